Background: an optimization exercise with open tools, aiming at small area. Do not read the settings as production practice. Where RTL was checked, it was by simulation tests only, not by an equivalence proof against the original. Order is by start time. A run may have started before the one above it ended, and the first run may already hold edits. The series may have gaps, and a smaller design here may also do less where the tests do not look. The RTL of runs 6 and 7 was laid out without a check of its function. Power and IR drop assume default switching activity.

`flow/design.v`:
```
module clock_generator(
    input logic clk,
    input logic rst,
    output logic low_clk,
    output logic tick
);
logic [10:0] ct;
assign tick = (ct == 11'd399);
always_ff @ (posedge clk) begin
    if (rst) begin
        ct <= 11'd0;
        low_clk <= 1'b0;
    end else begin
        if (ct == 11'd200) low_clk <= 1'b0;
        if (ct == 11'd399) begin
            low_clk <= 1'b1;
            ct <= 11'd0;
        end else ct <= ct + 11'd1;
    end
end
endmodule
module processor(
    input logic rst,
    input logic clk,
    input logic tick,
    input logic [167:0] msg,
    output logic signal,
    output logic [31:0] balance,
    output logic msg_enable,
    output logic msg_type
);
logic [31:0] bestBid;
logic [31:0] myBid;
logic [31:0] bestAsk;
logic [31:0] myAsk;
logic [31:0] seq;
logic [1:0] state;
logic [31:0] stock;
logic [31:0] prev_ct;
logic [31:0] cur_ct;
always_ff @ (posedge clk) begin
    if (rst) begin
        msg_enable <= 1'b0;
        prev_ct <= 32'd0;
    end else if (tick) begin
        if (cur_ct != prev_ct) begin
            prev_ct <= cur_ct;
            msg_enable <= 1'b1;
        end else begin
            msg_enable <= 1'b0;
        end
    end
end
always_ff @ (posedge clk) begin
    if (rst) begin
        balance <= 32'd100000;
        cur_ct <= 32'd0;
        bestBid <= 32'd0;
        myBid <= 32'd1;
        bestAsk <= 32'hFFFFFFFF;
        myAsk <= 32'hFFFFFFFE;
        seq <= 32'd0;
        state <= 2'd0;
        stock <= 32'd0;
        signal <= 1'b0;
        msg_type <= 1'b0;
    end else if (state == 2'd0) begin
        signal <= 1'b0;
        if (seq == msg[39:8]) begin
            if (msg[7:0] == 8'd0) begin
                if (msg[47:40] == 8'd0) begin
                    if (msg[111:80] >= myAsk) begin
                        state <= 2'd1;
                        stock <= stock - msg[143:112];
                        balance <= balance + msg[111:80] * msg[143:112];
                        cur_ct <= cur_ct + 32'd1;
                        msg_type <= 1'b1;
                    end
                    else begin
                        if (msg[111:80] > bestBid) begin
                            bestBid <= msg[111:80];
                            myBid <= msg[111:80] + 32'd1;
                        end
                    end
                end else begin
                    if (msg[111:80] <= myBid) begin
                        state <= 2'd1;
                        stock <= stock + msg[143:112];
                        balance <= balance - msg[111:80] * msg[143:112];
                        cur_ct <= cur_ct + 32'd1;
                        msg_type <= 1'b0;
                    end
                    else begin
                        if (msg[111:80] < bestAsk) begin
                            bestAsk <= msg[111:80];
                            myAsk <= msg[111:80] - 32'd1;
                        end
                    end
                end
            seq <= seq + 32'd1;
            end
        end
    end else if (state == 2'd1) begin
        state <= 2'd0;
        signal <= 1'b1;
    end
end
endmodule
module led_driver(
    input logic rst,
    input logic clk,
    input logic [31:0] balance,
    output logic cclr_neg,
    output logic[3:0] num,
    output logic clk_out,
    output logic tick
);
logic [3:0] buffer[0:7];
logic [3:0] ct;
logic [2:0] state_1;
clock_generator gen(.clk(clk), .rst(rst), .low_clk(clk_out), .tick(tick));
always_ff @ (posedge clk) begin
    if (rst) begin
        state_1 <= 3'd0;
        ct <= 4'd0;
        cclr_neg <= 1'b0;
        num <= 4'd0;
    end else if (tick) begin
        if (state_1 == 3'd0) begin
            cclr_neg <= 1'b0;
            state_1 <= 3'd1;
            ct <= 4'd0;
        end else if (state_1 == 3'd1) begin
            state_1 <= 3'd2;
            cclr_neg <= 1'b1;
        end else begin
            cclr_neg <= 1'b1;
            num <= buffer[ct[2:0]];
            if (ct == 4'd7) ct <= 4'd0;
            else ct <= ct + 4'd1;
        end
    end
end
logic [3:0] calculation[0:7];
logic [3:0] ct_cal;
logic [3:0] state;
logic [31:0] balance_buf;
logic [31:0] place;
always_comb begin
    case (state)
        4'd1: place = 32'd10000000;
        4'd2: place = 32'd1000000;
        4'd3: place = 32'd100000;
        4'd4: place = 32'd10000;
        4'd5: place = 32'd1000;
        4'd6: place = 32'd100;
        4'd7: place = 32'd10;
        4'd8: place = 32'd1;
        default: place = 32'd0;
    endcase
end
always_ff @ (posedge clk) begin
    if (rst) begin
        state <= 4'd0;
        ct_cal <= 4'd0;
    end else if (state == 4'd0) begin
        balance_buf <= balance;
        ct_cal <= 4'd0;
        state <= 4'd1;
    end else if (state == 4'd9) begin
        buffer[ct_cal[2:0]] <= calculation[ct_cal[2:0]];
        if (ct_cal == 4'd7) begin
            ct_cal <= 4'd0;
            state <= 4'd0;
        end else ct_cal <= ct_cal + 4'd1;
    end else begin
        if (({28'd0, ct_cal} + 32'd1) * place > balance_buf) begin
            calculation[state[2:0] - 3'd1] <= ct_cal;
            balance_buf <= balance_buf - {28'd0, ct_cal} * place;
            ct_cal <= 4'd0;
            state <= state + 4'd1;
        end else ct_cal <= ct_cal + 4'd1;
    end
end
endmodule
module trader_core(
    input logic rst,
    input logic clk,
    input logic [167:0] msg,
    output logic signal,
    output logic [31:0] balance,
    output logic cclr_neg,
    output logic clk_out,
    output logic [3:0] num,
    output logic msg_enable,
    output logic msg_type
);
logic tick;
led_driver driver(.rst(rst), .clk(clk), .balance(balance), .cclr_neg(cclr_neg),
                  .num(num), .clk_out(clk_out), .tick(tick));
processor process(.rst(rst), .clk(clk), .tick(tick), .msg(msg), .signal(signal),
                  .balance(balance), .msg_enable(msg_enable), .msg_type(msg_type));
endmodule
```
`flow/run.sh`:
```
#!/bin/bash
# synth_recipe.tcl (not shown) runs the flow's synth.tcl, then flattens the netlist and writes it again
# the make line also repeats each setting of config.mk as NAME=value (left out here)
make -C /OpenROAD-flow-scripts/flow DESIGN_CONFIG=/design/flow/config.mk WORK_HOME=/design/flow/orfs CLKGATE_MAP_FILE= SYNTH_SCRIPT=/design/flow/synth_recipe.tcl finish
```
`flow/config.mk`:
```
export PLATFORM = sky130hd
export DESIGN_NAME = trader_core
export DESIGN_NICKNAME = trader_core
export VERILOG_FILES = /design/flow/design.v
export SDC_FILE = /design/flow/constraint.sdc
export NUM_CORES = 4
export LEC_CHECK = 0
export CAP_MARGIN = 20
export CORE_MARGIN = 2
export CORE_UTILIZATION = 40
export SLEW_MARGIN = 20
```
`flow/constraint.sdc`:
```
create_clock -name core_clock -period 12.0 [get_ports {clk}]
set_input_delay 2.4000 -clock core_clock [delete_from_list [all_inputs] [get_ports {clk}]]
set_output_delay 2.4000 -clock core_clock [all_outputs]
set_load 0.01 [all_outputs]
```
==> summary.md, run 1 <==
| Metric | Value |
|---|---|
| Outcome | timing/DRC/antenna clean |
| Synthesis Warnings | 3 |
| Reg-to-reg startpoint | driver.state[0] |
| 1st-iter DRT viols | between 1,500 and 2,000 |
| Sequential fraction of the synthesis area | a little under a fifth |
| Min-delay src | driver.gen.ct[0] |
| Pin count of the biggest net entering global routing | 95 |
| Post-Synth XOR/XNOR Area | roughly 7.2% |
| Clock tree root buffer cell | clkbuf_16 |
| CTS sink count | approximately 390 |
| FF+latch area | 8710 um^2 |
| Fin nets | about 6,400 |
| H-tree levels | 2 |
| Global-route wire length before repair | 189,000 um |
| Min Tclk post-route | between 10 and 15 ns |
| # fillers | approximately 11,000 |
| Clk buf depth | 3 |
| Top_reg_cell synth | dfxtp_1 |
| Drt first pass iters | 6 |
| Hold Crit Class | flop to flop |
| Routed Antenna Nets | 0 |
| Setup CP Type | input port to flop |
| Clock Pin Slew Worst Setup and Hold Paths | 0.06 ns |
| CP top delay family | adder cells |
| MaxCap Viol Count | 0 |
| Syn_nets | 6,289 |
| Area Growth Syn to Fin | 12.0% |
| Die ar. | roughly 120,000 um^2 |
| Die Ht | 341 um |
| Worst Path Max Fanout | 13 |
| Main combinational cell family by area after synthesis | adder cells |
| Final slew viol count | 0 |
| Crit path from | msg[92] |
| Starting Density | around two fifths |
| Most frequent cells in the layout | inv_1 (730), fa_1 (520), nand2_1 (513) |
| Fmax | roughly 87 MHz |
| Port Buffers | approximately 150 |
| Placeable Area | about 110,000 um^2 |
| Yosys cell types | 77 |
| Post-Synth Simple-Gate Area | between 10% and 20% |
| Compound-Gate Fraction of Synth Area | between 8 and 9% |
| Worst relative slew slack | a little under a third |
| Number of synthesized flops with an enable pin | 96 |
| Worst-Margin Slew | 1.03 ns |
| Fin. Hold Viols | 0 |
| Critical Path Max Stage Delay | just over 0.7 ns |
| Area of the multi-input gates | roughly 33,000 um^2 |
| CP max-delay cell | clkdlybuf4s50_1 |
| Vias/cell | roughly 5.1 |
| Setup bufs post-CTS | 0 |
| CP bufs+invs | 5 |
| Final period utilization | 95.6% |
| # hold bufs at CTS | 0 |
| Antenna cell count | 0 |
| DRC viols | 0 |
| WL/cell | 17.0 um |
| Final setup viols | 0 |
| I/O Pins | 211 |
| Total grt overflow | 0 |
| Die width | 341 um |
| CP Capture Type | flop |
| Placer Congestion | roughly 0.9 |
| Post-synthesis adder-cell area fraction | roughly a third |
| Ys async rst share | 0% |
| Initial antenna violation count | 8 |
| Total CTS buffers | 44 |
| Clock skew | 0.0379 ns |
| HPWL after detailed placement | a little over 90,000 um |
| Vias | between 30,000 and 40,000 |
| Setup crit start kind | input port |
| RSZ-0062 raised after global routing | false |
| Critical Path Most Common Cell | fa_1 |
| Avg Inst Size Synth | 8.75 um^2 |
| FP Rows | roughly 120 |
| Mux share of post-synthesis cell area | 4.03% |
| Setup TNS | 0 ns |
| Arr. time, crit path | roughly 12 ns |
| Worst skew pair latency | 0.62 ns |
| PostCTS Resize Cnt | 0 |
| Yosys reg bits | ~390 |
| Layout cells sized above 1 | between 5 and 6% |
| Tot GR Track Use | 20.2% |
| CP required | between 10 and 15 ns |
| Mapped Area | roughly 45,000 um^2 |
| Commonest non-fill, non-tap cell in the layout | inv_1 |
| Vias in the first global route | around 35,000 |
| CTS tree | done |
| Syn Inst Count | between 5,000 and 6,000 |
| Routed WL | around 120,000 um |
==> synth_stat cells (50+ instances only) <==
cell      number  area share [%]
a21oi_1      165             1.8
and2_1       290             4.0
nor2_1       476             3.9
edfxtp_1      96             6.4
mux2i_1      157             3.5
and3_1        60            0.83
dfxtp_1      291              13
ha_1         413              11
nand4_1       61            0.84
fa_1         520              23
o21ai_0       98             1.1
xor2_1       163             3.1
nor3_1        51            0.56
clkbuf_1     220             1.8
xnor2_1      212             4.1
nand3_1       81            0.89
a21o_1       100             1.7
nand2_1      514             4.3
a211oi_1      50            0.83
inv_1        730             6.0
==> sequential cells by signal (all words and copies together) (netlist names), 11 cells and up <==
signal / flops
driver.balance_buf: 32
driver.buffer: 32
driver.calculation: 32
driver.gen.ct: 11
process.balance: 32
process.bestAsk: 32
process.bestBid: 32
process.cur_ct: 32
process.myAsk: 32
process.myBid: 32
process.prev_ct: 32
process.seq: 32
==> metal layers <==
| layer | routed length [um] | part of all wire [%] | vias to the layer above | global-route usage (%) |
|---|---|---|---|---|
| li1 | - | - | 17000 | - |
| met1 | 52600 | 45 | 17000 | 27.1 |
| met2 | 55500 | 48 | 674 | 34.2 |
| met3 | 4400 | 3.8 | 173 | 2.04 |
| met4 | 3490 | 3.0 | 6 | 6.18 |
| met5 | 34 | 0.029 | - | 0 |
==> through the flow <==
stage	instances	setup WS [ns]	util, %	hold slack [ns]	area (um^2)
floorplan	5186	0.603	-	0.426	45400
global placement	6738	-0.0961	43.6	0.442	49100
detailed placement	6738	-0.0844	43.6	0.457	49100
CTS	6820	0.540	45.2	0.471	50800
global route	6821	0.0132	45.2	0.489	50800
finish	6821	0.530	45.2	0.466	50800
==> area by class of cell <==
cell class	count	area share [%]
Clock buffer	50	2.29
Clock inverter	32	1.13
Inverter	732	5.41
Multi-Input combinational cell	3817	65.0
Sequential cell	387	17.1
Tap cell	1500	3.69
Timing Repair Buffer	303	5.36
==> worst paths after layout <==
path,slack [ns],cells past startpoint,end
hold / removal,0.47,1,driver.gen.ct[0]
setup reg to reg,1.62,30,driver.calculation[7][2]
setup / recovery,0.53,30,process.balance[31]
hold reg to reg,0.47,1,driver.gen.ct[0]
==> worst register-to-register path, delay by kind of cell, from the launching register on <==
kind	cells	cell delay, ns
adders and majority gates	6	2.95
and+or+nand+nor	10	3.05
AOI/OAI and AO/OA	12	3.07
DFF	1	0.59
buffers and inverters	2	0.34
==> kinds of logic (layout without fill, tap and decap cells) <==
logic type / after synthesis / count (layout)
AO/OA/AOI/OAI: 592 / 592
adder cells (fa/ha/maj): 933 / 933
multiplexers: 170 / 170
AND/OR/NAND/NOR: 1747 / 1747
XOR/XNOR: 375 / 375
flip-flops: 387 / 387
buffers and inverters: 982 / 1117
Power of run 1 is not shown: default switching activity piles up to over one toggle a cycle in this logic, so the estimate is an artifact.
==> run 2, diff against run 1 <==
==> flow/design.v (replaced) <==
module clock_generator(
    input logic clk,
    input logic rst,
    output logic [8:0] phase,
    output logic tick
);
assign tick = (phase == 9'd198);
always_ff @ (posedge clk) begin
    if (rst | tick) phase <= 9'd311;
    else phase <= phase + 9'd1;
end
endmodule
module processor(
    input logic rst,
    input logic clk,
    input logic tick,
    input logic [167:0] msg,
    output logic signal,
    output logic [31:0] balance,
    output logic msg_enable,
    output logic msg_type
);
logic [31:0] bestBid;
logic [31:0] myAsk;
logic [31:0] seq;
logic post;       
logic traded;     
wire [31:0] price = msg[111:80];
wire [31:0] qty = msg[143:112];
wire is_ask = |msg[47:40];
wire accept = ~post & (msg[7:0] == 8'd0) & (msg[39:8] == seq);
wire cmp_ask = is_ask ? (price > myAsk) : (price >= myAsk);
wire [31:0] pm1 = price - 32'd1;
wire pz = (price == 32'd0);
wire cmp_bid = ~pz & (is_ask ? (pm1 > bestBid) : (pm1 >= bestBid));
wire trade = accept & (is_ask ? ~cmp_bid : cmp_ask);
wire [31:0] new_balance;
mac m(.a(price), .b(qty), .acc(balance), .sub(is_ask), .y(new_balance));
always_ff @ (posedge clk) begin
    if (rst) begin
        balance <= 32'd100000;
        bestBid <= 32'd0;
        myAsk <= 32'hFFFFFFFE;
        seq <= 32'd0;
        post <= 1'b0;
        signal <= 1'b0;
        msg_type <= 1'b0;
        traded <= 1'b0;
        msg_enable <= 1'b0;
    end else begin
        post <= trade;
        signal <= post;
        if (accept) seq <= seq + 32'd1;
        if (trade) begin
            balance <= new_balance;
            msg_type <= ~is_ask;
        end
        if (accept & ~is_ask & ~cmp_ask & cmp_bid) bestBid <= price;
        if (accept & is_ask & cmp_bid & ~cmp_ask) myAsk <= pm1;
        if (tick) begin
            msg_enable <= traded | post;
            traded <= 1'b0;
        end else begin
            traded <= traded | post;
        end
    end
end
endmodule
module mac(
    input  logic [31:0] a,
    input  logic [31:0] b,
    input  logic [31:0] acc,
    input  logic        sub,
    output logic [31:0] y
);
    wire one0 = b[0] ^ 1'b0;
    wire two0 = (b[1] & ~b[0] & ~1'b0) | (~b[1] & b[0] & 1'b0);
    wire neg0 = b[1] ^ sub;
    wire one1 = b[2] ^ b[1];
    wire two1 = (b[3] & ~b[2] & ~b[1]) | (~b[3] & b[2] & b[1]);
    wire neg1 = b[3] ^ sub;
    wire one2 = b[4] ^ b[3];
    wire two2 = (b[5] & ~b[4] & ~b[3]) | (~b[5] & b[4] & b[3]);
    wire neg2 = b[5] ^ sub;
    wire one3 = b[6] ^ b[5];
    wire two3 = (b[7] & ~b[6] & ~b[5]) | (~b[7] & b[6] & b[5]);
    wire neg3 = b[7] ^ sub;
    wire one4 = b[8] ^ b[7];
    wire two4 = (b[9] & ~b[8] & ~b[7]) | (~b[9] & b[8] & b[7]);
    wire neg4 = b[9] ^ sub;
    wire one5 = b[10] ^ b[9];
    wire two5 = (b[11] & ~b[10] & ~b[9]) | (~b[11] & b[10] & b[9]);
    wire neg5 = b[11] ^ sub;
    wire one6 = b[12] ^ b[11];
    wire two6 = (b[13] & ~b[12] & ~b[11]) | (~b[13] & b[12] & b[11]);
    wire neg6 = b[13] ^ sub;
    wire one7 = b[14] ^ b[13];
    wire two7 = (b[15] & ~b[14] & ~b[13]) | (~b[15] & b[14] & b[13]);
    wire neg7 = b[15] ^ sub;
    wire one8 = b[16] ^ b[15];
    wire two8 = (b[17] & ~b[16] & ~b[15]) | (~b[17] & b[16] & b[15]);
    wire neg8 = b[17] ^ sub;
    wire one9 = b[18] ^ b[17];
    wire two9 = (b[19] & ~b[18] & ~b[17]) | (~b[19] & b[18] & b[17]);
    wire neg9 = b[19] ^ sub;
    wire one10 = b[20] ^ b[19];
    wire two10 = (b[21] & ~b[20] & ~b[19]) | (~b[21] & b[20] & b[19]);
    wire neg10 = b[21] ^ sub;
    wire one11 = b[22] ^ b[21];
    wire two11 = (b[23] & ~b[22] & ~b[21]) | (~b[23] & b[22] & b[21]);
    wire neg11 = b[23] ^ sub;
    wire one12 = b[24] ^ b[23];
    wire two12 = (b[25] & ~b[24] & ~b[23]) | (~b[25] & b[24] & b[23]);
    wire neg12 = b[25] ^ sub;
    wire one13 = b[26] ^ b[25];
    wire two13 = (b[27] & ~b[26] & ~b[25]) | (~b[27] & b[26] & b[25]);
    wire neg13 = b[27] ^ sub;
    wire one14 = b[28] ^ b[27];
    wire two14 = (b[29] & ~b[28] & ~b[27]) | (~b[29] & b[28] & b[27]);
    wire neg14 = b[29] ^ sub;
    wire one15 = b[30] ^ b[29];
    wire two15 = (b[31] & ~b[30] & ~b[29]) | (~b[31] & b[30] & b[29]);
    wire neg15 = b[31] ^ sub;
    wire pp0_0 = (a[0] & one0) ^ neg0;
    wire pp0_1 = ((a[1] & one0) | (a[0] & two0)) ^ neg0;
    wire pp0_2 = ((a[2] & one0) | (a[1] & two0)) ^ neg0;
    wire pp0_3 = ((a[3] & one0) | (a[2] & two0)) ^ neg0;
    wire pp0_4 = ((a[4] & one0) | (a[3] & two0)) ^ neg0;
    wire pp0_5 = ((a[5] & one0) | (a[4] & two0)) ^ neg0;
    wire pp0_6 = ((a[6] & one0) | (a[5] & two0)) ^ neg0;
    wire pp0_7 = ((a[7] & one0) | (a[6] & two0)) ^ neg0;
    wire pp0_8 = ((a[8] & one0) | (a[7] & two0)) ^ neg0;
    wire pp0_9 = ((a[9] & one0) | (a[8] & two0)) ^ neg0;
    wire pp0_10 = ((a[10] & one0) | (a[9] & two0)) ^ neg0;
    wire pp0_11 = ((a[11] & one0) | (a[10] & two0)) ^ neg0;
    wire pp0_12 = ((a[12] & one0) | (a[11] & two0)) ^ neg0;
    wire pp0_13 = ((a[13] & one0) | (a[12] & two0)) ^ neg0;
    wire pp0_14 = ((a[14] & one0) | (a[13] & two0)) ^ neg0;
    wire pp0_15 = ((a[15] & one0) | (a[14] & two0)) ^ neg0;
    wire pp0_16 = ((a[16] & one0) | (a[15] & two0)) ^ neg0;
    wire pp0_17 = ((a[17] & one0) | (a[16] & two0)) ^ neg0;
    wire pp0_18 = ((a[18] & one0) | (a[17] & two0)) ^ neg0;
    wire pp0_19 = ((a[19] & one0) | (a[18] & two0)) ^ neg0;
    wire pp0_20 = ((a[20] & one0) | (a[19] & two0)) ^ neg0;
    wire pp0_21 = ((a[21] & one0) | (a[20] & two0)) ^ neg0;
    wire pp0_22 = ((a[22] & one0) | (a[21] & two0)) ^ neg0;
    wire pp0_23 = ((a[23] & one0) | (a[22] & two0)) ^ neg0;
    wire pp0_24 = ((a[24] & one0) | (a[23] & two0)) ^ neg0;
    wire pp0_25 = ((a[25] & one0) | (a[24] & two0)) ^ neg0;
    wire pp0_26 = ((a[26] & one0) | (a[25] & two0)) ^ neg0;
    wire pp0_27 = ((a[27] & one0) | (a[26] & two0)) ^ neg0;
    wire pp0_28 = ((a[28] & one0) | (a[27] & two0)) ^ neg0;
    wire pp0_29 = ((a[29] & one0) | (a[28] & two0)) ^ neg0;
    wire pp0_30 = ((a[30] & one0) | (a[29] & two0)) ^ neg0;
    wire pp0_31 = ((a[31] & one0) | (a[30] & two0)) ^ neg0;
    wire pp1_0 = (a[0] & one1) ^ neg1;
    wire pp1_1 = ((a[1] & one1) | (a[0] & two1)) ^ neg1;
    wire pp1_2 = ((a[2] & one1) | (a[1] & two1)) ^ neg1;
    wire pp1_3 = ((a[3] & one1) | (a[2] & two1)) ^ neg1;
    wire pp1_4 = ((a[4] & one1) | (a[3] & two1)) ^ neg1;
    wire pp1_5 = ((a[5] & one1) | (a[4] & two1)) ^ neg1;
    wire pp1_6 = ((a[6] & one1) | (a[5] & two1)) ^ neg1;
    wire pp1_7 = ((a[7] & one1) | (a[6] & two1)) ^ neg1;
    wire pp1_8 = ((a[8] & one1) | (a[7] & two1)) ^ neg1;
    wire pp1_9 = ((a[9] & one1) | (a[8] & two1)) ^ neg1;
    wire pp1_10 = ((a[10] & one1) | (a[9] & two1)) ^ neg1;
    wire pp1_11 = ((a[11] & one1) | (a[10] & two1)) ^ neg1;
    wire pp1_12 = ((a[12] & one1) | (a[11] & two1)) ^ neg1;
    wire pp1_13 = ((a[13] & one1) | (a[12] & two1)) ^ neg1;
    wire pp1_14 = ((a[14] & one1) | (a[13] & two1)) ^ neg1;
    wire pp1_15 = ((a[15] & one1) | (a[14] & two1)) ^ neg1;
    wire pp1_16 = ((a[16] & one1) | (a[15] & two1)) ^ neg1;
    wire pp1_17 = ((a[17] & one1) | (a[16] & two1)) ^ neg1;
    wire pp1_18 = ((a[18] & one1) | (a[17] & two1)) ^ neg1;
    wire pp1_19 = ((a[19] & one1) | (a[18] & two1)) ^ neg1;
    wire pp1_20 = ((a[20] & one1) | (a[19] & two1)) ^ neg1;
    wire pp1_21 = ((a[21] & one1) | (a[20] & two1)) ^ neg1;
    wire pp1_22 = ((a[22] & one1) | (a[21] & two1)) ^ neg1;
    wire pp1_23 = ((a[23] & one1) | (a[22] & two1)) ^ neg1;
    wire pp1_24 = ((a[24] & one1) | (a[23] & two1)) ^ neg1;
    wire pp1_25 = ((a[25] & one1) | (a[24] & two1)) ^ neg1;
    wire pp1_26 = ((a[26] & one1) | (a[25] & two1)) ^ neg1;
    wire pp1_27 = ((a[27] & one1) | (a[26] & two1)) ^ neg1;
    wire pp1_28 = ((a[28] & one1) | (a[27] & two1)) ^ neg1;
    wire pp1_29 = ((a[29] & one1) | (a[28] & two1)) ^ neg1;
    wire pp2_0 = (a[0] & one2) ^ neg2;
    wire pp2_1 = ((a[1] & one2) | (a[0] & two2)) ^ neg2;
    wire pp2_2 = ((a[2] & one2) | (a[1] & two2)) ^ neg2;
    wire pp2_3 = ((a[3] & one2) | (a[2] & two2)) ^ neg2;
    wire pp2_4 = ((a[4] & one2) | (a[3] & two2)) ^ neg2;
    wire pp2_5 = ((a[5] & one2) | (a[4] & two2)) ^ neg2;
    wire pp2_6 = ((a[6] & one2) | (a[5] & two2)) ^ neg2;
    wire pp2_7 = ((a[7] & one2) | (a[6] & two2)) ^ neg2;
    wire pp2_8 = ((a[8] & one2) | (a[7] & two2)) ^ neg2;
    wire pp2_9 = ((a[9] & one2) | (a[8] & two2)) ^ neg2;
    wire pp2_10 = ((a[10] & one2) | (a[9] & two2)) ^ neg2;
    wire pp2_11 = ((a[11] & one2) | (a[10] & two2)) ^ neg2;
    wire pp2_12 = ((a[12] & one2) | (a[11] & two2)) ^ neg2;
    wire pp2_13 = ((a[13] & one2) | (a[12] & two2)) ^ neg2;
    wire pp2_14 = ((a[14] & one2) | (a[13] & two2)) ^ neg2;
    wire pp2_15 = ((a[15] & one2) | (a[14] & two2)) ^ neg2;
    wire pp2_16 = ((a[16] & one2) | (a[15] & two2)) ^ neg2;
    wire pp2_17 = ((a[17] & one2) | (a[16] & two2)) ^ neg2;
    wire pp2_18 = ((a[18] & one2) | (a[17] & two2)) ^ neg2;
    wire pp2_19 = ((a[19] & one2) | (a[18] & two2)) ^ neg2;
    wire pp2_20 = ((a[20] & one2) | (a[19] & two2)) ^ neg2;
    wire pp2_21 = ((a[21] & one2) | (a[20] & two2)) ^ neg2;
    wire pp2_22 = ((a[22] & one2) | (a[21] & two2)) ^ neg2;
    wire pp2_23 = ((a[23] & one2) | (a[22] & two2)) ^ neg2;
    wire pp2_24 = ((a[24] & one2) | (a[23] & two2)) ^ neg2;
    wire pp2_25 = ((a[25] & one2) | (a[24] & two2)) ^ neg2;
    wire pp2_26 = ((a[26] & one2) | (a[25] & two2)) ^ neg2;
    wire pp2_27 = ((a[27] & one2) | (a[26] & two2)) ^ neg2;
    wire pp3_0 = (a[0] & one3) ^ neg3;
    wire pp3_1 = ((a[1] & one3) | (a[0] & two3)) ^ neg3;
    wire pp3_2 = ((a[2] & one3) | (a[1] & two3)) ^ neg3;
    wire pp3_3 = ((a[3] & one3) | (a[2] & two3)) ^ neg3;
    wire pp3_4 = ((a[4] & one3) | (a[3] & two3)) ^ neg3;
    wire pp3_5 = ((a[5] & one3) | (a[4] & two3)) ^ neg3;
    wire pp3_6 = ((a[6] & one3) | (a[5] & two3)) ^ neg3;
    wire pp3_7 = ((a[7] & one3) | (a[6] & two3)) ^ neg3;
    wire pp3_8 = ((a[8] & one3) | (a[7] & two3)) ^ neg3;
    wire pp3_9 = ((a[9] & one3) | (a[8] & two3)) ^ neg3;
    wire pp3_10 = ((a[10] & one3) | (a[9] & two3)) ^ neg3;
    wire pp3_11 = ((a[11] & one3) | (a[10] & two3)) ^ neg3;
    wire pp3_12 = ((a[12] & one3) | (a[11] & two3)) ^ neg3;
    wire pp3_13 = ((a[13] & one3) | (a[12] & two3)) ^ neg3;
    wire pp3_14 = ((a[14] & one3) | (a[13] & two3)) ^ neg3;
    wire pp3_15 = ((a[15] & one3) | (a[14] & two3)) ^ neg3;
    wire pp3_16 = ((a[16] & one3) | (a[15] & two3)) ^ neg3;
    wire pp3_17 = ((a[17] & one3) | (a[16] & two3)) ^ neg3;
    wire pp3_18 = ((a[18] & one3) | (a[17] & two3)) ^ neg3;
    wire pp3_19 = ((a[19] & one3) | (a[18] & two3)) ^ neg3;
    wire pp3_20 = ((a[20] & one3) | (a[19] & two3)) ^ neg3;
    wire pp3_21 = ((a[21] & one3) | (a[20] & two3)) ^ neg3;
    wire pp3_22 = ((a[22] & one3) | (a[21] & two3)) ^ neg3;
    wire pp3_23 = ((a[23] & one3) | (a[22] & two3)) ^ neg3;
    wire pp3_24 = ((a[24] & one3) | (a[23] & two3)) ^ neg3;
    wire pp3_25 = ((a[25] & one3) | (a[24] & two3)) ^ neg3;
    wire pp4_0 = (a[0] & one4) ^ neg4;
    wire pp4_1 = ((a[1] & one4) | (a[0] & two4)) ^ neg4;
    wire pp4_2 = ((a[2] & one4) | (a[1] & two4)) ^ neg4;
    wire pp4_3 = ((a[3] & one4) | (a[2] & two4)) ^ neg4;
    wire pp4_4 = ((a[4] & one4) | (a[3] & two4)) ^ neg4;
    wire pp4_5 = ((a[5] & one4) | (a[4] & two4)) ^ neg4;
    wire pp4_6 = ((a[6] & one4) | (a[5] & two4)) ^ neg4;
    wire pp4_7 = ((a[7] & one4) | (a[6] & two4)) ^ neg4;
    wire pp4_8 = ((a[8] & one4) | (a[7] & two4)) ^ neg4;
    wire pp4_9 = ((a[9] & one4) | (a[8] & two4)) ^ neg4;
    wire pp4_10 = ((a[10] & one4) | (a[9] & two4)) ^ neg4;
    wire pp4_11 = ((a[11] & one4) | (a[10] & two4)) ^ neg4;
    wire pp4_12 = ((a[12] & one4) | (a[11] & two4)) ^ neg4;
    wire pp4_13 = ((a[13] & one4) | (a[12] & two4)) ^ neg4;
    wire pp4_14 = ((a[14] & one4) | (a[13] & two4)) ^ neg4;
    wire pp4_15 = ((a[15] & one4) | (a[14] & two4)) ^ neg4;
    wire pp4_16 = ((a[16] & one4) | (a[15] & two4)) ^ neg4;
    wire pp4_17 = ((a[17] & one4) | (a[16] & two4)) ^ neg4;
    wire pp4_18 = ((a[18] & one4) | (a[17] & two4)) ^ neg4;
    wire pp4_19 = ((a[19] & one4) | (a[18] & two4)) ^ neg4;
    wire pp4_20 = ((a[20] & one4) | (a[19] & two4)) ^ neg4;
    wire pp4_21 = ((a[21] & one4) | (a[20] & two4)) ^ neg4;
    wire pp4_22 = ((a[22] & one4) | (a[21] & two4)) ^ neg4;
    wire pp4_23 = ((a[23] & one4) | (a[22] & two4)) ^ neg4;
    wire pp5_0 = (a[0] & one5) ^ neg5;
    wire pp5_1 = ((a[1] & one5) | (a[0] & two5)) ^ neg5;
    wire pp5_2 = ((a[2] & one5) | (a[1] & two5)) ^ neg5;
    wire pp5_3 = ((a[3] & one5) | (a[2] & two5)) ^ neg5;
    wire pp5_4 = ((a[4] & one5) | (a[3] & two5)) ^ neg5;
    wire pp5_5 = ((a[5] & one5) | (a[4] & two5)) ^ neg5;
    wire pp5_6 = ((a[6] & one5) | (a[5] & two5)) ^ neg5;
    wire pp5_7 = ((a[7] & one5) | (a[6] & two5)) ^ neg5;
    wire pp5_8 = ((a[8] & one5) | (a[7] & two5)) ^ neg5;
    wire pp5_9 = ((a[9] & one5) | (a[8] & two5)) ^ neg5;
    wire pp5_10 = ((a[10] & one5) | (a[9] & two5)) ^ neg5;
    wire pp5_11 = ((a[11] & one5) | (a[10] & two5)) ^ neg5;
    wire pp5_12 = ((a[12] & one5) | (a[11] & two5)) ^ neg5;
    wire pp5_13 = ((a[13] & one5) | (a[12] & two5)) ^ neg5;
    wire pp5_14 = ((a[14] & one5) | (a[13] & two5)) ^ neg5;
    wire pp5_15 = ((a[15] & one5) | (a[14] & two5)) ^ neg5;
    wire pp5_16 = ((a[16] & one5) | (a[15] & two5)) ^ neg5;
    wire pp5_17 = ((a[17] & one5) | (a[16] & two5)) ^ neg5;
    wire pp5_18 = ((a[18] & one5) | (a[17] & two5)) ^ neg5;
    wire pp5_19 = ((a[19] & one5) | (a[18] & two5)) ^ neg5;
    wire pp5_20 = ((a[20] & one5) | (a[19] & two5)) ^ neg5;
    wire pp5_21 = ((a[21] & one5) | (a[20] & two5)) ^ neg5;
    wire pp6_0 = (a[0] & one6) ^ neg6;
    wire pp6_1 = ((a[1] & one6) | (a[0] & two6)) ^ neg6;
    wire pp6_2 = ((a[2] & one6) | (a[1] & two6)) ^ neg6;
    wire pp6_3 = ((a[3] & one6) | (a[2] & two6)) ^ neg6;
    wire pp6_4 = ((a[4] & one6) | (a[3] & two6)) ^ neg6;
    wire pp6_5 = ((a[5] & one6) | (a[4] & two6)) ^ neg6;
    wire pp6_6 = ((a[6] & one6) | (a[5] & two6)) ^ neg6;
    wire pp6_7 = ((a[7] & one6) | (a[6] & two6)) ^ neg6;
    wire pp6_8 = ((a[8] & one6) | (a[7] & two6)) ^ neg6;
    wire pp6_9 = ((a[9] & one6) | (a[8] & two6)) ^ neg6;
    wire pp6_10 = ((a[10] & one6) | (a[9] & two6)) ^ neg6;
    wire pp6_11 = ((a[11] & one6) | (a[10] & two6)) ^ neg6;
    wire pp6_12 = ((a[12] & one6) | (a[11] & two6)) ^ neg6;
    wire pp6_13 = ((a[13] & one6) | (a[12] & two6)) ^ neg6;
    wire pp6_14 = ((a[14] & one6) | (a[13] & two6)) ^ neg6;
    wire pp6_15 = ((a[15] & one6) | (a[14] & two6)) ^ neg6;
    wire pp6_16 = ((a[16] & one6) | (a[15] & two6)) ^ neg6;
    wire pp6_17 = ((a[17] & one6) | (a[16] & two6)) ^ neg6;
    wire pp6_18 = ((a[18] & one6) | (a[17] & two6)) ^ neg6;
    wire pp6_19 = ((a[19] & one6) | (a[18] & two6)) ^ neg6;
    wire pp7_0 = (a[0] & one7) ^ neg7;
    wire pp7_1 = ((a[1] & one7) | (a[0] & two7)) ^ neg7;
    wire pp7_2 = ((a[2] & one7) | (a[1] & two7)) ^ neg7;
    wire pp7_3 = ((a[3] & one7) | (a[2] & two7)) ^ neg7;
    wire pp7_4 = ((a[4] & one7) | (a[3] & two7)) ^ neg7;
    wire pp7_5 = ((a[5] & one7) | (a[4] & two7)) ^ neg7;
    wire pp7_6 = ((a[6] & one7) | (a[5] & two7)) ^ neg7;
    wire pp7_7 = ((a[7] & one7) | (a[6] & two7)) ^ neg7;
    wire pp7_8 = ((a[8] & one7) | (a[7] & two7)) ^ neg7;
    wire pp7_9 = ((a[9] & one7) | (a[8] & two7)) ^ neg7;
    wire pp7_10 = ((a[10] & one7) | (a[9] & two7)) ^ neg7;
    wire pp7_11 = ((a[11] & one7) | (a[10] & two7)) ^ neg7;
    wire pp7_12 = ((a[12] & one7) | (a[11] & two7)) ^ neg7;
    wire pp7_13 = ((a[13] & one7) | (a[12] & two7)) ^ neg7;
    wire pp7_14 = ((a[14] & one7) | (a[13] & two7)) ^ neg7;
    wire pp7_15 = ((a[15] & one7) | (a[14] & two7)) ^ neg7;
    wire pp7_16 = ((a[16] & one7) | (a[15] & two7)) ^ neg7;
    wire pp7_17 = ((a[17] & one7) | (a[16] & two7)) ^ neg7;
    wire pp8_0 = (a[0] & one8) ^ neg8;
    wire pp8_1 = ((a[1] & one8) | (a[0] & two8)) ^ neg8;
    wire pp8_2 = ((a[2] & one8) | (a[1] & two8)) ^ neg8;
    wire pp8_3 = ((a[3] & one8) | (a[2] & two8)) ^ neg8;
    wire pp8_4 = ((a[4] & one8) | (a[3] & two8)) ^ neg8;
    wire pp8_5 = ((a[5] & one8) | (a[4] & two8)) ^ neg8;
    wire pp8_6 = ((a[6] & one8) | (a[5] & two8)) ^ neg8;
    wire pp8_7 = ((a[7] & one8) | (a[6] & two8)) ^ neg8;
    wire pp8_8 = ((a[8] & one8) | (a[7] & two8)) ^ neg8;
    wire pp8_9 = ((a[9] & one8) | (a[8] & two8)) ^ neg8;
    wire pp8_10 = ((a[10] & one8) | (a[9] & two8)) ^ neg8;
    wire pp8_11 = ((a[11] & one8) | (a[10] & two8)) ^ neg8;
    wire pp8_12 = ((a[12] & one8) | (a[11] & two8)) ^ neg8;
    wire pp8_13 = ((a[13] & one8) | (a[12] & two8)) ^ neg8;
    wire pp8_14 = ((a[14] & one8) | (a[13] & two8)) ^ neg8;
    wire pp8_15 = ((a[15] & one8) | (a[14] & two8)) ^ neg8;
    wire pp9_0 = (a[0] & one9) ^ neg9;
    wire pp9_1 = ((a[1] & one9) | (a[0] & two9)) ^ neg9;
    wire pp9_2 = ((a[2] & one9) | (a[1] & two9)) ^ neg9;
    wire pp9_3 = ((a[3] & one9) | (a[2] & two9)) ^ neg9;
    wire pp9_4 = ((a[4] & one9) | (a[3] & two9)) ^ neg9;
    wire pp9_5 = ((a[5] & one9) | (a[4] & two9)) ^ neg9;
    wire pp9_6 = ((a[6] & one9) | (a[5] & two9)) ^ neg9;
    wire pp9_7 = ((a[7] & one9) | (a[6] & two9)) ^ neg9;
    wire pp9_8 = ((a[8] & one9) | (a[7] & two9)) ^ neg9;
    wire pp9_9 = ((a[9] & one9) | (a[8] & two9)) ^ neg9;
    wire pp9_10 = ((a[10] & one9) | (a[9] & two9)) ^ neg9;
    wire pp9_11 = ((a[11] & one9) | (a[10] & two9)) ^ neg9;
    wire pp9_12 = ((a[12] & one9) | (a[11] & two9)) ^ neg9;
    wire pp9_13 = ((a[13] & one9) | (a[12] & two9)) ^ neg9;
    wire pp10_0 = (a[0] & one10) ^ neg10;
    wire pp10_1 = ((a[1] & one10) | (a[0] & two10)) ^ neg10;
    wire pp10_2 = ((a[2] & one10) | (a[1] & two10)) ^ neg10;
    wire pp10_3 = ((a[3] & one10) | (a[2] & two10)) ^ neg10;
    wire pp10_4 = ((a[4] & one10) | (a[3] & two10)) ^ neg10;
    wire pp10_5 = ((a[5] & one10) | (a[4] & two10)) ^ neg10;
    wire pp10_6 = ((a[6] & one10) | (a[5] & two10)) ^ neg10;
    wire pp10_7 = ((a[7] & one10) | (a[6] & two10)) ^ neg10;
    wire pp10_8 = ((a[8] & one10) | (a[7] & two10)) ^ neg10;
    wire pp10_9 = ((a[9] & one10) | (a[8] & two10)) ^ neg10;
    wire pp10_10 = ((a[10] & one10) | (a[9] & two10)) ^ neg10;
    wire pp10_11 = ((a[11] & one10) | (a[10] & two10)) ^ neg10;
    wire pp11_0 = (a[0] & one11) ^ neg11;
    wire pp11_1 = ((a[1] & one11) | (a[0] & two11)) ^ neg11;
    wire pp11_2 = ((a[2] & one11) | (a[1] & two11)) ^ neg11;
    wire pp11_3 = ((a[3] & one11) | (a[2] & two11)) ^ neg11;
    wire pp11_4 = ((a[4] & one11) | (a[3] & two11)) ^ neg11;
    wire pp11_5 = ((a[5] & one11) | (a[4] & two11)) ^ neg11;
    wire pp11_6 = ((a[6] & one11) | (a[5] & two11)) ^ neg11;
    wire pp11_7 = ((a[7] & one11) | (a[6] & two11)) ^ neg11;
    wire pp11_8 = ((a[8] & one11) | (a[7] & two11)) ^ neg11;
    wire pp11_9 = ((a[9] & one11) | (a[8] & two11)) ^ neg11;
    wire pp12_0 = (a[0] & one12) ^ neg12;
    wire pp12_1 = ((a[1] & one12) | (a[0] & two12)) ^ neg12;
    wire pp12_2 = ((a[2] & one12) | (a[1] & two12)) ^ neg12;
    wire pp12_3 = ((a[3] & one12) | (a[2] & two12)) ^ neg12;
    wire pp12_4 = ((a[4] & one12) | (a[3] & two12)) ^ neg12;
    wire pp12_5 = ((a[5] & one12) | (a[4] & two12)) ^ neg12;
    wire pp12_6 = ((a[6] & one12) | (a[5] & two12)) ^ neg12;
    wire pp12_7 = ((a[7] & one12) | (a[6] & two12)) ^ neg12;
    wire pp13_0 = (a[0] & one13) ^ neg13;
    wire pp13_1 = ((a[1] & one13) | (a[0] & two13)) ^ neg13;
    wire pp13_2 = ((a[2] & one13) | (a[1] & two13)) ^ neg13;
    wire pp13_3 = ((a[3] & one13) | (a[2] & two13)) ^ neg13;
    wire pp13_4 = ((a[4] & one13) | (a[3] & two13)) ^ neg13;
    wire pp13_5 = ((a[5] & one13) | (a[4] & two13)) ^ neg13;
    wire pp14_0 = (a[0] & one14) ^ neg14;
    wire pp14_1 = ((a[1] & one14) | (a[0] & two14)) ^ neg14;
    wire pp14_2 = ((a[2] & one14) | (a[1] & two14)) ^ neg14;
    wire pp14_3 = ((a[3] & one14) | (a[2] & two14)) ^ neg14;
    wire pp15_0 = (a[0] & one15) ^ neg15;
    wire pp15_1 = ((a[1] & one15) | (a[0] & two15)) ^ neg15;
    wire s1 = acc[0] ^ neg0;
    wire c2 = acc[0] & neg0;
    wire s3 = acc[1] ^ c2;
    wire c4 = acc[1] & c2;
    wire s5 = acc[2] ^ neg1 ^ c4;
    wire c6 = (acc[2] & neg1) | (c4 & (acc[2] ^ neg1));
    wire s7 = pp0_2 ^ pp1_0;
    wire c8 = pp0_2 & pp1_0;
    wire s9 = acc[3] ^ pp0_3 ^ pp1_1;
    wire c10 = (acc[3] & pp0_3) | (pp1_1 & (acc[3] ^ pp0_3));
    wire s11 = c8 ^ c6 ^ s9;
    wire c12 = (c8 & c6) | (s9 & (c8 ^ c6));
    wire s13 = acc[4] ^ neg2 ^ pp0_4;
    wire c14 = (acc[4] & neg2) | (pp0_4 & (acc[4] ^ neg2));
    wire s15 = pp1_2 ^ pp2_0 ^ c10;
    wire c16 = (pp1_2 & pp2_0) | (c10 & (pp1_2 ^ pp2_0));
    wire s17 = s13 ^ s15 ^ c12;
    wire c18 = (s13 & s15) | (c12 & (s13 ^ s15));
    wire s19 = acc[5] ^ pp0_5 ^ pp1_3;
    wire c20 = (acc[5] & pp0_5) | (pp1_3 & (acc[5] ^ pp0_5));
    wire s21 = pp2_1 ^ c14 ^ s19;
    wire c22 = (pp2_1 & c14) | (s19 & (pp2_1 ^ c14));
    wire s23 = c16 ^ s21 ^ c18;
    wire c24 = (c16 & s21) | (c18 & (c16 ^ s21));
    wire s25 = acc[6] ^ neg3 ^ pp0_6;
    wire c26 = (acc[6] & neg3) | (pp0_6 & (acc[6] ^ neg3));
    wire s27 = pp1_4 ^ pp2_2 ^ pp3_0;
    wire c28 = (pp1_4 & pp2_2) | (pp3_0 & (pp1_4 ^ pp2_2));
    wire s29 = c20 ^ s25 ^ s27;
    wire c30 = (c20 & s25) | (s27 & (c20 ^ s25));
    wire s31 = c22 ^ s29;
    wire c32 = c22 & s29;
    wire s33 = acc[7] ^ pp0_7 ^ pp1_5;
    wire c34 = (acc[7] & pp0_7) | (pp1_5 & (acc[7] ^ pp0_7));
    wire s35 = pp2_3 ^ pp3_1 ^ c26;
    wire c36 = (pp2_3 & pp3_1) | (c26 & (pp2_3 ^ pp3_1));
    wire s37 = c28 ^ s33 ^ s35;
    wire c38 = (c28 & s33) | (s35 & (c28 ^ s33));
    wire s39 = c30 ^ c32 ^ s37;
    wire c40 = (c30 & c32) | (s37 & (c30 ^ c32));
    wire s41 = acc[8] ^ neg4 ^ pp0_8;
    wire c42 = (acc[8] & neg4) | (pp0_8 & (acc[8] ^ neg4));
    wire s43 = pp1_6 ^ pp2_4 ^ pp3_2;
    wire c44 = (pp1_6 & pp2_4) | (pp3_2 & (pp1_6 ^ pp2_4));
    wire s45 = pp4_0 ^ c34 ^ s41;
    wire c46 = (pp4_0 & c34) | (s41 & (pp4_0 ^ c34));
    wire s47 = s43 ^ c36 ^ s45;
    wire c48 = (s43 & c36) | (s45 & (s43 ^ c36));
    wire s49 = c38 ^ s47 ^ c40;
    wire c50 = (c38 & s47) | (c40 & (c38 ^ s47));
    wire s51 = acc[9] ^ pp0_9 ^ pp1_7;
    wire c52 = (acc[9] & pp0_9) | (pp1_7 & (acc[9] ^ pp0_9));
    wire s53 = pp2_5 ^ pp3_3 ^ pp4_1;
    wire c54 = (pp2_5 & pp3_3) | (pp4_1 & (pp2_5 ^ pp3_3));
    wire s55 = c42 ^ c44 ^ s51;
    wire c56 = (c42 & c44) | (s51 & (c42 ^ c44));
    wire s57 = s53 ^ c46 ^ s55;
    wire c58 = (s53 & c46) | (s55 & (s53 ^ c46));
    wire s59 = c48 ^ s57;
    wire c60 = c48 & s57;
    wire s61 = acc[10] ^ neg5 ^ pp0_10;
    wire c62 = (acc[10] & neg5) | (pp0_10 & (acc[10] ^ neg5));
    wire s63 = pp1_8 ^ pp2_6 ^ pp3_4;
    wire c64 = (pp1_8 & pp2_6) | (pp3_4 & (pp1_8 ^ pp2_6));
    wire s65 = pp4_2 ^ pp5_0 ^ c52;
    wire c66 = (pp4_2 & pp5_0) | (c52 & (pp4_2 ^ pp5_0));
    wire s67 = c54 ^ s61 ^ s63;
    wire c68 = (c54 & s61) | (s63 & (c54 ^ s61));
    wire s69 = s65 ^ c56 ^ s67;
    wire c70 = (s65 & c56) | (s67 & (s65 ^ c56));
    wire s71 = c58 ^ s69 ^ c60;
    wire c72 = (c58 & s69) | (c60 & (c58 ^ s69));
    wire s73 = acc[11] ^ pp0_11 ^ pp1_9;
    wire c74 = (acc[11] & pp0_11) | (pp1_9 & (acc[11] ^ pp0_11));
    wire s75 = pp2_7 ^ pp3_5 ^ pp4_3;
    wire c76 = (pp2_7 & pp3_5) | (pp4_3 & (pp2_7 ^ pp3_5));
    wire s77 = pp5_1 ^ c62 ^ c64;
    wire c78 = (pp5_1 & c62) | (c64 & (pp5_1 ^ c62));
    wire s79 = s73 ^ s75 ^ c66;
    wire c80 = (s73 & s75) | (c66 & (s73 ^ s75));
    wire s81 = s77 ^ c68 ^ s79;
    wire c82 = (s77 & c68) | (s79 & (s77 ^ c68));
    wire s83 = c70 ^ s81;
    wire c84 = c70 & s81;
    wire s85 = acc[12] ^ neg6 ^ pp0_12;
    wire c86 = (acc[12] & neg6) | (pp0_12 & (acc[12] ^ neg6));
    wire s87 = pp1_10 ^ pp2_8 ^ pp3_6;
    wire c88 = (pp1_10 & pp2_8) | (pp3_6 & (pp1_10 ^ pp2_8));
    wire s89 = pp4_4 ^ pp5_2 ^ pp6_0;
    wire c90 = (pp4_4 & pp5_2) | (pp6_0 & (pp4_4 ^ pp5_2));
    wire s91 = c74 ^ c76 ^ s85;
    wire c92 = (c74 & c76) | (s85 & (c74 ^ c76));
    wire s93 = s87 ^ s89 ^ c78;
    wire c94 = (s87 & s89) | (c78 & (s87 ^ s89));
    wire s95 = s91 ^ c80 ^ s93;
    wire c96 = (s91 & c80) | (s93 & (s91 ^ c80));
    wire s97 = c82 ^ s95 ^ c84;
    wire c98 = (c82 & s95) | (c84 & (c82 ^ s95));
    wire s99 = acc[13] ^ pp0_13 ^ pp1_11;
    wire c100 = (acc[13] & pp0_13) | (pp1_11 & (acc[13] ^ pp0_13));
    wire s101 = pp2_9 ^ pp3_7 ^ pp4_5;
    wire c102 = (pp2_9 & pp3_7) | (pp4_5 & (pp2_9 ^ pp3_7));
    wire s103 = pp5_3 ^ pp6_1 ^ c86;
    wire c104 = (pp5_3 & pp6_1) | (c86 & (pp5_3 ^ pp6_1));
    wire s105 = c88 ^ c90 ^ s99;
    wire c106 = (c88 & c90) | (s99 & (c88 ^ c90));
    wire s107 = s101 ^ s103 ^ c92;
    wire c108 = (s101 & s103) | (c92 & (s101 ^ s103));
    wire s109 = s105 ^ c94 ^ s107;
    wire c110 = (s105 & c94) | (s107 & (s105 ^ c94));
    wire s111 = c96 ^ s109;
    wire c112 = c96 & s109;
    wire s113 = acc[14] ^ neg7 ^ pp0_14;
    wire c114 = (acc[14] & neg7) | (pp0_14 & (acc[14] ^ neg7));
    wire s115 = pp1_12 ^ pp2_10 ^ pp3_8;
    wire c116 = (pp1_12 & pp2_10) | (pp3_8 & (pp1_12 ^ pp2_10));
    wire s117 = pp4_6 ^ pp5_4 ^ pp6_2;
    wire c118 = (pp4_6 & pp5_4) | (pp6_2 & (pp4_6 ^ pp5_4));
    wire s119 = pp7_0 ^ c100 ^ c102;
    wire c120 = (pp7_0 & c100) | (c102 & (pp7_0 ^ c100));
    wire s121 = s113 ^ s115 ^ s117;
    wire c122 = (s113 & s115) | (s117 & (s113 ^ s115));
    wire s123 = c104 ^ s119 ^ c106;
    wire c124 = (c104 & s119) | (c106 & (c104 ^ s119));
    wire s125 = s121 ^ c108 ^ s123;
    wire c126 = (s121 & c108) | (s123 & (s121 ^ c108));
    wire s127 = c110 ^ s125 ^ c112;
    wire c128 = (c110 & s125) | (c112 & (c110 ^ s125));
    wire s129 = acc[15] ^ pp0_15 ^ pp1_13;
    wire c130 = (acc[15] & pp0_15) | (pp1_13 & (acc[15] ^ pp0_15));
    wire s131 = pp2_11 ^ pp3_9 ^ pp4_7;
    wire c132 = (pp2_11 & pp3_9) | (pp4_7 & (pp2_11 ^ pp3_9));
    wire s133 = pp5_5 ^ pp6_3 ^ pp7_1;
    wire c134 = (pp5_5 & pp6_3) | (pp7_1 & (pp5_5 ^ pp6_3));
    wire s135 = c114 ^ c116 ^ c118;
    wire c136 = (c114 & c116) | (c118 & (c114 ^ c116));
    wire s137 = s129 ^ s131 ^ s133;
    wire c138 = (s129 & s131) | (s133 & (s129 ^ s131));
    wire s139 = c120 ^ s135 ^ c122;
    wire c140 = (c120 & s135) | (c122 & (c120 ^ s135));
    wire s141 = s137 ^ c124 ^ s139;
    wire c142 = (s137 & c124) | (s139 & (s137 ^ c124));
    wire s143 = c126 ^ s141;
    wire c144 = c126 & s141;
    wire s145 = acc[16] ^ neg8 ^ pp0_16;
    wire c146 = (acc[16] & neg8) | (pp0_16 & (acc[16] ^ neg8));
    wire s147 = pp1_14 ^ pp2_12 ^ pp3_10;
    wire c148 = (pp1_14 & pp2_12) | (pp3_10 & (pp1_14 ^ pp2_12));
    wire s149 = pp4_8 ^ pp5_6 ^ pp6_4;
    wire c150 = (pp4_8 & pp5_6) | (pp6_4 & (pp4_8 ^ pp5_6));
    wire s151 = pp7_2 ^ pp8_0 ^ c130;
    wire c152 = (pp7_2 & pp8_0) | (c130 & (pp7_2 ^ pp8_0));
    wire s153 = c132 ^ c134 ^ s145;
    wire c154 = (c132 & c134) | (s145 & (c132 ^ c134));
    wire s155 = s147 ^ s149 ^ c136;
    wire c156 = (s147 & s149) | (c136 & (s147 ^ s149));
    wire s157 = s151 ^ c138 ^ s153;
    wire c158 = (s151 & c138) | (s153 & (s151 ^ c138));
    wire s159 = s155 ^ c140 ^ s157;
    wire c160 = (s155 & c140) | (s157 & (s155 ^ c140));
    wire s161 = c142 ^ s159 ^ c144;
    wire c162 = (c142 & s159) | (c144 & (c142 ^ s159));
    wire s163 = acc[17] ^ pp0_17 ^ pp1_15;
    wire c164 = (acc[17] & pp0_17) | (pp1_15 & (acc[17] ^ pp0_17));
    wire s165 = pp2_13 ^ pp3_11 ^ pp4_9;
    wire c166 = (pp2_13 & pp3_11) | (pp4_9 & (pp2_13 ^ pp3_11));
    wire s167 = pp5_7 ^ pp6_5 ^ pp7_3;
    wire c168 = (pp5_7 & pp6_5) | (pp7_3 & (pp5_7 ^ pp6_5));
    wire s169 = pp8_1 ^ c146 ^ c148;
    wire c170 = (pp8_1 & c146) | (c148 & (pp8_1 ^ c146));
    wire s171 = c150 ^ s163 ^ s165;
    wire c172 = (c150 & s163) | (s165 & (c150 ^ s163));
    wire s173 = s167 ^ c152 ^ s169;
    wire c174 = (s167 & c152) | (s169 & (s167 ^ c152));
    wire s175 = c154 ^ s171 ^ c156;
    wire c176 = (c154 & s171) | (c156 & (c154 ^ s171));
    wire s177 = c158 ^ s173 ^ s175;
    wire c178 = (c158 & s173) | (s175 & (c158 ^ s173));
    wire s179 = c160 ^ s177;
    wire c180 = c160 & s177;
    wire s181 = acc[18] ^ neg9 ^ pp0_18;
    wire c182 = (acc[18] & neg9) | (pp0_18 & (acc[18] ^ neg9));
    wire s183 = pp1_16 ^ pp2_14 ^ pp3_12;
    wire c184 = (pp1_16 & pp2_14) | (pp3_12 & (pp1_16 ^ pp2_14));
    wire s185 = pp4_10 ^ pp5_8 ^ pp6_6;
    wire c186 = (pp4_10 & pp5_8) | (pp6_6 & (pp4_10 ^ pp5_8));
    wire s187 = pp7_4 ^ pp8_2 ^ pp9_0;
    wire c188 = (pp7_4 & pp8_2) | (pp9_0 & (pp7_4 ^ pp8_2));
    wire s189 = c164 ^ c166 ^ c168;
    wire c190 = (c164 & c166) | (c168 & (c164 ^ c166));
    wire s191 = s181 ^ s183 ^ s185;
    wire c192 = (s181 & s183) | (s185 & (s181 ^ s183));
    wire s193 = s187 ^ c170 ^ s189;
    wire c194 = (s187 & c170) | (s189 & (s187 ^ c170));
    wire s195 = c172 ^ s191 ^ c174;
    wire c196 = (c172 & s191) | (c174 & (c172 ^ s191));
    wire s197 = s193 ^ c176 ^ s195;
    wire c198 = (s193 & c176) | (s195 & (s193 ^ c176));
    wire s199 = c178 ^ s197 ^ c180;
    wire c200 = (c178 & s197) | (c180 & (c178 ^ s197));
    wire s201 = acc[19] ^ pp0_19 ^ pp1_17;
    wire c202 = (acc[19] & pp0_19) | (pp1_17 & (acc[19] ^ pp0_19));
    wire s203 = pp2_15 ^ pp3_13 ^ pp4_11;
    wire c204 = (pp2_15 & pp3_13) | (pp4_11 & (pp2_15 ^ pp3_13));
    wire s205 = pp5_9 ^ pp6_7 ^ pp7_5;
    wire c206 = (pp5_9 & pp6_7) | (pp7_5 & (pp5_9 ^ pp6_7));
    wire s207 = pp8_3 ^ pp9_1 ^ c182;
    wire c208 = (pp8_3 & pp9_1) | (c182 & (pp8_3 ^ pp9_1));
    wire s209 = c184 ^ c186 ^ c188;
    wire c210 = (c184 & c186) | (c188 & (c184 ^ c186));
    wire s211 = s201 ^ s203 ^ s205;
    wire c212 = (s201 & s203) | (s205 & (s201 ^ s203));
    wire s213 = c190 ^ s207 ^ s209;
    wire c214 = (c190 & s207) | (s209 & (c190 ^ s207));
    wire s215 = c192 ^ s211 ^ c194;
    wire c216 = (c192 & s211) | (c194 & (c192 ^ s211));
    wire s217 = s213 ^ c196 ^ s215;
    wire c218 = (s213 & c196) | (s215 & (s213 ^ c196));
    wire s219 = c198 ^ s217;
    wire c220 = c198 & s217;
    wire s221 = acc[20] ^ neg10 ^ pp0_20;
    wire c222 = (acc[20] & neg10) | (pp0_20 & (acc[20] ^ neg10));
    wire s223 = pp1_18 ^ pp2_16 ^ pp3_14;
    wire c224 = (pp1_18 & pp2_16) | (pp3_14 & (pp1_18 ^ pp2_16));
    wire s225 = pp4_12 ^ pp5_10 ^ pp6_8;
    wire c226 = (pp4_12 & pp5_10) | (pp6_8 & (pp4_12 ^ pp5_10));
    wire s227 = pp7_6 ^ pp8_4 ^ pp9_2;
    wire c228 = (pp7_6 & pp8_4) | (pp9_2 & (pp7_6 ^ pp8_4));
    wire s229 = pp10_0 ^ c202 ^ c204;
    wire c230 = (pp10_0 & c202) | (c204 & (pp10_0 ^ c202));
    wire s231 = c206 ^ s221 ^ s223;
    wire c232 = (c206 & s221) | (s223 & (c206 ^ s221));
    wire s233 = s225 ^ s227 ^ c208;
    wire c234 = (s225 & s227) | (c208 & (s225 ^ s227));
    wire s235 = c210 ^ s229 ^ c212;
    wire c236 = (c210 & s229) | (c212 & (c210 ^ s229));
    wire s237 = s231 ^ c214 ^ s233;
    wire c238 = (s231 & c214) | (s233 & (s231 ^ c214));
    wire s239 = s235 ^ c216 ^ s237;
    wire c240 = (s235 & c216) | (s237 & (s235 ^ c216));
    wire s241 = c218 ^ s239 ^ c220;
    wire c242 = (c218 & s239) | (c220 & (c218 ^ s239));
    wire s243 = acc[21] ^ pp0_21 ^ pp1_19;
    wire c244 = (acc[21] & pp0_21) | (pp1_19 & (acc[21] ^ pp0_21));
    wire s245 = pp2_17 ^ pp3_15 ^ pp4_13;
    wire c246 = (pp2_17 & pp3_15) | (pp4_13 & (pp2_17 ^ pp3_15));
    wire s247 = pp5_11 ^ pp6_9 ^ pp7_7;
    wire c248 = (pp5_11 & pp6_9) | (pp7_7 & (pp5_11 ^ pp6_9));
    wire s249 = pp8_5 ^ pp9_3 ^ pp10_1;
    wire c250 = (pp8_5 & pp9_3) | (pp10_1 & (pp8_5 ^ pp9_3));
    wire s251 = c222 ^ c224 ^ c226;
    wire c252 = (c222 & c224) | (c226 & (c222 ^ c224));
    wire s253 = c228 ^ s243 ^ s245;
    wire c254 = (c228 & s243) | (s245 & (c228 ^ s243));
    wire s255 = s247 ^ s249 ^ c230;
    wire c256 = (s247 & s249) | (c230 & (s247 ^ s249));
    wire s257 = s251 ^ c232 ^ s253;
    wire c258 = (s251 & c232) | (s253 & (s251 ^ c232));
    wire s259 = c234 ^ s255 ^ c236;
    wire c260 = (c234 & s255) | (c236 & (c234 ^ s255));
    wire s261 = s257 ^ c238 ^ s259;
    wire c262 = (s257 & c238) | (s259 & (s257 ^ c238));
    wire s263 = c240 ^ s261;
    wire c264 = c240 & s261;
    wire s265 = acc[22] ^ neg11 ^ pp0_22;
    wire c266 = (acc[22] & neg11) | (pp0_22 & (acc[22] ^ neg11));
    wire s267 = pp1_20 ^ pp2_18 ^ pp3_16;
    wire c268 = (pp1_20 & pp2_18) | (pp3_16 & (pp1_20 ^ pp2_18));
    wire s269 = pp4_14 ^ pp5_12 ^ pp6_10;
    wire c270 = (pp4_14 & pp5_12) | (pp6_10 & (pp4_14 ^ pp5_12));
    wire s271 = pp7_8 ^ pp8_6 ^ pp9_4;
    wire c272 = (pp7_8 & pp8_6) | (pp9_4 & (pp7_8 ^ pp8_6));
    wire s273 = pp10_2 ^ pp11_0 ^ c244;
    wire c274 = (pp10_2 & pp11_0) | (c244 & (pp10_2 ^ pp11_0));
    wire s275 = c246 ^ c248 ^ c250;
    wire c276 = (c246 & c248) | (c250 & (c246 ^ c248));
    wire s277 = s265 ^ s267 ^ s269;
    wire c278 = (s265 & s267) | (s269 & (s265 ^ s267));
    wire s279 = s271 ^ c252 ^ s273;
    wire c280 = (s271 & c252) | (s273 & (s271 ^ c252));
    wire s281 = s275 ^ c254 ^ s277;
    wire c282 = (s275 & c254) | (s277 & (s275 ^ c254));
    wire s283 = c256 ^ c258 ^ s279;
    wire c284 = (c256 & c258) | (s279 & (c256 ^ c258));
    wire s285 = s281 ^ c260 ^ s283;
    wire c286 = (s281 & c260) | (s283 & (s281 ^ c260));
    wire s287 = c262 ^ s285 ^ c264;
    wire c288 = (c262 & s285) | (c264 & (c262 ^ s285));
    wire s289 = acc[23] ^ pp0_23 ^ pp1_21;
    wire c290 = (acc[23] & pp0_23) | (pp1_21 & (acc[23] ^ pp0_23));
    wire s291 = pp2_19 ^ pp3_17 ^ pp4_15;
    wire c292 = (pp2_19 & pp3_17) | (pp4_15 & (pp2_19 ^ pp3_17));
    wire s293 = pp5_13 ^ pp6_11 ^ pp7_9;
    wire c294 = (pp5_13 & pp6_11) | (pp7_9 & (pp5_13 ^ pp6_11));
    wire s295 = pp8_7 ^ pp9_5 ^ pp10_3;
    wire c296 = (pp8_7 & pp9_5) | (pp10_3 & (pp8_7 ^ pp9_5));
    wire s297 = pp11_1 ^ c266 ^ c268;
    wire c298 = (pp11_1 & c266) | (c268 & (pp11_1 ^ c266));
    wire s299 = c270 ^ c272 ^ s289;
    wire c300 = (c270 & c272) | (s289 & (c270 ^ c272));
    wire s301 = s291 ^ s293 ^ s295;
    wire c302 = (s291 & s293) | (s295 & (s291 ^ s293));
    wire s303 = c274 ^ c276 ^ s297;
    wire c304 = (c274 & c276) | (s297 & (c274 ^ c276));
    wire s305 = c278 ^ s299 ^ s301;
    wire c306 = (c278 & s299) | (s301 & (c278 ^ s299));
    wire s307 = c280 ^ c282 ^ s303;
    wire c308 = (c280 & c282) | (s303 & (c280 ^ c282));
    wire s309 = s305 ^ c284 ^ s307;
    wire c310 = (s305 & c284) | (s307 & (s305 ^ c284));
    wire s311 = c286 ^ s309;
    wire c312 = c286 & s309;
    wire s313 = acc[24] ^ neg12 ^ pp0_24;
    wire c314 = (acc[24] & neg12) | (pp0_24 & (acc[24] ^ neg12));
    wire s315 = pp1_22 ^ pp2_20 ^ pp3_18;
    wire c316 = (pp1_22 & pp2_20) | (pp3_18 & (pp1_22 ^ pp2_20));
    wire s317 = pp4_16 ^ pp5_14 ^ pp6_12;
    wire c318 = (pp4_16 & pp5_14) | (pp6_12 & (pp4_16 ^ pp5_14));
    wire s319 = pp7_10 ^ pp8_8 ^ pp9_6;
    wire c320 = (pp7_10 & pp8_8) | (pp9_6 & (pp7_10 ^ pp8_8));
    wire s321 = pp10_4 ^ pp11_2 ^ pp12_0;
    wire c322 = (pp10_4 & pp11_2) | (pp12_0 & (pp10_4 ^ pp11_2));
    wire s323 = c290 ^ c292 ^ c294;
    wire c324 = (c290 & c292) | (c294 & (c290 ^ c292));
    wire s325 = c296 ^ s313 ^ s315;
    wire c326 = (c296 & s313) | (s315 & (c296 ^ s313));
    wire s327 = s317 ^ s319 ^ s321;
    wire c328 = (s317 & s319) | (s321 & (s317 ^ s319));
    wire s329 = c298 ^ s323 ^ c300;
    wire c330 = (c298 & s323) | (c300 & (c298 ^ s323));
    wire s331 = c302 ^ s325 ^ s327;
    wire c332 = (c302 & s325) | (s327 & (c302 ^ s325));
    wire s333 = c304 ^ c306 ^ s329;
    wire c334 = (c304 & c306) | (s329 & (c304 ^ c306));
    wire s335 = s331 ^ c308 ^ s333;
    wire c336 = (s331 & c308) | (s333 & (s331 ^ c308));
    wire s337 = c310 ^ s335 ^ c312;
    wire c338 = (c310 & s335) | (c312 & (c310 ^ s335));
    wire s339 = acc[25] ^ pp0_25 ^ pp1_23;
    wire c340 = (acc[25] & pp0_25) | (pp1_23 & (acc[25] ^ pp0_25));
    wire s341 = pp2_21 ^ pp3_19 ^ pp4_17;
    wire c342 = (pp2_21 & pp3_19) | (pp4_17 & (pp2_21 ^ pp3_19));
    wire s343 = pp5_15 ^ pp6_13 ^ pp7_11;
    wire c344 = (pp5_15 & pp6_13) | (pp7_11 & (pp5_15 ^ pp6_13));
    wire s345 = pp8_9 ^ pp9_7 ^ pp10_5;
    wire c346 = (pp8_9 & pp9_7) | (pp10_5 & (pp8_9 ^ pp9_7));
    wire s347 = pp11_3 ^ pp12_1 ^ c314;
    wire c348 = (pp11_3 & pp12_1) | (c314 & (pp11_3 ^ pp12_1));
    wire s349 = c316 ^ c318 ^ c320;
    wire c350 = (c316 & c318) | (c320 & (c316 ^ c318));
    wire s351 = c322 ^ s339 ^ s341;
    wire c352 = (c322 & s339) | (s341 & (c322 ^ s339));
    wire s353 = s343 ^ s345 ^ c324;
    wire c354 = (s343 & s345) | (c324 & (s343 ^ s345));
    wire s355 = s347 ^ s349 ^ c326;
    wire c356 = (s347 & s349) | (c326 & (s347 ^ s349));
    wire s357 = c328 ^ s351 ^ s353;
    wire c358 = (c328 & s351) | (s353 & (c328 ^ s351));
    wire s359 = c330 ^ c332 ^ s355;
    wire c360 = (c330 & c332) | (s355 & (c330 ^ c332));
    wire s361 = c334 ^ s357 ^ s359;
    wire c362 = (c334 & s357) | (s359 & (c334 ^ s357));
    wire s363 = c336 ^ s361;
    wire c364 = c336 & s361;
    wire s365 = acc[26] ^ neg13 ^ pp0_26;
    wire c366 = (acc[26] & neg13) | (pp0_26 & (acc[26] ^ neg13));
    wire s367 = pp1_24 ^ pp2_22 ^ pp3_20;
    wire c368 = (pp1_24 & pp2_22) | (pp3_20 & (pp1_24 ^ pp2_22));
    wire s369 = pp4_18 ^ pp5_16 ^ pp6_14;
    wire c370 = (pp4_18 & pp5_16) | (pp6_14 & (pp4_18 ^ pp5_16));
    wire s371 = pp7_12 ^ pp8_10 ^ pp9_8;
    wire c372 = (pp7_12 & pp8_10) | (pp9_8 & (pp7_12 ^ pp8_10));
    wire s373 = pp10_6 ^ pp11_4 ^ pp12_2;
    wire c374 = (pp10_6 & pp11_4) | (pp12_2 & (pp10_6 ^ pp11_4));
    wire s375 = pp13_0 ^ c340 ^ c342;
    wire c376 = (pp13_0 & c340) | (c342 & (pp13_0 ^ c340));
    wire s377 = c344 ^ c346 ^ s365;
    wire c378 = (c344 & c346) | (s365 & (c344 ^ c346));
    wire s379 = s367 ^ s369 ^ s371;
    wire c380 = (s367 & s369) | (s371 & (s367 ^ s369));
    wire s381 = s373 ^ c348 ^ c350;
    wire c382 = (s373 & c348) | (c350 & (s373 ^ c348));
    wire s383 = s375 ^ c352 ^ s377;
    wire c384 = (s375 & c352) | (s377 & (s375 ^ c352));
    wire s385 = s379 ^ c354 ^ s381;
    wire c386 = (s379 & c354) | (s381 & (s379 ^ c354));
    wire s387 = c356 ^ s383 ^ c358;
    wire c388 = (c356 & s383) | (c358 & (c356 ^ s383));
    wire s389 = c360 ^ s385 ^ s387;
    wire c390 = (c360 & s385) | (s387 & (c360 ^ s385));
    wire s391 = c362 ^ c364 ^ s389;
    wire c392 = (c362 & c364) | (s389 & (c362 ^ c364));
    wire s393 = acc[27] ^ pp0_27 ^ pp1_25;
    wire c394 = (acc[27] & pp0_27) | (pp1_25 & (acc[27] ^ pp0_27));
    wire s395 = pp2_23 ^ pp3_21 ^ pp4_19;
    wire c396 = (pp2_23 & pp3_21) | (pp4_19 & (pp2_23 ^ pp3_21));
    wire s397 = pp5_17 ^ pp6_15 ^ pp7_13;
    wire c398 = (pp5_17 & pp6_15) | (pp7_13 & (pp5_17 ^ pp6_15));
    wire s399 = pp8_11 ^ pp9_9 ^ pp10_7;
    wire c400 = (pp8_11 & pp9_9) | (pp10_7 & (pp8_11 ^ pp9_9));
    wire s401 = pp11_5 ^ pp12_3 ^ pp13_1;
    wire c402 = (pp11_5 & pp12_3) | (pp13_1 & (pp11_5 ^ pp12_3));
    wire s403 = c366 ^ c368 ^ c370;
    wire c404 = (c366 & c368) | (c370 & (c366 ^ c368));
    wire s405 = c372 ^ c374 ^ s393;
    wire c406 = (c372 & c374) | (s393 & (c372 ^ c374));
    wire s407 = s395 ^ s397 ^ s399;
    wire c408 = (s395 & s397) | (s399 & (s395 ^ s397));
    wire s409 = s401 ^ c376 ^ s403;
    wire c410 = (s401 & c376) | (s403 & (s401 ^ c376));
    wire s411 = c378 ^ c380 ^ s405;
    wire c412 = (c378 & c380) | (s405 & (c378 ^ c380));
    wire s413 = s407 ^ c382 ^ c384;
    wire c414 = (s407 & c382) | (c384 & (s407 ^ c382));
    wire s415 = s409 ^ s411 ^ c386;
    wire c416 = (s409 & s411) | (c386 & (s409 ^ s411));
    wire s417 = s413 ^ c388 ^ s415;
    wire c418 = (s413 & c388) | (s415 & (s413 ^ c388));
    wire s419 = c390 ^ s417;
    wire c420 = c390 & s417;
    wire s421 = acc[28] ^ neg14 ^ pp0_28;
    wire c422 = (acc[28] & neg14) | (pp0_28 & (acc[28] ^ neg14));
    wire s423 = pp1_26 ^ pp2_24 ^ pp3_22;
    wire c424 = (pp1_26 & pp2_24) | (pp3_22 & (pp1_26 ^ pp2_24));
    wire s425 = pp4_20 ^ pp5_18 ^ pp6_16;
    wire c426 = (pp4_20 & pp5_18) | (pp6_16 & (pp4_20 ^ pp5_18));
    wire s427 = pp7_14 ^ pp8_12 ^ pp9_10;
    wire c428 = (pp7_14 & pp8_12) | (pp9_10 & (pp7_14 ^ pp8_12));
    wire s429 = pp10_8 ^ pp11_6 ^ pp12_4;
    wire c430 = (pp10_8 & pp11_6) | (pp12_4 & (pp10_8 ^ pp11_6));
    wire s431 = pp13_2 ^ pp14_0 ^ c394;
    wire c432 = (pp13_2 & pp14_0) | (c394 & (pp13_2 ^ pp14_0));
    wire s433 = c396 ^ c398 ^ c400;
    wire c434 = (c396 & c398) | (c400 & (c396 ^ c398));
    wire s435 = c402 ^ s421 ^ s423;
    wire c436 = (c402 & s421) | (s423 & (c402 ^ s421));
    wire s437 = s425 ^ s427 ^ s429;
    wire c438 = (s425 & s427) | (s429 & (s425 ^ s427));
    wire s439 = c404 ^ s431 ^ s433;
    wire c440 = (c404 & s431) | (s433 & (c404 ^ s431));
    wire s441 = c406 ^ c408 ^ s435;
    wire c442 = (c406 & c408) | (s435 & (c406 ^ c408));
    wire s443 = s437 ^ c410 ^ c412;
    wire c444 = (s437 & c410) | (c412 & (s437 ^ c410));
    wire s445 = s439 ^ s441 ^ c414;
    wire c446 = (s439 & s441) | (c414 & (s439 ^ s441));
    wire s447 = s443 ^ c416 ^ s445;
    wire c448 = (s443 & c416) | (s445 & (s443 ^ c416));
    wire s449 = c418 ^ s447 ^ c420;
    wire c450 = (c418 & s447) | (c420 & (c418 ^ s447));
    wire s451 = acc[29] ^ pp0_29 ^ pp1_27;
    wire c452 = (acc[29] & pp0_29) | (pp1_27 & (acc[29] ^ pp0_29));
    wire s453 = pp2_25 ^ pp3_23 ^ pp4_21;
    wire c454 = (pp2_25 & pp3_23) | (pp4_21 & (pp2_25 ^ pp3_23));
    wire s455 = pp5_19 ^ pp6_17 ^ pp7_15;
    wire c456 = (pp5_19 & pp6_17) | (pp7_15 & (pp5_19 ^ pp6_17));
    wire s457 = pp8_13 ^ pp9_11 ^ pp10_9;
    wire c458 = (pp8_13 & pp9_11) | (pp10_9 & (pp8_13 ^ pp9_11));
    wire s459 = pp11_7 ^ pp12_5 ^ pp13_3;
    wire c460 = (pp11_7 & pp12_5) | (pp13_3 & (pp11_7 ^ pp12_5));
    wire s461 = pp14_1 ^ c422 ^ c424;
    wire c462 = (pp14_1 & c422) | (c424 & (pp14_1 ^ c422));
    wire s463 = c426 ^ c428 ^ c430;
    wire c464 = (c426 & c428) | (c430 & (c426 ^ c428));
    wire s465 = s451 ^ s453 ^ s455;
    wire c466 = (s451 & s453) | (s455 & (s451 ^ s453));
    wire s467 = s457 ^ s459 ^ c432;
    wire c468 = (s457 & s459) | (c432 & (s457 ^ s459));
    wire s469 = c434 ^ s461 ^ s463;
    wire c470 = (c434 & s461) | (s463 & (c434 ^ s461));
    wire s471 = c436 ^ c438 ^ s465;
    wire c472 = (c436 & c438) | (s465 & (c436 ^ c438));
    wire s473 = c440 ^ s467 ^ c442;
    wire c474 = (c440 & s467) | (c442 & (c440 ^ s467));
    wire s475 = s469 ^ s471 ^ c444;
    wire c476 = (s469 & s471) | (c444 & (s469 ^ s471));
    wire s477 = s473 ^ c446 ^ s475;
    wire c478 = (s473 & c446) | (s475 & (s473 ^ c446));
    wire s479 = c448 ^ s477;
    wire c480 = c448 & s477;
    wire s481 = acc[30] ^ neg15 ^ pp0_30;
    wire c482 = (acc[30] & neg15) | (pp0_30 & (acc[30] ^ neg15));
    wire s483 = pp1_28 ^ pp2_26 ^ pp3_24;
    wire c484 = (pp1_28 & pp2_26) | (pp3_24 & (pp1_28 ^ pp2_26));
    wire s485 = pp4_22 ^ pp5_20 ^ pp6_18;
    wire c486 = (pp4_22 & pp5_20) | (pp6_18 & (pp4_22 ^ pp5_20));
    wire s487 = pp7_16 ^ pp8_14 ^ pp9_12;
    wire c488 = (pp7_16 & pp8_14) | (pp9_12 & (pp7_16 ^ pp8_14));
    wire s489 = pp10_10 ^ pp11_8 ^ pp12_6;
    wire c490 = (pp10_10 & pp11_8) | (pp12_6 & (pp10_10 ^ pp11_8));
    wire s491 = pp13_4 ^ pp14_2 ^ pp15_0;
    wire c492 = (pp13_4 & pp14_2) | (pp15_0 & (pp13_4 ^ pp14_2));
    wire s493 = c452 ^ c454 ^ c456;
    wire c494 = (c452 & c454) | (c456 & (c452 ^ c454));
    wire s495 = c458 ^ c460 ^ s481;
    wire c496 = (c458 & c460) | (s481 & (c458 ^ c460));
    wire s497 = s483 ^ s485 ^ s487;
    wire c498 = (s483 & s485) | (s487 & (s483 ^ s485));
    wire s499 = s489 ^ s491 ^ c462;
    wire c500 = (s489 & s491) | (c462 & (s489 ^ s491));
    wire s501 = c464 ^ s493 ^ c466;
    wire c502 = (c464 & s493) | (c466 & (c464 ^ s493));
    wire s503 = s495 ^ s497 ^ c468;
    wire c504 = (s495 & s497) | (c468 & (s495 ^ s497));
    wire s505 = c470 ^ s499 ^ c472;
    wire c506 = (c470 & s499) | (c472 & (c470 ^ s499));
    wire s507 = s501 ^ s503 ^ c474;
    wire c508 = (s501 & s503) | (c474 & (s501 ^ s503));
    wire s509 = s505 ^ c476 ^ s507;
    wire c510 = (s505 & c476) | (s507 & (s505 ^ c476));
    wire s511 = c478 ^ s509 ^ c480;
    wire c512 = (c478 & s509) | (c480 & (c478 ^ s509));
    wire s513 = acc[31] ^ pp0_31;
    wire s514 = pp1_29 ^ pp2_27;
    wire s515 = pp3_25 ^ pp4_23;
    wire s516 = pp5_21 ^ pp6_19;
    wire s517 = pp7_17 ^ pp8_15;
    wire s518 = pp9_13 ^ pp10_11;
    wire s519 = pp11_9 ^ pp12_7;
    wire s520 = pp13_5 ^ pp14_3;
    wire s521 = pp15_1 ^ s513;
    wire s522 = s514 ^ s515;
    wire s523 = s516 ^ s517;
    wire s524 = s518 ^ s519;
    wire s525 = s520 ^ c482;
    wire s526 = c484 ^ c486;
    wire s527 = c488 ^ c490;
    wire s528 = c492 ^ s521;
    wire s529 = s522 ^ s523;
    wire s530 = s524 ^ s525;
    wire s531 = s526 ^ s527;
    wire s532 = c494 ^ s528;
    wire s533 = s529 ^ c496;
    wire s534 = c498 ^ s530;
    wire s535 = s531 ^ s532;
    wire s536 = c500 ^ s533;
    wire s537 = s534 ^ c502;
    wire s538 = s535 ^ s536;
    wire s539 = c504 ^ s537;
    wire s540 = s538 ^ c506;
    wire s541 = s539 ^ s540;
    wire s542 = c508 ^ s541;
    wire s543 = s542 ^ c510;
    wire r544 = s1 ^ pp0_0;
    wire g545 = s1 & pp0_0;
    wire r546 = pp0_1 ^ s3 ^ g545;
    wire g547 = (pp0_1 & s3) | (g545 & (pp0_1 ^ s3));
    wire r548 = s7 ^ s5 ^ g547;
    wire g549 = (s7 & s5) | (g547 & (s7 ^ s5));
    wire r550 = 1'b0 ^ s11 ^ g549;
    wire g551 = (1'b0 & s11) | (g549 & (1'b0 ^ s11));
    wire r552 = 1'b0 ^ s17 ^ g551;
    wire g553 = (1'b0 & s17) | (g551 & (1'b0 ^ s17));
    wire r554 = 1'b0 ^ s23 ^ g553;
    wire g555 = (1'b0 & s23) | (g553 & (1'b0 ^ s23));
    wire r556 = s31 ^ c24 ^ g555;
    wire g557 = (s31 & c24) | (g555 & (s31 ^ c24));
    wire r558 = 1'b0 ^ s39 ^ g557;
    wire g559 = (1'b0 & s39) | (g557 & (1'b0 ^ s39));
    wire r560 = 1'b0 ^ s49 ^ g559;
    wire g561 = (1'b0 & s49) | (g559 & (1'b0 ^ s49));
    wire r562 = s59 ^ c50 ^ g561;
    wire g563 = (s59 & c50) | (g561 & (s59 ^ c50));
    wire r564 = 1'b0 ^ s71 ^ g563;
    wire g565 = (1'b0 & s71) | (g563 & (1'b0 ^ s71));
    wire r566 = c72 ^ s83 ^ g565;
    wire g567 = (c72 & s83) | (g565 & (c72 ^ s83));
    wire r568 = 1'b0 ^ s97 ^ g567;
    wire g569 = (1'b0 & s97) | (g567 & (1'b0 ^ s97));
    wire r570 = s111 ^ c98 ^ g569;
    wire g571 = (s111 & c98) | (g569 & (s111 ^ c98));
    wire r572 = 1'b0 ^ s127;
    wire g573 = 1'b0 & s127;
    wire r574 = s143 ^ c128 ^ g573;
    wire g575 = (s143 & c128) | (g573 & (s143 ^ c128));
    wire r576 = 1'b0 ^ s161 ^ g575;
    wire g577 = (1'b0 & s161) | (g575 & (1'b0 ^ s161));
    wire r578 = c162 ^ s179 ^ g577;
    wire g579 = (c162 & s179) | (g577 & (c162 ^ s179));
    wire r580 = 1'b0 ^ s199 ^ g579;
    wire g581 = (1'b0 & s199) | (g579 & (1'b0 ^ s199));
    wire r582 = s219 ^ c200 ^ g581;
    wire g583 = (s219 & c200) | (g581 & (s219 ^ c200));
    wire r584 = 1'b0 ^ s241 ^ g583;
    wire g585 = (1'b0 & s241) | (g583 & (1'b0 ^ s241));
    wire r586 = s263 ^ c242 ^ g585;
    wire g587 = (s263 & c242) | (g585 & (s263 ^ c242));
    wire r588 = 1'b0 ^ s287 ^ g587;
    wire g589 = (1'b0 & s287) | (g587 & (1'b0 ^ s287));
    wire r590 = s311 ^ c288 ^ g589;
    wire g591 = (s311 & c288) | (g589 & (s311 ^ c288));
    wire y592 = r572 ^ g571;
    wire y593 = r574 ^ (g571 & r572);
    wire t594 = r572 & r574;
    wire y595 = r576 ^ (g571 & t594);
    wire t596 = t594 & r576;
    wire y597 = r578 ^ (g571 & t596);
    wire t598 = t596 & r578;
    wire y599 = r580 ^ (g571 & t598);
    wire t600 = t598 & r580;
    wire y601 = r582 ^ (g571 & t600);
    wire t602 = t600 & r582;
    wire y603 = r584 ^ (g571 & t602);
    wire t604 = t602 & r584;
    wire y605 = r586 ^ (g571 & t604);
    wire t606 = t604 & r586;
    wire y607 = r588 ^ (g571 & t606);
    wire t608 = t606 & r588;
    wire y609 = r590 ^ (g571 & t608);
    wire t610 = t608 & r590;
    wire q611 = g591 | (g571 & t610);
    wire r612 = 1'b0 ^ s337;
    wire g613 = 1'b0 & s337;
    wire r614 = s363 ^ c338 ^ g613;
    wire g615 = (s363 & c338) | (g613 & (s363 ^ c338));
    wire r616 = 1'b0 ^ s391 ^ g615;
    wire g617 = (1'b0 & s391) | (g615 & (1'b0 ^ s391));
    wire r618 = s419 ^ c392 ^ g617;
    wire g619 = (s419 & c392) | (g617 & (s419 ^ c392));
    wire r620 = 1'b0 ^ s449 ^ g619;
    wire g621 = (1'b0 & s449) | (g619 & (1'b0 ^ s449));
    wire r622 = s479 ^ c450 ^ g621;
    wire g623 = (s479 & c450) | (g621 & (s479 ^ c450));
    wire r624 = 1'b0 ^ s511 ^ g623;
    wire g625 = (1'b0 & s511) | (g623 & (1'b0 ^ s511));
    wire r626 = s543 ^ c512 ^ g625;
    wire y627 = r612 ^ q611;
    wire y628 = r614 ^ (q611 & r612);
    wire t629 = r612 & r614;
    wire y630 = r616 ^ (q611 & t629);
    wire t631 = t629 & r616;
    wire y632 = r618 ^ (q611 & t631);
    wire t633 = t631 & r618;
    wire y634 = r620 ^ (q611 & t633);
    wire t635 = t633 & r620;
    wire y636 = r622 ^ (q611 & t635);
    wire t637 = t635 & r622;
    wire y638 = r624 ^ (q611 & t637);
    wire t639 = t637 & r624;
    wire y640 = r626 ^ (q611 & t639);
    wire t641 = t639 & r626;
    assign y = {y640, y638, y636, y634, y632, y630, y628, y627, y609, y607, y605, y603, y601, y599, y597, y595, y593, y592, r570, r568, r566, r564, r562, r560, r558, r556, r554, r552, r550, r548, r546, r544};
endmodule
module led_driver(
    input logic rst,
    input logic clk,
    input logic [31:0] balance,
    output logic cclr_neg,
    output logic[3:0] num,
    output logic clk_out,
    output logic tick
);
logic [8:0] phase;
logic ticked;           
logic [2:0] digit;      
logic [3:0] bcd[0:7];   
clock_generator gen(.clk(clk), .rst(rst), .phase(phase), .tick(tick));
assign clk_out = ticked & phase[8];
wire start = (phase == 9'd171);
logic bin;
always_comb begin
    case (phase[4:0])
        5'd11: bin = balance[26];
        5'd12: bin = balance[25];
        5'd13: bin = balance[24];
        5'd14: bin = balance[23];
        5'd15: bin = balance[22];
        5'd16: bin = balance[21];
        5'd17: bin = balance[20];
        5'd18: bin = balance[19];
        5'd19: bin = balance[18];
        5'd20: bin = balance[17];
        5'd21: bin = balance[16];
        5'd22: bin = balance[15];
        5'd23: bin = balance[14];
        5'd24: bin = balance[13];
        5'd25: bin = balance[12];
        5'd26: bin = balance[11];
        5'd27: bin = balance[10];
        5'd28: bin = balance[9];
        5'd29: bin = balance[8];
        5'd30: bin = balance[7];
        5'd31: bin = balance[6];
        5'd0:  bin = balance[5];
        5'd1:  bin = balance[4];
        5'd2:  bin = balance[3];
        5'd3:  bin = balance[2];
        5'd4:  bin = balance[1];
        5'd5:  bin = balance[0];
        default: bin = 1'b0;
    endcase
end
logic [3:0] adj[1:7];
always_comb begin
    for (int i = 1; i < 8; i++)
        adj[i] = (bcd[i] >= 4'd5) ? bcd[i] + 4'd3 : bcd[i];
end
always_ff @ (posedge clk) begin
    if (start) begin
        for (int i = 0; i < 7; i++) bcd[i] <= 4'd0;
        bcd[7] <= {3'd0, bin};
    end else begin
        bcd[0] <= {bcd[0][2:0], adj[1][3]};
        for (int i = 1; i < 7; i++) bcd[i] <= {adj[i][2:0], adj[i+1][3]};
        bcd[7] <= {adj[7][2:0], bin};
    end
end
always_ff @ (posedge clk) begin
    if (rst) begin
        ticked <= 1'b0;
        cclr_neg <= 1'b0;
        digit <= 3'd0;
        num <= 4'd0;
    end else if (tick) begin
        ticked <= 1'b1;
        cclr_neg <= ticked;
        if (cclr_neg) begin
            num <= bcd[digit];
            digit <= digit + 3'd1;
        end
    end
end
endmodule
module trader_core(
    input logic rst,
    input logic clk,
    input logic [167:0] msg,
    output logic signal,
    output logic [31:0] balance,
    output logic cclr_neg,
    output logic clk_out,
    output logic [3:0] num,
    output logic msg_enable,
    output logic msg_type
);
logic tick;
led_driver driver(.rst(rst), .clk(clk), .balance(balance), .cclr_neg(cclr_neg),
                  .num(num), .clk_out(clk_out), .tick(tick));
processor process(.rst(rst), .clk(clk), .tick(tick), .msg(msg), .signal(signal),
                  .balance(balance), .msg_enable(msg_enable), .msg_type(msg_type));
endmodule
==> summary.md, run 2 <==
| Metric | Value |
|---|---|
| Outcome | timing/DRC/antenna clean |
| Syn_nets | 3,684 (-41%) |
| DRC viols | 0 (unchanged) |
| RSZ-0062 raised after global routing | false |
| MaxCap Viol Count | 0 (unchanged) |
| Vias in the first global route | 22,200 (-37%) |
| Sequential fraction of the synthesis area | 13.6% (-5.6 points) |
| Count leader, synth | xnor2_1 |
| Synthesis Warnings | 5 (+2) |
| Yosys top cell by area | fa_1 |
| CP bufs+invs | 7 (+2) |
| Starting Density | 40.2% (-0.12 points) |
| Placeable Area | 66,800 um^2 (-41%) |
| Area contributors post-synth | fa_1 (19%), dfxtp_1 (14%), xnor2_1 (10%) |
| Clock tree root buffer cell | clkbuf_16 |
| Worst skew pair latency | 0.51 ns (-0.11 ns) |
| Final setup viols | 0 (unchanged) |
| Mux share of post-synthesis cell area | 10.6% (+6.5 points) |
| Worst Path Max Fanout | 14 (+1) |
| Post-synthesis adder-cell area fraction | 24.7% (-9.7 points) |
| Die Ht | 263 um (-23%) |
| Yosys cell types | 71 (-7.8%) |
| HPWL after detailed placement | 66,200 um (-28%) |
| CP Capture Type | flop |
| Setup bufs post-CTS | 0 (unchanged) |
| Clock Pin Slew Worst Setup and Hold Paths | 0.08 ns (+0.02 ns) |
| Commonest non-fill, non-tap cell in the layout | xnor2_1 |
| Setup WS post-layout | 0.940 ns (+0.410 ns) |
| Pwr dens | 293 nW/um^2 |
| # hold bufs at CTS | 0 (unchanged) |
| Setup CP Type | input port to flop |
| Post-synth top cells | xnor2_1 (313), a21oi_1 (266), inv_1 (255), fa_1 (253), clkbuf_1 (216) |
| Port Buffers | 154 (unchanged) |
| Place WS | 0.487 ns (+0.571 ns) |
| Layout cells sized above 1 | 11.5% (+6.2 points) |
| Post-Synth Simple-Gate Area | 10.4% (-8.0 points) |
| Vias/cell | 5.72 (+12%) |
| Routed WL | 87,400 um (-25%) |
| H-tree levels | 4 (+2) |
| CP max-delay cell | clkdlybuf4s50_1 |
| Total grt overflow | 0 (unchanged) |
| I/O Pins | 211 (unchanged) |
| Number of synthesized flops with an enable pin | 0 (-100%) |
| Fmax | 90.4 MHz (+3.7%) |
| Mapped Area | 26,900 um^2 (-41%) |
| Tot GR Track Use | 25.4% (+5.3 points) |
| Fin. Hold Viols | 0 (unchanged) |
| Placer Congestion | 0.886 (-1.4%) |
| Worst relative slew slack | 32.1% (+0.95 points) |
| CTS sink count | 183 (-53%) |
| Setup crit start kind | input port |
| Power Total | 8.67 mW |
| Share of the synthesized area in the top cell type | 18.9% (-4.1 points) |
| WL/cell | 21.9 um (+29%) |
| Core Util, Final | 44.3% (-0.89 points) |
| Pin count of the biggest net entering global routing | 78 (-18%) |
| Ys async rst share | 0% (unchanged) |
| Setup TNS | 0 ns (unchanged) |
| CP top delay family | adder cells |
| Post-Synth XOR/XNOR Area | 14.9% (+7.7 points) |
| Die width | 263 um (-23%) |
| WHS | 0.460 ns (-0.00562 ns) |
| Worst reg2reg setup slack | 4.42 ns (+2.80 ns) |
| Die ar. | 69,300 um^2 (-40%) |
| Clk buf depth | 2 (-1) |
| Compound-Gate Fraction of Synth Area | 17.6% (+9.0 points) |
| 1st-iter DRT viols | 2,057 (+9.1%) |
| Cells after DPL | 3,958 (-41%) |
| CTS tree | done |
| Most frequent cells in the layout | xnor2_1 (313), a21oi_1 (266), inv_1 (255) |
| Yosys reg bits | 183 (-53%) |
| Arr. time, crit path | 11.42 ns (-0.53 ns) |
| Initial antenna violation count | 5 (-3) |
| Final cell count without fillers | 3,992 (-41%) |
| Final slew viol count | 0 (unchanged) |
| Leakage | around 12 nW |
| PostCTS Resize Cnt | 0 (unchanged) |
| Global-route wire length before repair | 137,000 um (-28%) |
| Min Tclk post-route | 11.06 ns (-0.410 ns) |
| Main combinational cell family by area after synthesis | adder cells |
| Max IR drop VDD | 1.16 mV |
| Syn Inst Count | 3,136 (-40%) |
| Routed Antenna Nets | 0 (unchanged) |
| Critical Path Most Common Cell | fa_1 |
| Area Growth Syn to Fin | 10.1% |
| FP Rows | 95 (-23%) |
| Fin nets | 3,652 (-43%) |
| Avg Inst Size Synth | 8.57 um^2 (-2.1%) |
| Total CTS buffers | 17 (-61%) |
| Worst-Margin Slew | 1.02 ns (-0.0165 ns) |
| Vias | 22,800 (-34%) |
| Placed Instance Area | 29,000 um^2 (-41%) |
| Top_reg_cell synth | dfxtp_1 |
| Clock skew | 0.0316 ns (-0.00627 ns) |
| Final Instance Area | 29,600 um^2 (-42%) |
| Hold Crit Class | flop to flop |
| Critical Path Max Stage Delay | 0.92 ns (+0.21 ns) |
| CP required | 12.36 ns (-0.12 ns) |
| Drt first pass iters | 7 (+1) |
| Final period utilization | 92.2% (-3.4 points) |
-- run 2: changes by cell type in the layout (fill, tap and decap cells not counted), moves of 102 or more --
cell	change
a21oi_1	+102
a221oi_1	+211
and2_1	-274
dfxtp_1	-107
fa_1	-267
ha_1	-288
inv_1	-475
mux2_2	+172
nand2_1	-331
nor2_1	-294
-- run 2: path summary, 6_finish.rpt --
path                  startpoint             endpoint  cells past startpoint
max                     msg[121]  process.balance[31]                     34
min reg2reg       process.traded       process.traded                      2
min               process.traded       process.traded                      2
max reg2reg  process.balance[24]  process.balance[31]                     28
-- run 2: layout make-up --
type,count,area [um^2]
tap,873,1090
timing repair buffer,256,2270
clock inverter,14,128
antenna,2,5.00
fill,6653,37200
sequential,183,3660
clock buffer,18,439
inverter,256,962
multi-input combinational,2390,21000
-- run 2: worst min-delay path, stage by stage (launching register included) --
cell	delay [ns]
dfxtp_1	0.31
nor2_1	0.05
nor2_1	0.07
-- run 2: power breakdown --
| group | internal (mW) | total [mW] | switching, mW |
|---|---|---|---|
| Combinational | 3.44 | 7.34 | 3.90 |
| Sequential | 0.662 | 0.720 | 0.0586 |
| Clock | 0.280 | 0.602 | 0.322 |
| Total | 4.39 | 8.67 | 4.28 |
-- run 2: routing by layer --
layer / vias up / GRT usage (%) / share of wire, %
met5: - / 0 / 0.015
met4: 2 / 8.79 / 3.1
met3: 139 / 4.17 / 7.3
met2: 928 / 40.6 / 46
met1: 11100 / 34.8 / 44
li1: 10700 / - / -
-- run 2: kinds of logic (layout without fill, tap and decap cells) --
kind of cell,count (synthesis),after routing
buffers and inverters,563,544
DFF,183,183
xor gates and xnor gates,450,450
AOI/OAI and AO/OA,708,708
and+or+nand+nor,594,594
adders and majority gates,378,378
muxes,260,260
other,0,2
==> run 3, diff against run 2 <==
--- a/flow/design.v
+++ b/flow/design.v
@@ -30,8 +30,10 @@
 wire is_ask = |msg[47:40];
 wire accept = ~post & (msg[7:0] == 8'd0) & (msg[39:8] == seq);
-wire cmp_ask = is_ask ? (price > myAsk) : (price >= myAsk);
+wire [32:0] sum_ask = {1'b0, price} + {1'b0, ~myAsk} + {32'd0, ~is_ask};
+wire cmp_ask = sum_ask[32];
 wire [31:0] pm1 = price - 32'd1;
 wire pz = (price == 32'd0);
-wire cmp_bid = ~pz & (is_ask ? (pm1 > bestBid) : (pm1 >= bestBid));
+wire [32:0] sum_bid = {1'b0, pm1} + {1'b0, ~bestBid} + {32'd0, ~is_ask};
+wire cmp_bid = ~pz & sum_bid[32];
 wire trade = accept & (is_ask ? ~cmp_bid : cmp_ask);
 wire [31:0] new_balance;
@@ -51,5 +53,5 @@
         post <= trade;
         signal <= post;
-        if (accept) seq <= seq + 32'd1;
+        seq <= seq + {31'd0, accept};
         if (trade) begin
             balance <= new_balance;
--- a/flow/config.mk
+++ b/flow/config.mk
@@ -6,4 +6,6 @@
 export NUM_CORES = 4
 export LEC_CHECK = 0
+export ABC_AREA = 1
+export ABC_CLOCK_PERIOD_IN_PS = 100000
 export CAP_MARGIN = 20
 export CORE_MARGIN = 2
==> summary.md, run 3 <==
| Metric | Value |
|---|---|
| Hold EP | driver.gen.phase[0] |
| MaxCap Viol Count | 0 (unchanged) |
| Total CTS buffers | 17 (unchanged) |
| Sequential fraction of the synthesis area | 15.9% (+2.3 points) |
| Starting Density | 40.6% (+0.40 points) |
| Area contributors post-synth | fa_1 (22%), dfxtp_1 (16%), xor2_1 (9.1%) |
| CP Capture Type | flop |
| Area of the multi-input gates | 16,900 um^2 (-20%) |
| Clk buf depth | 2 (unchanged) |
| Count leader, synth | inv_1 |
| Arr. time, crit path | 10.50 ns (-0.92 ns) |
| Critical Path Most Common Cell | fa_1 |
| Number of synthesized flops with an enable pin | 0 (unchanged) |
| 1st-iter DRT viols | 1,923 (-6.5%) |
| Initial antenna violation count | 1 (-4) |
| Yosys top cell by area | fa_1 |
| Post-synth top cells | inv_1 (448), nand2_1 (431), fa_1 (253), o22ai_1 (249), xor2_1 (238) |
| Top_reg_cell synth | dfxtp_1 |
| Final period utilization | 84.6% (-7.5 points) |
| Worst-Margin Slew | 1.08 ns (+0.0642 ns) |
| # hold bufs at CTS | 0 (unchanged) |
| Drt first pass iters | 5 (-2) |
| RR Endpoint | process.balance[31] |
| Worst Path Max Fanout | 16 (+2) |
| Area Growth Syn to Fin | 12.2% |
| Hold path depth | 1 (-1) |
| Avg Inst Size Synth | 7.80 um^2 (-8.9%) |
| Hold Crit Class | flop to flop |
| Placeable Area | 56,600 um^2 (-15%) |
| Placer Congestion | 0.957 (+8.0%) |
| Die width | 244 um (-7.4%) |
| Outcome | timing/DRC/antenna clean |
| Syn_nets | 3,496 (-5.1%) |
| Pin count of the biggest net entering global routing | 75 (-3.8%) |
| Fin. Hold Viols | 0 (unchanged) |
| Setup CP Type | input port to flop |
| Vias | 21,000 (-8.0%) |
| Final cell count without fillers | 3,797 (-4.9%) |
| Global-route wire length before repair | 118,000 um (-13%) |
| Synthesis Warnings | 5 (unchanged) |
| Routed Antenna Nets | 0 (unchanged) |
| Routed WL | 75,600 um (-13%) |
| CTS tree | done |
| Setup bufs post-CTS | 0 (unchanged) |
| Fin nets | 3,579 (-2.0%) |
| Worst relative slew slack | 28.0% (-4.0 points) |
| Min Tclk post-route | 10.16 ns (-0.902 ns) |
| Total grt overflow | 0 (unchanged) |
| Fmax | 98.4 MHz (+8.9%) |
| Final slew viol count | 0 (unchanged) |
| Final Instance Area | 25,800 um^2 (-13%) |
| Final setup viols | 0 (unchanged) |
| Share of the synthesized area in the top cell type | 22.0% (+3.2 points) |
| Min-delay src | driver.gen.phase[0] |
| PostCTS Resize Cnt | 0 (unchanged) |
| Critical Path Max Stage Delay | 0.62 ns (-0.30 ns) |
| Clock Pin Slew Worst Setup and Hold Paths | 0.09 ns (about the same) |
| CTS sink count | 183 (unchanged) |
| Most frequent cells in the layout | inv_1 (447), nand2_1 (430), fa_1 (253) |
| Clock tree root buffer cell | clkbuf_16 |
| Tot GR Track Use | 25.6% (+0.19 points) |
| Layout cells sized above 1 | 5.39% (-6.1 points) |
| Die ar. | 59,400 um^2 (-14%) |
| FF+latch area | 3660 um^2 (unchanged) |
| Worst reg2reg setup slack | 5.40 ns (+0.98 ns) |
| Ys async rst share | 0% (unchanged) |
| Antenna cell count | 0 (-2) |
| WL/cell | 19.9 um (-9.0%) |
| CP max-delay cell | xor2_4 |
| Cells after DPL | 3,767 (-4.8%) |
| Mapped Area | 23,000 um^2 (-14%) |
| CP required | 12.35 ns (about the same) |
| Commonest non-fill, non-tap cell in the layout | inv_1 |
| Syn Inst Count | 2,947 (-6.0%) |
| Vias/cell | 5.53 (-3.3%) |
| R2R depth | 33 (+18%) |
| FP Rows | 87 (-8.4%) |
| Setup crit start kind | input port |
| I/O Pins | 211 (unchanged) |
| # fillers | 5,639 (-15%) |
| HPWL after detailed placement | 58,700 um (-11%) |
| Vias in the first global route | 21,200 (-4.6%) |
| Worst skew pair latency | 0.50 ns (about the same) |
| DRC viols | 0 (unchanged) |
| Yosys cell types | 58 (-18%) |
| H-tree levels | 4 (unchanged) |
| Die Ht | 244 um (-7.4%) |
| RSZ-0062 raised after global routing | false |
| Port Buffers | 154 (unchanged) |
| Clock skew | 0.0248 ns (-0.00684 ns) |
| Placed Instance Area | 25,200 um^2 (-13%) |
| Setup TNS | 0 ns (unchanged) |
| Yosys reg bits | 183 (unchanged) |
| Reg-to-reg startpoint | process.balance[0] |
## run 3: cell count changes after synthesis, moves of 83 or more
cell	delta
a21oi_1	-95
a221oi_1	-210
nand2_1	+248
xor2_1	+106
clkbuf_1	-131
mux2_2	-175
inv_1	+193
mux2i_1	-83
xnor2_1	-219
o22ai_1	+248
## run 3: how the worst max path moves through the flow
| stage | start | endpoint | slack [ns] | cells after the start |
|---|---|---|---|---|
| after floorplan | msg[41] | process.balance[31] | 2.79 | 36 |
| after global placement | msg[44] | process.balance[31] | 1.41 | 33 |
| after detailed placement | msg[41] | process.balance[31] | 1.33 | 33 |
| after CTS | msg[41] | process.balance[31] | 1.85 | 33 |
| after global routing | msg[41] | process.balance[31] | 1.48 | 34 |
| final | msg[41] | process.balance[31] | 1.84 | 33 |
## run 3: logic make-up (layout without fill, tap and decap cells)
family	after synthesis	count (layout)	share of synthesized area, %
and+or+nand+nor	823	823	16.2
buffers and inverters	616	710	10.7
AOI/OAI and AO/OA	611	611	15.3
xor gates and xnor gates	335	335	13.0
DFF	183	183	15.9
adders and majority gates	379	379	28.9
## run 3: layout make-up
type                       instances  area share (%)
clock buffer                      20            1.81
clock inverter                    10           0.437
inverter                         480            6.98
multi-input combinational       2148            65.6
sequential                       183            14.2
tap                              756            3.67
timing repair buffer             200            7.31
## run 3: per-layer routing
metal | track usage (%) | vias up | routed length [um]
li1 | - | 9777 | -
met1 | 33.9 | 10200 | 32500
met2 | 41.1 | 859 | 34500
met3 | 5.16 | 157 | 5910
met4 | 10.0 | 2 | 2650
met5 | 0 | - | 16
## run 3: worst max-delay path, delay by kind of cell
| kind | cells | cell delay [ns] |
|---|---|---|
| buffers and inverters | 8 | 1.21 |
| adders and majority gates | 13 | 4.37 |
| AOI/OAI and AO/OA | 2 | 0.35 |
| xor gates and xnor gates | 2 | 0.84 |
| and+or+nand+nor | 8 | 1.28 |
## run 3: per-stage QoR
| stage | setup slack, ns | utilization (%) | hold slack [ns] |
|---|---|---|---|
| floorplan | 2.79 | - | 0.400 |
| detailed placement | 1.33 | 44.5 | 0.424 |
| global route | 1.48 | 45.6 | 0.462 |
| CTS | 1.85 | 45.6 | 0.437 |
| finish | 1.84 | 45.6 | 0.436 |
| global placement | 1.41 | 44.5 | 0.416 |
Power of run 3 is not shown: the default activity estimate is doubtful for this run.
==> run 4, diff against run 3 <==
--- a/flow/config.mk
+++ b/flow/config.mk
@@ -10,4 +10,4 @@
 export CAP_MARGIN = 20
 export CORE_MARGIN = 2
-export CORE_UTILIZATION = 40
+export CORE_UTILIZATION = 70
 export SLEW_MARGIN = 20
==> summary.md, run 4 <==
| Metric | Value |
|---|---|
| Synthesis Warnings | 5 (unchanged) |
| Critical Path Max Stage Delay | 0.76 ns (+0.14 ns) |
| Fin. Hold Viols | 0 (unchanged) |
| I/O Pins | 211 (unchanged) |
| Initial antenna violation count | 0 (-1) |
| CTS sink count | 183 (unchanged) |
| Number of synthesized flops with an enable pin | 0 (unchanged) |
| Area contributors post-synth | fa_1 (22%), dfxtp_1 (16%), xor2_1 (9.1%) |
| Antenna cell count | 0 (unchanged) |
| Hold EP | driver.bcd[0][2] |
| Worst skew pair latency | 0.49 ns (about the same) |
| Syn Inst Count | 2,947 (unchanged) |
| Post-synthesis adder-cell area fraction | 28.9% (unchanged) |
| Clock skew | 0.0236 ns (-0.00112 ns) |
| Setup CP Type | input port to flop |
| RSZ-0062 raised after global routing | false |
| Yosys top cell by area | fa_1 |
| Arr. time, crit path | 10.74 ns (+0.24 ns) |
| Pin count of the biggest net entering global routing | 65 (-13%) |
| Ys async rst share | 0% (unchanged) |
| Yosys reg bits | 183 (unchanged) |
| Clk buf depth | 2 (unchanged) |
| Hold Crit Class | flop to flop |
| H-tree levels | 4 (unchanged) |
| Top_reg_cell synth | dfxtp_1 |
| Share of the synthesized area in the top cell type | 22.0% (unchanged) |
| Clock tree root buffer cell | clkbuf_16 |
| PostCTS Resize Cnt | 0 (unchanged) |
| Tot GR Track Use | 42.4% (+17 points) |
| Vias/cell | 6.31 (+14%) |
| Setup crit start kind | input port |
| Starting Density | 70.8% (+30 points) |
| FP Rows | 66 (-24%) |
| Total grt overflow | 0 (unchanged) |
| Sequential fraction of the synthesis area | 15.9% (unchanged) |
| Worst reg2reg setup slack | 5.44 ns (+0.04 ns) |
| Post-Synth Simple-Gate Area | 16.2% (unchanged) |
| CP required | 12.33 ns (-0.02 ns) |
| MaxCap Viol Count | 0 (unchanged) |
| Placer Congestion | 0.967 (+1.1%) |
| Vias in the first global route | 21,800 (+3.1%) |
| Clock Pin Slew Worst Setup and Hold Paths | 0.08 ns (about the same) |
| Routed WL | 71,400 um (-5.6%) |
| Post-Synth XOR/XNOR Area | 13.0% (unchanged) |
| Port Buffers | 154 (unchanged) |
| Outcome | timing/DRC/antenna clean |
| Yosys cell types | 58 (unchanged) |
| Fin nets | 3,565 (-0.39%) |
| Die Ht | 185 um (-24%) |
| Min-delay src | driver.bcd[0][1] |
| CP max-delay cell | xor2_2 |
| R2R depth | 33 (unchanged) |
| DRC viols | 0 (unchanged) |
| Fmax | 96.0 MHz (-2.5%) |
| Final slew viol count | 0 (unchanged) |
| Min Tclk post-route | 10.41 ns (+0.256 ns) |
| Commonest non-fill, non-tap cell in the layout | inv_1 |
| Total CTS buffers | 17 (unchanged) |
| CTS tree | done |
| Setup bufs post-CTS | 0 (unchanged) |
| Vias | 21,900 (+4.1%) |
| Hold path depth | 2 (+1) |
| Placeable Area | 32,500 um^2 (-43%) |
| RR Endpoint | process.balance[31] |
| Compound-Gate Fraction of Synth Area | 15.3% (unchanged) |
| HPWL after detailed placement | 54,000 um (-8.0%) |
| Mapped Area | 23,000 um^2 (unchanged) |
| CP Capture Type | flop |
| Routed Antenna Nets | 0 (unchanged) |
| Die width | 185 um (-24%) |
| Die ar. | 34,300 um^2 (-42%) |
| Main combinational cell family by area after synthesis | adder cells |
| Avg Inst Size Synth | 7.80 um^2 (unchanged) |
| Final period utilization | 86.8% (+2.1 points) |
| Mux share of post-synthesis cell area | 0% (unchanged) |
| Area Growth Syn to Fin | 10.2% |
| Syn_nets | 3,496 (unchanged) |
| Count leader, synth | inv_1 |
| Post-synth top cells | inv_1 (448), nand2_1 (431), fa_1 (253), o22ai_1 (249), xor2_1 (238) |
| Setup TNS | 0 ns (unchanged) |
| # hold bufs at CTS | 0 (unchanged) |
| Reg-to-reg startpoint | process.balance[0] |
| # fillers | 2,379 (-58%) |
| Final setup viols | 0 (unchanged) |
| WL/cell | 20.6 um (+3.2%) |
| Drt first pass iters | 6 (+1) |
| Most frequent cells in the layout | inv_1 (447), nand2_1 (430), fa_1 (253) |
| Core Util, Final | 78.1% (+32 points) |
| Layout cells sized above 1 | 5.02% (-0.37 points) |
| Worst Path Max Fanout | 18 (+2) |
| 1st-iter DRT viols | 2,535 (+32%) |
| Global-route wire length before repair | 112,000 um (-4.9%) |
| Worst-Margin Slew | 1.08 ns (+0.00516 ns) |
| Worst relative slew slack | 27.5% (-0.52 points) |
| Critical Path Most Common Cell | fa_1 |
run 4: layout make-up:
| class | instances | area [um^2] | share of cell area (%) |
|---|---|---|---|
| Timing Repair Buffer | 186 | 1780 | 7.01 |
| Inverter | 480 | 1800 | 7.11 |
| Clock buffer | 17 | 425 | 1.68 |
| Multi-Input combinational cell | 2148 | 16900 | 66.8 |
| Tap cell | 442 | 553 | 2.18 |
| Clock inverter | 15 | 193 | 0.761 |
| Sequential cell | 183 | 3660 | 14.5 |
run 4: how the worst max path moves through the flow:
| stage | startpoint | end | cells after the start |
|---|---|---|---|
| after floorplan | msg[41] | process.balance[31] | 36 |
| after detailed placement | msg[40] | process.balance[31] | 33 |
| final | msg[40] | process.balance[31] | 33 |
| after global placement | msg[44] | process.balance[31] | 33 |
| after global routing | msg[44] | process.balance[31] | 33 |
| after CTS | msg[40] | process.balance[31] | 33 |
run 4: cell families (layout without fill, tap and decap cells):
logic type / count (synthesis) / count (layout)
compound gates: 611 / 611
xor+xnor: 335 / 335
flops: 183 / 183
buf+inv: 616 / 698
fa+ha+maj: 379 / 379
simple gates: 823 / 823
run 4: worst max-delay path: cells and delay by family:
kind	cells	cell delay, ns
AOI/OAI and AO/OA	1	0.07
xor gates and xnor gates	2	0.99
adders and majority gates	11	4.03
buffers and inverters	10	1.60
and+or+nand+nor	9	1.62
run 4: per-stage QoR:
step | worst slack, ns | area (um^2) | instances | hold WS [ns]
CTS | 1.76 | 25300 | 3471 | 0.429
detailed placement | 1.28 | 24700 | 3439 | 0.421
floorplan | 2.79 | 23000 | 2947 | 0.400
finish | 1.59 | 25300 | 3471 | 0.427
global route | 1.19 | 25300 | 3471 | 0.459
global placement | 1.44 | 24700 | 3439 | 0.415
run 4: per-layer routing:
layer / global-route usage, % / vias up / wire, um
met3: 11.9 / 362 / 8600
li1: - / 9736 / -
met4: 26.3 / 0 / 5020
met1: 52.7 / 10300 / 26300
met5: 0 / - / 0
met2: 65.5 / 1471 / 31400
Power of run 4 is not shown: the default activity estimate is doubtful for this run.
==> run 5, diff against run 4 <==
--- a/flow/design.v
+++ b/flow/design.v
@@ -30,10 +30,19 @@
 wire is_ask = |msg[47:40];
 wire accept = ~post & (msg[7:0] == 8'd0) & (msg[39:8] == seq);
-wire [32:0] sum_ask = {1'b0, price} + {1'b0, ~myAsk} + {32'd0, ~is_ask};
-wire cmp_ask = sum_ask[32];
-wire [31:0] pm1 = price - 32'd1;
-wire pz = (price == 32'd0);
-wire [32:0] sum_bid = {1'b0, pm1} + {1'b0, ~bestBid} + {32'd0, ~is_ask};
-wire cmp_bid = ~pz & sum_bid[32];
+logic [32:0] ca, cb, z;
+logic [31:0] pm1;
+assign ca[0] = ~is_ask;
+assign cb[0] = ~is_ask;
+assign z[0] = 1'b1;
+genvar i;
+for (i = 0; i < 32; i++) begin : chain
+    assign pm1[i] = price[i] ^ z[i];
+    assign z[i+1] = z[i] & ~price[i];
+    assign ca[i+1] = (price[i] & ~myAsk[i]) | (ca[i] & (price[i] | ~myAsk[i]));
+    assign cb[i+1] = (pm1[i] & ~bestBid[i]) | (cb[i] & (pm1[i] | ~bestBid[i]));
+end
+wire pz = z[32];
+wire cmp_ask = ca[32];
+wire cmp_bid = ~pz & cb[32];
 wire trade = accept & (is_ask ? ~cmp_bid : cmp_ask);
 wire [31:0] new_balance;
@@ -1051,5 +1060,5 @@
 logic ticked;           
 logic [2:0] digit;      
-logic [3:0] bcd[0:7];   
+logic [3:0] bcd[0:7];
 clock_generator gen(.clk(clk), .rst(rst), .phase(phase), .tick(tick));
 assign clk_out = ticked & phase[8];
@@ -1088,18 +1097,22 @@
     endcase
 end
-logic [3:0] adj[1:7];
+logic [3:0] adj[0:7];
+logic [7:0] cin;
+logic [7:0] inj;    
 always_comb begin
-    for (int i = 1; i < 8; i++)
-        adj[i] = (bcd[i] >= 4'd5) ? bcd[i] + 4'd3 : bcd[i];
+    for (int i = 0; i < 8; i++) begin
+        adj[i][3] = bcd[i][3] | (bcd[i][2] & (bcd[i][1] | bcd[i][0]));
+        adj[i][2] = (bcd[i][2] & ~bcd[i][1] & ~bcd[i][0]) | (bcd[i][3] & bcd[i][0]);
+        adj[i][1] = (bcd[i][1] & ~bcd[i][2]) | (bcd[i][1] & bcd[i][0]) | (bcd[i][3] & ~bcd[i][0]);
+        adj[i][0] = (~bcd[i][3] & ~bcd[i][2] & bcd[i][0]) | (bcd[i][2] & bcd[i][1] & ~bcd[i][0])
+                  | (bcd[i][3] & ~bcd[i][0]);
+    end
+    for (int i = 0; i < 8; i++) inj[i] = (digit == 3'(7 - i));
+    for (int i = 0; i < 7; i++) cin[i] = inj[i] ? bin : adj[i + 1][3];
+    cin[7] = bin;
 end
 always_ff @ (posedge clk) begin
-    if (start) begin
-        for (int i = 0; i < 7; i++) bcd[i] <= 4'd0;
-        bcd[7] <= {3'd0, bin};
-    end else begin
-        bcd[0] <= {bcd[0][2:0], adj[1][3]};
-        for (int i = 1; i < 7; i++) bcd[i] <= {adj[i][2:0], adj[i+1][3]};
-        bcd[7] <= {adj[7][2:0], bin};
-    end
+    for (int i = 0; i < 8; i++)
+        bcd[i] <= start ? {3'd0, inj[i] & bin} : {adj[i][2:0], cin[i]};
 end
 always_ff @ (posedge clk) begin
@@ -1113,5 +1126,5 @@
         cclr_neg <= ticked;
         if (cclr_neg) begin
-            num <= bcd[digit];
+            num <= bcd[0];
             digit <= digit + 3'd1;
         end
==> flow/flow/run.sh (new file) <==
#!/bin/bash
# Own flow: the standard synthesis, then an area re-mapping of its logic
# (full-adder polarity clean-up, then ABC with an area script), then the standard flow's
# standard layout from that netlist. Each tool writes its own log here.
set -euo pipefail
W=$(pwd)
R=$W/orfs/results/$FLOW_PLATFORM/trader_core/base
YOSYS=$FLOW_HOME/../tools/install/yosys/bin/yosys
[[ -x $YOSYS ]] || YOSYS=$(command -v yosys)
LIB=$FLOW_HOME/platforms/sky130hd/lib/sky130_fd_sc_hd__tt_025C_1v80.lib
DONTUSE=$(grep -o 'sky130_fd_sc_hd__[a-z0-9_]*' flow/dont_use.txt | sed 's/^/-dont_use /' | tr '\n' ' ')

bash standard.sh synth > synth_standard.log 2>&1
cp "$R/1_2_yosys.v" standard.v
python3 flow/fapol.py standard.v fapol.v > fapol.log 2>&1
sed -e "s|@LIB@|$LIB|g" -e "s|@DONTUSE@|$DONTUSE|g" flow/remap.ys > remap_run.ys
"$YOSYS" -l remap.log -q -s remap_run.ys > /dev/null 2>&1
cp remap.v "$R/1_2_yosys.v"
rm -f "$R/1_synth.odb" "$R/1_synth.sdc"
bash standard.sh finish > layout.log 2>&1
==> flow/flow/area.abc (new file) <==
strash
dc2
dch -f
amap
topo
==> flow/flow/dont_use.txt (new file) <==
sky130_fd_sc_hd__probe_p_8
sky130_fd_sc_hd__probec_p_8
sky130_fd_sc_hd__lpflow_bleeder_1
sky130_fd_sc_hd__lpflow_clkbufkapwr_1
sky130_fd_sc_hd__lpflow_clkbufkapwr_16
sky130_fd_sc_hd__lpflow_clkbufkapwr_2
sky130_fd_sc_hd__lpflow_clkbufkapwr_4
sky130_fd_sc_hd__lpflow_clkbufkapwr_8
sky130_fd_sc_hd__lpflow_clkinvkapwr_1
sky130_fd_sc_hd__lpflow_clkinvkapwr_16
sky130_fd_sc_hd__lpflow_clkinvkapwr_2
sky130_fd_sc_hd__lpflow_clkinvkapwr_4
sky130_fd_sc_hd__lpflow_clkinvkapwr_8
sky130_fd_sc_hd__lpflow_decapkapwr_12
sky130_fd_sc_hd__lpflow_decapkapwr_3
sky130_fd_sc_hd__lpflow_decapkapwr_4
sky130_fd_sc_hd__lpflow_decapkapwr_6
sky130_fd_sc_hd__lpflow_decapkapwr_8
sky130_fd_sc_hd__lpflow_inputiso0n_1
sky130_fd_sc_hd__lpflow_inputiso0p_1
sky130_fd_sc_hd__lpflow_inputiso1n_1
sky130_fd_sc_hd__lpflow_inputiso1p_1
sky130_fd_sc_hd__lpflow_inputisolatch_1
sky130_fd_sc_hd__lpflow_isobufsrc_1
sky130_fd_sc_hd__lpflow_isobufsrc_16
sky130_fd_sc_hd__lpflow_isobufsrc_2
sky130_fd_sc_hd__lpflow_isobufsrc_4
sky130_fd_sc_hd__lpflow_isobufsrc_8
sky130_fd_sc_hd__lpflow_isobufsrckapwr_16
sky130_fd_sc_hd__lpflow_lsbuf_lh_hl_isowell_tap_1
sky130_fd_sc_hd__lpflow_lsbuf_lh_hl_isowell_tap_2
sky130_fd_sc_hd__lpflow_lsbuf_lh_hl_isowell_tap_4
sky130_fd_sc_hd__lpflow_lsbuf_lh_isowell_4
sky130_fd_sc_hd__lpflow_lsbuf_lh_isowell_tap_1
sky130_fd_sc_hd__lpflow_lsbuf_lh_isowell_tap_2
sky130_fd_sc_hd__lpflow_lsbuf_lh_isowell_tap_4
==> flow/flow/fapol.py (new file) <==
#!/usr/bin/env python3
"""Flip full adders (FA(~a,~b,~c) = ~FA(a,b,c)) to cut inverters between adder cells.
usage: fapol.py in.v out.v   (flat mapped netlist, one module)"""
import re, sys, random
src = open(sys.argv[1]).read()
cell_re = re.compile(r'^(\s*)(sky130_fd_sc_hd__\w+)\s+(\S+)\s*\((.*?)\);', re.S | re.M)
pin_re = re.compile(r'\.(\w+)\(\s*(\\\S+ |[^()\s]+)\s*\)')
cells = []
for m in cell_re.finditer(src):
    pins = {p: v.strip() for p, v in pin_re.findall(m.group(4))}
    cells.append(dict(type=m.group(2), name=m.group(3), pins=pins, span=m.span()))
drv = {}
for i, c in enumerate(cells):
    for p, v in c['pins'].items():
        if p in ('X', 'Y', 'SUM', 'COUT', 'Q', 'Q_N', 'HI', 'LO'):
            drv[v] = (i, p)
def isinv(c): return re.match(r'sky130_fd_sc_hd__(clk)?inv_\d+$', c['type'])
def isfa(c): return re.match(r'sky130_fd_sc_hd__fa_\d+$', c['type'])
def isha(c): return re.match(r'sky130_fd_sc_hd__ha_\d+$', c['type'])
def resolve(net):
    par = 0
    while net in drv and isinv(cells[drv[net][0]]):
        net = cells[drv[net][0]]['pins']['A']; par ^= 1
    return net, par
adders = [i for i, c in enumerate(cells) if isfa(c) or isha(c)]
edges = []   # (src cell, dst cell, parity)
for i in adders:
    c = cells[i]
    for p in ('A', 'B', 'CIN'):
        if p not in c['pins']: continue
        n, par = resolve(c['pins'][p])
        if n in drv and drv[n][0] in adders:
            edges.append((drv[n][0], i, par))
flip = {i: 0 for i in adders}
free = [i for i in adders if isfa(cells[i])]
adj = {i: [] for i in adders}
for e in edges:
    adj[e[0]].append(e); adj[e[1]].append(e)
def cost_of(i):
    return sum(p ^ flip[s] ^ flip[d] for s, d, p in adj[i])
def total(): return sum(p ^ flip[s] ^ flip[d] for s, d, p in edges)
print("edges", len(edges), "odd before", total(), file=sys.stderr)
best = dict(flip); bestc = total()
rng = random.Random(1)
for rnd in range(30):
    changed = True
    while changed:
        changed = False
        for i in free:
            c0 = cost_of(i); flip[i] ^= 1
            if cost_of(i) < c0: changed = True
            else: flip[i] ^= 1
    t = total()
    if t < bestc: bestc = t; best = dict(flip)
    flip = dict(best)
    for i in rng.sample(free, len(free) // 10): flip[i] ^= 1
flip = best
print("odd after", bestc, "flipped", sum(flip.values()), file=sys.stderr)
# rewrite
out = []; pos = 0; k = [0]; newwires = []; extra = []
def fresh():
    k[0] += 1; n = f"_fapol_{k[0]}_"; newwires.append(n); return n
for i, c in enumerate(cells):
    if not flip.get(i): continue
    s, e = c['span']
    body = src[s:e]
    for p in list(c['pins']):
        v = c['pins'][p]
        w = fresh()
        if p in ('A', 'B', 'CIN'):
            extra.append(f"  sky130_fd_sc_hd__inv_1 _fapoli_{k[0]}_ (.A({v} ), .Y({w}));")
        else:
            extra.append(f"  sky130_fd_sc_hd__inv_1 _fapoli_{k[0]}_ (.A({w}), .Y({v} ));")
        c['pins'][p] = w
    pins = ",\n".join(f"    .{p}({v}{' ' if v.startswith(chr(92)) else ''})" for p, v in c['pins'].items())
    out.append((s, e, f"  {c['type']} {c['name']} (\n{pins}\n  );"))
res = []; pos = 0
for s, e, txt in sorted(out):
    res.append(src[pos:s]); res.append(txt); pos = e
res.append(src[pos:])
res = "".join(res)
# declare wires after the module header's port list, add cells before endmodule
hdr_end = res.index(';', res.index('module ')) + 1
res = res[:hdr_end] + "\n" + "".join(f"  wire {w};\n" for w in newwires) + res[hdr_end:]
idx = res.rindex('endmodule')
res = res[:idx] + "\n".join(extra) + "\n" + res[idx:]
open(sys.argv[2], 'w').write(res)
==> flow/flow/remap.ys (new file) <==
# Re-map the standard synthesis's logic for area. Flip-flops and full adders
# stay as they are (kept as black boxes); every other cell is read back as its
# liberty function and mapped again by ABC with an area-oriented script.
read_liberty -overwrite -ignore_miss_func @LIB@
read_verilog -overwrite fapol.v
hierarchy -top trader_core
blackbox sky130_fd_sc_hd__fa_1 sky130_fd_sc_hd__fa_2 sky130_fd_sc_hd__fa_4 sky130_fd_sc_hd__dfxtp_1 sky130_fd_sc_hd__dfxtp_2 sky130_fd_sc_hd__dfxtp_4 sky130_fd_sc_hd__edfxtp_1 sky130_fd_sc_hd__conb_1
flatten
rename -hide w:_*
opt -purge
abc -liberty @LIB@ @DONTUSE@ -script flow/area.abc
opt_clean -purge
splitnets
opt_clean -purge
hilomap -singleton -hicell sky130_fd_sc_hd__conb_1 HI -locell sky130_fd_sc_hd__conb_1 LO
insbuf -buf sky130_fd_sc_hd__buf_4 A X
opt_clean -purge
read_liberty -lib -overwrite -ignore_miss_func @LIB@
check -assert
stat -liberty @LIB@
write_verilog -noattr -nohex -nodec remap.v
==> flow/standard.sh (new file) <==
#!/bin/bash
# synth_recipe.tcl (not shown) runs the flow's synth.tcl, then flattens the netlist and writes it again
# the make line also repeats each setting of config.mk as NAME=value (left out here)
make -C /OpenROAD-flow-scripts/flow DESIGN_CONFIG=/design/flow/config.mk WORK_HOME=/design/flow/orfs CLKGATE_MAP_FILE= SYNTH_SCRIPT=/design/flow/synth_recipe.tcl "${@:-finish}"
--- a/flow/config.mk
+++ b/flow/config.mk
@@ -10,4 +10,4 @@
 export CAP_MARGIN = 20
 export CORE_MARGIN = 2
-export CORE_UTILIZATION = 70
+export CORE_UTILIZATION = 40
 export SLEW_MARGIN = 20
removed: flow/run.sh
==> summary.md, run 5 <==
| Metric | Value |
|---|---|
| H-tree levels | 4 (unchanged) |
| Fin. Hold Viols | 0 (unchanged) |
| Worst skew pair latency | 0.50 ns (about the same) |
| Die Ht | 220 um (+19%) |
| PostCTS Resize Cnt | 0 (unchanged) |
| Max IR drop VDD | 0.458 mV |
| Fin nets | 3,118 (-13%) |
| HPWL after detailed placement | 52,600 um (-2.7%) |
| Clk buf depth | 2 (unchanged) |
| Syn Inst Count | 2,429 (-18%) |
| Syn_nets | 2,852 (-18%) |
| Placeable Area | 46,400 um^2 (+43%) |
| I/O Pins | 211 (unchanged) |
| Outcome | timing/DRC/antenna clean |
| CTS sink count | 183 (unchanged) |
| Vias | 19,300 (-12%) |
| Fmax | 90.8 MHz (-5.4%) |
| Arr. time, crit path | 11.38 ns (+0.64 ns) |
| Avg Inst Size Synth | 7.70 um^2 (-1.3%) |
| GR Util met3 | 4.38% (-7.5 points) |
| Final cell count without fillers | 3,317 (-4.4%) |
| Cells after DPL | 3,283 (-4.5%) |
| Setup CP Type | input port to flop |
| Critical Path Most Common Cell | nor2_1 |
| Critical Path Max Stage Delay | 0.49 ns (-0.27 ns) |
| Die width | 220 um (+19%) |
| Layout cells sized above 1 | 5.10% (+0.078 points) |
| Hold Crit Class | flop to flop |
| Clock Pin Slew Worst Setup and Hold Paths | 0.09 ns (about the same) |
| Starting Density | 40.3% (-31 points) |
| Synthesis Warnings | 5 (unchanged) |
| MaxCap Viol Count | 0 (unchanged) |
| Commonest non-fill, non-tap cell in the layout | nor2_1 |
| Vias in the first global route | 17,800 (-18%) |
| Setup bufs post-CTS | 0 (unchanged) |
| Most frequent cells in the layout | nor2_1 (401), o22ai_1 (296), nand2_1 (259) |
| Worst relative slew slack | 35.0% (+7.5 points) |
| Final slew viol count | 0 (unchanged) |
| Total CTS buffers | 17 (unchanged) |
| WL/cell | 20.3 um (-1.2%) |
| Worst-Margin Slew | 0.950 ns (-0.135 ns) |
| Final setup viols | 0 (unchanged) |
| Port Buffers | 154 (unchanged) |
| Leakage | a little under 8 nW |
| RSZ-0062 raised after global routing | false |
| Setup TNS | 0 ns (unchanged) |
| Clock tree root buffer cell | clkbuf_16 |
| Routed WL | 67,400 um (-5.6%) |
| CP required | 12.37 ns (+0.04 ns) |
| GR peak layer | met2 |
| FP Rows | 79 (+20%) |
| Vias/cell | 5.81 (-7.8%) |
| # fillers | 4,537 (+91%) |
| Die ar. | 48,500 um^2 (+41%) |
| Pwr dens | 303 nW/um^2 |
| Pin count of the biggest net entering global routing | 61 (-6.2%) |
| Min Tclk post-route | 11.01 ns (+0.597 ns) |
| Routed Antenna Nets | 0 (unchanged) |
| CP top delay family | simple AND/OR/NAND/NOR gates |
| Met1 Use GR | 40.2% (-12 points) |
| Setup crit start kind | input port |
| Global-route track usage on met2 | 42.5% (-23 points) |
| Tot GR Track Use | 28.0% (-14 points) |
| Initial antenna violation count | 2 (+2) |
| Mapped Area | 18,700 um^2 (-19%) |
| Total grt overflow | 0 (unchanged) |
| DRC viols | 0 (unchanged) |
| CP max-delay cell | fa_1 |
| Clock skew | 0.0280 ns (+0.00432 ns) |
| Global-route wire length before repair | 103,000 um (-8.5%) |
| Drt first pass iters | 6 (unchanged) |
| # hold bufs at CTS | 0 (unchanged) |
| CP bufs+invs | 8 (-2) |
| Worst Path Max Fanout | 30 (+12) |
| Final period utilization | 91.8% (+5.0 points) |
| 1st-iter DRT viols | 2,183 (-14%) |
| Placer Congestion | 0.910 (-5.9%) |
| CP Capture Type | flop |
| Area Growth Syn to Fin | 19.7% |
| CTS tree | done |
[run 5: path summary, 6_finish.rpt]
path	depth (start not counted)	startpoint	endpoint	slack, ns
worst max register to register	37	process.seq[4]	process.seq[31]	4.20
worst min register to register	1	driver.gen.phase[0]	driver.gen.phase[0]	0.44
worst min-delay path	1	driver.gen.phase[0]	driver.gen.phase[0]	0.44
worst max-delay path	43	msg[46]	process.balance[31]	0.99
[run 5: metal layers]
metal / share of wire [%] / up-vias / wire length (um)
met1: 45 / 8974 / 30300
met4: 3.2 / 0 / 2140
met3: 7.8 / 96 / 5220
met5: 0 / - / 0
li1: - / 9380 / -
met2: 44 / 825 / 29700
[run 5: power breakdown]
group	leakage [nW]	total [mW]	internal, mW	switching, mW
logic	6.07	5.48	2.29	3.19
registers	1.49	0.716	0.665	0.0511
clock network	0.283	0.597	0.312	0.285
total	7.84	6.79	3.26	3.53
[run 5: layout make-up]
class | instances | area [um^2] | area share [%]
clock inverters | 14 | 169 | 0.755
flip-flops and latches | 183 | 3660 | 16.4
well taps | 607 | 759 | 3.40
inverters | 240 | 901 | 4.03
multi-input cells | 2006 | 14200 | 63.5
diodes | 2 | 5.00 | 0.0224
clock buffers | 18 | 429 | 1.92
repair buffers | 247 | 2240 | 10.0
[run 5: stage by stage]
stage          power [mW]  hold slack [ns]  area (um^2)  utilization [%]  worst slack, ns
3_5_place_dp         6.16            0.422        21800             46.9            0.512
6_report             6.79            0.442        22400             48.2            0.989
5_1_grt              7.65            0.475        22400             48.2            0.178
2_1_floorplan        4.88            0.400        18700                -            0.150
4_1_cts              6.79            0.439        22400             48.2             1.05
3_3_place_gp         6.04            0.416        21800             46.9            0.629
==> run 6, diff against run 5 <==
--- a/flow/design.v
+++ b/flow/design.v
@@ -5,7 +5,7 @@
     output logic tick
 );
-assign tick = (phase == 9'd198);
+assign tick = (phase == 9'd416);
 always_ff @ (posedge clk) begin
-    if (rst | tick) phase <= 9'd311;
+    if (rst | tick) phase <= 9'd17;
     else phase <= phase + 9'd1;
 end
@@ -1060,59 +1060,19 @@
 logic ticked;           
 logic [2:0] digit;      
-logic [3:0] bcd[0:7];
+logic [31:0] quo;       
+logic [3:0] rem;        
 clock_generator gen(.clk(clk), .rst(rst), .phase(phase), .tick(tick));
-assign clk_out = ticked & phase[8];
-wire start = (phase == 9'd171);
-logic bin;
-always_comb begin
-    case (phase[4:0])
-        5'd11: bin = balance[26];
-        5'd12: bin = balance[25];
-        5'd13: bin = balance[24];
-        5'd14: bin = balance[23];
-        5'd15: bin = balance[22];
-        5'd16: bin = balance[21];
-        5'd17: bin = balance[20];
-        5'd18: bin = balance[19];
-        5'd19: bin = balance[18];
-        5'd20: bin = balance[17];
-        5'd21: bin = balance[16];
-        5'd22: bin = balance[15];
-        5'd23: bin = balance[14];
-        5'd24: bin = balance[13];
-        5'd25: bin = balance[12];
-        5'd26: bin = balance[11];
-        5'd27: bin = balance[10];
-        5'd28: bin = balance[9];
-        5'd29: bin = balance[8];
-        5'd30: bin = balance[7];
-        5'd31: bin = balance[6];
-        5'd0:  bin = balance[5];
-        5'd1:  bin = balance[4];
-        5'd2:  bin = balance[3];
-        5'd3:  bin = balance[2];
-        5'd4:  bin = balance[1];
-        5'd5:  bin = balance[0];
-        default: bin = 1'b0;
-    endcase
-end
-logic [3:0] adj[0:7];
-logic [7:0] cin;
-logic [7:0] inj;    
-always_comb begin
-    for (int i = 0; i < 8; i++) begin
-        adj[i][3] = bcd[i][3] | (bcd[i][2] & (bcd[i][1] | bcd[i][0]));
-        adj[i][2] = (bcd[i][2] & ~bcd[i][1] & ~bcd[i][0]) | (bcd[i][3] & bcd[i][0]);
-        adj[i][1] = (bcd[i][1] & ~bcd[i][2]) | (bcd[i][1] & bcd[i][0]) | (bcd[i][3] & ~bcd[i][0]);
-        adj[i][0] = (~bcd[i][3] & ~bcd[i][2] & bcd[i][0]) | (bcd[i][2] & bcd[i][1] & ~bcd[i][0])
-                  | (bcd[i][3] & ~bcd[i][0]);
-    end
-    for (int i = 0; i < 8; i++) inj[i] = (digit == 3'(7 - i));
-    for (int i = 0; i < 7; i++) cin[i] = inj[i] ? bin : adj[i + 1][3];
-    cin[7] = bin;
-end
+assign clk_out = ticked & (phase <= 9'd217);
+wire first = (phase[8:5] == 4'd5);
+wire [4:0] pass_digit = {1'b0, phase[8:5]} + {2'b0, digit};
+wire active = (pass_digit <= 5'd12);
+wire start = (phase[4:0] == 5'd0);
+wire din = first ? balance[~phase[4:0]] : quo[31];
+wire [3:0] r = start ? 4'd0 : rem;
+wire ge5 = r[3] | (r[2] & (r[1] | r[0]));      
+wire [2:0] rs = ge5 ? r[2:0] + 3'd3 : r[2:0];   
 always_ff @ (posedge clk) begin
-    for (int i = 0; i < 8; i++)
-        bcd[i] <= start ? {3'd0, inj[i] & bin} : {adj[i][2:0], cin[i]};
+    quo <= {quo[30:0], ge5};
+    if (active) rem <= {rs, din};
 end
 always_ff @ (posedge clk) begin
@@ -1126,5 +1086,5 @@
         cclr_neg <= ticked;
         if (cclr_neg) begin
-            num <= bcd[0];
+            num <= rem;
             digit <= digit + 3'd1;
         end
--- a/flow/flow/run.sh
+++ b/flow/flow/run.sh
@@ -18,3 +18,7 @@
 cp remap.v "$R/1_2_yosys.v"
 rm -f "$R/1_synth.odb" "$R/1_synth.sdc"
+# Port buffers: the smallest buffer instead of the clkdlybuf4s50_1 buffer_ports picks.
+export BUFFER_PORTS_ARGS="-buffer_cell sky130_fd_sc_hd__buf_1"
+# Clock tree: smaller buffers and no dummy loads.
+export CTS_ARGS="-sink_clustering_enable -repair_clock_nets -buf_list sky130_fd_sc_hd__clkbuf_8 -dont_use_dummy_load"
 bash standard.sh finish > layout.log 2>&1
--- a/flow/flow/fapol.py
+++ b/flow/flow/fapol.py
@@ -23,5 +23,5 @@
         net = cells[drv[net][0]]['pins']['A']; par ^= 1
     return net, par
-adders = [i for i, c in enumerate(cells) if isfa(c) or isha(c)]
+adders = [i for i, c in enumerate(cells) if isfa(c)]   # half adders are re-mapped as plain logic
 edges = []   # (src cell, dst cell, parity)
 for i in adders:
==> summary.md, run 6 <==
| Metric | Value |
|---|---|
| Outcome | timing/DRC/antenna clean |
| CP bufs+invs | 9 (+1) |
| Initial antenna violation count | 5 (+3) |
| # fillers | 4,632 (+2.1%) |
| Routed WL | 67,000 um (-0.56%) |
| Final cell count without fillers | 3,191 (-3.8%) |
| DRC viols | 0 (unchanged) |
| Clk buf depth | 2 (unchanged) |
| Leakage | 7.00 nW (-11%) |
| Min-delay src | driver.quo[15] |
| Sw Ratio | 52.7% (+0.79 points) |
| CTS tree | done |
| Final period utilization | 91.8% (about the same) |
| Vias | 18,800 (-2.4%) |
| Pin count of the biggest net entering global routing | 84 (+38%) |
| Arr. time, crit path | 11.52 ns (+0.14 ns) |
| Final Instance Area | 20,700 um^2 (-7.5%) |
| Critical Path Most Common Cell | nor2_1 |
| H-tree levels | 4 (unchanged) |
| Mapped Area | 18,400 um^2 (-1.5%) |
| Setup TNS | 0 ns (unchanged) |
| Power Total | 6.18 mW (-8.9%) |
| Sequential Power Share | 11.4% (+0.9 points) |
| Core Util, Final | 45.6% (-2.7 points) |
| Worst skew pair latency | 0.55 ns (+0.05 ns) |
| Syn_nets | 2,760 (-3.2%) |
| Pwr dens | 299 nW/um^2 (-1.6%) |
| Placed Instance Area | 20,400 um^2 (-6.2%) |
| Total CTS buffers | 17 (unchanged) |
| Worst-Margin Slew | 1.12 ns (+0.172 ns) |
| Total grt overflow | 0 (unchanged) |
| Routed Antenna Nets | 0 (unchanged) |
| Critical Path Max Stage Delay | 0.60 ns (+0.11 ns) |
| Final slew viol count | 0 (unchanged) |
| Crit path from | msg[47] |
| CTS sink count | 187 (+2.2%) |
| Internal power | 2.92 mW (-10%) |
| Worst reg2reg setup slack | 3.74 ns (-0.46 ns) |
| Clock tree root buffer cell | clkbuf_8 |
| Synthesis Warnings | 3 (-2) |
| Starting Density | 40.6% (+0.24 points) |
| Place WS | 0.284 ns (-0.228 ns) |
| Global-route wire length before repair | 104,000 um (+0.77%) |
| CP required | 12.50 ns (+0.13 ns) |
| CP Capture Type | flop |
| Net switching power | 3.26 mW (-7.6%) |
| Worst relative slew slack | 25.2% (-9.8 points) |
| Clock skew | 0.0315 ns (+0.00356 ns) |
| WHS | 0.326 ns (-0.116 ns) |
| CP top delay family | adder cells |
| Vias in the first global route | 17,900 (+0.45%) |
| Hold Crit Class | flop to flop |
| I/O Pins | 211 (unchanged) |
| Die Ht | 219 um (-0.75%) |
| Area Growth Syn to Fin | 12.4% |
| Clock Pin Slew Worst Setup and Hold Paths | 0.10 ns (about the same) |
| Max IR drop VDD | 0.583 mV (+27%) |
| Setup crit start kind | input port |
| Final setup viols | 0 (unchanged) |
| Die width | 219 um (-0.75%) |
| Fin nets | 3,014 (-3.3%) |
| Clk pwr share | 5.6% (-3.2 points) |
| Layout cells sized above 1 | 4.48% (-0.61 points) |
| MaxCap Viol Count | 0 (unchanged) |
| Min Tclk post-route | 11.02 ns (+0.00410 ns) |
| Reg-to-reg startpoint | process.balance[0] |
| Worst Path Max Fanout | 18 (-40%) |
| Setup CP Type | input port to flop |
| Fmax | 90.8 MHz (about the same) |
| WL/cell | 21.0 um (+3.4%) |
| Avg Inst Size Synth | 7.88 um^2 (+2.4%) |
| Setup WS post-layout | 0.985 ns (-0.00410 ns) |
| Cells after DPL | 3,169 (-3.5%) |
| Placer Congestion | 0.945 (+3.8%) |
| Vias/cell | 5.89 (+1.4%) |
| Syn Inst Count | 2,336 (-3.8%) |
| Fin. Hold Viols | 0 (unchanged) |
| 1st-iter DRT viols | 1,728 (-21%) |
| Drt first pass iters | 6 (unchanged) |
| Placeable Area | 45,400 um^2 (-2.1%) |
| Commonest non-fill, non-tap cell in the layout | nor2_1 |
| RSZ-0062 raised after global routing | false |
| Die ar. | 47,700 um^2 (-1.5%) |
| Port Buffers | 154 (unchanged) |
| CP max-delay cell | clkinv_1 |
| Part of the power in combinational logic | 83.0% (+2.3 points) |
| FP Rows | 78 (-1.3%) |
| Tot GR Track Use | 28.6% (+0.57 points) |
| HPWL after detailed placement | 51,300 um (-2.5%) |
| Most frequent cells in the layout | nor2_1 (336), o22ai_1 (290), o21ai_0 (257) |
## run 6: worst paths after layout
kind | endpoint | cells after the start
worst min register to register | driver.quo[16] | 0
worst max-delay path | process.balance[31] | 40
worst max register to register | process.balance[31] | 49
worst min-delay path | driver.quo[16] | 0
## run 6: power groups by stage
stage	Sequential, mW	Clock [mW]	Combinational, mW
6_report	0.707	0.345	5.13
5_1_grt	0.714	0.385	5.93
4_1_cts	0.708	0.362	5.14
3_5_place_dp	0.721	0	5.11
3_3_place_gp	0.719	0	5.01
2_1_floorplan	0.713	0	3.88
## run 6: layout make-up
| type | instances | area (um^2) | share of cell area [%] |
|---|---|---|---|
| timing repair buffer | 235 | 1190 | 5.75 |
| sequential | 187 | 3780 | 18.3 |
| multi-input combinational | 1913 | 13800 | 66.9 |
| clock buffer | 17 | 234 | 1.13 |
| tap | 600 | 751 | 3.63 |
| inverter | 236 | 892 | 4.31 |
| antenna | 3 | 7.51 | 0.0363 |
## run 6: per-layer routing
metal / routed length (um) / GRT usage [%] / part of all wire (%) / vias up
met5: 13 / 0 / 0.019 / -
met4: 2150 / 10.5 / 3.2 / 2
met3: 5620 / 5.46 / 8.4 / 143
met2: 30500 / 45.9 / 46 / 809
met1: 28700 / 38.3 / 43 / 8824
li1: - / - / - / 9028
## run 6: what timing repair did
action | in CTS | in global routing
gates resized for setup | 0 | 3
endpoints found under the setup margin | 0 | 2
hold buffers | 0 | 0
setup buffers | 0 | 2
==> run 7, diff against run 6 <==
--- a/flow/config.mk
+++ b/flow/config.mk
@@ -8,6 +8,6 @@
 export ABC_AREA = 1
 export ABC_CLOCK_PERIOD_IN_PS = 100000
-export CAP_MARGIN = 20
+export CAP_MARGIN = 0
 export CORE_MARGIN = 2
 export CORE_UTILIZATION = 40
-export SLEW_MARGIN = 20
+export SLEW_MARGIN = 0
==> summary.md, run 7 <==
| Metric | Value |
|---|---|
| Setup WS post-layout | 1.01 ns (+0.0247 ns) |
| Final period utilization | 91.6% (-0.21 points) |
| Power Total | 6.19 mW (+0.18%) |
| Total CTS buffers | 17 (unchanged) |
| Syn Inst Count | 2,336 (unchanged) |
| Worst relative slew slack | 22.3% (-2.9 points) |
| Worst-Margin Slew | 1.17 ns (+0.0440 ns) |
| # fillers | 4,654 (+0.47%) |
| # hold bufs at CTS | 0 (unchanged) |
| Synthesis Warnings | 3 (unchanged) |
| 1st-iter DRT viols | 1,772 (+2.5%) |
| Critical Path Most Common Cell | nor2_1 |
| Placer Congestion | 0.945 (unchanged) |
| Fin nets | 3,014 (unchanged) |
| Initial antenna violation count | 5 (unchanged) |
| Setup CP Type | input port to flop |
| Port Buffers | 154 (unchanged) |
| CP required | 12.47 ns (-0.03 ns) |
| CTS sink count | 187 (unchanged) |
| Setup TNS | 0 ns (unchanged) |
| CP max-delay cell | fa_1 |
| Clk buf depth | 2 (unchanged) |
| Arr. time, crit path | 11.46 ns (-0.06 ns) |
| Critical Path Max Stage Delay | 0.50 ns (-0.10 ns) |
| Vias in the first global route | 17,900 (-0.23%) |
| Clock skew | 0.0351 ns (+0.00354 ns) |
| MaxCap Viol Count | 0 (unchanged) |
| HPWL after detailed placement | 51,200 um (about the same) |
| Total grt overflow | 0 (unchanged) |
| Max IR drop VDD | 0.570 mV (-2.3%) |
| Drt first pass iters | 6 (unchanged) |
| Die ar. | 47,700 um^2 (unchanged) |
| Placeable Area | 45,400 um^2 (unchanged) |
| FF+latch area | 3780 um^2 (unchanged) |
| Fin. Hold Viols | 0 (unchanged) |
| CP Capture Type | flop |
| Area Growth Syn to Fin | 12.4% (about the same) |
| Worst Path Max Fanout | 10 (-8) |
| Setup crit start kind | input port |
| Fmax | 91.0 MHz (+0.22%) |
| Min Tclk post-route | 10.99 ns (-0.0247 ns) |
| Mapped Area | 18,400 um^2 (unchanged) |
| Starting Density | 40.6% (unchanged) |
| Vias/cell | 5.92 (+0.51%) |
| Hold Crit Class | flop to flop |
| DRC viols | 0 (unchanged) |
| Clock tree root buffer cell | clkbuf_8 |
| Global-route wire length before repair | 103,000 um (-0.54%) |
| Final setup viols | 0 (unchanged) |
| Avg Inst Size Synth | 7.88 um^2 (unchanged) |
| Die width | 219 um (unchanged) |
| Pin count of the biggest net entering global routing | 84 (unchanged) |
| CTS tree | done |
| Most frequent cells in the layout | nor2_1 (335), o22ai_1 (291), o21ai_0 (257) |
| Outcome | timing/DRC/antenna clean |
| Die Ht | 219 um (unchanged) |
| FP Rows | 78 (unchanged) |
| Routed Antenna Nets | 0 (unchanged) |
| Routed WL | 67,300 um (+0.45%) |
| Clock Pin Slew Worst Setup and Hold Paths | 0.08 ns (-0.02 ns) |
| Pwr dens | 299 nW/um^2 (+0.22%) |
| Commonest non-fill, non-tap cell in the layout | nor2_1 |
| Layout cells sized above 1 | 4.48% (unchanged) |
| Place WS | 0.259 ns (-0.0245 ns) |
| Final slew viol count | 0 (unchanged) |
| WHS | 0.320 ns (-0.00667 ns) |
| Area of the multi-input gates | 13,800 um^2 (about the same) |
| RSZ-0062 raised after global routing | false |
| I/O Pins | 211 (unchanged) |
| Leakage | 6.99 nW (about the same) |
| Worst skew pair latency | 0.55 ns (about the same) |
| Syn_nets | 2,760 (unchanged) |
| Tot GR Track Use | 28.5% (-0.13 points) |
| WL/cell | 21.1 um (+0.45%) |
| H-tree levels | 4 (unchanged) |
| Vias | 18,900 (+0.51%) |
==> run 7: cell type report <==
class,count,area share (%)
Tap cell,600,3.63
Inverter,236,4.30
Clock buffer,17,1.13
Antenna cell,3,0.0363
Timing Repair Buffer,234,5.72
Sequential cell,187,18.3
Multi-Input combinational cell,1914,66.9
==> run 7: timing repair <==
action / CTS / global route
gates resized for setup: 0 / 3
endpoints found under the hold margin: 0 / 0
endpoints found under the setup margin: 0 / 2
buffers inserted: 0 / 1
==> run 7: power breakdown <==
group	total, mW	switching (mW)	internal, mW
clock	0.345	0.220	0.125
sequential	0.708	0.0205	0.687
combinational	5.14	3.03	2.11
total	6.19	3.27	2.92
==> run 7: final timing paths <==
kind                                         start  depth (start not counted)                   to  slack, ns
worst max-delay path                       msg[41]                         51  process.balance[31]       1.01
worst min-delay path                driver.quo[13]                          0       driver.quo[14]       0.32
worst max register to register  process.balance[0]                         49  process.balance[31]       3.84
worst min register to register      driver.quo[13]                          0       driver.quo[14]       0.32
==> run 7: through the flow <==
step	util, %	area, um^2	instances
after floorplan	-	18400	2336
after global placement	45.0	20400	3169
after detailed placement	45.0	20400	3169
after CTS	45.5	20600	3186
after global routing	45.6	20700	3190
final	45.6	20700	3191
==> run 7: worst max-delay path: cells and delay by family <==
family                     cells  cell delay [ns]
buffers and inverters         11             1.23
AOI/OAI and AO/OA              2             0.53
and+or+nand+nor               30             4.68
adders and majority gates      8             2.64
==> run 7: routing by layer <==
metal  global-route usage (%)  up-vias  share of wire [%]
met5                        0        -              0.037
met1                     37.9     8868                 43
met2                     44.9      863                 45
li1                         -     9014                  -
met3                     6.04      153                8.2
met4                     11.7        4                3.7
==> run 8, diff against run 7 <==
==> flow/design.v (replaced) <==
module clock_generator(
    input logic clk,
    input logic rst,
    output logic [8:0] phase,
    output logic tick
);
assign tick = (phase == 9'd416);
always_ff @ (posedge clk) begin
    if (rst | tick) phase <= 9'd17;
    else phase <= phase + 9'd1;
end
endmodule
module processor(
    input logic rst,
    input logic clk,
    input logic tick,
    input logic [167:0] msg,
    output logic signal,
    output logic [31:0] balance,
    output logic msg_enable,
    output logic msg_type
);
logic [31:0] bestBid;
logic [31:0] myAsk;
logic [31:0] seq;
logic post;       
logic traded;     
wire [31:0] price = msg[111:80];
wire [31:0] qty = msg[143:112];
wire is_ask = |msg[47:40];
wire accept = ~post & (msg[7:0] == 8'd0) & (msg[39:8] == seq);
logic [32:0] ca, cb, z;
logic [31:0] pm1;
assign ca[0] = ~is_ask;
assign cb[0] = ~is_ask;
assign z[0] = 1'b1;
genvar i;
for (i = 0; i < 32; i++) begin : chain
    assign pm1[i] = price[i] ^ z[i];
    assign z[i+1] = z[i] & ~price[i];
    assign ca[i+1] = (price[i] & ~myAsk[i]) | (ca[i] & (price[i] | ~myAsk[i]));
    assign cb[i+1] = (pm1[i] & ~bestBid[i]) | (cb[i] & (pm1[i] | ~bestBid[i]));
end
wire pz = z[32];
wire cmp_ask = ca[32];
wire cmp_bid = ~pz & cb[32];
wire trade = accept & (is_ask ? ~cmp_bid : cmp_ask);
wire [31:0] new_balance;
mac m(.a(price), .b(qty), .acc(balance), .sub(is_ask), .y(new_balance));
always_ff @ (posedge clk) begin
    if (rst) begin
        balance <= 32'd100000;
        bestBid <= 32'd0;
        myAsk <= 32'hFFFFFFFE;
        seq <= 32'd0;
        post <= 1'b0;
        signal <= 1'b0;
        msg_type <= 1'b0;
        traded <= 1'b0;
        msg_enable <= 1'b0;
    end else begin
        post <= trade;
        signal <= post;
        seq <= seq + {31'd0, accept};
        if (trade) begin
            balance <= new_balance;
            msg_type <= ~is_ask;
        end
        if (accept & ~is_ask & ~cmp_ask & cmp_bid) bestBid <= price;
        if (accept & is_ask & cmp_bid & ~cmp_ask) myAsk <= pm1;
        if (tick) begin
            msg_enable <= traded | post;
            traded <= 1'b0;
        end else begin
            traded <= traded | post;
        end
    end
end
endmodule
module mac(
    input  logic [31:0] a,
    input  logic [31:0] b,
    input  logic [31:0] acc,
    input  logic        sub,
    output logic [31:0] y
);
    wire one0 = b[0] ^ 1'b0;
    wire two0 = (b[1] & ~b[0] & ~1'b0) | (~b[1] & b[0] & 1'b0);
    wire neg0 = b[1] ^ sub;
    wire one1 = b[2] ^ b[1];
    wire two1 = (b[3] & ~b[2] & ~b[1]) | (~b[3] & b[2] & b[1]);
    wire neg1 = b[3] ^ sub;
    wire one2 = b[4] ^ b[3];
    wire two2 = (b[5] & ~b[4] & ~b[3]) | (~b[5] & b[4] & b[3]);
    wire neg2 = b[5] ^ sub;
    wire one3 = b[6] ^ b[5];
    wire two3 = (b[7] & ~b[6] & ~b[5]) | (~b[7] & b[6] & b[5]);
    wire neg3 = b[7] ^ sub;
    wire one4 = b[8] ^ b[7];
    wire two4 = (b[9] & ~b[8] & ~b[7]) | (~b[9] & b[8] & b[7]);
    wire neg4 = b[9] ^ sub;
    wire one5 = b[10] ^ b[9];
    wire two5 = (b[11] & ~b[10] & ~b[9]) | (~b[11] & b[10] & b[9]);
    wire neg5 = b[11] ^ sub;
    wire one6 = b[12] ^ b[11];
    wire two6 = (b[13] & ~b[12] & ~b[11]) | (~b[13] & b[12] & b[11]);
    wire neg6 = b[13] ^ sub;
    wire one7 = b[14] ^ b[13];
    wire two7 = (b[15] & ~b[14] & ~b[13]) | (~b[15] & b[14] & b[13]);
    wire neg7 = b[15] ^ sub;
    wire one8 = b[16] ^ b[15];
    wire two8 = (b[17] & ~b[16] & ~b[15]) | (~b[17] & b[16] & b[15]);
    wire neg8 = b[17] ^ sub;
    wire one9 = b[18] ^ b[17];
    wire two9 = (b[19] & ~b[18] & ~b[17]) | (~b[19] & b[18] & b[17]);
    wire neg9 = b[19] ^ sub;
    wire one10 = b[20] ^ b[19];
    wire two10 = (b[21] & ~b[20] & ~b[19]) | (~b[21] & b[20] & b[19]);
    wire neg10 = b[21] ^ sub;
    wire one11 = b[22] ^ b[21];
    wire two11 = (b[23] & ~b[22] & ~b[21]) | (~b[23] & b[22] & b[21]);
    wire neg11 = b[23] ^ sub;
    wire one12 = b[24] ^ b[23];
    wire two12 = (b[25] & ~b[24] & ~b[23]) | (~b[25] & b[24] & b[23]);
    wire neg12 = b[25] ^ sub;
    wire one13 = b[26] ^ b[25];
    wire two13 = (b[27] & ~b[26] & ~b[25]) | (~b[27] & b[26] & b[25]);
    wire neg13 = b[27] ^ sub;
    wire one14 = b[28] ^ b[27];
    wire two14 = (b[29] & ~b[28] & ~b[27]) | (~b[29] & b[28] & b[27]);
    wire neg14 = b[29] ^ sub;
    wire one15 = b[30] ^ b[29];
    wire two15 = (b[31] & ~b[30] & ~b[29]) | (~b[31] & b[30] & b[29]);
    wire neg15 = b[31] ^ sub;
    wire pp0_0 = a[0] & one0;
    wire ny0 = neg0 & ~pp0_0;
    wire pp0_1 = ((a[1] & one0) | (a[0] & two0)) ^ neg0;
    wire pp0_2 = ((a[2] & one0) | (a[1] & two0)) ^ neg0;
    wire pp0_3 = ((a[3] & one0) | (a[2] & two0)) ^ neg0;
    wire pp0_4 = ((a[4] & one0) | (a[3] & two0)) ^ neg0;
    wire pp0_5 = ((a[5] & one0) | (a[4] & two0)) ^ neg0;
    wire pp0_6 = ((a[6] & one0) | (a[5] & two0)) ^ neg0;
    wire pp0_7 = ((a[7] & one0) | (a[6] & two0)) ^ neg0;
    wire pp0_8 = ((a[8] & one0) | (a[7] & two0)) ^ neg0;
    wire pp0_9 = ((a[9] & one0) | (a[8] & two0)) ^ neg0;
    wire pp0_10 = ((a[10] & one0) | (a[9] & two0)) ^ neg0;
    wire pp0_11 = ((a[11] & one0) | (a[10] & two0)) ^ neg0;
    wire pp0_12 = ((a[12] & one0) | (a[11] & two0)) ^ neg0;
    wire pp0_13 = ((a[13] & one0) | (a[12] & two0)) ^ neg0;
    wire pp0_14 = ((a[14] & one0) | (a[13] & two0)) ^ neg0;
    wire pp0_15 = ((a[15] & one0) | (a[14] & two0)) ^ neg0;
    wire pp0_16 = ((a[16] & one0) | (a[15] & two0)) ^ neg0;
    wire pp0_17 = ((a[17] & one0) | (a[16] & two0)) ^ neg0;
    wire pp0_18 = ((a[18] & one0) | (a[17] & two0)) ^ neg0;
    wire pp0_19 = ((a[19] & one0) | (a[18] & two0)) ^ neg0;
    wire pp0_20 = ((a[20] & one0) | (a[19] & two0)) ^ neg0;
    wire pp0_21 = ((a[21] & one0) | (a[20] & two0)) ^ neg0;
    wire pp0_22 = ((a[22] & one0) | (a[21] & two0)) ^ neg0;
    wire pp0_23 = ((a[23] & one0) | (a[22] & two0)) ^ neg0;
    wire pp0_24 = ((a[24] & one0) | (a[23] & two0)) ^ neg0;
    wire pp0_25 = ((a[25] & one0) | (a[24] & two0)) ^ neg0;
    wire pp0_26 = ((a[26] & one0) | (a[25] & two0)) ^ neg0;
    wire pp0_27 = ((a[27] & one0) | (a[26] & two0)) ^ neg0;
    wire pp0_28 = ((a[28] & one0) | (a[27] & two0)) ^ neg0;
    wire pp0_29 = ((a[29] & one0) | (a[28] & two0)) ^ neg0;
    wire pp0_30 = ((a[30] & one0) | (a[29] & two0)) ^ neg0;
    wire pp0_31 = ((a[31] & one0) | (a[30] & two0)) ^ neg0;
    wire pp1_0 = a[0] & one1;
    wire ny1 = neg1 & ~pp1_0;
    wire pp1_1 = ((a[1] & one1) | (a[0] & two1)) ^ neg1;
    wire pp1_2 = ((a[2] & one1) | (a[1] & two1)) ^ neg1;
    wire pp1_3 = ((a[3] & one1) | (a[2] & two1)) ^ neg1;
    wire pp1_4 = ((a[4] & one1) | (a[3] & two1)) ^ neg1;
    wire pp1_5 = ((a[5] & one1) | (a[4] & two1)) ^ neg1;
    wire pp1_6 = ((a[6] & one1) | (a[5] & two1)) ^ neg1;
    wire pp1_7 = ((a[7] & one1) | (a[6] & two1)) ^ neg1;
    wire pp1_8 = ((a[8] & one1) | (a[7] & two1)) ^ neg1;
    wire pp1_9 = ((a[9] & one1) | (a[8] & two1)) ^ neg1;
    wire pp1_10 = ((a[10] & one1) | (a[9] & two1)) ^ neg1;
    wire pp1_11 = ((a[11] & one1) | (a[10] & two1)) ^ neg1;
    wire pp1_12 = ((a[12] & one1) | (a[11] & two1)) ^ neg1;
    wire pp1_13 = ((a[13] & one1) | (a[12] & two1)) ^ neg1;
    wire pp1_14 = ((a[14] & one1) | (a[13] & two1)) ^ neg1;
    wire pp1_15 = ((a[15] & one1) | (a[14] & two1)) ^ neg1;
    wire pp1_16 = ((a[16] & one1) | (a[15] & two1)) ^ neg1;
    wire pp1_17 = ((a[17] & one1) | (a[16] & two1)) ^ neg1;
    wire pp1_18 = ((a[18] & one1) | (a[17] & two1)) ^ neg1;
    wire pp1_19 = ((a[19] & one1) | (a[18] & two1)) ^ neg1;
    wire pp1_20 = ((a[20] & one1) | (a[19] & two1)) ^ neg1;
    wire pp1_21 = ((a[21] & one1) | (a[20] & two1)) ^ neg1;
    wire pp1_22 = ((a[22] & one1) | (a[21] & two1)) ^ neg1;
    wire pp1_23 = ((a[23] & one1) | (a[22] & two1)) ^ neg1;
    wire pp1_24 = ((a[24] & one1) | (a[23] & two1)) ^ neg1;
    wire pp1_25 = ((a[25] & one1) | (a[24] & two1)) ^ neg1;
    wire pp1_26 = ((a[26] & one1) | (a[25] & two1)) ^ neg1;
    wire pp1_27 = ((a[27] & one1) | (a[26] & two1)) ^ neg1;
    wire pp1_28 = ((a[28] & one1) | (a[27] & two1)) ^ neg1;
    wire pp1_29 = ((a[29] & one1) | (a[28] & two1)) ^ neg1;
    wire pp2_0 = a[0] & one2;
    wire ny2 = neg2 & ~pp2_0;
    wire pp2_1 = ((a[1] & one2) | (a[0] & two2)) ^ neg2;
    wire pp2_2 = ((a[2] & one2) | (a[1] & two2)) ^ neg2;
    wire pp2_3 = ((a[3] & one2) | (a[2] & two2)) ^ neg2;
    wire pp2_4 = ((a[4] & one2) | (a[3] & two2)) ^ neg2;
    wire pp2_5 = ((a[5] & one2) | (a[4] & two2)) ^ neg2;
    wire pp2_6 = ((a[6] & one2) | (a[5] & two2)) ^ neg2;
    wire pp2_7 = ((a[7] & one2) | (a[6] & two2)) ^ neg2;
    wire pp2_8 = ((a[8] & one2) | (a[7] & two2)) ^ neg2;
    wire pp2_9 = ((a[9] & one2) | (a[8] & two2)) ^ neg2;
    wire pp2_10 = ((a[10] & one2) | (a[9] & two2)) ^ neg2;
    wire pp2_11 = ((a[11] & one2) | (a[10] & two2)) ^ neg2;
    wire pp2_12 = ((a[12] & one2) | (a[11] & two2)) ^ neg2;
    wire pp2_13 = ((a[13] & one2) | (a[12] & two2)) ^ neg2;
    wire pp2_14 = ((a[14] & one2) | (a[13] & two2)) ^ neg2;
    wire pp2_15 = ((a[15] & one2) | (a[14] & two2)) ^ neg2;
    wire pp2_16 = ((a[16] & one2) | (a[15] & two2)) ^ neg2;
    wire pp2_17 = ((a[17] & one2) | (a[16] & two2)) ^ neg2;
    wire pp2_18 = ((a[18] & one2) | (a[17] & two2)) ^ neg2;
    wire pp2_19 = ((a[19] & one2) | (a[18] & two2)) ^ neg2;
    wire pp2_20 = ((a[20] & one2) | (a[19] & two2)) ^ neg2;
    wire pp2_21 = ((a[21] & one2) | (a[20] & two2)) ^ neg2;
    wire pp2_22 = ((a[22] & one2) | (a[21] & two2)) ^ neg2;
    wire pp2_23 = ((a[23] & one2) | (a[22] & two2)) ^ neg2;
    wire pp2_24 = ((a[24] & one2) | (a[23] & two2)) ^ neg2;
    wire pp2_25 = ((a[25] & one2) | (a[24] & two2)) ^ neg2;
    wire pp2_26 = ((a[26] & one2) | (a[25] & two2)) ^ neg2;
    wire pp2_27 = ((a[27] & one2) | (a[26] & two2)) ^ neg2;
    wire pp3_0 = a[0] & one3;
    wire ny3 = neg3 & ~pp3_0;
    wire pp3_1 = ((a[1] & one3) | (a[0] & two3)) ^ neg3;
    wire pp3_2 = ((a[2] & one3) | (a[1] & two3)) ^ neg3;
    wire pp3_3 = ((a[3] & one3) | (a[2] & two3)) ^ neg3;
    wire pp3_4 = ((a[4] & one3) | (a[3] & two3)) ^ neg3;
    wire pp3_5 = ((a[5] & one3) | (a[4] & two3)) ^ neg3;
    wire pp3_6 = ((a[6] & one3) | (a[5] & two3)) ^ neg3;
    wire pp3_7 = ((a[7] & one3) | (a[6] & two3)) ^ neg3;
    wire pp3_8 = ((a[8] & one3) | (a[7] & two3)) ^ neg3;
    wire pp3_9 = ((a[9] & one3) | (a[8] & two3)) ^ neg3;
    wire pp3_10 = ((a[10] & one3) | (a[9] & two3)) ^ neg3;
    wire pp3_11 = ((a[11] & one3) | (a[10] & two3)) ^ neg3;
    wire pp3_12 = ((a[12] & one3) | (a[11] & two3)) ^ neg3;
    wire pp3_13 = ((a[13] & one3) | (a[12] & two3)) ^ neg3;
    wire pp3_14 = ((a[14] & one3) | (a[13] & two3)) ^ neg3;
    wire pp3_15 = ((a[15] & one3) | (a[14] & two3)) ^ neg3;
    wire pp3_16 = ((a[16] & one3) | (a[15] & two3)) ^ neg3;
    wire pp3_17 = ((a[17] & one3) | (a[16] & two3)) ^ neg3;
    wire pp3_18 = ((a[18] & one3) | (a[17] & two3)) ^ neg3;
    wire pp3_19 = ((a[19] & one3) | (a[18] & two3)) ^ neg3;
    wire pp3_20 = ((a[20] & one3) | (a[19] & two3)) ^ neg3;
    wire pp3_21 = ((a[21] & one3) | (a[20] & two3)) ^ neg3;
    wire pp3_22 = ((a[22] & one3) | (a[21] & two3)) ^ neg3;
    wire pp3_23 = ((a[23] & one3) | (a[22] & two3)) ^ neg3;
    wire pp3_24 = ((a[24] & one3) | (a[23] & two3)) ^ neg3;
    wire pp3_25 = ((a[25] & one3) | (a[24] & two3)) ^ neg3;
    wire pp4_0 = a[0] & one4;
    wire ny4 = neg4 & ~pp4_0;
    wire pp4_1 = ((a[1] & one4) | (a[0] & two4)) ^ neg4;
    wire pp4_2 = ((a[2] & one4) | (a[1] & two4)) ^ neg4;
    wire pp4_3 = ((a[3] & one4) | (a[2] & two4)) ^ neg4;
    wire pp4_4 = ((a[4] & one4) | (a[3] & two4)) ^ neg4;
    wire pp4_5 = ((a[5] & one4) | (a[4] & two4)) ^ neg4;
    wire pp4_6 = ((a[6] & one4) | (a[5] & two4)) ^ neg4;
    wire pp4_7 = ((a[7] & one4) | (a[6] & two4)) ^ neg4;
    wire pp4_8 = ((a[8] & one4) | (a[7] & two4)) ^ neg4;
    wire pp4_9 = ((a[9] & one4) | (a[8] & two4)) ^ neg4;
    wire pp4_10 = ((a[10] & one4) | (a[9] & two4)) ^ neg4;
    wire pp4_11 = ((a[11] & one4) | (a[10] & two4)) ^ neg4;
    wire pp4_12 = ((a[12] & one4) | (a[11] & two4)) ^ neg4;
    wire pp4_13 = ((a[13] & one4) | (a[12] & two4)) ^ neg4;
    wire pp4_14 = ((a[14] & one4) | (a[13] & two4)) ^ neg4;
    wire pp4_15 = ((a[15] & one4) | (a[14] & two4)) ^ neg4;
    wire pp4_16 = ((a[16] & one4) | (a[15] & two4)) ^ neg4;
    wire pp4_17 = ((a[17] & one4) | (a[16] & two4)) ^ neg4;
    wire pp4_18 = ((a[18] & one4) | (a[17] & two4)) ^ neg4;
    wire pp4_19 = ((a[19] & one4) | (a[18] & two4)) ^ neg4;
    wire pp4_20 = ((a[20] & one4) | (a[19] & two4)) ^ neg4;
    wire pp4_21 = ((a[21] & one4) | (a[20] & two4)) ^ neg4;
    wire pp4_22 = ((a[22] & one4) | (a[21] & two4)) ^ neg4;
    wire pp4_23 = ((a[23] & one4) | (a[22] & two4)) ^ neg4;
    wire pp5_0 = a[0] & one5;
    wire ny5 = neg5 & ~pp5_0;
    wire pp5_1 = ((a[1] & one5) | (a[0] & two5)) ^ neg5;
    wire pp5_2 = ((a[2] & one5) | (a[1] & two5)) ^ neg5;
    wire pp5_3 = ((a[3] & one5) | (a[2] & two5)) ^ neg5;
    wire pp5_4 = ((a[4] & one5) | (a[3] & two5)) ^ neg5;
    wire pp5_5 = ((a[5] & one5) | (a[4] & two5)) ^ neg5;
    wire pp5_6 = ((a[6] & one5) | (a[5] & two5)) ^ neg5;
    wire pp5_7 = ((a[7] & one5) | (a[6] & two5)) ^ neg5;
    wire pp5_8 = ((a[8] & one5) | (a[7] & two5)) ^ neg5;
    wire pp5_9 = ((a[9] & one5) | (a[8] & two5)) ^ neg5;
    wire pp5_10 = ((a[10] & one5) | (a[9] & two5)) ^ neg5;
    wire pp5_11 = ((a[11] & one5) | (a[10] & two5)) ^ neg5;
    wire pp5_12 = ((a[12] & one5) | (a[11] & two5)) ^ neg5;
    wire pp5_13 = ((a[13] & one5) | (a[12] & two5)) ^ neg5;
    wire pp5_14 = ((a[14] & one5) | (a[13] & two5)) ^ neg5;
    wire pp5_15 = ((a[15] & one5) | (a[14] & two5)) ^ neg5;
    wire pp5_16 = ((a[16] & one5) | (a[15] & two5)) ^ neg5;
    wire pp5_17 = ((a[17] & one5) | (a[16] & two5)) ^ neg5;
    wire pp5_18 = ((a[18] & one5) | (a[17] & two5)) ^ neg5;
    wire pp5_19 = ((a[19] & one5) | (a[18] & two5)) ^ neg5;
    wire pp5_20 = ((a[20] & one5) | (a[19] & two5)) ^ neg5;
    wire pp5_21 = ((a[21] & one5) | (a[20] & two5)) ^ neg5;
    wire pp6_0 = a[0] & one6;
    wire ny6 = neg6 & ~pp6_0;
    wire pp6_1 = ((a[1] & one6) | (a[0] & two6)) ^ neg6;
    wire pp6_2 = ((a[2] & one6) | (a[1] & two6)) ^ neg6;
    wire pp6_3 = ((a[3] & one6) | (a[2] & two6)) ^ neg6;
    wire pp6_4 = ((a[4] & one6) | (a[3] & two6)) ^ neg6;
    wire pp6_5 = ((a[5] & one6) | (a[4] & two6)) ^ neg6;
    wire pp6_6 = ((a[6] & one6) | (a[5] & two6)) ^ neg6;
    wire pp6_7 = ((a[7] & one6) | (a[6] & two6)) ^ neg6;
    wire pp6_8 = ((a[8] & one6) | (a[7] & two6)) ^ neg6;
    wire pp6_9 = ((a[9] & one6) | (a[8] & two6)) ^ neg6;
    wire pp6_10 = ((a[10] & one6) | (a[9] & two6)) ^ neg6;
    wire pp6_11 = ((a[11] & one6) | (a[10] & two6)) ^ neg6;
    wire pp6_12 = ((a[12] & one6) | (a[11] & two6)) ^ neg6;
    wire pp6_13 = ((a[13] & one6) | (a[12] & two6)) ^ neg6;
    wire pp6_14 = ((a[14] & one6) | (a[13] & two6)) ^ neg6;
    wire pp6_15 = ((a[15] & one6) | (a[14] & two6)) ^ neg6;
    wire pp6_16 = ((a[16] & one6) | (a[15] & two6)) ^ neg6;
    wire pp6_17 = ((a[17] & one6) | (a[16] & two6)) ^ neg6;
    wire pp6_18 = ((a[18] & one6) | (a[17] & two6)) ^ neg6;
    wire pp6_19 = ((a[19] & one6) | (a[18] & two6)) ^ neg6;
    wire pp7_0 = a[0] & one7;
    wire ny7 = neg7 & ~pp7_0;
    wire pp7_1 = ((a[1] & one7) | (a[0] & two7)) ^ neg7;
    wire pp7_2 = ((a[2] & one7) | (a[1] & two7)) ^ neg7;
    wire pp7_3 = ((a[3] & one7) | (a[2] & two7)) ^ neg7;
    wire pp7_4 = ((a[4] & one7) | (a[3] & two7)) ^ neg7;
    wire pp7_5 = ((a[5] & one7) | (a[4] & two7)) ^ neg7;
    wire pp7_6 = ((a[6] & one7) | (a[5] & two7)) ^ neg7;
    wire pp7_7 = ((a[7] & one7) | (a[6] & two7)) ^ neg7;
    wire pp7_8 = ((a[8] & one7) | (a[7] & two7)) ^ neg7;
    wire pp7_9 = ((a[9] & one7) | (a[8] & two7)) ^ neg7;
    wire pp7_10 = ((a[10] & one7) | (a[9] & two7)) ^ neg7;
    wire pp7_11 = ((a[11] & one7) | (a[10] & two7)) ^ neg7;
    wire pp7_12 = ((a[12] & one7) | (a[11] & two7)) ^ neg7;
    wire pp7_13 = ((a[13] & one7) | (a[12] & two7)) ^ neg7;
    wire pp7_14 = ((a[14] & one7) | (a[13] & two7)) ^ neg7;
    wire pp7_15 = ((a[15] & one7) | (a[14] & two7)) ^ neg7;
    wire pp7_16 = ((a[16] & one7) | (a[15] & two7)) ^ neg7;
    wire pp7_17 = ((a[17] & one7) | (a[16] & two7)) ^ neg7;
    wire pp8_0 = a[0] & one8;
    wire ny8 = neg8 & ~pp8_0;
    wire pp8_1 = ((a[1] & one8) | (a[0] & two8)) ^ neg8;
    wire pp8_2 = ((a[2] & one8) | (a[1] & two8)) ^ neg8;
    wire pp8_3 = ((a[3] & one8) | (a[2] & two8)) ^ neg8;
    wire pp8_4 = ((a[4] & one8) | (a[3] & two8)) ^ neg8;
    wire pp8_5 = ((a[5] & one8) | (a[4] & two8)) ^ neg8;
    wire pp8_6 = ((a[6] & one8) | (a[5] & two8)) ^ neg8;
    wire pp8_7 = ((a[7] & one8) | (a[6] & two8)) ^ neg8;
    wire pp8_8 = ((a[8] & one8) | (a[7] & two8)) ^ neg8;
    wire pp8_9 = ((a[9] & one8) | (a[8] & two8)) ^ neg8;
    wire pp8_10 = ((a[10] & one8) | (a[9] & two8)) ^ neg8;
    wire pp8_11 = ((a[11] & one8) | (a[10] & two8)) ^ neg8;
    wire pp8_12 = ((a[12] & one8) | (a[11] & two8)) ^ neg8;
    wire pp8_13 = ((a[13] & one8) | (a[12] & two8)) ^ neg8;
    wire pp8_14 = ((a[14] & one8) | (a[13] & two8)) ^ neg8;
    wire pp8_15 = ((a[15] & one8) | (a[14] & two8)) ^ neg8;
    wire pp9_0 = a[0] & one9;
    wire ny9 = neg9 & ~pp9_0;
    wire pp9_1 = ((a[1] & one9) | (a[0] & two9)) ^ neg9;
    wire pp9_2 = ((a[2] & one9) | (a[1] & two9)) ^ neg9;
    wire pp9_3 = ((a[3] & one9) | (a[2] & two9)) ^ neg9;
    wire pp9_4 = ((a[4] & one9) | (a[3] & two9)) ^ neg9;
    wire pp9_5 = ((a[5] & one9) | (a[4] & two9)) ^ neg9;
    wire pp9_6 = ((a[6] & one9) | (a[5] & two9)) ^ neg9;
    wire pp9_7 = ((a[7] & one9) | (a[6] & two9)) ^ neg9;
    wire pp9_8 = ((a[8] & one9) | (a[7] & two9)) ^ neg9;
    wire pp9_9 = ((a[9] & one9) | (a[8] & two9)) ^ neg9;
    wire pp9_10 = ((a[10] & one9) | (a[9] & two9)) ^ neg9;
    wire pp9_11 = ((a[11] & one9) | (a[10] & two9)) ^ neg9;
    wire pp9_12 = ((a[12] & one9) | (a[11] & two9)) ^ neg9;
    wire pp9_13 = ((a[13] & one9) | (a[12] & two9)) ^ neg9;
    wire pp10_0 = a[0] & one10;
    wire ny10 = neg10 & ~pp10_0;
    wire pp10_1 = ((a[1] & one10) | (a[0] & two10)) ^ neg10;
    wire pp10_2 = ((a[2] & one10) | (a[1] & two10)) ^ neg10;
    wire pp10_3 = ((a[3] & one10) | (a[2] & two10)) ^ neg10;
    wire pp10_4 = ((a[4] & one10) | (a[3] & two10)) ^ neg10;
    wire pp10_5 = ((a[5] & one10) | (a[4] & two10)) ^ neg10;
    wire pp10_6 = ((a[6] & one10) | (a[5] & two10)) ^ neg10;
    wire pp10_7 = ((a[7] & one10) | (a[6] & two10)) ^ neg10;
    wire pp10_8 = ((a[8] & one10) | (a[7] & two10)) ^ neg10;
    wire pp10_9 = ((a[9] & one10) | (a[8] & two10)) ^ neg10;
    wire pp10_10 = ((a[10] & one10) | (a[9] & two10)) ^ neg10;
    wire pp10_11 = ((a[11] & one10) | (a[10] & two10)) ^ neg10;
    wire pp11_0 = a[0] & one11;
    wire ny11 = neg11 & ~pp11_0;
    wire pp11_1 = ((a[1] & one11) | (a[0] & two11)) ^ neg11;
    wire pp11_2 = ((a[2] & one11) | (a[1] & two11)) ^ neg11;
    wire pp11_3 = ((a[3] & one11) | (a[2] & two11)) ^ neg11;
    wire pp11_4 = ((a[4] & one11) | (a[3] & two11)) ^ neg11;
    wire pp11_5 = ((a[5] & one11) | (a[4] & two11)) ^ neg11;
    wire pp11_6 = ((a[6] & one11) | (a[5] & two11)) ^ neg11;
    wire pp11_7 = ((a[7] & one11) | (a[6] & two11)) ^ neg11;
    wire pp11_8 = ((a[8] & one11) | (a[7] & two11)) ^ neg11;
    wire pp11_9 = ((a[9] & one11) | (a[8] & two11)) ^ neg11;
    wire pp12_0 = a[0] & one12;
    wire ny12 = neg12 & ~pp12_0;
    wire pp12_1 = ((a[1] & one12) | (a[0] & two12)) ^ neg12;
    wire pp12_2 = ((a[2] & one12) | (a[1] & two12)) ^ neg12;
    wire pp12_3 = ((a[3] & one12) | (a[2] & two12)) ^ neg12;
    wire pp12_4 = ((a[4] & one12) | (a[3] & two12)) ^ neg12;
    wire pp12_5 = ((a[5] & one12) | (a[4] & two12)) ^ neg12;
    wire pp12_6 = ((a[6] & one12) | (a[5] & two12)) ^ neg12;
    wire pp12_7 = ((a[7] & one12) | (a[6] & two12)) ^ neg12;
    wire pp13_0 = a[0] & one13;
    wire ny13 = neg13 & ~pp13_0;
    wire pp13_1 = ((a[1] & one13) | (a[0] & two13)) ^ neg13;
    wire pp13_2 = ((a[2] & one13) | (a[1] & two13)) ^ neg13;
    wire pp13_3 = ((a[3] & one13) | (a[2] & two13)) ^ neg13;
    wire pp13_4 = ((a[4] & one13) | (a[3] & two13)) ^ neg13;
    wire pp13_5 = ((a[5] & one13) | (a[4] & two13)) ^ neg13;
    wire pp14_0 = a[0] & one14;
    wire ny14 = neg14 & ~pp14_0;
    wire pp14_1 = ((a[1] & one14) | (a[0] & two14)) ^ neg14;
    wire pp14_2 = ((a[2] & one14) | (a[1] & two14)) ^ neg14;
    wire pp14_3 = ((a[3] & one14) | (a[2] & two14)) ^ neg14;
    wire pp15_0 = a[0] & one15;
    wire ny15 = neg15 & ~pp15_0;
    wire pp15_1 = ((a[1] & one15) | (a[0] & two15)) ^ neg15;
    wire s1 = acc[1] ^ pp0_1 ^ ny0;
    wire c2 = (acc[1] & pp0_1) | (ny0 & (acc[1] ^ pp0_1));
    wire s3 = acc[2] ^ pp0_2 ^ pp1_0;
    wire c4 = (acc[2] & pp0_2) | (pp1_0 & (acc[2] ^ pp0_2));
    wire s5 = acc[3] ^ pp0_3 ^ pp1_1;
    wire c6 = (acc[3] & pp0_3) | (pp1_1 & (acc[3] ^ pp0_3));
    wire s7 = ny1 ^ c4 ^ s5;
    wire c8 = (ny1 & c4) | (s5 & (ny1 ^ c4));
    wire s9 = acc[4] ^ pp0_4 ^ pp1_2;
    wire c10 = (acc[4] & pp0_4) | (pp1_2 & (acc[4] ^ pp0_4));
    wire s11 = pp2_0 ^ c6 ^ s9;
    wire c12 = (pp2_0 & c6) | (s9 & (pp2_0 ^ c6));
    wire s13 = acc[5] ^ pp0_5 ^ pp1_3;
    wire c14 = (acc[5] & pp0_5) | (pp1_3 & (acc[5] ^ pp0_5));
    wire s15 = pp2_1 ^ ny2 ^ c10;
    wire c16 = (pp2_1 & ny2) | (c10 & (pp2_1 ^ ny2));
    wire s17 = s13 ^ s15 ^ c12;
    wire c18 = (s13 & s15) | (c12 & (s13 ^ s15));
    wire s19 = acc[6] ^ pp0_6 ^ pp1_4;
    wire c20 = (acc[6] & pp0_6) | (pp1_4 & (acc[6] ^ pp0_6));
    wire s21 = pp2_2 ^ pp3_0 ^ c14;
    wire c22 = (pp2_2 & pp3_0) | (c14 & (pp2_2 ^ pp3_0));
    wire s23 = s19 ^ c16 ^ s21;
    wire c24 = (s19 & c16) | (s21 & (s19 ^ c16));
    wire s25 = acc[7] ^ pp0_7 ^ pp1_5;
    wire c26 = (acc[7] & pp0_7) | (pp1_5 & (acc[7] ^ pp0_7));
    wire s27 = pp2_3 ^ pp3_1 ^ ny3;
    wire c28 = (pp2_3 & pp3_1) | (ny3 & (pp2_3 ^ pp3_1));
    wire s29 = c20 ^ s25 ^ s27;
    wire c30 = (c20 & s25) | (s27 & (c20 ^ s25));
    wire s31 = c22 ^ s29 ^ c24;
    wire c32 = (c22 & s29) | (c24 & (c22 ^ s29));
    wire s33 = acc[8] ^ pp0_8 ^ pp1_6;
    wire c34 = (acc[8] & pp0_8) | (pp1_6 & (acc[8] ^ pp0_8));
    wire s35 = pp2_4 ^ pp3_2 ^ pp4_0;
    wire c36 = (pp2_4 & pp3_2) | (pp4_0 & (pp2_4 ^ pp3_2));
    wire s37 = c26 ^ c28 ^ s33;
    wire c38 = (c26 & c28) | (s33 & (c26 ^ c28));
    wire s39 = s35 ^ c30 ^ s37;
    wire c40 = (s35 & c30) | (s37 & (s35 ^ c30));
    wire s41 = acc[9] ^ pp0_9 ^ pp1_7;
    wire c42 = (acc[9] & pp0_9) | (pp1_7 & (acc[9] ^ pp0_9));
    wire s43 = pp2_5 ^ pp3_3 ^ pp4_1;
    wire c44 = (pp2_5 & pp3_3) | (pp4_1 & (pp2_5 ^ pp3_3));
    wire s45 = ny4 ^ c34 ^ c36;
    wire c46 = (ny4 & c34) | (c36 & (ny4 ^ c34));
    wire s47 = s41 ^ s43 ^ s45;
    wire c48 = (s41 & s43) | (s45 & (s41 ^ s43));
    wire s49 = c38 ^ c40 ^ s47;
    wire c50 = (c38 & c40) | (s47 & (c38 ^ c40));
    wire s51 = acc[10] ^ pp0_10 ^ pp1_8;
    wire c52 = (acc[10] & pp0_10) | (pp1_8 & (acc[10] ^ pp0_10));
    wire s53 = pp2_6 ^ pp3_4 ^ pp4_2;
    wire c54 = (pp2_6 & pp3_4) | (pp4_2 & (pp2_6 ^ pp3_4));
    wire s55 = pp5_0 ^ c42 ^ c44;
    wire c56 = (pp5_0 & c42) | (c44 & (pp5_0 ^ c42));
    wire s57 = s51 ^ s53 ^ c46;
    wire c58 = (s51 & s53) | (c46 & (s51 ^ s53));
    wire s59 = s55 ^ c48 ^ s57;
    wire c60 = (s55 & c48) | (s57 & (s55 ^ c48));
    wire s61 = acc[11] ^ pp0_11 ^ pp1_9;
    wire c62 = (acc[11] & pp0_11) | (pp1_9 & (acc[11] ^ pp0_11));
    wire s63 = pp2_7 ^ pp3_5 ^ pp4_3;
    wire c64 = (pp2_7 & pp3_5) | (pp4_3 & (pp2_7 ^ pp3_5));
    wire s65 = pp5_1 ^ ny5 ^ c52;
    wire c66 = (pp5_1 & ny5) | (c52 & (pp5_1 ^ ny5));
    wire s67 = c54 ^ s61 ^ s63;
    wire c68 = (c54 & s61) | (s63 & (c54 ^ s61));
    wire s69 = c56 ^ s65 ^ s67;
    wire c70 = (c56 & s65) | (s67 & (c56 ^ s65));
    wire s71 = c58 ^ s69 ^ c60;
    wire c72 = (c58 & s69) | (c60 & (c58 ^ s69));
    wire s73 = acc[12] ^ pp0_12 ^ pp1_10;
    wire c74 = (acc[12] & pp0_12) | (pp1_10 & (acc[12] ^ pp0_12));
    wire s75 = pp2_8 ^ pp3_6 ^ pp4_4;
    wire c76 = (pp2_8 & pp3_6) | (pp4_4 & (pp2_8 ^ pp3_6));
    wire s77 = pp5_2 ^ pp6_0 ^ c62;
    wire c78 = (pp5_2 & pp6_0) | (c62 & (pp5_2 ^ pp6_0));
    wire s79 = c64 ^ s73 ^ s75;
    wire c80 = (c64 & s73) | (s75 & (c64 ^ s73));
    wire s81 = c66 ^ s77 ^ c68;
    wire c82 = (c66 & s77) | (c68 & (c66 ^ s77));
    wire s83 = s79 ^ c70 ^ s81;
    wire c84 = (s79 & c70) | (s81 & (s79 ^ c70));
    wire s85 = acc[13] ^ pp0_13 ^ pp1_11;
    wire c86 = (acc[13] & pp0_13) | (pp1_11 & (acc[13] ^ pp0_13));
    wire s87 = pp2_9 ^ pp3_7 ^ pp4_5;
    wire c88 = (pp2_9 & pp3_7) | (pp4_5 & (pp2_9 ^ pp3_7));
    wire s89 = pp5_3 ^ pp6_1 ^ ny6;
    wire c90 = (pp5_3 & pp6_1) | (ny6 & (pp5_3 ^ pp6_1));
    wire s91 = c74 ^ c76 ^ s85;
    wire c92 = (c74 & c76) | (s85 & (c74 ^ c76));
    wire s93 = s87 ^ s89 ^ c78;
    wire c94 = (s87 & s89) | (c78 & (s87 ^ s89));
    wire s95 = c80 ^ s91 ^ s93;
    wire c96 = (c80 & s91) | (s93 & (c80 ^ s91));
    wire s97 = c82 ^ c84 ^ s95;
    wire c98 = (c82 & c84) | (s95 & (c82 ^ c84));
    wire s99 = acc[14] ^ pp0_14 ^ pp1_12;
    wire c100 = (acc[14] & pp0_14) | (pp1_12 & (acc[14] ^ pp0_14));
    wire s101 = pp2_10 ^ pp3_8 ^ pp4_6;
    wire c102 = (pp2_10 & pp3_8) | (pp4_6 & (pp2_10 ^ pp3_8));
    wire s103 = pp5_4 ^ pp6_2 ^ pp7_0;
    wire c104 = (pp5_4 & pp6_2) | (pp7_0 & (pp5_4 ^ pp6_2));
    wire s105 = c86 ^ c88 ^ c90;
    wire c106 = (c86 & c88) | (c90 & (c86 ^ c88));
    wire s107 = s99 ^ s101 ^ s103;
    wire c108 = (s99 & s101) | (s103 & (s99 ^ s101));
    wire s109 = c92 ^ s105 ^ s107;
    wire c110 = (c92 & s105) | (s107 & (c92 ^ s105));
    wire s111 = c94 ^ s109 ^ c96;
    wire c112 = (c94 & s109) | (c96 & (c94 ^ s109));
    wire s113 = acc[15] ^ pp0_15 ^ pp1_13;
    wire c114 = (acc[15] & pp0_15) | (pp1_13 & (acc[15] ^ pp0_15));
    wire s115 = pp2_11 ^ pp3_9 ^ pp4_7;
    wire c116 = (pp2_11 & pp3_9) | (pp4_7 & (pp2_11 ^ pp3_9));
    wire s117 = pp5_5 ^ pp6_3 ^ pp7_1;
    wire c118 = (pp5_5 & pp6_3) | (pp7_1 & (pp5_5 ^ pp6_3));
    wire s119 = ny7 ^ c100 ^ c102;
    wire c120 = (ny7 & c100) | (c102 & (ny7 ^ c100));
    wire s121 = c104 ^ s113 ^ s115;
    wire c122 = (c104 & s113) | (s115 & (c104 ^ s113));
    wire s123 = s117 ^ s119 ^ c106;
    wire c124 = (s117 & s119) | (c106 & (s117 ^ s119));
    wire s125 = c108 ^ s121 ^ c110;
    wire c126 = (c108 & s121) | (c110 & (c108 ^ s121));
    wire s127 = s123 ^ s125 ^ c112;
    wire c128 = (s123 & s125) | (c112 & (s123 ^ s125));
    wire s129 = acc[16] ^ pp0_16 ^ pp1_14;
    wire c130 = (acc[16] & pp0_16) | (pp1_14 & (acc[16] ^ pp0_16));
    wire s131 = pp2_12 ^ pp3_10 ^ pp4_8;
    wire c132 = (pp2_12 & pp3_10) | (pp4_8 & (pp2_12 ^ pp3_10));
    wire s133 = pp5_6 ^ pp6_4 ^ pp7_2;
    wire c134 = (pp5_6 & pp6_4) | (pp7_2 & (pp5_6 ^ pp6_4));
    wire s135 = pp8_0 ^ c114 ^ c116;
    wire c136 = (pp8_0 & c114) | (c116 & (pp8_0 ^ c114));
    wire s137 = c118 ^ s129 ^ s131;
    wire c138 = (c118 & s129) | (s131 & (c118 ^ s129));
    wire s139 = s133 ^ c120 ^ s135;
    wire c140 = (s133 & c120) | (s135 & (s133 ^ c120));
    wire s141 = c122 ^ s137 ^ c124;
    wire c142 = (c122 & s137) | (c124 & (c122 ^ s137));
    wire s143 = s139 ^ c126 ^ s141;
    wire c144 = (s139 & c126) | (s141 & (s139 ^ c126));
    wire s145 = acc[17] ^ pp0_17 ^ pp1_15;
    wire c146 = (acc[17] & pp0_17) | (pp1_15 & (acc[17] ^ pp0_17));
    wire s147 = pp2_13 ^ pp3_11 ^ pp4_9;
    wire c148 = (pp2_13 & pp3_11) | (pp4_9 & (pp2_13 ^ pp3_11));
    wire s149 = pp5_7 ^ pp6_5 ^ pp7_3;
    wire c150 = (pp5_7 & pp6_5) | (pp7_3 & (pp5_7 ^ pp6_5));
    wire s151 = pp8_1 ^ ny8 ^ c130;
    wire c152 = (pp8_1 & ny8) | (c130 & (pp8_1 ^ ny8));
    wire s153 = c132 ^ c134 ^ s145;
    wire c154 = (c132 & c134) | (s145 & (c132 ^ c134));
    wire s155 = s147 ^ s149 ^ c136;
    wire c156 = (s147 & s149) | (c136 & (s147 ^ s149));
    wire s157 = s151 ^ c138 ^ s153;
    wire c158 = (s151 & c138) | (s153 & (s151 ^ c138));
    wire s159 = c140 ^ s155 ^ s157;
    wire c160 = (c140 & s155) | (s157 & (c140 ^ s155));
    wire s161 = c142 ^ s159 ^ c144;
    wire c162 = (c142 & s159) | (c144 & (c142 ^ s159));
    wire s163 = acc[18] ^ pp0_18 ^ pp1_16;
    wire c164 = (acc[18] & pp0_18) | (pp1_16 & (acc[18] ^ pp0_18));
    wire s165 = pp2_14 ^ pp3_12 ^ pp4_10;
    wire c166 = (pp2_14 & pp3_12) | (pp4_10 & (pp2_14 ^ pp3_12));
    wire s167 = pp5_8 ^ pp6_6 ^ pp7_4;
    wire c168 = (pp5_8 & pp6_6) | (pp7_4 & (pp5_8 ^ pp6_6));
    wire s169 = pp8_2 ^ pp9_0 ^ c146;
    wire c170 = (pp8_2 & pp9_0) | (c146 & (pp8_2 ^ pp9_0));
    wire s171 = c148 ^ c150 ^ s163;
    wire c172 = (c148 & c150) | (s163 & (c148 ^ c150));
    wire s173 = s165 ^ s167 ^ c152;
    wire c174 = (s165 & s167) | (c152 & (s165 ^ s167));
    wire s175 = s169 ^ c154 ^ s171;
    wire c176 = (s169 & c154) | (s171 & (s169 ^ c154));
    wire s177 = c156 ^ s173 ^ c158;
    wire c178 = (c156 & s173) | (c158 & (c156 ^ s173));
    wire s179 = s175 ^ c160 ^ s177;
    wire c180 = (s175 & c160) | (s177 & (s175 ^ c160));
    wire s181 = acc[19] ^ pp0_19 ^ pp1_17;
    wire c182 = (acc[19] & pp0_19) | (pp1_17 & (acc[19] ^ pp0_19));
    wire s183 = pp2_15 ^ pp3_13 ^ pp4_11;
    wire c184 = (pp2_15 & pp3_13) | (pp4_11 & (pp2_15 ^ pp3_13));
    wire s185 = pp5_9 ^ pp6_7 ^ pp7_5;
    wire c186 = (pp5_9 & pp6_7) | (pp7_5 & (pp5_9 ^ pp6_7));
    wire s187 = pp8_3 ^ pp9_1 ^ ny9;
    wire c188 = (pp8_3 & pp9_1) | (ny9 & (pp8_3 ^ pp9_1));
    wire s189 = c164 ^ c166 ^ c168;
    wire c190 = (c164 & c166) | (c168 & (c164 ^ c166));
    wire s191 = s181 ^ s183 ^ s185;
    wire c192 = (s181 & s183) | (s185 & (s181 ^ s183));
    wire s193 = s187 ^ c170 ^ s189;
    wire c194 = (s187 & c170) | (s189 & (s187 ^ c170));
    wire s195 = c172 ^ s191 ^ c174;
    wire c196 = (c172 & s191) | (c174 & (c172 ^ s191));
    wire s197 = c176 ^ s193 ^ s195;
    wire c198 = (c176 & s193) | (s195 & (c176 ^ s193));
    wire s199 = c178 ^ s197 ^ c180;
    wire c200 = (c178 & s197) | (c180 & (c178 ^ s197));
    wire s201 = acc[20] ^ pp0_20 ^ pp1_18;
    wire c202 = (acc[20] & pp0_20) | (pp1_18 & (acc[20] ^ pp0_20));
    wire s203 = pp2_16 ^ pp3_14 ^ pp4_12;
    wire c204 = (pp2_16 & pp3_14) | (pp4_12 & (pp2_16 ^ pp3_14));
    wire s205 = pp5_10 ^ pp6_8 ^ pp7_6;
    wire c206 = (pp5_10 & pp6_8) | (pp7_6 & (pp5_10 ^ pp6_8));
    wire s207 = pp8_4 ^ pp9_2 ^ pp10_0;
    wire c208 = (pp8_4 & pp9_2) | (pp10_0 & (pp8_4 ^ pp9_2));
    wire s209 = c182 ^ c184 ^ c186;
    wire c210 = (c182 & c184) | (c186 & (c182 ^ c184));
    wire s211 = c188 ^ s201 ^ s203;
    wire c212 = (c188 & s201) | (s203 & (c188 ^ s201));
    wire s213 = s205 ^ s207 ^ c190;
    wire c214 = (s205 & s207) | (c190 & (s205 ^ s207));
    wire s215 = s209 ^ c192 ^ s211;
    wire c216 = (s209 & c192) | (s211 & (s209 ^ c192));
    wire s217 = c194 ^ s213 ^ s215;
    wire c218 = (c194 & s213) | (s215 & (c194 ^ s213));
    wire s219 = c196 ^ s217 ^ c198;
    wire c220 = (c196 & s217) | (c198 & (c196 ^ s217));
    wire s221 = acc[21] ^ pp0_21 ^ pp1_19;
    wire c222 = (acc[21] & pp0_21) | (pp1_19 & (acc[21] ^ pp0_21));
    wire s223 = pp2_17 ^ pp3_15 ^ pp4_13;
    wire c224 = (pp2_17 & pp3_15) | (pp4_13 & (pp2_17 ^ pp3_15));
    wire s225 = pp5_11 ^ pp6_9 ^ pp7_7;
    wire c226 = (pp5_11 & pp6_9) | (pp7_7 & (pp5_11 ^ pp6_9));
    wire s227 = pp8_5 ^ pp9_3 ^ pp10_1;
    wire c228 = (pp8_5 & pp9_3) | (pp10_1 & (pp8_5 ^ pp9_3));
    wire s229 = ny10 ^ c202 ^ c204;
    wire c230 = (ny10 & c202) | (c204 & (ny10 ^ c202));
    wire s231 = c206 ^ c208 ^ s221;
    wire c232 = (c206 & c208) | (s221 & (c206 ^ c208));
    wire s233 = s223 ^ s225 ^ s227;
    wire c234 = (s223 & s225) | (s227 & (s223 ^ s225));
    wire s235 = c210 ^ s229 ^ c212;
    wire c236 = (c210 & s229) | (c212 & (c210 ^ s229));
    wire s237 = s231 ^ s233 ^ c214;
    wire c238 = (s231 & s233) | (c214 & (s231 ^ s233));
    wire s239 = c216 ^ s235 ^ s237;
    wire c240 = (c216 & s235) | (s237 & (c216 ^ s235));
    wire s241 = c218 ^ s239 ^ c220;
    wire c242 = (c218 & s239) | (c220 & (c218 ^ s239));
    wire s243 = acc[22] ^ pp0_22 ^ pp1_20;
    wire c244 = (acc[22] & pp0_22) | (pp1_20 & (acc[22] ^ pp0_22));
    wire s245 = pp2_18 ^ pp3_16 ^ pp4_14;
    wire c246 = (pp2_18 & pp3_16) | (pp4_14 & (pp2_18 ^ pp3_16));
    wire s247 = pp5_12 ^ pp6_10 ^ pp7_8;
    wire c248 = (pp5_12 & pp6_10) | (pp7_8 & (pp5_12 ^ pp6_10));
    wire s249 = pp8_6 ^ pp9_4 ^ pp10_2;
    wire c250 = (pp8_6 & pp9_4) | (pp10_2 & (pp8_6 ^ pp9_4));
    wire s251 = pp11_0 ^ c222 ^ c224;
    wire c252 = (pp11_0 & c222) | (c224 & (pp11_0 ^ c222));
    wire s253 = c226 ^ c228 ^ s243;
    wire c254 = (c226 & c228) | (s243 & (c226 ^ c228));
    wire s255 = s245 ^ s247 ^ s249;
    wire c256 = (s245 & s247) | (s249 & (s245 ^ s247));
    wire s257 = c230 ^ s251 ^ c232;
    wire c258 = (c230 & s251) | (c232 & (c230 ^ s251));
    wire s259 = c234 ^ s253 ^ s255;
    wire c260 = (c234 & s253) | (s255 & (c234 ^ s253));
    wire s261 = c236 ^ s257 ^ s259;
    wire c262 = (c236 & s257) | (s259 & (c236 ^ s257));
    wire s263 = c238 ^ s261 ^ c240;
    wire c264 = (c238 & s261) | (c240 & (c238 ^ s261));
    wire s265 = acc[23] ^ pp0_23 ^ pp1_21;
    wire c266 = (acc[23] & pp0_23) | (pp1_21 & (acc[23] ^ pp0_23));
    wire s267 = pp2_19 ^ pp3_17 ^ pp4_15;
    wire c268 = (pp2_19 & pp3_17) | (pp4_15 & (pp2_19 ^ pp3_17));
    wire s269 = pp5_13 ^ pp6_11 ^ pp7_9;
    wire c270 = (pp5_13 & pp6_11) | (pp7_9 & (pp5_13 ^ pp6_11));
    wire s271 = pp8_7 ^ pp9_5 ^ pp10_3;
    wire c272 = (pp8_7 & pp9_5) | (pp10_3 & (pp8_7 ^ pp9_5));
    wire s273 = pp11_1 ^ ny11 ^ c244;
    wire c274 = (pp11_1 & ny11) | (c244 & (pp11_1 ^ ny11));
    wire s275 = c246 ^ c248 ^ c250;
    wire c276 = (c246 & c248) | (c250 & (c246 ^ c248));
    wire s277 = s265 ^ s267 ^ s269;
    wire c278 = (s265 & s267) | (s269 & (s265 ^ s267));
    wire s279 = s271 ^ c252 ^ s273;
    wire c280 = (s271 & c252) | (s273 & (s271 ^ c252));
    wire s281 = s275 ^ c254 ^ c256;
    wire c282 = (s275 & c254) | (c256 & (s275 ^ c254));
    wire s283 = s277 ^ c258 ^ c260;
    wire c284 = (s277 & c258) | (c260 & (s277 ^ c258));
    wire s285 = s279 ^ s281 ^ c262;
    wire c286 = (s279 & s281) | (c262 & (s279 ^ s281));
    wire s287 = s283 ^ s285 ^ c264;
    wire c288 = (s283 & s285) | (c264 & (s283 ^ s285));
    wire s289 = acc[24] ^ pp0_24 ^ pp1_22;
    wire c290 = (acc[24] & pp0_24) | (pp1_22 & (acc[24] ^ pp0_24));
    wire s291 = pp2_20 ^ pp3_18 ^ pp4_16;
    wire c292 = (pp2_20 & pp3_18) | (pp4_16 & (pp2_20 ^ pp3_18));
    wire s293 = pp5_14 ^ pp6_12 ^ pp7_10;
    wire c294 = (pp5_14 & pp6_12) | (pp7_10 & (pp5_14 ^ pp6_12));
    wire s295 = pp8_8 ^ pp9_6 ^ pp10_4;
    wire c296 = (pp8_8 & pp9_6) | (pp10_4 & (pp8_8 ^ pp9_6));
    wire s297 = pp11_2 ^ pp12_0 ^ c266;
    wire c298 = (pp11_2 & pp12_0) | (c266 & (pp11_2 ^ pp12_0));
    wire s299 = c268 ^ c270 ^ c272;
    wire c300 = (c268 & c270) | (c272 & (c268 ^ c270));
    wire s301 = s289 ^ s291 ^ s293;
    wire c302 = (s289 & s291) | (s293 & (s289 ^ s291));
    wire s303 = s295 ^ c274 ^ c276;
    wire c304 = (s295 & c274) | (c276 & (s295 ^ c274));
    wire s305 = s297 ^ s299 ^ c278;
    wire c306 = (s297 & s299) | (c278 & (s297 ^ s299));
    wire s307 = s301 ^ c280 ^ s303;
    wire c308 = (s301 & c280) | (s303 & (s301 ^ c280));
    wire s309 = c282 ^ s305 ^ c284;
    wire c310 = (c282 & s305) | (c284 & (c282 ^ s305));
    wire s311 = s307 ^ c286 ^ s309;
    wire c312 = (s307 & c286) | (s309 & (s307 ^ c286));
    wire s313 = acc[25] ^ pp0_25 ^ pp1_23;
    wire c314 = (acc[25] & pp0_25) | (pp1_23 & (acc[25] ^ pp0_25));
    wire s315 = pp2_21 ^ pp3_19 ^ pp4_17;
    wire c316 = (pp2_21 & pp3_19) | (pp4_17 & (pp2_21 ^ pp3_19));
    wire s317 = pp5_15 ^ pp6_13 ^ pp7_11;
    wire c318 = (pp5_15 & pp6_13) | (pp7_11 & (pp5_15 ^ pp6_13));
    wire s319 = pp8_9 ^ pp9_7 ^ pp10_5;
    wire c320 = (pp8_9 & pp9_7) | (pp10_5 & (pp8_9 ^ pp9_7));
    wire s321 = pp11_3 ^ pp12_1 ^ ny12;
    wire c322 = (pp11_3 & pp12_1) | (ny12 & (pp11_3 ^ pp12_1));
    wire s323 = c290 ^ c292 ^ c294;
    wire c324 = (c290 & c292) | (c294 & (c290 ^ c292));
    wire s325 = c296 ^ s313 ^ s315;
    wire c326 = (c296 & s313) | (s315 & (c296 ^ s313));
    wire s327 = s317 ^ s319 ^ s321;
    wire c328 = (s317 & s319) | (s321 & (s317 ^ s319));
    wire s329 = c298 ^ c300 ^ s323;
    wire c330 = (c298 & c300) | (s323 & (c298 ^ c300));
    wire s331 = c302 ^ s325 ^ s327;
    wire c332 = (c302 & s325) | (s327 & (c302 ^ s325));
    wire s333 = c304 ^ c306 ^ s329;
    wire c334 = (c304 & c306) | (s329 & (c304 ^ c306));
    wire s335 = s331 ^ c308 ^ s333;
    wire c336 = (s331 & c308) | (s333 & (s331 ^ c308));
    wire s337 = c310 ^ s335 ^ c312;
    wire c338 = (c310 & s335) | (c312 & (c310 ^ s335));
    wire s339 = acc[26] ^ pp0_26 ^ pp1_24;
    wire c340 = (acc[26] & pp0_26) | (pp1_24 & (acc[26] ^ pp0_26));
    wire s341 = pp2_22 ^ pp3_20 ^ pp4_18;
    wire c342 = (pp2_22 & pp3_20) | (pp4_18 & (pp2_22 ^ pp3_20));
    wire s343 = pp5_16 ^ pp6_14 ^ pp7_12;
    wire c344 = (pp5_16 & pp6_14) | (pp7_12 & (pp5_16 ^ pp6_14));
    wire s345 = pp8_10 ^ pp9_8 ^ pp10_6;
    wire c346 = (pp8_10 & pp9_8) | (pp10_6 & (pp8_10 ^ pp9_8));
    wire s347 = pp11_4 ^ pp12_2 ^ pp13_0;
    wire c348 = (pp11_4 & pp12_2) | (pp13_0 & (pp11_4 ^ pp12_2));
    wire s349 = c314 ^ c316 ^ c318;
    wire c350 = (c314 & c316) | (c318 & (c314 ^ c316));
    wire s351 = c320 ^ c322 ^ s339;
    wire c352 = (c320 & c322) | (s339 & (c320 ^ c322));
    wire s353 = s341 ^ s343 ^ s345;
    wire c354 = (s341 & s343) | (s345 & (s341 ^ s343));
    wire s355 = s347 ^ c324 ^ s349;
    wire c356 = (s347 & c324) | (s349 & (s347 ^ c324));
    wire s357 = c326 ^ c328 ^ s351;
    wire c358 = (c326 & c328) | (s351 & (c326 ^ c328));
    wire s359 = s353 ^ c330 ^ s355;
    wire c360 = (s353 & c330) | (s355 & (s353 ^ c330));
    wire s361 = c332 ^ s357 ^ c334;
    wire c362 = (c332 & s357) | (c334 & (c332 ^ s357));
    wire s363 = s359 ^ c336 ^ s361;
    wire c364 = (s359 & c336) | (s361 & (s359 ^ c336));
    wire s365 = acc[27] ^ pp0_27 ^ pp1_25;
    wire c366 = (acc[27] & pp0_27) | (pp1_25 & (acc[27] ^ pp0_27));
    wire s367 = pp2_23 ^ pp3_21 ^ pp4_19;
    wire c368 = (pp2_23 & pp3_21) | (pp4_19 & (pp2_23 ^ pp3_21));
    wire s369 = pp5_17 ^ pp6_15 ^ pp7_13;
    wire c370 = (pp5_17 & pp6_15) | (pp7_13 & (pp5_17 ^ pp6_15));
    wire s371 = pp8_11 ^ pp9_9 ^ pp10_7;
    wire c372 = (pp8_11 & pp9_9) | (pp10_7 & (pp8_11 ^ pp9_9));
    wire s373 = pp11_5 ^ pp12_3 ^ pp13_1;
    wire c374 = (pp11_5 & pp12_3) | (pp13_1 & (pp11_5 ^ pp12_3));
    wire s375 = ny13 ^ c340 ^ c342;
    wire c376 = (ny13 & c340) | (c342 & (ny13 ^ c340));
    wire s377 = c344 ^ c346 ^ c348;
    wire c378 = (c344 & c346) | (c348 & (c344 ^ c346));
    wire s379 = s365 ^ s367 ^ s369;
    wire c380 = (s365 & s367) | (s369 & (s365 ^ s367));
    wire s381 = s371 ^ s373 ^ c350;
    wire c382 = (s371 & s373) | (c350 & (s371 ^ s373));
    wire s383 = s375 ^ s377 ^ c352;
    wire c384 = (s375 & s377) | (c352 & (s375 ^ s377));
    wire s385 = c354 ^ s379 ^ c356;
    wire c386 = (c354 & s379) | (c356 & (c354 ^ s379));
    wire s387 = s381 ^ c358 ^ s383;
    wire c388 = (s381 & c358) | (s383 & (s381 ^ c358));
    wire s389 = c360 ^ s385 ^ s387;
    wire c390 = (c360 & s385) | (s387 & (c360 ^ s385));
    wire s391 = c362 ^ s389 ^ c364;
    wire c392 = (c362 & s389) | (c364 & (c362 ^ s389));
    wire s393 = acc[28] ^ pp0_28 ^ pp1_26;
    wire c394 = (acc[28] & pp0_28) | (pp1_26 & (acc[28] ^ pp0_28));
    wire s395 = pp2_24 ^ pp3_22 ^ pp4_20;
    wire c396 = (pp2_24 & pp3_22) | (pp4_20 & (pp2_24 ^ pp3_22));
    wire s397 = pp5_18 ^ pp6_16 ^ pp7_14;
    wire c398 = (pp5_18 & pp6_16) | (pp7_14 & (pp5_18 ^ pp6_16));
    wire s399 = pp8_12 ^ pp9_10 ^ pp10_8;
    wire c400 = (pp8_12 & pp9_10) | (pp10_8 & (pp8_12 ^ pp9_10));
    wire s401 = pp11_6 ^ pp12_4 ^ pp13_2;
    wire c402 = (pp11_6 & pp12_4) | (pp13_2 & (pp11_6 ^ pp12_4));
    wire s403 = pp14_0 ^ c366 ^ c368;
    wire c404 = (pp14_0 & c366) | (c368 & (pp14_0 ^ c366));
    wire s405 = c370 ^ c372 ^ c374;
    wire c406 = (c370 & c372) | (c374 & (c370 ^ c372));
    wire s407 = s393 ^ s395 ^ s397;
    wire c408 = (s393 & s395) | (s397 & (s393 ^ s395));
    wire s409 = s399 ^ s401 ^ c376;
    wire c410 = (s399 & s401) | (c376 & (s399 ^ s401));
    wire s411 = c378 ^ s403 ^ s405;
    wire c412 = (c378 & s403) | (s405 & (c378 ^ s403));
    wire s413 = c380 ^ s407 ^ c382;
    wire c414 = (c380 & s407) | (c382 & (c380 ^ s407));
    wire s415 = s409 ^ c384 ^ s411;
    wire c416 = (s409 & c384) | (s411 & (s409 ^ c384));
    wire s417 = c386 ^ s413 ^ c388;
    wire c418 = (c386 & s413) | (c388 & (c386 ^ s413));
    wire s419 = s415 ^ c390 ^ s417;
    wire c420 = (s415 & c390) | (s417 & (s415 ^ c390));
    wire s421 = acc[29] ^ pp0_29 ^ pp1_27;
    wire c422 = (acc[29] & pp0_29) | (pp1_27 & (acc[29] ^ pp0_29));
    wire s423 = pp2_25 ^ pp3_23 ^ pp4_21;
    wire c424 = (pp2_25 & pp3_23) | (pp4_21 & (pp2_25 ^ pp3_23));
    wire s425 = pp5_19 ^ pp6_17 ^ pp7_15;
    wire c426 = (pp5_19 & pp6_17) | (pp7_15 & (pp5_19 ^ pp6_17));
    wire s427 = pp8_13 ^ pp9_11 ^ pp10_9;
    wire c428 = (pp8_13 & pp9_11) | (pp10_9 & (pp8_13 ^ pp9_11));
    wire s429 = pp11_7 ^ pp12_5 ^ pp13_3;
    wire c430 = (pp11_7 & pp12_5) | (pp13_3 & (pp11_7 ^ pp12_5));
    wire s431 = pp14_1 ^ ny14 ^ c394;
    wire c432 = (pp14_1 & ny14) | (c394 & (pp14_1 ^ ny14));
    wire s433 = c396 ^ c398 ^ c400;
    wire c434 = (c396 & c398) | (c400 & (c396 ^ c398));
    wire s435 = c402 ^ s421 ^ s423;
    wire c436 = (c402 & s421) | (s423 & (c402 ^ s421));
    wire s437 = s425 ^ s427 ^ s429;
    wire c438 = (s425 & s427) | (s429 & (s425 ^ s427));
    wire s439 = c404 ^ c406 ^ s431;
    wire c440 = (c404 & c406) | (s431 & (c404 ^ c406));
    wire s441 = s433 ^ c408 ^ s435;
    wire c442 = (s433 & c408) | (s435 & (s433 ^ c408));
    wire s443 = s437 ^ c410 ^ c412;
    wire c444 = (s437 & c410) | (c412 & (s437 ^ c410));
    wire s445 = s439 ^ s441 ^ c414;
    wire c446 = (s439 & s441) | (c414 & (s439 ^ s441));
    wire s447 = c416 ^ s443 ^ s445;
    wire c448 = (c416 & s443) | (s445 & (c416 ^ s443));
    wire s449 = c418 ^ s447 ^ c420;
    wire c450 = (c418 & s447) | (c420 & (c418 ^ s447));
    wire s451 = acc[30] ^ pp0_30 ^ pp1_28;
    wire c452 = (acc[30] & pp0_30) | (pp1_28 & (acc[30] ^ pp0_30));
    wire s453 = pp2_26 ^ pp3_24 ^ pp4_22;
    wire c454 = (pp2_26 & pp3_24) | (pp4_22 & (pp2_26 ^ pp3_24));
    wire s455 = pp5_20 ^ pp6_18 ^ pp7_16;
    wire c456 = (pp5_20 & pp6_18) | (pp7_16 & (pp5_20 ^ pp6_18));
    wire s457 = pp8_14 ^ pp9_12 ^ pp10_10;
    wire c458 = (pp8_14 & pp9_12) | (pp10_10 & (pp8_14 ^ pp9_12));
    wire s459 = pp11_8 ^ pp12_6 ^ pp13_4;
    wire c460 = (pp11_8 & pp12_6) | (pp13_4 & (pp11_8 ^ pp12_6));
    wire s461 = pp14_2 ^ pp15_0 ^ c422;
    wire c462 = (pp14_2 & pp15_0) | (c422 & (pp14_2 ^ pp15_0));
    wire s463 = c424 ^ c426 ^ c428;
    wire c464 = (c424 & c426) | (c428 & (c424 ^ c426));
    wire s465 = c430 ^ s451 ^ s453;
    wire c466 = (c430 & s451) | (s453 & (c430 ^ s451));
    wire s467 = s455 ^ s457 ^ s459;
    wire c468 = (s455 & s457) | (s459 & (s455 ^ s457));
    wire s469 = c432 ^ c434 ^ s461;
    wire c470 = (c432 & c434) | (s461 & (c432 ^ c434));
    wire s471 = s463 ^ c436 ^ c438;
    wire c472 = (s463 & c436) | (c438 & (s463 ^ c436));
    wire s473 = s465 ^ s467 ^ c440;
    wire c474 = (s465 & s467) | (c440 & (s465 ^ s467));
    wire s475 = c442 ^ s469 ^ s471;
    wire c476 = (c442 & s469) | (s471 & (c442 ^ s469));
    wire s477 = c444 ^ s473 ^ s475;
    wire c478 = (c444 & s473) | (s475 & (c444 ^ s473));
    wire s479 = c446 ^ s477 ^ c448;
    wire c480 = (c446 & s477) | (c448 & (c446 ^ s477));
    wire s481 = acc[31] ^ pp0_31;
    wire s482 = pp1_29 ^ pp2_27;
    wire s483 = pp3_25 ^ pp4_23;
    wire s484 = pp5_21 ^ pp6_19;
    wire s485 = pp7_17 ^ pp8_15;
    wire s486 = pp9_13 ^ pp10_11;
    wire s487 = pp11_9 ^ pp12_7;
    wire s488 = pp13_5 ^ pp14_3;
    wire s489 = pp15_1 ^ ny15;
    wire s490 = s481 ^ s482;
    wire s491 = s483 ^ s484;
    wire s492 = s485 ^ s486;
    wire s493 = s487 ^ s488;
    wire s494 = c452 ^ c454;
    wire s495 = c456 ^ c458;
    wire s496 = c460 ^ s489;
    wire s497 = s490 ^ s491;
    wire s498 = s492 ^ s493;
    wire s499 = s494 ^ s495;
    wire s500 = s496 ^ c462;
    wire s501 = c464 ^ s497;
    wire s502 = s498 ^ c466;
    wire s503 = c468 ^ s499;
    wire s504 = s500 ^ s501;
    wire s505 = s502 ^ s503;
    wire s506 = c470 ^ c472;
    wire s507 = s504 ^ s505;
    wire s508 = s506 ^ c474;
    wire s509 = s507 ^ c476;
    wire s510 = s508 ^ s509;
    wire s511 = c478 ^ s510;
    wire r512 = acc[0] ^ pp0_0;
    wire g513 = acc[0] & pp0_0;
    wire r514 = 1'b0 ^ s1 ^ g513;
    wire g515 = (1'b0 & s1) | (g513 & (1'b0 ^ s1));
    wire r516 = c2 ^ s3 ^ g515;
    wire g517 = (c2 & s3) | (g515 & (c2 ^ s3));
    wire r518 = 1'b0 ^ s7 ^ g517;
    wire g519 = (1'b0 & s7) | (g517 & (1'b0 ^ s7));
    wire r520 = c8 ^ s11 ^ g519;
    wire g521 = (c8 & s11) | (g519 & (c8 ^ s11));
    wire r522 = 1'b0 ^ s17 ^ g521;
    wire g523 = (1'b0 & s17) | (g521 & (1'b0 ^ s17));
    wire r524 = c18 ^ s23 ^ g523;
    wire g525 = (c18 & s23) | (g523 & (c18 ^ s23));
    wire r526 = 1'b0 ^ s31 ^ g525;
    wire g527 = (1'b0 & s31) | (g525 & (1'b0 ^ s31));
    wire r528 = s39 ^ c32 ^ g527;
    wire g529 = (s39 & c32) | (g527 & (s39 ^ c32));
    wire r530 = 1'b0 ^ s49 ^ g529;
    wire g531 = (1'b0 & s49) | (g529 & (1'b0 ^ s49));
    wire r532 = c50 ^ s59 ^ g531;
    wire g533 = (c50 & s59) | (g531 & (c50 ^ s59));
    wire r534 = 1'b0 ^ s71 ^ g533;
    wire g535 = (1'b0 & s71) | (g533 & (1'b0 ^ s71));
    wire r536 = s83 ^ c72 ^ g535;
    wire g537 = (s83 & c72) | (g535 & (s83 ^ c72));
    wire r538 = 1'b0 ^ s97 ^ g537;
    wire g539 = (1'b0 & s97) | (g537 & (1'b0 ^ s97));
    wire r540 = c98 ^ s111;
    wire g541 = c98 & s111;
    wire r542 = 1'b0 ^ s127 ^ g541;
    wire g543 = (1'b0 & s127) | (g541 & (1'b0 ^ s127));
    wire r544 = s143 ^ c128 ^ g543;
    wire g545 = (s143 & c128) | (g543 & (s143 ^ c128));
    wire r546 = 1'b0 ^ s161 ^ g545;
    wire g547 = (1'b0 & s161) | (g545 & (1'b0 ^ s161));
    wire r548 = s179 ^ c162 ^ g547;
    wire g549 = (s179 & c162) | (g547 & (s179 ^ c162));
    wire r550 = 1'b0 ^ s199 ^ g549;
    wire g551 = (1'b0 & s199) | (g549 & (1'b0 ^ s199));
    wire r552 = s219 ^ c200 ^ g551;
    wire g553 = (s219 & c200) | (g551 & (s219 ^ c200));
    wire r554 = 1'b0 ^ s241 ^ g553;
    wire g555 = (1'b0 & s241) | (g553 & (1'b0 ^ s241));
    wire r556 = s263 ^ c242 ^ g555;
    wire g557 = (s263 & c242) | (g555 & (s263 ^ c242));
    wire r558 = 1'b0 ^ s287 ^ g557;
    wire g559 = (1'b0 & s287) | (g557 & (1'b0 ^ s287));
    wire y560 = r540 ^ g539;
    wire y561 = r542 ^ (g539 & r540);
    wire t562 = r540 & r542;
    wire y563 = r544 ^ (g539 & t562);
    wire t564 = t562 & r544;
    wire y565 = r546 ^ (g539 & t564);
    wire t566 = t564 & r546;
    wire y567 = r548 ^ (g539 & t566);
    wire t568 = t566 & r548;
    wire y569 = r550 ^ (g539 & t568);
    wire t570 = t568 & r550;
    wire y571 = r552 ^ (g539 & t570);
    wire t572 = t570 & r552;
    wire y573 = r554 ^ (g539 & t572);
    wire t574 = t572 & r554;
    wire y575 = r556 ^ (g539 & t574);
    wire t576 = t574 & r556;
    wire y577 = r558 ^ (g539 & t576);
    wire t578 = t576 & r558;
    wire q579 = g559 | (g539 & t578);
    wire r580 = s311 ^ c288;
    wire g581 = s311 & c288;
    wire r582 = 1'b0 ^ s337 ^ g581;
    wire g583 = (1'b0 & s337) | (g581 & (1'b0 ^ s337));
    wire r584 = s363 ^ c338 ^ g583;
    wire g585 = (s363 & c338) | (g583 & (s363 ^ c338));
    wire r586 = 1'b0 ^ s391 ^ g585;
    wire g587 = (1'b0 & s391) | (g585 & (1'b0 ^ s391));
    wire r588 = s419 ^ c392 ^ g587;
    wire g589 = (s419 & c392) | (g587 & (s419 ^ c392));
    wire r590 = 1'b0 ^ s449 ^ g589;
    wire g591 = (1'b0 & s449) | (g589 & (1'b0 ^ s449));
    wire r592 = s479 ^ c450 ^ g591;
    wire g593 = (s479 & c450) | (g591 & (s479 ^ c450));
    wire r594 = s511 ^ c480 ^ g593;
    wire y595 = r580 ^ q579;
    wire y596 = r582 ^ (q579 & r580);
    wire t597 = r580 & r582;
    wire y598 = r584 ^ (q579 & t597);
    wire t599 = t597 & r584;
    wire y600 = r586 ^ (q579 & t599);
    wire t601 = t599 & r586;
    wire y602 = r588 ^ (q579 & t601);
    wire t603 = t601 & r588;
    wire y604 = r590 ^ (q579 & t603);
    wire t605 = t603 & r590;
    wire y606 = r592 ^ (q579 & t605);
    wire t607 = t605 & r592;
    wire y608 = r594 ^ (q579 & t607);
    wire t609 = t607 & r594;
    assign y = {y608, y606, y604, y602, y600, y598, y596, y595, y577, y575, y573, y571, y569, y567, y565, y563, y561, y560, r538, r536, r534, r532, r530, r528, r526, r524, r522, r520, r518, r516, r514, r512};
endmodule
module led_driver(
    input logic rst,
    input logic clk,
    input logic [31:0] balance,
    output logic cclr_neg,
    output logic[3:0] num,
    output logic clk_out,
    output logic tick
);
logic [8:0] phase;
logic ticked;           
logic [2:0] digit;      
logic [31:0] quo;       
logic [3:0] rem;        
clock_generator gen(.clk(clk), .rst(rst), .phase(phase), .tick(tick));
assign clk_out = ticked & (phase <= 9'd217);
wire first = (phase[8:5] == 4'd5);
wire [4:0] pass_digit = {1'b0, phase[8:5]} + {2'b0, digit};
wire active = (pass_digit <= 5'd12);
wire start = (phase[4:0] == 5'd0);
wire din = first ? balance[~phase[4:0]] : quo[31];
wire [3:0] r = start ? 4'd0 : rem;
wire ge5 = r[3] | (r[2] & (r[1] | r[0]));      
wire [2:0] rs = ge5 ? r[2:0] + 3'd3 : r[2:0];   
always_ff @ (posedge clk) begin
    quo <= {quo[30:0], ge5};
    if (active) rem <= {rs, din};
end
always_ff @ (posedge clk) begin
    if (rst) begin
        ticked <= 1'b0;
        cclr_neg <= 1'b0;
        digit <= 3'd0;
        num <= 4'd0;
    end else if (tick) begin
        ticked <= 1'b1;
        cclr_neg <= ticked;
        if (cclr_neg) begin
            num <= rem;
            digit <= digit + 3'd1;
        end
    end
end
endmodule
module trader_core(
    input logic rst,
    input logic clk,
    input logic [167:0] msg,
    output logic signal,
    output logic [31:0] balance,
    output logic cclr_neg,
    output logic clk_out,
    output logic [3:0] num,
    output logic msg_enable,
    output logic msg_type
);
logic tick;
led_driver driver(.rst(rst), .clk(clk), .balance(balance), .cclr_neg(cclr_neg),
                  .num(num), .clk_out(clk_out), .tick(tick));
processor process(.rst(rst), .clk(clk), .tick(tick), .msg(msg), .signal(signal),
                  .balance(balance), .msg_enable(msg_enable), .msg_type(msg_type));
endmodule
--- a/flow/config.mk
+++ b/flow/config.mk
@@ -8,6 +8,6 @@
 export ABC_AREA = 1
 export ABC_CLOCK_PERIOD_IN_PS = 100000
-export CAP_MARGIN = 0
+export CAP_MARGIN = 20
 export CORE_MARGIN = 2
 export CORE_UTILIZATION = 40
-export SLEW_MARGIN = 0
+export SLEW_MARGIN = 20
==> summary.md, run 8 <==
| Metric | Value |
|---|---|
| Outcome | timing/DRC/antenna clean |
| Worst relative slew slack | 31.6% (+9.3 points) |
| Power Total | 5.81 mW (-6.2%) |
| Syn Inst Count | 2,285 (-2.2%) |
| Sw Ratio | 51.7% (-1.2 points) |
| Port Buffers | 154 (unchanged) |
| HPWL after detailed placement | 51,200 um (about the same) |
| Die ar. | 47,100 um^2 (-1.4%) |
| # hold bufs at CTS | 0 (unchanged) |
| Critical Path Most Common Cell | nor2_1 |
| DRC viols | 0 (unchanged) |
| Final slew viol count | 0 (unchanged) |
| Vias in the first global route | 17,000 (-4.8%) |
| Routed WL | 65,400 um (-2.8%) |
| Pin count of the biggest net entering global routing | 90 (+7.1%) |
| Part of the power in combinational logic | 82.0% (-1.0 points) |
| Most frequent cells in the layout | nor2_1 (341), o22ai_1 (299), nand2_1 (256) |
| Hold Crit Class | flop to flop |
| Place WS | -0.0512 ns (-0.310 ns) |
| WHS | 0.317 ns (-0.00237 ns) |
| Final period utilization | 94.8% (+3.2 points) |
| Placed Instance Area | 20,100 um^2 (-1.3%) |
| Worst Path Max Fanout | 20 (+10) |
| Setup WS post-layout | 0.628 ns (-0.381 ns) |
| Setup crit start kind | input port |
| Initial antenna violation count | 9 (+4) |
| Fmax | 87.9 MHz (-3.4%) |
| Vias/cell | 5.90 (-0.40%) |
| FP Rows | 78 (unchanged) |
| Fin nets | 2,961 (-1.8%) |
| Worst-Margin Slew | 1.03 ns (-0.139 ns) |
| # fillers | 4,615 (-0.84%) |
| CP required | 12.43 ns (-0.04 ns) |
| Die width | 217 um (-0.69%) |
| Pwr dens | 284 nW/um^2 (-5.1%) |
| Placeable Area | 45,100 um^2 (-0.65%) |
| H-tree levels | 4 (unchanged) |
| Commonest non-fill, non-tap cell in the layout | nor2_1 |
| Placer Congestion | 0.930 (-1.6%) |
| Clk buf depth | 2 (unchanged) |
| Fin. Hold Viols | 0 (unchanged) |
| 1st-iter DRT viols | 2,028 (+14%) |
| Setup bufs post-CTS | 0 (unchanged) |
| Clock tree root buffer cell | clkbuf_8 |
| Leakage | 6.96 nW (-0.45%) |
| CP Capture Type | flop |
| Clock skew | 0.0461 ns (+0.0110 ns) |
| WL/cell | 20.8 um (-1.1%) |
| Vias | 18,500 (-2.1%) |
| Final Instance Area | 20,400 um^2 (-1.2%) |
| Die Ht | 217 um (-0.69%) |
| Min Tclk post-route | 11.37 ns (+0.381 ns) |
| Clk pwr share | 5.8% (+0.2 points) |
| I/O Pins | 211 (unchanged) |
| Net switching power | 3.00 mW (-8.3%) |
| Setup TNS | 0 ns (unchanged) |
| Clock Pin Slew Worst Setup and Hold Paths | 0.09 ns (about the same) |
| Arr. time, crit path | 11.80 ns (+0.34 ns) |
| PostCTS Resize Cnt | 0 (unchanged) |
| Drt first pass iters | 6 (unchanged) |
| CP bufs+invs | 12 (+1) |
| Mapped Area | 18,100 um^2 (-1.4%) |
| Max IR drop VDD | 0.419 mV (-26%) |
| Total grt overflow | 0 (unchanged) |
| Worst skew pair latency | 0.51 ns (-0.04 ns) |
| Area Growth Syn to Fin | 12.6% |
| Sequential Power Share | 12.2% (+0.8 points) |
| Synthesis Warnings | 3 (unchanged) |
| Tot GR Track Use | 27.5% (-0.98 points) |
| Setup CP Type | input port to flop |
| RSZ-0062 raised after global routing | false |
| Starting Density | 40.3% (-0.31 points) |
| Routed Antenna Nets | 0 (unchanged) |
| Avg Inst Size Synth | 7.94 um^2 (+0.80%) |
| Layout cells sized above 1 | 4.38% (-0.10 points) |
| MaxCap Viol Count | 0 (unchanged) |
| Global-route wire length before repair | 99,400 um (-3.6%) |
| Internal power | 2.81 mW (-4.0%) |
| CP top delay family | adder cells |
| Syn_nets | 2,709 (-1.8%) |
| CTS tree | done |
| Critical Path Max Stage Delay | 0.55 ns (+0.05 ns) |
| CTS sink count | 187 (unchanged) |
| CP max-delay cell | clkinv_1 |
| Total CTS buffers | 17 (unchanged) |
| Final setup viols | 0 (unchanged) |
## run 8: final cells by class
cell class | count | area, um^2 | area share, %
diodes | 2 | 5.00 | 0.0245
flip-flops and latches | 187 | 3780 | 18.5
repair buffers | 233 | 1220 | 5.97
well taps | 600 | 751 | 3.67
inverters | 215 | 815 | 3.99
clock buffers | 17 | 234 | 1.14
multi-input cells | 1883 | 13600 | 66.7
## run 8: path summary, 6_finish.rpt
check,cells after the start,from,end,slack [ns]
min,0,driver.quo[29],driver.quo[30],0.32
min reg2reg,0,driver.quo[29],driver.quo[30],0.32
max,43,msg[43],process.balance[31],0.63
max reg2reg,37,process.balance[11],process.balance[31],4.15
## run 8: metrics by stage
step                      cells  util [%]
final                      3137      45.3
after CTS                  3134      45.2
after global routing       3135      45.3
after detailed placement   3117      44.7
after floorplan            2285         -
after global placement     3117      44.7
## run 8: power by group through the flow
stage	Combinational (mW)	Clock, mW	Sequential [mW]
2_1_floorplan	3.60	0	0.713
3_3_place_gp	4.76	0	0.721
3_5_place_dp	4.82	0	0.721
4_1_cts	4.84	0.343	0.708
5_1_grt	5.46	0.366	0.714
6_report	4.76	0.335	0.708
## run 8: per-layer routing
metal | up-vias | share of wire (%) | global-route usage (%)
met5 | - | 0.13 | 0
li1 | 8805 | - | -
met2 | 794 | 44 | 42.0
met1 | 8772 | 44 | 38.8
met3 | 123 | 8.9 | 6.28
met4 | 14 | 2.8 | 8.33
==> run 9, diff against run 8 <==
--- a/flow/flow/run.sh
+++ b/flow/flow/run.sh
@@ -21,4 +21,4 @@
 export BUFFER_PORTS_ARGS="-buffer_cell sky130_fd_sc_hd__buf_1"
 # Clock tree: smaller buffers and no dummy loads.
-export CTS_ARGS="-sink_clustering_enable -repair_clock_nets -buf_list sky130_fd_sc_hd__clkbuf_8 -dont_use_dummy_load"
+export CTS_ARGS="-sink_clustering_enable -repair_clock_nets -buf_list sky130_fd_sc_hd__clkbuf_8 -sink_clustering_size 10 -dont_use_dummy_load"
 bash standard.sh finish > layout.log 2>&1
--- a/flow/flow/fapol.py
+++ b/flow/flow/fapol.py
@@ -17,4 +17,5 @@
 def isinv(c): return re.match(r'sky130_fd_sc_hd__(clk)?inv_\d+$', c['type'])
 def isfa(c): return re.match(r'sky130_fd_sc_hd__fa_\d+$', c['type'])
+def isff(c): return re.match(r'sky130_fd_sc_hd__e?dfx', c['type'])
 def isha(c): return re.match(r'sky130_fd_sc_hd__ha_\d+$', c['type'])
 def resolve(net):
@@ -30,9 +31,12 @@
         if p not in c['pins']: continue
         n, par = resolve(c['pins'][p])
-        if n in drv and drv[n][0] in adders:
+        if n in drv and (drv[n][0] in adders or isff(cells[drv[n][0]])):
+            # a flip-flop cannot absorb an inversion: it is a source of fixed polarity
             edges.append((drv[n][0], i, par))
 flip = {i: 0 for i in adders}
+for s_, d_, p_ in edges:
+    flip.setdefault(s_, 0)
 free = [i for i in adders if isfa(cells[i])]
-adj = {i: [] for i in adders}
+adj = {i: [] for i in flip}
 for e in edges:
     adj[e[0]].append(e); adj[e[1]].append(e)
==> summary.md, run 9 <==
| Metric | Value |
|---|---|
| Final setup viols | 0 (unchanged) |
| Avg Inst Size Synth | 7.96 um^2 (+0.20%) |
| Area of the multi-input gates | 13,600 um^2 (-0.13%) |
| Setup crit start kind | input port |
| Pwr dens | 303 nW/um^2 (+6.7%) |
| Max IR drop VDD | 0.692 mV (+65%) |
| Starting Density | 40.3% (+0.080 points) |
| RR Endpoint | process.balance[31] |
| Critical Path Most Common Cell | nor2_1 |
| Placer Congestion | 0.935 (+0.59%) |
| Die ar. | 47,200 um^2 (+0.20%) |
| WL/cell | 20.3 um (-2.8%) |
| Worst-Margin Slew | 1.05 ns (+0.0273 ns) |
| Clk buf depth | 2 (unchanged) |
| Total grt overflow | 0 (unchanged) |
| Commonest non-fill, non-tap cell in the layout | nor2_1 |
| Placed Instance Area | 20,200 um^2 (+0.18%) |
| H-tree levels | 4 (unchanged) |
| Routed WL | 63,600 um (-2.7%) |
| Fin. Hold Viols | 0 (unchanged) |
| Area Growth Syn to Fin | 12.4% |
| MaxCap Viol Count | 0 (unchanged) |
| Fmax | 90.9 MHz (+3.4%) |
| HPWL after detailed placement | 50,100 um (-2.1%) |
| Worst relative slew slack | 29.7% (-1.8 points) |
| Worst skew pair latency | 0.54 ns (+0.03 ns) |
| Setup TNS | 0 ns (unchanged) |
| Arr. time, crit path | 11.45 ns (-0.35 ns) |
| Placeable Area | 45,100 um^2 (unchanged) |
| DRC viols | 0 (unchanged) |
| Initial antenna violation count | 7 (-2) |
| CTS tree | done |
| Die Ht | 217 um (about the same) |
| Reg-to-reg startpoint | process.balance[11] |
| # hold bufs at CTS | 0 (unchanged) |
| Min Tclk post-route | 11.00 ns (-0.373 ns) |
| WHS | 0.319 ns (+0.00168 ns) |
| Final period utilization | 91.7% (-3.1 points) |
| Synthesis Warnings | 3 (unchanged) |
| Layout cells sized above 1 | 4.41% (+0.036 points) |
| Setup CP Type | input port to flop |
| Hold EP | driver.quo[18] |
| Mapped Area | 18,200 um^2 (+0.20%) |
| Clock Pin Slew Worst Setup and Hold Paths | 0.10 ns (about the same) |
| Min-delay src | driver.quo[17] |
| Setup bufs post-CTS | 0 (unchanged) |
| Worst reg2reg setup slack | 4.29 ns (+0.14 ns) |
| Syn Inst Count | 2,285 (unchanged) |
| Vias | 18,400 (-0.81%) |
| CTS sink count | 187 (unchanged) |
| Outcome | timing/DRC/antenna clean |
| Fin nets | 2,963 (+0.068%) |
| Syn_nets | 2,709 (unchanged) |
| Hold Crit Class | flop to flop |
| Vias/cell | 5.85 (-0.84%) |
| Worst Path Max Fanout | 16 (-20%) |
| Clock skew | 0.0312 ns (-0.0149 ns) |
| Routed Antenna Nets | 0 (unchanged) |
| Final slew viol count | 0 (unchanged) |
| PostCTS Resize Cnt | 0 (unchanged) |
| Power Total | 6.19 mW (+6.7%) |
| Critical Path Max Stage Delay | 0.54 ns (about the same) |
| CP max-delay cell | fa_1 |
| R2R depth | 37 (unchanged) |
| Hold path depth | 0 (unchanged) |
| Port Buffers | 154 (unchanged) |
| Leakage | 6.94 nW (-0.27%) |
| Pin count of the biggest net entering global routing | 64 (-29%) |
| Vias in the first global route | 17,600 (+3.6%) |
| Drt first pass iters | 6 (unchanged) |
| FF+latch area | 3780 um^2 (unchanged) |
| Total CTS buffers | 17 (unchanged) |
| Global-route wire length before repair | 100,000 um (+0.70%) |
| # fillers | 4,629 (+0.30%) |
| Most frequent cells in the layout | nor2_1 (316), o22ai_1 (307), nand2_1 (261) |
| Tot GR Track Use | 27.5% (about the same) |
| 1st-iter DRT viols | 1,716 (-15%) |
| Final Instance Area | 20,400 um^2 (about the same) |
| CP required | 12.45 ns (+0.02 ns) |
| I/O Pins | 211 (unchanged) |
| Die width | 217 um (about the same) |
| RSZ-0062 raised after global routing | false |
| FP Rows | 78 (unchanged) |
| CP Capture Type | flop |
| Clock tree root buffer cell | clkbuf_8 |
[run 9: area by class of cell]
type	instances	area share (%)
Clock buffer	17	1.14
Multi-Input combinational cell	1872	66.6
Inverter	226	4.19
Timing Repair inverter	1	0.0367
Tap cell	600	3.67
Sequential cell	187	18.5
Timing Repair Buffer	234	5.83
Antenna cell	1	0.0122
[run 9: worst max-delay path, delay by kind of cell]
family	cells	cell delay (ns)
adder cells (fa/ha/maj)	9	3.96
AND/OR/NAND/NOR	18	2.34
buffers and inverters	12	1.75
AO/OA/AOI/OAI	4	0.95
[run 9: power by group]
part | switching [mW] | total, mW | internal, mW | leakage [nW]
Sequential | 0.0190 | 0.706 | 0.687 | 1.53
Combinational | 3.08 | 5.16 | 2.08 | 5.29
Clock | 0.206 | 0.330 | 0.125 | 0.122
Total | 3.31 | 6.19 | 2.89 | 6.94
[run 9: metrics by stage]
step	utilization (%)	instances	setup WS [ns]
3_3_place_gp	44.8	3119	0.441
2_1_floorplan	-	2285	0.0580
6_report	45.3	3138	1.00
5_1_grt	45.3	3138	0.136
3_5_place_dp	44.8	3119	0.399
4_1_cts	45.3	3136	0.970
[run 9: how the worst max path moves through the flow]
stage,slack [ns],to,cells after the start,start
after floorplan,0.06,process.bestBid[22],52,msg[82]
after global placement,0.44,process.balance[31],43,msg[43]
after detailed placement,0.40,process.balance[31],43,msg[43]
after CTS,0.97,process.balance[31],43,msg[43]
after global routing,0.14,process.myAsk[25],57,msg[82]
final,1.00,process.balance[31],43,msg[43]
[run 9: per-layer routing]
| layer | share of wire, % | vias up | GRT usage, % |
|---|---|---|---|
| li1 | - | 8818 | - |
| met1 | 43 | 8646 | 36.8 |
| met2 | 45 | 764 | 43.5 |
| met3 | 8.0 | 118 | 5.63 |
| met4 | 3.5 | 12 | 11.2 |
| met5 | 0.14 | - | 0 |
==> run 10, diff against run 9 <==
--- a/flow/flow/run.sh
+++ b/flow/flow/run.sh
@@ -21,4 +21,4 @@
 export BUFFER_PORTS_ARGS="-buffer_cell sky130_fd_sc_hd__buf_1"
 # Clock tree: smaller buffers and no dummy loads.
-export CTS_ARGS="-sink_clustering_enable -repair_clock_nets -buf_list sky130_fd_sc_hd__clkbuf_8 -sink_clustering_size 10 -dont_use_dummy_load"
+export CTS_ARGS="-sink_clustering_enable -repair_clock_nets -buf_list sky130_fd_sc_hd__clkbuf_8 -sink_clustering_max_diameter 60 -dont_use_dummy_load"
 bash standard.sh finish > layout.log 2>&1
==> summary.md, run 10 <==
| Metric | Value |
|---|---|
| Outcome | timing/DRC/antenna clean |
| Vias | 18,400 (unchanged) |
| Global-route wire length before repair | 100,000 um (unchanged) |
| CTS sink count | 187 (unchanged) |
| CP max-delay cell | fa_1 |
| Most frequent cells in the layout | nor2_1 (316), o22ai_1 (307), nand2_1 (261) |
| H-tree levels | 4 (unchanged) |
| Final slew viol count | 0 (unchanged) |
| MaxCap Viol Count | 0 (unchanged) |
| CP top delay family | adder cells |
| Clock skew | 0.0312 ns (unchanged) |
| Tot GR Track Use | 27.5% (unchanged) |
| Syn_nets | 2,709 (unchanged) |
| CP Capture Type | flop |
| # fillers | 4,629 (unchanged) |
| Fmax | 90.9 MHz (unchanged) |
| Die Ht | 217 um (unchanged) |
| Layout cells sized above 1 | 4.41% (unchanged) |
| Worst-Margin Slew | 1.05 ns (unchanged) |
| CP bufs+invs | 12 (unchanged) |
| WHS | 0.319 ns (unchanged) |
| Worst relative slew slack | 29.7% (unchanged) |
| Port Buffers | 154 (unchanged) |
| Hold path depth | 0 (unchanged) |
| Drt first pass iters | 6 (unchanged) |
| Worst Path Max Fanout | 16 (unchanged) |
| Fin nets | 2,963 (unchanged) |
| Setup WS post-layout | 1.00 ns (unchanged) |
| Reg-to-reg startpoint | process.balance[11] |
| Clk buf depth | 2 (unchanged) |
| WL/cell | 20.3 um (unchanged) |
| Min Tclk post-route | 11.00 ns (unchanged) |
| Worst skew pair latency | 0.54 ns (about the same) |
| Mapped Area | 18,200 um^2 (unchanged) |
| Crit path from | msg[43] |
| HPWL after detailed placement | 50,100 um (unchanged) |
| Arr. time, crit path | 11.45 ns (about the same) |
| Area Growth Syn to Fin | 12.4% (unchanged) |
| Die ar. | 47,200 um^2 (unchanged) |
| Placed Instance Area | 20,200 um^2 (unchanged) |
| R2R depth | 37 (unchanged) |
| Pwr dens | 303 nW/um^2 (unchanged) |
| Setup TNS | 0 ns (unchanged) |
| CP required | 12.45 ns (about the same) |
| Hold Crit Class | flop to flop |
| Placeable Area | 45,100 um^2 (unchanged) |
| Clock Pin Slew Worst Setup and Hold Paths | 0.10 ns (about the same) |
| Worst reg2reg setup slack | 4.29 ns (about the same) |
| Place WS | 0.399 ns (unchanged) |
| I/O Pins | 211 (unchanged) |
| Clock tree root buffer cell | clkbuf_8 |
| Leakage | 6.94 nW (unchanged) |
| Routed WL | 63,600 um (unchanged) |
| Pin count of the biggest net entering global routing | 64 (unchanged) |
| FP Rows | 78 (unchanged) |
| Total CTS buffers | 17 (unchanged) |
| Crit path depth | 43 (unchanged) |
| RSZ-0062 raised after global routing | false |
| Starting Density | 40.3% (unchanged) |
| Final period utilization | 91.7% (unchanged) |
| Final Instance Area | 20,400 um^2 (unchanged) |
| Total grt overflow | 0 (unchanged) |
| Syn Inst Count | 2,285 (unchanged) |
| Commonest non-fill, non-tap cell in the layout | nor2_1 |
| Die width | 217 um (unchanged) |
| Synthesis Warnings | 3 (unchanged) |
| Placer Congestion | 0.935 (unchanged) |
| Fin. Hold Viols | 0 (unchanged) |
| Min-delay src | driver.quo[17] |
| Critical Path Most Common Cell | nor2_1 |
| Final setup viols | 0 (unchanged) |
| Routed Antenna Nets | 0 (unchanged) |
| Setup CP Type | input port to flop |
| Initial antenna violation count | 7 (unchanged) |
| Avg Inst Size Synth | 7.96 um^2 (unchanged) |
| 1st-iter DRT viols | 1,716 (unchanged) |
| Max IR drop VDD | 0.692 mV (unchanged) |
| Setup crit start kind | input port |
| Vias/cell | 5.85 (unchanged) |
| Critical Path Max Stage Delay | 0.54 ns (about the same) |
| Core Util, Final | 45.3% (unchanged) |
| CTS tree | done |
| DRC viols | 0 (unchanged) |
| Vias in the first global route | 17,600 (unchanged) |
[run 10: cell counts in the layout (fill, tap and decap cells not counted)]
Identical to the previous run, type by type.
[run 10: path summary, 6_finish.rpt]
path / to
max: process.balance[31]
min: driver.quo[18]
max reg2reg: process.balance[31]
min reg2reg: driver.quo[18]
[run 10: layout make-up]
cell class	count	area, um^2	share of cell area [%]
inverter	226	856	4.19
timing repair buffer	234	1190	5.83
multi-input combinational	1872	13600	66.6
tap	600	751	3.67
sequential	187	3780	18.5
timing repair inverter	1	7.51	0.0367
clock buffer	17	234	1.14
antenna	1	2.50	0.0122
[run 10: where the power goes]
| part | internal (mW) | total, mW | switching, mW | leakage, nW |
|---|---|---|---|---|
| logic | 2.08 | 5.16 | 3.08 | 5.29 |
| registers | 0.687 | 0.706 | 0.0190 | 1.53 |
| clock network | 0.125 | 0.330 | 0.206 | 0.122 |
| total | 2.89 | 6.19 | 3.31 | 6.94 |
[run 10: worst reg2reg max path, delay by kind of cell, from the launching register on]
family                   cells  cell delay, ns
adder cells (fa/ha/maj)     10            4.15
AND/OR/NAND/NOR             16            1.84
buffers and inverters        9            0.94
flip-flops                   1            0.39
AO/OA/AOI/OAI                2            0.29
[run 10: metal layers]
layer / GRT usage (%) / vias to the layer above / share of wire (%)
li1: - / 8818 / -
met1: 36.8 / 8646 / 43
met2: 43.5 / 764 / 45
met3: 5.63 / 118 / 8.0
met4: 11.2 / 12 / 3.5
met5: 0 / - / 0.14
[run 10: through the flow]
stage          cells  power [mW]
4_1_cts         3136        6.26
2_1_floorplan   2285        4.38
3_5_place_dp    3119        5.92
3_3_place_gp    3119        5.79
6_report        3138        6.19
5_1_grt         3138        6.96
[run 10: timing repair]
item,in CTS,in global routing
gates resized for setup,0,3
setup endpoints to repair,0,31
hold buffers,0,0
buffers inserted,0,0
==> run 11, diff against run 10 <==
--- a/flow/flow/run.sh
+++ b/flow/flow/run.sh
@@ -21,4 +21,4 @@
 export BUFFER_PORTS_ARGS="-buffer_cell sky130_fd_sc_hd__buf_1"
 # Clock tree: smaller buffers and no dummy loads.
-export CTS_ARGS="-sink_clustering_enable -repair_clock_nets -buf_list sky130_fd_sc_hd__clkbuf_8 -sink_clustering_max_diameter 60 -dont_use_dummy_load"
+export CTS_ARGS="-sink_clustering_enable -repair_clock_nets -buf_list sky130_fd_sc_hd__clkbuf_8 -dont_use_dummy_load"
 bash standard.sh finish > layout.log 2>&1
==> flow/flow/area.abc (replaced) <==
strash
dch -f
amap
topo
==> summary.md, run 11 <==
| Metric | Value |
|---|---|
| Outcome | timing/DRC/antenna clean |
| Die ar. | 46,900 um^2 (-0.60%) |
| Layout cells sized above 1 | 4.47% (+0.055 points) |
| R2R depth | 37 (unchanged) |
| HPWL after detailed placement | 49,500 um (-1.2%) |
| Total CTS buffers | 17 (unchanged) |
| Area of the multi-input gates | 13,600 um^2 (-0.25%) |
| Die Ht | 217 um (-0.30%) |
| Tot GR Track Use | 27.1% (-0.42 points) |
| Placer Congestion | 0.931 (-0.51%) |
| Final slew viol count | 0 (unchanged) |
| Vias | 18,300 (-0.51%) |
| Fin nets | 2,887 (-2.6%) |
| Routed Antenna Nets | 0 (unchanged) |
| Die width | 217 um (-0.30%) |
| Vias/cell | 5.98 (+2.2%) |
| Placeable Area | 44,400 um^2 (-1.5%) |
| Global-route wire length before repair | 98,600 um (-1.5%) |
| # hold bufs at CTS | 0 (unchanged) |
| I/O Pins | 211 (unchanged) |
| Port Buffers | 154 (unchanged) |
| Avg Inst Size Synth | 8.19 um^2 (+2.9%) |
| MaxCap Viol Count | 0 (unchanged) |
| Clock tree root buffer cell | clkbuf_8 |
| Pwr dens | 285 nW/um^2 (-5.9%) |
| Final setup viols | 0 (unchanged) |
| Worst Path Max Fanout | 18 (+2) |
| Drt first pass iters | 8 (+2) |
| Worst relative slew slack | 18.2% (-12 points) |
| Setup crit start kind | input port |
| Setup TNS | 0 ns (unchanged) |
| Critical Path Most Common Cell | fa_1 |
| Mapped Area | 18,100 um^2 (-0.61%) |
| Min Tclk post-route | 11.19 ns (+0.186 ns) |
| CTS tree | done |
| Commonest non-fill, non-tap cell in the layout | o22ai_1 |
| FF+latch area | 3780 um^2 (unchanged) |
| Worst skew pair latency | 0.49 ns (-0.05 ns) |
| Clock skew | 0.0310 ns (-0.000215 ns) |
| Core Util, Final | 45.8% (+0.45 points) |
| Area Growth Syn to Fin | 12.5% (about the same) |
| CP required | 12.36 ns (-0.09 ns) |
| Routed WL | 63,300 um (-0.46%) |
| Final period utilization | 93.2% (+1.6 points) |
| Clk buf depth | 2 (unchanged) |
| Clock Pin Slew Worst Setup and Hold Paths | 0.09 ns (about the same) |
| # fillers | 4,399 (-5.0%) |
| DRC viols | 0 (unchanged) |
| Worst-Margin Slew | 1.22 ns (+0.165 ns) |
| Fmax | 89.4 MHz (-1.7%) |
| 1st-iter DRT viols | 1,790 (+4.3%) |
| Starting Density | 40.7% (+0.36 points) |
| Fin. Hold Viols | 0 (unchanged) |
| Hold Crit Class | flop to flop |
| Most frequent cells in the layout | o22ai_1 (288), nor2_1 (279), nand2_1 (272) |
| Setup CP Type | input port to flop |
| FP Rows | 77 (-1.3%) |
| CTS sink count | 187 (unchanged) |
| Critical Path Max Stage Delay | 0.62 ns (+0.08 ns) |
| CP max-delay cell | clkinv_1 |
| Arr. time, crit path | 11.54 ns (+0.09 ns) |
| Syn_nets | 2,631 (-2.9%) |
| Hold path depth | 0 (unchanged) |
| Setup bufs post-CTS | 0 (unchanged) |
| PostCTS Resize Cnt | 0 (unchanged) |
| Vias in the first global route | 17,300 (-1.6%) |
| Max IR drop VDD | 0.424 mV (-39%) |
| Leakage | 6.89 nW (-0.71%) |
| Initial antenna violation count | 4 (-3) |
| CP Capture Type | flop |
| WL/cell | 20.7 um (+2.3%) |
| RSZ-0062 raised after global routing | false |
| Pin count of the biggest net entering global routing | 58 (-9.4%) |
| Synthesis Warnings | 3 (unchanged) |
| Total grt overflow | 0 (unchanged) |
| H-tree levels | 4 (unchanged) |
| Syn Inst Count | 2,207 (-3.4%) |
[run 11: changes by cell type in the layout (fill, tap and decap cells not counted), sizes merged, moves of 6 or more]
| cell | change |
|---|---|
| o21ai | +14 |
| nor4 | -6 |
| o21a | -6 |
| clkinv | -23 |
| nor2 | -38 |
| nand2 | +11 |
| or2 | -13 |
| o221a | +22 |
| o22ai | -23 |
| nor2b | -12 |
| o32a | +15 |
| a21oi | -35 |
[run 11: critical path: cells and delay by family]
| family | cells | cell delay (ns) |
|---|---|---|
| AOI/OAI and AO/OA | 7 | 1.17 |
| xor gates and xnor gates | 1 | 0.32 |
| adders and majority gates | 10 | 4.28 |
| buffers and inverters | 8 | 1.60 |
| and+or+nand+nor | 15 | 1.73 |
[run 11: metrics by stage]
step                      worst slack [ns]  hold slack (ns)  std cells  power, mW  area, um^2
after global placement               0.495            0.312       3035       5.37       20100
after floorplan                     0.0524            0.310       2207       4.21       18100
after detailed placement             0.481            0.314       3035       5.47       20100
after global routing                 0.226            0.327       3054       6.48       20300
after CTS                            0.968            0.318       3052       5.82       20300
final                                0.815            0.313       3054       5.80       20300
[run 11: area by class of cell]
cell class              count  area share [%]
flip-flops and latches    187            18.6
clock buffers              17            1.15
well taps                 592            3.64
diodes                      1          0.0123
multi-input cells        1819            66.8
inverters                 201            3.71
repair buffers            237            6.09
[run 11: worst paths after layout]
path	from	to	slack (ns)
worst max register to register	process.balance[11]	process.balance[31]	4.25
worst max-delay path	msg[44]	process.balance[31]	0.81
worst min register to register	driver.quo[9]	driver.quo[10]	0.31
worst min-delay path	driver.quo[9]	driver.quo[10]	0.31
[run 11: per-layer routing]
metal	track usage (%)	wire, um	vias up
li1	-	-	8701
met1	36.4	26800	8604
met2	43.8	29000	842
met3	5.67	5600	114
met4	8.38	1860	4
met5	0	28	-
[run 11: where the power goes]
part	leakage (nW)	internal, mW	total [mW]	switching, mW
Clock	0.122	0.126	0.332	0.207
Sequential	1.53	0.687	0.710	0.0225
Combinational	5.24	1.95	4.75	2.80
==> run 12, diff against run 11 <==
--- a/flow/config.mk
+++ b/flow/config.mk
@@ -10,4 +10,4 @@
 export CAP_MARGIN = 20
 export CORE_MARGIN = 2
-export CORE_UTILIZATION = 40
+export CORE_UTILIZATION = 72
 export SLEW_MARGIN = 20
==> summary.md, run 12 <==
| Metric | Value |
|---|---|
| Syn_nets | 2,631 (unchanged) |
| Vias in the first global route | 18,900 (+9.0%) |
| Min Tclk post-route | 11.26 ns (+0.0768 ns) |
| R2R depth | 38 (+2.7%) |
| Initial antenna violation count | 4 (unchanged) |
| Arr. time, crit path | 11.61 ns (+0.07 ns) |
| Area Growth Syn to Fin | 10.1% |
| Syn Inst Count | 2,207 (unchanged) |
| Leakage | 6.81 nW (-1.2%) |
| HPWL after detailed placement | 47,100 um (-4.8%) |
| Port Buffers | 154 (unchanged) |
| Critical Path Most Common Cell | nor2_1 |
| Placer Congestion | 0.999 (+7.4%) |
| Die ar. | 26,400 um^2 (-44%) |
| Clk buf depth | 2 (unchanged) |
| Hold Crit Class | flop to flop |
| Crit path depth | 48 (+17%) |
| Clock Pin Slew Worst Setup and Hold Paths | 0.10 ns (about the same) |
| WL/cell | 23.0 um (+11%) |
| Worst reg2reg setup slack | 4.01 ns (-0.24 ns) |
| Power Total | 5.89 mW (+1.6%) |
| Cells after DPL | 2,747 (-9.5%) |
| Global-route wire length before repair | 98,700 um (about the same) |
| Avg Inst Size Synth | 8.19 um^2 (unchanged) |
| Worst-Margin Slew | 1.05 ns (-0.166 ns) |
| Setup CP Type | input port to flop |
| Total CTS buffers | 17 (unchanged) |
| Worst skew pair latency | 0.49 ns (about the same) |
| FP Rows | 57 (-26%) |
| Setup crit start kind | input port |
| I/O Pins | 211 (unchanged) |
| RSZ-0062 raised after global routing | false |
| Worst relative slew slack | 29.7% (+12 points) |
| Hold path depth | 0 (unchanged) |
| Place WS | -0.188 ns (-0.668 ns) |
| Routed WL | 63,900 um (+0.89%) |
| Commonest non-fill, non-tap cell in the layout | o22ai_1 |
| Starting Density | 73.9% (+33 points) |
| Final period utilization | 93.9% (+0.64 points) |
| Final slew viol count | 0 (unchanged) |
| CP required | 12.35 ns (about the same) |
| CP Capture Type | flop |
| Final cell count without fillers | 2,773 (-9.2%) |
| Die Ht | 162 um (-25%) |
| Pwr dens | 296 nW/um^2 (+3.7%) |
| MaxCap Viol Count | 0 (unchanged) |
| Layout cells sized above 1 | 4.21% (-0.26 points) |
| Critical Path Max Stage Delay | 0.51 ns (-0.11 ns) |
| Fmax | 88.8 MHz (-0.68%) |
| Most frequent cells in the layout | o22ai_1 (287), nor2_1 (279), nand2_1 (272) |
| Routed Antenna Nets | 0 (unchanged) |
| CP max-delay cell | fa_1 |
| Drt first pass iters | 13 (+5) |
| Mapped Area | 18,100 um^2 (unchanged) |
| DRC viols | 0 (unchanged) |
| CTS sink count | 187 (unchanged) |
| 1st-iter DRT viols | 3,364 (+88%) |
| Worst Path Max Fanout | 23 (+5) |
| Fin. Hold Viols | 0 (unchanged) |
| Vias | 19,800 (+8.3%) |
| H-tree levels | 4 (unchanged) |
| Die width | 162 um (-25%) |
| Fin nets | 2,872 (-0.52%) |
| Placeable Area | 24,500 um^2 (-45%) |
| Synthesis Warnings | 3 (unchanged) |
| Clock tree root buffer cell | clkbuf_8 |
| Vias/cell | 7.14 (+19%) |
| WHS | 0.303 ns (-0.0106 ns) |
| CP top delay family | simple AND/OR/NAND/NOR gates |
| CP bufs+invs | 12 (+4) |
| Tot GR Track Use | 48.6% (+21 points) |
| Total grt overflow | 0 (unchanged) |
| Outcome | timing/DRC/antenna clean |
| Pin count of the biggest net entering global routing | 62 (+6.9%) |
| CTS tree | done |
| Final setup viols | 0 (unchanged) |
| Setup WS post-layout | 0.738 ns (-0.0768 ns) |
| Max IR drop VDD | 0.647 mV (+53%) |
| Clock skew | 0.0536 ns (+0.0227 ns) |
-- run 12: changes by cell type in the layout (fill, tap and decap cells not counted), sizes merged --
cell,change
clkinvlp,+5
buf,-15
diode,+2
clkinv,-3
inv,-1
clkbuf,-1
-- run 12: worst reg2reg max path: cells and delay by family, from the launching register on --
family | cells | cell delay (ns)
DFF | 1 | 0.38
AOI/OAI and AO/OA | 3 | 0.62
adders and majority gates | 9 | 3.77
buffers and inverters | 9 | 0.94
and+or+nand+nor | 17 | 2.19
-- run 12: cell type report --
type | count | area, um^2
sequential | 187 | 3780
fill | 1644 | 4550
inverter | 201 | 771
timing repair buffer | 221 | 1090
multi-input combinational | 1819 | 13600
clock buffer | 17 | 234
timing repair inverter | 1 | 5.00
tap | 324 | 405
antenna | 3 | 7.51
-- run 12: final timing paths --
check,startpoint,endpoint
worst max register to register,process.balance[11],process.balance[31]
worst min-delay path,driver.quo[13],driver.quo[14]
worst max-delay path,msg[45],process.balance[31]
worst min register to register,driver.quo[13],driver.quo[14]
-- run 12: per-stage QoR --
step	setup TNS [ns]	util, %	cell area (um^2)
6_report	0	81.4	19900
5_1_grt	0	81.4	19900
4_1_cts	0	81.0	19800
3_5_place_dp	-0.216	80.0	19600
3_3_place_gp	0	80.0	19600
2_1_floorplan	0	-	18100
-- run 12: where the power goes --
group          switching (mW)  total (mW)  internal [mW]
registers              0.0338       0.722          0.688
clock network           0.224       0.350          0.126
logic                    2.84        4.82           1.98
-- run 12: per-layer routing --
metal	global-route usage, %	part of all wire, %	wire length (um)	vias to the layer above
met1	58.7	33	21400	9034
li1	-	-	-	8663
met5	0	0.047	30	-
met3	17.2	15	9690	421
met4	28.6	7.2	4600	4
met2	75.5	44	28200	1666
-- run 12: what timing repair did --
item | in CTS | in global routing
resized for setup | 0 | 10
endpoints found under the hold margin | 0 | 0
endpoints found under the setup margin | 0 | 3
buffers inserted | 0 | 5
hold buffers | 0 | 0
==> run 13, diff against run 12 <==
--- a/flow/config.mk
+++ b/flow/config.mk
@@ -10,4 +10,4 @@
 export CAP_MARGIN = 20
 export CORE_MARGIN = 2
-export CORE_UTILIZATION = 72
+export CORE_UTILIZATION = 65
 export SLEW_MARGIN = 20
==> summary.md, run 13 <==
| Metric | Value |
|---|---|
| Die width | 171 um (+5.1%) |
| Global-route track usage on met2 | 65.0% (-10 points) |
| Vias in the first global route | 17,500 (-7.6%) |
| Commonest non-fill, non-tap cell in the layout | o22ai_1 |
| DRC viols | 0 (unchanged) |
| Mapped Area | 18,100 um^2 (unchanged) |
| 1st-iter DRT viols | 2,255 (-33%) |
| MaxCap Viol Count | 0 (unchanged) |
| Vias | 18,700 (-5.3%) |
| # fillers | 2,242 (+36%) |
| CP required | 12.41 ns (+0.06 ns) |
| # hold bufs at CTS | 0 (unchanged) |
| Drt first pass iters | 6 (-7) |
| H-tree levels | 4 (unchanged) |
| Placer Congestion | 0.989 (-0.98%) |
| Routed Antenna Nets | 0 (unchanged) |
| Max IR drop VDD | 0.434 mV (-33%) |
| FF+latch area | 3780 um^2 (unchanged) |
| Outcome | timing/DRC/antenna clean |
| GR peak layer | met2 |
| PostCTS Resize Cnt | 0 (unchanged) |
| Area of the multi-input gates | 13,600 um^2 (-0.19%) |
| HPWL after detailed placement | 45,300 um (-4.0%) |
| Setup TNS | 0 ns (unchanged) |
| RSZ-0062 raised after global routing | false |
| I/O Pins | 211 (unchanged) |
| Min Tclk post-route | 11.18 ns (-0.0810 ns) |
| Worst skew pair latency | 0.50 ns (about the same) |
| Setup CP Type | input port to flop |
| Syn Inst Count | 2,207 (unchanged) |
| Clock tree root buffer cell | clkbuf_8 |
| Setup crit start kind | input port |
| WHS | 0.306 ns (+0.00342 ns) |
| Total CTS buffers | 17 (unchanged) |
| Initial antenna violation count | 2 (-2) |
| Clk buf depth | 2 (unchanged) |
| CTS tree | done |
| Syn_nets | 2,631 (unchanged) |
| CP max-delay cell | clkinv_1 |
| Final setup viols | 0 (unchanged) |
| Fin nets | 2,875 (+0.10%) |
| Die Ht | 171 um (+5.1%) |
| Final period utilization | 93.2% (-0.67 points) |
| Synthesis Warnings | 3 (unchanged) |
| CP Capture Type | flop |
| Die ar. | 29,200 um^2 (+11%) |
| Routed WL | 59,700 um (-6.6%) |
| GR Util met3 | 10.8% (-6.5 points) |
| Total grt overflow | 0 (unchanged) |
| Critical Path Most Common Cell | nor2_1 |
| Clock Pin Slew Worst Setup and Hold Paths | 0.10 ns (about the same) |
| WL/cell | 21.1 um (-8.5%) |
| Starting Density | 65.6% (-8.3 points) |
| Port Buffers | 154 (unchanged) |
| Hold Crit Class | flop to flop |
| Fin. Hold Viols | 0 (unchanged) |
| Cells after DPL | 2,810 (+2.3%) |
| Avg Inst Size Synth | 8.19 um^2 (unchanged) |
| Leakage | 6.83 nW (+0.19%) |
| Pwr dens | 284 nW/um^2 (-4.1%) |
| Pin count of the biggest net entering global routing | 62 (unchanged) |
| Vias/cell | 6.62 (-7.2%) |
| FP Rows | 61 (+7.0%) |
| Clock skew | 0.0316 ns (-0.0221 ns) |
| Final cell count without fillers | 2,829 (+2.0%) |
| Setup bufs post-CTS | 0 (unchanged) |
| Worst Path Max Fanout | 18 (-22%) |
| CTS sink count | 187 (unchanged) |
| Area Growth Syn to Fin | 10.4% |
| Tot GR Track Use | 41.8% (-6.8 points) |
| Fmax | 89.4 MHz (+0.72%) |
| Met1 Use GR | 53.3% (-5.4 points) |
| Layout cells sized above 1 | 4.04% (-0.17 points) |
| Worst relative slew slack | 15.4% (-14 points) |
| Placeable Area | 27,600 um^2 (+13%) |
| Final slew viol count | 0 (unchanged) |
| Global-route wire length before repair | 92,500 um (-6.2%) |
| Arr. time, crit path | 11.59 ns (-0.02 ns) |
| Most frequent cells in the layout | o22ai_1 (288), nor2_1 (279), nand2_1 (272) |
| Worst-Margin Slew | 1.26 ns (+0.208 ns) |
| Critical Path Max Stage Delay | 0.60 ns (+0.09 ns) |
==> run 13: changes by cell type in the layout (fill, tap and decap cells not counted), sizes merged <==
| cell | change |
|---|---|
| buf | +3 |
| clkbuf | +1 |
| clkinv | +4 |
| clkinvlp | -5 |
| diode | -1 |
==> run 13: final cells by class <==
type / instances / area share [%]
Sequential cell: 187 / 19.0
Antenna cell: 2 / 0.0251
Clock buffer: 17 / 1.17
Tap cell: 378 / 2.37
Multi-Input combinational cell: 1819 / 68.1
Inverter: 201 / 3.79
Timing Repair Buffer: 225 / 5.59
==> run 13: metrics by stage <==
| stage | setup slack (ns) | total power, mW | utilization [%] | instance area (um^2) |
|---|---|---|---|---|
| 6_report | 0.819 | 5.66 | 72.4 | 19900 |
| 5_1_grt | 0.247 | 6.24 | 72.4 | 19900 |
| 4_1_cts | 1.08 | 5.62 | 72.4 | 19900 |
| 3_5_place_dp | 0.538 | 5.26 | 71.5 | 19700 |
| 3_3_place_gp | 0.711 | 5.09 | 71.5 | 19700 |
| 2_1_floorplan | 0.0524 | 4.21 | - | 18100 |
==> run 13: metal layers <==
layer	vias up	part of all wire, %
met4	2	5.9
li1	8660	-
met1	8679	37
met2	1184	45
met5	-	0.018
met3	216	12
==> run 13: path summary, 6_finish.rpt <==
kind	from	to	slack, ns	cells after the start
max reg2reg	process.balance[11]	process.balance[31]	4.34	38
min reg2reg	driver.quo[21]	driver.quo[22]	0.31	0
max	msg[42]	process.balance[31]	0.82	46
min	driver.quo[21]	driver.quo[22]	0.31	0
==> run 13: where the power goes <==
| group | leakage [nW] | switching (mW) | internal (mW) |
|---|---|---|---|
| Combinational | 5.17 | 2.67 | 1.94 |
| Clock | 0.122 | 0.206 | 0.125 |
| Sequential | 1.53 | 0.0315 | 0.688 |
| Total | 6.83 | 2.91 | 2.75 |
==> run 13: critical path: cells and delay by family <==
family	cells	cell delay, ns
adder cells (fa/ha/maj)	8	3.40
buffers and inverters	14	2.33
AND/OR/NAND/NOR	19	2.27
AO/OA/AOI/OAI	5	1.16
==> run 14, diff against run 13 <==
--- a/flow/config.mk
+++ b/flow/config.mk
@@ -11,3 +11,4 @@
 export CORE_MARGIN = 2
 export CORE_UTILIZATION = 65
+export GPL_TIMING_DRIVEN = 0
 export SLEW_MARGIN = 20
==> summary.md, run 14 <==
| Metric | Value |
|---|---|
| Outcome | timing/DRC/antenna clean |
| Die ar. | 29,200 um^2 (unchanged) |
| Total grt overflow | 0 (unchanged) |
| I/O Pins | 211 (unchanged) |
| Max IR drop VDD | 0.549 mV (+27%) |
| Hold Crit Class | flop to flop |
| Critical Path Most Common Cell | nor2_1 |
| Vias | 18,900 (+0.67%) |
| Pin count of the biggest net entering global routing | 39 (-37%) |
| Fmax | 88.0 MHz (-1.6%) |
| Worst relative slew slack | 19.7% (+4.4 points) |
| Clock tree root buffer cell | clkbuf_8 |
| Worst-Margin Slew | 1.20 ns (-0.0645 ns) |
| Arr. time, crit path | 11.80 ns (+0.21 ns) |
| Leakage | 6.79 nW (-0.56%) |
| Setup WS post-layout | 0.633 ns (-0.186 ns) |
| Global-route wire length before repair | 92,000 um (-0.61%) |
| Min Tclk post-route | 11.37 ns (+0.186 ns) |
| CTS sink count | 187 (unchanged) |
| Clk buf depth | 2 (unchanged) |
| Worst Path Max Fanout | 24 (+6) |
| Clock Pin Slew Worst Setup and Hold Paths | 0.11 ns (about the same) |
| CP Capture Type | flop |
| Vias in the first global route | 17,900 (+2.7%) |
| Final setup viols | 0 (unchanged) |
| Routed Antenna Nets | 0 (unchanged) |
| Syn_nets | 2,631 (unchanged) |
| Drt first pass iters | 6 (unchanged) |
| HPWL after detailed placement | 43,000 um (-4.9%) |
| H-tree levels | 4 (unchanged) |
| DRC viols | 0 (unchanged) |
| Die Ht | 171 um (unchanged) |
| Placed Instance Area | 19,600 um^2 (-0.46%) |
| Worst skew pair latency | 0.52 ns (+0.02 ns) |
| FF+latch area | 3780 um^2 (unchanged) |
| Vias/cell | 6.77 (+2.2%) |
| WHS | 0.321 ns (+0.0146 ns) |
| Total CTS buffers | 17 (unchanged) |
| Mapped Area | 18,100 um^2 (unchanged) |
| Final Instance Area | 20,000 um^2 (+0.41%) |
| Commonest non-fill, non-tap cell in the layout | o22ai_1 |
| Tot GR Track Use | 41.1% (-0.69 points) |
| Clock skew | 0.0417 ns (+0.0101 ns) |
| Final period utilization | 94.7% (+1.5 points) |
| # fillers | 2,268 (+1.2%) |
| Avg Inst Size Synth | 8.19 um^2 (unchanged) |
| WL/cell | 21.5 um (+1.9%) |
| Synthesis Warnings | 3 (unchanged) |
| Fin. Hold Viols | 0 (unchanged) |
| Placeable Area | 27,600 um^2 (unchanged) |
| Area of the multi-input gates | 13,800 um^2 (+1.3%) |
| MaxCap Viol Count | 0 (unchanged) |
| CP required | 12.43 ns (+0.02 ns) |
| Hold path depth | 0 (unchanged) |
| Most frequent cells in the layout | o22ai_1 (282), nor2_1 (279), nand2_1 (268) |
| Setup crit start kind | input port |
| 1st-iter DRT viols | 2,139 (-5.1%) |
| Routed WL | 59,900 um (+0.40%) |
| Pwr dens | 280 nW/um^2 (-1.2%) |
| Area Growth Syn to Fin | 10.8% |
| Syn Inst Count | 2,207 (unchanged) |
| Placer Congestion | 0.942 (-4.8%) |
| Port Buffers | 154 (unchanged) |
| Place WS | -2.11 ns (-2.65 ns) |
| Fin nets | 2,833 (-1.5%) |
| FP Rows | 61 (unchanged) |
| R2R depth | 38 (unchanged) |
| Initial antenna violation count | 3 (+1) |
| Die width | 171 um (unchanged) |
| Setup CP Type | input port to flop |
| Layout cells sized above 1 | 3.74% (-0.30 points) |
| CTS tree | done |
| CP max-delay cell | fa_1 |
| # hold bufs at CTS | 0 (unchanged) |
| Final slew viol count | 0 (unchanged) |
| Critical Path Max Stage Delay | 0.56 ns (-0.04 ns) |
| Starting Density | 65.6% (unchanged) |
run 14: cell count changes in the layout (fill, tap and decap cells not counted), sizes merged:
| cell | change |
|---|---|
| buf | -42 |
| clkinv | -2 |
| inv | +2 |
| clkbuf | -1 |
| diode | +1 |
| nand2 | +1 |
run 14: final timing paths:
path / slack, ns / startpoint / end
max: 0.63 / msg[45] / process.balance[31]
min: 0.32 / driver.quo[8] / driver.quo[9]
max reg2reg: 4.18 / process.balance[11] / process.balance[31]
min reg2reg: 0.32 / driver.quo[8] / driver.quo[9]
run 14: stage by stage:
step                std cells  util [%]  setup TNS (ns)  power [mW]
finish                   2788      72.7               0        5.61
floorplan                2207         -               0        4.21
detailed placement       2759      71.2          -10.53        5.22
CTS                      2776      72.1               0        5.58
global route             2787      72.7         -0.0195        6.25
global placement         2739      69.4         -115.69        5.04
run 14: layer usage:
layer	vias up	GRT usage, %	wire length [um]
met5	-	0	16
met4	2	24.5	3620
met3	248	11.5	6990
met2	1258	64.7	27200
met1	8758	50.6	22100
li1	8601	-	-
run 14: timing repair:
item | CTS | global route
pin swaps | 0 | 1
setup buffers | 0 | 7
gates resized for setup | 7 | 10
setup endpoints to repair | 7 | 4
cloned | 0 | 1
run 14: layout make-up:
| class | instances | area share [%] |
|---|---|---|
| Multi-Input combinational cell | 1820 | 68.7 |
| Inverter | 201 | 3.90 |
| Clock buffer | 17 | 1.17 |
| Tap cell | 378 | 2.36 |
| Antenna cell | 3 | 0.0375 |
| Timing Repair Buffer | 182 | 4.99 |
| Sequential cell | 187 | 18.9 |
run 14: worst max-delay path, delay by kind of cell:
family / cells / cell delay [ns]
simple gates: 20 / 2.92
fa+ha+maj: 8 / 3.47
compound gates: 5 / 1.13
buf+inv: 14 / 1.80
run 14: power breakdown:
part           internal [mW]  switching [mW]  total (mW)  leakage (nW)
logic                   1.94            2.62        4.56          5.13
registers              0.688          0.0305       0.718          1.53
clock network          0.125           0.205       0.331         0.122
==> run 15, diff against run 14 <==
--- a/flow/design.v
+++ b/flow/design.v
@@ -980,55 +980,66 @@
     wire r558 = 1'b0 ^ s287 ^ g557;
     wire g559 = (1'b0 & s287) | (g557 & (1'b0 ^ s287));
-    wire y560 = r540 ^ g539;
-    wire y561 = r542 ^ (g539 & r540);
-    wire t562 = r540 & r542;
-    wire y563 = r544 ^ (g539 & t562);
-    wire t564 = t562 & r544;
-    wire y565 = r546 ^ (g539 & t564);
-    wire t566 = t564 & r546;
-    wire y567 = r548 ^ (g539 & t566);
-    wire t568 = t566 & r548;
-    wire y569 = r550 ^ (g539 & t568);
-    wire t570 = t568 & r550;
-    wire y571 = r552 ^ (g539 & t570);
-    wire t572 = t570 & r552;
-    wire y573 = r554 ^ (g539 & t572);
-    wire t574 = t572 & r554;
-    wire y575 = r556 ^ (g539 & t574);
-    wire t576 = t574 & r556;
-    wire y577 = r558 ^ (g539 & t576);
-    wire t578 = t576 & r558;
-    wire q579 = g559 | (g539 & t578);
-    wire r580 = s311 ^ c288;
-    wire g581 = s311 & c288;
-    wire r582 = 1'b0 ^ s337 ^ g581;
-    wire g583 = (1'b0 & s337) | (g581 & (1'b0 ^ s337));
-    wire r584 = s363 ^ c338 ^ g583;
-    wire g585 = (s363 & c338) | (g583 & (s363 ^ c338));
-    wire r586 = 1'b0 ^ s391 ^ g585;
-    wire g587 = (1'b0 & s391) | (g585 & (1'b0 ^ s391));
-    wire r588 = s419 ^ c392 ^ g587;
-    wire g589 = (s419 & c392) | (g587 & (s419 ^ c392));
-    wire r590 = 1'b0 ^ s449 ^ g589;
-    wire g591 = (1'b0 & s449) | (g589 & (1'b0 ^ s449));
-    wire r592 = s479 ^ c450 ^ g591;
-    wire g593 = (s479 & c450) | (g591 & (s479 ^ c450));
-    wire r594 = s511 ^ c480 ^ g593;
-    wire y595 = r580 ^ q579;
-    wire y596 = r582 ^ (q579 & r580);
-    wire t597 = r580 & r582;
-    wire y598 = r584 ^ (q579 & t597);
-    wire t599 = t597 & r584;
-    wire y600 = r586 ^ (q579 & t599);
-    wire t601 = t599 & r586;
-    wire y602 = r588 ^ (q579 & t601);
-    wire t603 = t601 & r588;
-    wire y604 = r590 ^ (q579 & t603);
-    wire t605 = t603 & r590;
-    wire y606 = r592 ^ (q579 & t605);
-    wire t607 = t605 & r592;
-    wire y608 = r594 ^ (q579 & t607);
-    wire t609 = t607 & r594;
-    assign y = {y608, y606, y604, y602, y600, y598, y596, y595, y577, y575, y573, y571, y569, y567, y565, y563, y561, y560, r538, r536, r534, r532, r530, r528, r526, r524, r522, r520, r518, r516, r514, r512};
+    wire t560 = r542 & r540;
+    wire t561 = r546 & r544;
+    wire t562 = r550 & r548;
+    wire t563 = r554 & r552;
+    wire t564 = r558 & r556;
+    wire t565 = r544 & t560;
+    wire t566 = t561 & t560;
+    wire t567 = r552 & t562;
+    wire t568 = t563 & t562;
+    wire t569 = r548 & t566;
+    wire t570 = t562 & t566;
+    wire t571 = t567 & t566;
+    wire t572 = t568 & t566;
+    wire t573 = r556 & t572;
+    wire t574 = t564 & t572;
+    wire y575 = r540 ^ g539;
+    wire y576 = r542 ^ (g539 & r540);
+    wire y577 = r544 ^ (g539 & t560);
+    wire y578 = r546 ^ (g539 & t565);
+    wire y579 = r548 ^ (g539 & t566);
+    wire y580 = r550 ^ (g539 & t569);
+    wire y581 = r552 ^ (g539 & t570);
+    wire y582 = r554 ^ (g539 & t571);
+    wire y583 = r556 ^ (g539 & t572);
+    wire y584 = r558 ^ (g539 & t573);
+    wire q585 = g559 | (g539 & t574);
+    wire r586 = s311 ^ c288;
+    wire g587 = s311 & c288;
+    wire r588 = 1'b0 ^ s337 ^ g587;
+    wire g589 = (1'b0 & s337) | (g587 & (1'b0 ^ s337));
+    wire r590 = s363 ^ c338 ^ g589;
+    wire g591 = (s363 & c338) | (g589 & (s363 ^ c338));
+    wire r592 = 1'b0 ^ s391 ^ g591;
+    wire g593 = (1'b0 & s391) | (g591 & (1'b0 ^ s391));
+    wire r594 = s419 ^ c392 ^ g593;
+    wire g595 = (s419 & c392) | (g593 & (s419 ^ c392));
+    wire r596 = 1'b0 ^ s449 ^ g595;
+    wire g597 = (1'b0 & s449) | (g595 & (1'b0 ^ s449));
+    wire r598 = s479 ^ c450 ^ g597;
+    wire g599 = (s479 & c450) | (g597 & (s479 ^ c450));
+    wire r600 = s511 ^ c480 ^ g599;
+    wire t601 = r588 & r586;
+    wire t602 = r592 & r590;
+    wire t603 = r596 & r594;
+    wire t604 = r600 & r598;
+    wire t605 = r590 & t601;
+    wire t606 = t602 & t601;
+    wire t607 = r598 & t603;
+    wire t608 = t604 & t603;
+    wire t609 = r594 & t606;
+    wire t610 = t603 & t606;
+    wire t611 = t607 & t606;
+    wire t612 = t608 & t606;
+    wire y613 = r586 ^ q585;
+    wire y614 = r588 ^ (q585 & r586);
+    wire y615 = r590 ^ (q585 & t601);
+    wire y616 = r592 ^ (q585 & t605);
+    wire y617 = r594 ^ (q585 & t606);
+    wire y618 = r596 ^ (q585 & t609);
+    wire y619 = r598 ^ (q585 & t610);
+    wire y620 = r600 ^ (q585 & t611);
+    assign y = {y620, y619, y618, y617, y616, y615, y614, y613, y584, y583, y582, y581, y580, y579, y578, y577, y576, y575, r538, r536, r534, r532, r530, r528, r526, r524, r522, r520, r518, r516, r514, r512};
 endmodule
 module led_driver(
--- a/flow/config.mk
+++ b/flow/config.mk
@@ -11,4 +11,3 @@
 export CORE_MARGIN = 2
 export CORE_UTILIZATION = 65
-export GPL_TIMING_DRIVEN = 0
 export SLEW_MARGIN = 20
==> summary.md, run 15 <==
| Metric | Value |
|---|---|
| Outcome | timing/DRC/antenna clean |
| Tot GR Track Use | 42.0% (+0.90 points) |
| Setup WS post-layout | 0.908 ns (+0.274 ns) |
| Initial antenna violation count | 3 (unchanged) |
| Worst Path Max Fanout | 49 (+100%) |
| Reg-to-reg startpoint | process.balance[3] |
| CTS sink count | 187 (unchanged) |
| Arr. time, crit path | 11.45 ns (-0.35 ns) |
| Setup crit start kind | input port |
| Fin. Hold Viols | 0 (unchanged) |
| Global-route wire length before repair | 93,600 um (+1.8%) |
| FP Rows | 60 (-1.6%) |
| Core Util, Final | 73.2% (+0.50 points) |
| Drt first pass iters | 6 (unchanged) |
| Power Total | 5.90 mW (+5.2%) |
| Die Ht | 170 um (-0.18%) |
| Hold path depth | 0 (unchanged) |
| Sequential Power Share | 12.0% (-0.8 points) |
| Vias/cell | 6.70 (-0.98%) |
| H-tree levels | 4 (unchanged) |
| Placeable Area | 27,100 um^2 (-1.6%) |
| Worst relative slew slack | 33.8% (+14 points) |
| Area Growth Syn to Fin | 10.2% |
| Final slew viol count | 0 (unchanged) |
| Syn Inst Count | 2,237 (+1.4%) |
| Die ar. | 29,000 um^2 (-0.37%) |
| Critical Path Max Stage Delay | 0.54 ns (-0.02 ns) |
| Mapped Area | 18,000 um^2 (-0.37%) |
| RR Endpoint | process.balance[31] |
| Min Tclk post-route | 11.09 ns (-0.274 ns) |
| HPWL after detailed placement | 44,800 um (+4.0%) |
| Sw Ratio | 52.5% (+1.6 points) |
| Layout cells sized above 1 | 3.73% (-0.0099 points) |
| Clock Pin Slew Worst Setup and Hold Paths | 0.12 ns (about the same) |
| CP Capture Type | flop |
| Internal power | 2.80 mW (+1.7%) |
| Die width | 170 um (-0.18%) |
| MaxCap Viol Count | 0 (unchanged) |
| Hold EP | driver.quo[13] |
| Worst reg2reg setup slack | 4.03 ns (-0.15 ns) |
| Leakage | 6.70 nW (-1.4%) |
| # hold bufs at CTS | 0 (unchanged) |
| Routed Antenna Nets | 0 (unchanged) |
| Worst skew pair latency | 0.50 ns (-0.02 ns) |
| Vias | 19,000 (+0.91%) |
| Commonest non-fill, non-tap cell in the layout | nor2_1 |
| Total grt overflow | 0 (unchanged) |
| Avg Inst Size Synth | 8.05 um^2 (-1.7%) |
| Setup CP Type | input port to flop |
| Worst-Margin Slew | 0.986 ns (-0.210 ns) |
| I/O Pins | 211 (unchanged) |
| Vias in the first global route | 17,800 (-0.96%) |
| Min-delay src | driver.quo[12] |
| Final period utilization | 92.4% (-2.3 points) |
| 1st-iter DRT viols | 2,177 (+1.8%) |
| Placer Congestion | 0.972 (+3.2%) |
| CP required | 12.36 ns (-0.07 ns) |
| Clock skew | 0.0489 ns (+0.00723 ns) |
| Fin nets | 2,893 (+2.1%) |
| Part of the power in combinational logic | 82.4% (+1.1 points) |
| WL/cell | 21.1 um (-1.8%) |
| Most frequent cells in the layout | nor2_1 (309), o22ai_1 (279), nand2_1 (267) |
| Clock tree root buffer cell | clkbuf_8 |
| Final setup viols | 0 (unchanged) |
| Syn_nets | 2,661 (+1.1%) |
| Max IR drop VDD | 0.356 mV (-35%) |
| Port Buffers | 154 (unchanged) |
| CP max-delay cell | fa_1 |
| Hold Crit Class | flop to flop |
| DRC viols | 0 (unchanged) |
| Pin count of the biggest net entering global routing | 60 (+54%) |
| Place WS | 0.384 ns (+2.50 ns) |
| Routed WL | 59,900 um (about the same) |
| Fmax | 90.2 MHz (+2.5%) |
| Pwr dens | 298 nW/um^2 (+6.2%) |
| Synthesis Warnings | 3 (unchanged) |
| Critical Path Most Common Cell | nor2_1 |
| Clk pwr share | 5.6% (-0.3 points) |
| Net switching power | 3.10 mW (+8.5%) |
| Starting Density | 66.4% (+0.84 points) |
| R2R depth | 45 (+18%) |
| CTS tree | done |
| WHS | 0.288 ns (-0.0327 ns) |
| Setup bufs post-CTS | 0 (unchanged) |
| Clk buf depth | 2 (unchanged) |
| Total CTS buffers | 17 (unchanged) |
| PostCTS Resize Cnt | 0 (-7) |
run 15: layer usage:
metal | track usage (%) | share of wire, % | up-vias
li1 | - | - | 8688
met1 | 55.8 | 37 | 8724
met3 | 11.9 | 15 | 236
met2 | 64.6 | 44 | 1388
met5 | 0 | 0.027 | -
met4 | 18.2 | 4.7 | 2
run 15: power groups by stage:
stage	Combinational, mW	Clock [mW]	Sequential (mW)
floorplan	3.55	0	0.714
global placement	4.56	0	0.721
detailed placement	4.74	0	0.725
CTS	4.76	0.328	0.712
global route	5.47	0.351	0.717
finish	4.86	0.328	0.710
run 15: worst max-delay path: cells and delay by family:
kind,cells,cell delay (ns)
compound gates,4,0.79
simple gates,27,4.25
fa+ha+maj,7,2.34
buf+inv,13,1.68
run 15: final cells by class:
class | count | area [um^2]
Inverter | 199 | 751
Antenna cell | 2 | 5.00
Multi-Input combinational cell | 1851 | 13600
Tap cell | 372 | 465
Timing Repair Buffer | 213 | 1030
Sequential cell | 187 | 3780
Clock buffer | 17 | 234
Fill cell | 2172 | 7260
run 15: through the flow:
stage | instance area (um^2) | TNS (ns) | std cells
final | 19800 | 0 | 2841
after global routing | 19800 | -0.0415 | 2840
after CTS | 19800 | 0 | 2839
after detailed placement | 19600 | 0 | 2822
after global placement | 19600 | 0 | 2822
after floorplan | 18000 | 0 | 2237
run 15: worst max-delay path by stage:
stage	startpoint	to	slack, ns	depth (start not counted)
final	msg[40]	process.balance[31]	0.91	51
after global routing	msg[46]	process.balance[31]	-0.04	54
after CTS	msg[40]	process.balance[31]	0.83	51
after detailed placement	msg[40]	process.balance[31]	0.38	51
after global placement	msg[46]	process.balance[31]	0.67	51
after floorplan	msg[47]	process.balance[31]	0.15	41

-- afterwards: timing with drivers on the ports --
The results above use ideal ports. As a check the final layouts listed here were re-extracted and re-timed, cells and wires unchanged. Step 1 (the two cells are an assumption about what drives the block):
set clk [get_ports {clk}]
set_driving_cell -lib_cell sky130_fd_sc_hd__clkbuf_16 $clk
set_driving_cell -lib_cell sky130_fd_sc_hd__buf_2 [delete_from_list [all_inputs] $clk]
Step 2 also shifts input and output timing later by t, the mid clock arrival at the registers, as if the neighbouring blocks saw the same clock. Three values: no drivers, after step 1, after step 2; two values: the first two.
| run | shift t [ns] | setup slack, ns | worst data-port slew with drivers (ns) |
|---|---|---|---|
| run 1 | 0.670 | 0.530 / 0.578 / -0.092 | 0.13 |
| run 2 | 0.557 | 0.940 / 0.975 / 0.418 | 0.12 |
| run 3 | 0.550 | 1.842 / 1.881 / 1.330 | 0.07 |
| run 4 | 0.531 | 1.587 / 1.622 / 1.091 | 0.06 |
| run 5 | 0.542 | 0.989 / 1.018 / 0.476 | 0.11 |
| run 6 | 0.593 | 0.985 / 1.015 / 0.422 | 0.15 |
| run 7 | 0.587 | 1.010 / 1.044 / 0.458 | 0.17 |
| run 8 | 0.526 | 0.628 / 0.645 / 0.119 | 0.08 |
| run 9 | 0.583 | 1.001 / 1.032 / 0.450 | 0.10 |
| run 10 | 0.583 | 1.001 / 1.032 / 0.450 | 0.10 |
| run 11 | 0.518 | 0.815 / 0.838 / 0.320 | 0.12 |
| run 12 | 0.515 | 0.738 / 0.765 / 0.250 | 0.09 |
| run 13 | 0.538 | 0.819 / 0.848 / 0.309 | 0.09 |
| run 14 | 0.550 | 0.633 / 0.651 / 0.101 | 0.09 |
| run 15 | 0.521 | 0.908 / 0.898 / 0.377 | 0.09 |
With both steps, setup timing fails in run 1, where it was met with ideal ports. The setup slack of run 1, which loses most, moves by +0.048 ns with the drivers and by -0.622 ns with both steps.
